This design comes from an exercise in tuning for small area on the open sky130 flow, not from production work.
Function was checked by simulation only, so behaviour that the tests miss may differ from the original.
Runs are listed by start time; runs that overlapped did not see each other's results, and the first one shown may already differ from the original design.
Not every run is shown, and edits may drop behaviour that the tests do not exercise.
Power figures rest on the tool's default switching activity, not on a simulated workload. The flow treats the clock pin as an ideal source, which a real chip does not have.

File: flow/config.mk
export PLATFORM = sky130hd
export DESIGN_NAME = vacc
export DESIGN_NICKNAME = vacc
export VERILOG_FILES = /design/flow/design.v
export SDC_FILE = /design/flow/constraint.sdc
export NUM_CORES = 4
export LEC_CHECK = 0
export CAP_MARGIN = 20
export CORE_MARGIN = 2
export CORE_UTILIZATION = 40
export SLEW_MARGIN = 20
File: flow/constraint.sdc
create_clock -name core_clock -period 8.0 [get_ports {clk}]
set_input_delay 1.6000 -clock core_clock [delete_from_list [all_inputs] [get_ports {clk}]]
set_output_delay 1.6000 -clock core_clock [all_outputs]
set_load 0.01 [all_outputs]
File: flow/design.v
module dpram (
	clk,
	rst,
	in_a,
	addr_a,
	en_a,
	we_a,
	in_b,
	addr_b,
	en_b,
	we_b,
	out_a,
	out_b
);
	parameter integer ADDR_WIDTH = 11;
	parameter integer DATA_WIDTH = 16;
	input wire clk;
	input wire rst;
	input wire [DATA_WIDTH - 1:0] in_a;
	input wire [ADDR_WIDTH - 1:0] addr_a;
	input wire en_a;
	input wire we_a;
	input wire [DATA_WIDTH - 1:0] in_b;
	input wire [ADDR_WIDTH - 1:0] addr_b;
	input wire en_b;
	input wire we_b;
	output reg [DATA_WIDTH - 1:0] out_a;
	output reg [DATA_WIDTH - 1:0] out_b;
	reg [DATA_WIDTH - 1:0] RAM [0:(2 ** ADDR_WIDTH) - 1];
	integer i;
	always @(posedge clk)
		if (rst) begin
			for (i = 0; i < (2 ** ADDR_WIDTH); i = i + 1)
				RAM[i] <= 0;
		end
		else begin
			if (en_a && we_a)
				RAM[addr_a] <= in_a;
			if (en_b && we_b)
				RAM[addr_b] <= in_b;
		end
	always @(posedge clk) begin : portA
		if (en_a)
			out_a <= RAM[addr_a];
	end
	always @(posedge clk) begin : portB
		if (en_b)
			out_b <= RAM[addr_b];
	end
endmodule
module vacc (
	clk,
	ce,
	rst,
	acc_n,
	data_in,
	sync,
	trig,
	data_out,
	we,
	addr
);
	parameter integer VECTOR_WIDTH = 5;
	parameter integer INPUT_WIDTH = 36;
	parameter integer OUTPUT_WIDTH = 40;
	input wire clk;
	input wire ce;
	input wire rst;
	input wire [31:0] acc_n;
	input wire [INPUT_WIDTH - 1:0] data_in;
	input wire sync;
	input wire trig;
	output reg [OUTPUT_WIDTH - 1:0] data_out;
	output reg we;
	output reg [VECTOR_WIDTH - 1:0] addr;
	reg [2:0] state;
	reg [VECTOR_WIDTH - 1:0] data_addr;
	always @(posedge clk)
		if (rst)
			data_addr <= 0;
		else if (ce && (state != 3'd0))
			data_addr <= data_addr + 1;
		else
			data_addr <= data_addr;
	reg start;
	always @(*) start = data_addr == ((2 ** VECTOR_WIDTH) - 1);
	reg finish;
	always @(*) finish = addr == ((2 ** VECTOR_WIDTH) - 1);
	integer accumulations;
	always @(posedge clk)
		if (rst)
			state <= 3'd0;
		else if ((ce && (state == 3'd0)) && sync)
			state <= 3'd1;
		else if ((ce && (state == 3'd1)) && trig)
			state <= 3'd2;
		else if ((ce && (state == 3'd2)) && start)
			state <= 3'd3;
		else if ((ce && (state == 3'd3)) && (accumulations == acc_n))
			state <= 3'd4;
		else if ((ce && (state == 3'd4)) && finish)
			state <= 3'd1;
		else
			state <= state;
	reg [OUTPUT_WIDTH - 1:0] last_data_in;
	always @(posedge clk)
		if (rst)
			last_data_in <= 0;
		else if (ce && (state == 3'd3))
			last_data_in[INPUT_WIDTH - 1:0] <= data_in;
		else
			last_data_in <= 0;
	reg [VECTOR_WIDTH - 1:0] last_addr;
	always @(posedge clk)
		if (rst)
			last_addr <= 0;
		else if (ce && ((state == 3'd3) || (state == 3'd4)))
			last_addr <= data_addr;
		else
			last_addr <= last_addr;
	reg [OUTPUT_WIDTH - 1:0] in_a;
	reg [OUTPUT_WIDTH - 1:0] in_b;
	wire [OUTPUT_WIDTH - 1:0] out_a;
	wire [OUTPUT_WIDTH - 1:0] out_b;
	reg [VECTOR_WIDTH - 1:0] addr_a;
	reg [VECTOR_WIDTH - 1:0] addr_b;
	reg we_a;
	reg we_b;
	dpram #(
		.ADDR_WIDTH(VECTOR_WIDTH),
		.DATA_WIDTH(OUTPUT_WIDTH)
	) mem(
		.clk(clk),
		.rst(rst),
		.en_a(ce),
		.en_b(ce),
		.we_a(we_a),
		.we_b(we_b),
		.addr_a(addr_a),
		.addr_b(addr_b),
		.in_a(in_a),
		.in_b(in_b),
		.out_a(out_a),
		.out_b(out_b)
	);
	reg [OUTPUT_WIDTH - 1:0] acc;
	always @(posedge clk)
		if (rst)
			acc <= 0;
		else if (ce && (state == 3'd3))
			acc <= out_a + last_data_in;
		else
			acc <= 0;
	reg [VECTOR_WIDTH - 1:0] acc_addr;
	always @(posedge clk)
		if (rst)
			acc_addr <= 0;
		else if (ce && ((state == 3'd3) || (state == 3'd4)))
			acc_addr <= last_addr;
		else
			acc_addr <= acc_addr;
	reg [VECTOR_WIDTH - 1:0] out_addr;
	always @(posedge clk)
		if (rst)
			out_addr <= 0;
		else if (ce && ((state == 3'd3) || (state == 3'd4)))
			out_addr <= acc_addr;
		else
			out_addr <= out_addr;
	always @(posedge clk)
		if (rst)
			accumulations <= 0;
		else if ((ce && (state == 3'd3)) && (acc_addr == ((2 ** VECTOR_WIDTH) - 1)))
			accumulations <= accumulations + 1;
		else if (ce && (state == 3'd4))
			accumulations <= 0;
		else
			accumulations <= accumulations;
	always @(*)
		if (ce && (state == 3'd3)) begin
			in_a = 0;
			we_a = 0;
			addr_a = data_addr;
		end
		else if (ce && (state == 3'd4)) begin
			in_a = 0;
			we_a = 1;
			addr_a = out_addr;
		end
		else begin
			in_a = 0;
			we_a = 0;
			addr_a = 0;
		end
	always @(*)
		if (ce && (state == 3'd3)) begin
			in_b = acc;
			we_b = 1;
			addr_b = acc_addr;
		end
		else if (ce && (state == 3'd4)) begin
			in_b = 0;
			we_b = 0;
			addr_b = out_addr;
		end
		else begin
			in_b = 0;
			we_b = 0;
			addr_b = 0;
		end
	always @(*)
		if ((ce && (state == 3'd4)) && we)
			data_out = out_b;
		else
			data_out = 0;
	always @(posedge clk)
		if (rst)
			addr <= 0;
		else if (ce && (state == 3'd4))
			addr <= out_addr;
		else
			addr <= 0;
	always @(posedge clk)
		if (rst)
			we <= 0;
		else if ((ce && (state == 3'd4)) && !finish)
			we <= 1;
		else
			we <= 0;
endmodule
File: flow/run.sh
#!/bin/bash
# synth_recipe.tcl (not shown) runs the flow's synth.tcl, then flattens the netlist and writes it again
# the make line also repeats each setting of config.mk as NAME=value (left out here)
make -C /OpenROAD-flow-scripts/flow DESIGN_CONFIG=/design/flow/config.mk WORK_HOME=/design/flow/orfs CLKGATE_MAP_FILE= SYNTH_SCRIPT=/design/flow/synth_recipe.tcl finish
==> impl_metrics.csv, run 1 <==
group,metric,value,unit
detailed_routing,finalWirelength,330000,um
synth,synth_area_per_cell,9.03,sq um
sta,max_slew_margin,0.161,
global_routing,track_usage,0.325,
finish,drive_gt1_frac,0.0675,
floorplan,row_count,161,
synth,synthFlopType,"edfxtp_1",
setup_path,worstPathArrival,3.96,ns
synth,ys_warn_count,2,
synth,seq_area_frac_synth,0.565,
floorplan,die_h,443,um
global_routing,antenna_found_initial,18,
setup_path,worstPathCellList,"nor3b_2, and3_2, buf_4, and2_1, clkdlybuf4s50_1",
clocking,clk_pin_slew,0.06,ns
sta,worst-slew-pin-transition,1.26,ns
synth,synthesis.area,77100,sq um
synth,synth_cells,8538,
setup_path,critical-path-top-delay-family,"simple AND/OR/NAND/NOR gates",
finish,syn_to_final_growth,11.9,%
sta,min_period_over_period,0.695,
setup_path,crit_path_start_kind,"flip-flop",
detailed_routing,post_drt_wl_per_cell,30.3,um
finish,final_util,0.449,
sta,drv_slew,0,
setup_path,crit_slowest_cell,"nor3b_2",
floorplan,die_w,443,um
setup_path,crit_path_end_kind,"output pin",
clocking,clock_tree.root_cell,"clkbuf_16",
synth,async_reset_ff_frac,0,
synth,synth_edf_count,1360,
floorplan,die_area,196000,sq um
detailed_routing,via_per_inst,6.47,
clocking,post_cts_buffers,0,
detailed_routing,drcViolationCount,0,
global_routing,grt_pass1_wl,463000,um
floorplan,num_io_pins,119,
setup_path,path_depth,5,
clocking,cts_resized,0,
setup_path,critical_path_buf_inv_count,2,
finish,nets,8312,
synth,ys_types,62,
synth,synth_nets,8651,
clocking,htree_levels,4,
synth,synthTopCellsByCount,"nand2_1 (2393), nor2_1 (1382), edfxtp_1 (1360), a21oi_1 (697), clkbuf_1 (581)",
worst_hold_path,hold_path.class,"reg -> reg",
clocking,cts_sinks,1497,
clocking,holdBufCountCts,0,
floorplan,initial_utilization,0.402,
detailed_routing,ant_nets,0,
setup_path,slowest_delay,0.66,ns
run,drv_cap,0,
detailed_routing,vias,70500,
power_and_ir_drop,vdd_drop_max,0.000163,V
sta,rsz0062_at_grt,"no",
global_routing,grt_overflow,0,
sta,fmax,180,MHz
sta,hold_violations,0,
sta,period_needed,5.56,ns
power_and_ir_drop,power.leakage,29.1,nW
worst_hold_path,holdPathStages,2,
synth,yosysTopAreaCell,"edfxtp_1",
detailed_routing,drtIter0Drc,11900,
sta,setup_viol,0,
floorplan,core_area,192000,sq um
clocking,clkLatencyLatePin,0.84,ns
synth,ys_ff_latch,1497,
synth,synth_area_leaders,"edfxtp_1 (53%), nand2_1 (12%), nor2_1 (6.7%)",
setup_path,worst_ep_required_time,6.40,ns
run_status,status,"no timing/DRC/antenna violations",
placed_design,port_buffers,118,
synth,synth_top_area_frac,0.530,
placed_design,gp_congestion,0.922,
setup_path,worstSetupPathType,"reg -> out",
global_routing,grt_max_degree,164,
sta,tns,0,ns
clocking,cts_tree,"yes",
clocking,clockBufferDepth,3,
power_and_ir_drop,power_density,205,nW/um^2
setup_path,r2r_cells,10,
synth,synthMostInstantiatedCell,"nand2_1",
setup_path,crit_fanout,31,
detailed_routing,dr.pass1.iters,9,
global_routing,grt_pass1_vias,65500,
clocking,cts_buffers,164,
sta,worst_clock_skew,0.0379,ns
placed_design,hpwl,168000,um
[through the flow]
stage | cells | total power (W) | worst slack (ns) | hold WS (ns) | area (sq um)
2_1_floorplan | 8538 | 0.00947 | 3.55 | 0.443 | 77100
3_3_place_gp | 10600 | 0.00983 | 2.35 | 0.469 | 80500
3_5_place_dp | 10600 | 0.00986 | 2.29 | 0.483 | 80500
6_report | 10900 | 0.0177 | 2.44 | 0.494 | 86300
4_1_cts | 10900 | 0.0176 | 2.39 | 0.497 | 86000
5_1_grt | 10900 | 0.0180 | 2.32 | 0.521 | 86200
[registers in the layout, indices dropped and copies added, names as in the netlist]
| signal | cells |
|---|---|
| addr | 5 |
| state | 3 |
| mem.RAM | 1280 |
| out_addr | 5 |
| acc | 40 |
| last_addr | 5 |
| last_data_in | 36 |
| data_addr | 5 |
| acc_addr | 5 |
| mem.out_a | 40 |
| accumulations | 32 |
| mem.out_b | 40 |
| we | 1 |
[final cells by class]
cell class / instances / area (sq um)
Fill cell: 17900 / 106000
Clock buffer: 228 / 4590
Antenna cell: 24 / 60.1
Tap cell: 2526 / 3160
Inverter: 22 / 82.6
Timing Repair Buffer: 287 / 2900
Multi-Input combinational cell: 6227 / 31000
Sequential cell: 1497 / 43600
Clock inverter: 79 / 927
[worst paths after layout]
check	start	end	slack [ns]
max	state[2]	data_out[31]	2.44
min	last_addr[0]	acc_addr[0]	0.49
max reg2reg	state[2]	mem.out_b[20]	2.98
min reg2reg	last_addr[0]	acc_addr[0]	0.49
[kinds of logic after synthesis]
logic type | Yosys count | synth area share
simple gates | 4619 | 0.252
xor+xnor | 63 | 0.00716
fa+ha+maj | 40 | 0.00659
buf+inv | 814 | 0.0426
flops | 1497 | 0.565
compound gates | 1474 | 0.122
mux | 31 | 0.00419
[power by group]
| part | switching [W] | internal (W) |
|---|---|---|
| combinational | 0.000502 | 0.000206 |
| clock | 0.00341 | 0.00452 |
| sequential | 0.000182 | 0.00885 |
[layout by cell type, fill, tap and decap left out, drive strengths merged, types with 24 or more instances in the layout]
cell type      count
xor2              39
ha                39
nand2b            38
edfxtp          1360
o21ai             47
clkbuf           228
inv               27
a211oi           168
nand2           2394
nor3              29
nand3             35
dfxtp            137
nor4             247
clkinv            56
a311oi           161
diode             24
clkdlybuf4s50    116
a31oi            169
and2             261
nor2            1382
a21oi            697
a2111oi          162
and3             175
xnor2             24
buf              171
[worst register-to-register path, cell delays in order, from the launching register on]
cell      delay (ns)
dfxtp_1         0.43
and3b_1         0.35
and2_1          0.28
o21ai_4         0.75
buf_12          0.67
buf_4           0.93
nand2_1         0.16
and3_1          0.21
a311oi_1        0.35
nor4_1          0.11
nor4_1          0.49
[routing by layer]
layer	part of all wire	vias up	track usage	wire length, um
met5	0.00016	-	0	53
met4	0.066	8	0.197	21700
met3	0.15	1268	0.0893	49200
met2	0.42	6222	0.473	140000
met1	0.36	33800	0.430	119000
li1	-	29200	-	-
==> run 2: changes to the inputs <==
==> flow/design.v (replaced) <==
module vacc (
	clk,
	ce,
	rst,
	acc_n,
	data_in,
	sync,
	trig,
	data_out,
	we,
	addr
);
	parameter integer VECTOR_WIDTH = 5;
	parameter integer INPUT_WIDTH = 36;
	parameter integer OUTPUT_WIDTH = 40;
	localparam integer N = 2 ** VECTOR_WIDTH;
	localparam integer W = OUTPUT_WIDTH;
	input wire clk;
	input wire ce;
	input wire rst;
	input wire [31:0] acc_n;
	input wire [INPUT_WIDTH - 1:0] data_in;
	input wire sync;
	input wire trig;
	output reg [OUTPUT_WIDTH - 1:0] data_out;
	output reg we;
	output reg [VECTOR_WIDTH - 1:0] addr;
	localparam [2:0] S_WAIT_SYNC = 3'd0;
	localparam [2:0] S_WAIT_TRIG = 3'd1;
	localparam [2:0] S_WAIT_START = 3'd2;
	localparam [2:0] S_ACC = 3'd3;
	localparam [2:0] S_DRAIN = 3'd4;
	reg [2:0] state;
	reg [VECTOR_WIDTH - 1:0] data_addr;
	reg [VECTOR_WIDTH - 1:0] last_addr;
	reg [VECTOR_WIDTH - 1:0] acc_addr;
	reg [VECTOR_WIDTH - 1:0] out_addr;
	reg [31:0] accumulations;
	reg [INPUT_WIDTH - 1:0] last_data_in;
	wire in_acc = state == S_ACC;
	wire in_drain = state == S_DRAIN;
	wire start = data_addr == (N - 1);
	wire finish = addr == (N - 1);
	wire acc_done = accumulations == acc_n;
	always @(posedge clk)
		if (rst)
			data_addr <= 0;
		else if (ce && (state != S_WAIT_SYNC))
			data_addr <= data_addr + 1'b1;
	always @(posedge clk)
		if (rst)
			state <= S_WAIT_SYNC;
		else if (ce)
			case (state)
				S_WAIT_SYNC: if (sync) state <= S_WAIT_TRIG;
				S_WAIT_TRIG: if (trig) state <= S_WAIT_START;
				S_WAIT_START: if (start) state <= S_ACC;
				S_ACC: if (acc_done) state <= S_DRAIN;
				S_DRAIN: if (finish) state <= S_WAIT_TRIG;
				default: state <= state;
			endcase
	always @(posedge clk)
		if (rst) begin
			last_addr <= 0;
			acc_addr <= 0;
			out_addr <= 0;
		end
		else if (ce && (in_acc || in_drain)) begin
			last_addr <= data_addr;
			acc_addr <= last_addr;
			out_addr <= acc_addr;
		end
	always @(posedge clk)
		if (rst)
			accumulations <= 0;
		else if (ce && in_acc && (acc_addr == (N - 1)))
			accumulations <= accumulations + 1;
		else if (ce && in_drain)
			accumulations <= 0;
	always @(posedge clk)
		if (rst || !(ce && in_acc))
			last_data_in <= 0;
		else
			last_data_in <= data_in;
	always @(posedge clk)
		if (rst || !(ce && in_drain))
			addr <= 0;
		else
			addr <= out_addr;
	always @(posedge clk)
		if (rst)
			we <= 0;
		else
			we <= ce && in_drain && !finish;
	reg acc_zero;
	always @(posedge clk)
		acc_zero <= rst || !(ce && in_acc);
	reg [N * W - 1:0] ring;
	reg [N - 1:0] zero;
	wire add_now = in_acc && !acc_done;
	wire [W - 1:0] word31 = zero[N - 1] ? {W {1'b0}} : ring[(N - 1) * W +: W];
	wire [W - 1:0] sum = word31 + {{(W - INPUT_WIDTH) {1'b0}}, last_data_in};
	wire [VECTOR_WIDTH - 1:0] zaddr = in_acc ? acc_addr : out_addr;
	wire [VECTOR_WIDTH - 1:0] zpos = zaddr + ~data_addr;
	wire in_place = acc_addr == (data_addr - 2'd2);
	wire zwrite = in_drain || (in_acc && (acc_zero || !in_place));
	integer k;
	always @(posedge clk)
		if (ce) begin
			ring[(N - 2) * W - 1:0] <= ring[(N - 1) * W - 1:W];
			ring[(N - 2) * W +: W] <= add_now ? sum : ring[(N - 1) * W +: W];
			ring[(N - 1) * W +: W] <= ring[0 +: W];
		end
	always @(posedge clk)
		if (rst)
			zero <= {N {1'b1}};
		else if (ce) begin
			for (k = 0; k < N; k = k + 1)
				zero[k] <= zero[(k + 1) % N] || (zwrite && (zpos == k));
			if (add_now)
				zero[N - 2] <= 1'b0;
		end
	wire [VECTOR_WIDTH - 1:0] rpos = out_addr - data_addr;
	reg rd_sel;
	reg rd_zero;
	always @(posedge clk)
		if (ce) begin
			rd_sel <= rpos == 5'd1;
			rd_zero <= (rpos == 5'd1) ? zero[1] : ((rpos == 5'd29) ? zero[29] : 1'b1);
		end
	always @(*)
		if (ce && in_drain && we && !rd_zero)
			data_out = rd_sel ? ring[0 +: W] : ring[(N - 4) * W +: W];
		else
			data_out = 0;
endmodule
==> run 2 against run 1 <==
Sequential share of layout area is 24 points higher. Register-to-register slack better by 0.90 ns. Cell area is 36% lower. Global-route usage is 19 points lower.
==> impl_metrics.csv, run 2 <==
group,metric,value,unit
run_status,status,"no timing/DRC/antenna violations",
placed_design,port_buffers,118,
sta,setup_viol,0,
floorplan,die_w,349,um
finish,drive_gt1_frac,0.103,
synth,synth_nets,2551,
clocking,cts_sinks,1412,
setup_path,worstSetupPathType,"in -> out",
sta,min_period_over_period,0.694,
global_routing,grt_pass1_wl,123000,um
clocking,holdBufCountCts,0,
detailed_routing,dr.pass1.iters,6,
synth,synth_area_per_cell,19.7,sq um
clocking,cts_resized,0,
power_and_ir_drop,clkPwrFrac,0.411,
floorplan,core_area,118000,sq um
finish,design_area,55200,sq um
setup_path,worstPathArrival,3.95,ns
synth,synth_area_leaders,"edfxtp_1 (81%), dfxtp_1 (5.5%), ha_1 (1.3%)",
finish,largest_reg_flops,1280,
power_and_ir_drop,power.leakage,18.8,nW
finish,final_common_cell,"edfxtp_1",
clocking,cts_buffers,140,
setup_path,crit_path_start_kind,"input pin",
finish,fin_cells,4293,
detailed_routing,drcViolationCount,0,
detailed_routing,vias,21200,
detailed_routing,finalWirelength,79800,um
placed_design,dp.cells,4036,
finish,layout_common_cells,"edfxtp_1 (1282), clkbuf_16 (144), nor2_1 (130), dfxtp_1 (129), clkdlybuf4s50_1 (116)",
detailed_routing,post_drt_wl_per_cell,18.6,um
finish,largest_register,"ring",
synth,async_reset_ff_frac,0,
sta,max_slew_margin,0.270,
global_routing,grt_max_degree,203,
finish,reg_top3,"ring: 1280 flops, last_data_in: 36 flops",
floorplan,num_io_pins,119,
synth,synth_edf_count,1282,
synth,synthMostInstantiatedCell,"edfxtp_1",
floorplan,row_count,126,
finish,n_fill_cell,9655,
finish,regArea,41100,sq um
finish,multi_input_area,6250,sq um
power_and_ir_drop,power_frac_comb,0.029,
detailed_routing,drtIter0Drc,1980,
sta,hold_violations,0,
placed_design,hpwl,45100,um
clocking,clockBufferDepth,3,
clocking,clock_tree.root_cell,"clkbuf_16",
placed_design,gp_congestion,0.828,
global_routing,track_usage,0.130,
synth,synthTopCellsByCount,"edfxtp_1 (1282), nor2_1 (131), dfxtp_1 (130), nand2_1 (96), a21oi_1 (88)",
power_and_ir_drop,vdd_drop_max,0.000184,V
global_routing,antenna_found_initial,4,
synth,synth_top_area_frac,0.807,
setup_path,r2r-end,"ring[1224]",
sta,rsz0062_at_grt,"no",
floorplan,initial_utilization,0.404,
setup_path,crit_fanout,89,
setup_path,rrSetupSlack,3.88,ns
setup_path,r2r-start,"zero[31]",
synth,synthFlopType,"edfxtp_1",
clocking,post_cts_buffers,0,
run,drv_cap,0,
synth,ys_warn_count,1,
global_routing,grt_pass1_vias,21000,
floorplan,die_h,349,um
setup_path,r2r_cells,12,
finish,nets,2767,
synth,yosysTopAreaCell,"edfxtp_1",
power_and_ir_drop,p_int,0.0123,W
clocking,clk_pin_slew,0.06,ns
floorplan,die_area,122000,sq um
synth,ys_ff_latch,1412,
placed_design,dpl-instance-area,50700,sq um
synth,seq_area_frac_synth,0.862,
worst_hold_path,hold_path.class,"reg -> reg",
power_and_ir_drop,netSwitchingFraction,0.204,
setup_path,crit_start,"ce",
synth,synthesis.area,47700,sq um
detailed_routing,via_per_inst,4.95,
clocking,cts_tree,"yes",
synth,ys_types,65,
sta,worst-slew-pin-transition,1.10,ns
setup_path,worst_ep_required_time,6.40,ns
power_and_ir_drop,p_seq_frac,0.559,
detailed_routing,ant_nets,0,
clocking,htree_levels,4,
setup_path,crit_path_end_kind,"output pin",
power_and_ir_drop,p_sw,0.00314,W
sta,tns,0,ns
finish,syn_to_final_growth,15.9,%
setup_path,crit_path_end,"data_out[18]",
synth,synth_cells,2426,
clocking,clkLatencyLatePin,0.72,ns
power_and_ir_drop,power_density,279,nW/um^2
global_routing,grt_overflow,0,
sta,fmax,180,MHz
sta,drv_slew,0,
sta,worst_clock_skew,0.0276,ns
finish,antenna_cells,0,
sta,period_needed,5.55,ns
==> run 2: changes by cell type after synthesis, moves of 219 or more <==
cell	before	now
nor2_1	1382	131
clkbuf_1	581	57
a21oi_1	697	88
nor4_1	247	7
nand2_1	2393	96
and2_1	261	42
==> run 2: critical path, stage by stage <==
cell and delay [ns]:
buf_8 0.49, and3_1 0.51, nand3b_1 0.25, buf_4 0.32, nor2_1 0.17, clkdlybuf4s50_1 0.55
==> run 2: metrics by stage <==
stage	total power (W)	worst slack [ns]	hold slack, ns	utilization
final	0.0154	2.45	0.392	0.468
after global routing	0.0160	2.27	0.399	0.468
after CTS	0.0157	2.41	0.397	0.468
after detailed placement	0.00924	2.40	0.405	0.430
after floorplan	0.00892	3.74	0.400	-
after global placement	0.00922	2.48	0.400	0.430
==> run 2: logic make-up after synthesis <==
kind of cell | Yosys count | share of synthesized area
buffers and inverters | 88 | 0.00727
AOI/OAI and AO/OA | 254 | 0.0353
muxes | 80 | 0.0177
adders and majority gates | 52 | 0.0141
and+or+nand+nor | 456 | 0.0481
xor gates and xnor gates | 84 | 0.0154
DFF | 1412 | 0.862
==> run 2: layout make-up <==
type / count / share of cell area
Multi-Input combinational cell: 926 / 0.113
Clock buffer: 178 / 0.0681
Tap cell: 1536 / 0.0348
Clock inverter: 79 / 0.0136
Sequential cell: 1412 / 0.744
Timing Repair Buffer: 138 / 0.0248
Inverter: 24 / 0.00163
==> run 2: worst min-delay path by stage <==
stage               slack (ns)   endpoint  cells past startpoint  startpoint
detailed placement        0.40  ring[101]                      0   ring[141]
floorplan                 0.40    ring[0]                      0    ring[40]
finish                    0.39  ring[763]                      0   ring[803]
global route              0.40  ring[763]                      0   ring[803]
global placement          0.40  ring[933]                      0   ring[973]
CTS                       0.40  ring[763]                      0   ring[803]
==> run 2: metal layers <==
layer	GRT usage	vias up	wire length [um]
met4	0.0471	0	1960
met2	0.185	566	34500
met5	0	-	0
met1	0.198	10800	39600
li1	-	9722	-
met3	0.0257	143	3780
==> run 2: power by group through the flow <==
stage / Sequential, W / Clock, W / Combinational (W)
floorplan: 0.00871 / 0 / 0.000211
global placement: 0.00878 / 0 / 0.000445
detailed placement: 0.00878 / 0 / 0.000463
CTS: 0.00864 / 0.00655 / 0.000463
global route: 0.00867 / 0.00685 / 0.000499
finish: 0.00864 / 0.00635 / 0.000451
==> run 3: changes to the inputs <==
--- a/flow/config.mk
+++ b/flow/config.mk
@@ -10,2 +10,3 @@
 export CORE_UTILIZATION = 40
+export CTS_BUF_LIST = sky130_fd_sc_hd__clkbuf_4
 export SLEW_MARGIN = 20
==> run 3 against run 2 <==
Combinational power about the same. Highest routed layer unchanged. Non-clock buffer count unchanged. Largest cell class unchanged. Total power down 3.5%. Synthesized cell count is the same. Critical path type unchanged. Largest power group unchanged. Fmax down 0.40%. Still clean on timing, DRC and antenna.
==> impl_metrics.csv, run 3 <==
group,metric,value,unit
floorplan,die_h,349,um
detailed_routing,post_drt_wl_per_cell,17.8,um
sta,worst_clock_skew,0.121,ns
floorplan,core_area,118000,sq um
synth,yosysTopAreaCell,"edfxtp_1",
setup_path,rrSetupSlack,3.73,ns
detailed_routing,drtIter0Drc,2104,
finish,largest_register,"ring",
detailed_routing,finalWirelength,82800,um
finish,final_common_cell,"edfxtp_1",
floorplan,row_count,126,
placed_design,pre_cts_ws,2.40,ns
sta,setup_viol,0,
finish,drive_gt1_frac,0.201,
synth,ys_warn_count,1,
synth,seq_area_frac_synth,0.862,
synth,synthTopCellsByCount,"edfxtp_1 (1282), nor2_1 (131), dfxtp_1 (130), nand2_1 (96), a21oi_1 (88)",
detailed_routing,vias,22500,
synth,synthMostInstantiatedCell,"edfxtp_1",
finish,layout_common_cells,"edfxtp_1 (1282), clkbuf_4 (525), nor2_1 (130), dfxtp_1 (129), clkdlybuf4s50_1 (116)",
power_and_ir_drop,p_seq_frac,0.580,
global_routing,grt_pass1_vias,23100,
synth,synth_cells,2426,
detailed_routing,drcViolationCount,0,
sta,min_period_over_period,0.697,
sta,rsz0062_at_grt,"no",
synth,synth_xor_area_frac,0.0154,
power_and_ir_drop,vdd_drop_max,0.000108,V
power_and_ir_drop,p_int,0.0117,W
finish,syn_to_final_growth,15.6,%
sta,period_needed,5.57,ns
finish,n_fill_cell,9861,
synth,synth_top_family_by_area,"simple AND/OR/NAND/NOR gates",
clocking,clock_tree.root_cell,"clkbuf_4",
synth,synth_nets,2551,
floorplan,die_area,122000,sq um
setup_path,crit_path_start_kind,"input pin",
worst_hold_path,hp-start,"ring[128]",
floorplan,initial_utilization,0.404,
clocking,clkLatencyLatePin,1.16,ns
floorplan,die_w,349,um
detailed_routing,ant_nets,0,
placed_design,port_buffers,118,
global_routing,track_usage,0.135,
synth,synthAdderAreaFrac,0.0141,
clocking,clk_pin_slew,0.07,ns
placed_design,gp_congestion,0.828,
power_and_ir_drop,power.leakage,19.2,nW
setup_path,crit_path_end_kind,"output pin",
synth,synthFlopType,"edfxtp_1",
power_and_ir_drop,finalPower,0.0149,W
synth,synth_edf_count,1282,
floorplan,num_io_pins,119,
sta,fmax,179,MHz
sta,tns,0,ns
synth,synth_compound_area_frac,0.0353,
global_routing,grt_overflow,0,
detailed_routing,dr.pass1.iters,7,
setup_path,crit_fanout,89,
setup_path,worst_ep_required_time,6.40,ns
setup_path,r2r_cells,12,
worst_hold_path,holdPathStages,0,
synth,synth_top_area_frac,0.807,
finish,reg_top3,"ring: 1280 flops, last_data_in: 36 flops",
synth,async_reset_ff_frac,0,
placed_design,hpwl,45100,um
sta,drv_slew,0,
sta,hold_violations,0,
global_routing,grt_pass1_wl,128000,um
global_routing,antenna_found_initial,6,
synth,synthesis.area,47700,sq um
clocking,clockBufferDepth,4,
run_status,status,"no timing/DRC/antenna violations",
sta,setup_ws,2.43,ns
synth,yosys-mux-area-fraction,0.0177,
synth,synthSimpleGateAreaFrac,0.0481,
sta,max_slew_margin,0.272,
run,drv_cap,0,
synth,synth_area_per_cell,19.7,sq um
power_and_ir_drop,clkPwrFrac,0.390,
setup_path,worstPathArrival,3.97,ns
clocking,holdBufCountCts,0,
clocking,post_cts_buffers,0,
clocking,cts_sinks,1412,
clocking,htree_levels,5,
synth,synth_area_leaders,"edfxtp_1 (81%), dfxtp_1 (5.5%), ha_1 (1.3%)",
worst_hold_path,whs_endpoint,"ring[88]",
clocking,cts_resized,0,
setup_path,worstSetupPathType,"in -> out",
setup_path,r2r-start,"zero[31]",
finish,largest_reg_flops,1280,
power_and_ir_drop,power_frac_comb,0.030,
worst_hold_path,hold_path.class,"reg -> reg",
power_and_ir_drop,netSwitchingFraction,0.215,
power_and_ir_drop,power_density,270,nW/um^2
power_and_ir_drop,p_sw,0.00320,W
synth,ys_ff_latch,1412,
detailed_routing,via_per_inst,4.84,
synth,ys_types,65,
global_routing,grt_max_degree,203,
finish,nets,2987,
sta,worst-slew-pin-transition,1.09,ns
finish,final_util,0.467,
clocking,cts_tree,"yes",
setup_path,r2r-end,"ring[1220]",
clocking,cts_buffers,360,
## run 3: cell counts after synthesis
Identical to the previous run, type by type.
## run 3: routing by layer
layer	up-vias	wire length (um)	GRT usage
met5	-	0	0
met4	0	1570	0.0558
met3	133	4390	0.0377
met2	670	35800	0.189
met1	11400	41100	0.198
li1	10400	-	-
## run 3: worst max-delay path by stage
stage               cells after the start  slack [ns]           end  start
floorplan                               6        3.74   data_out[0]     ce
global placement                        6        2.48  data_out[35]     ce
detailed placement                      6        2.40  data_out[19]     ce
CTS                                     6        2.41  data_out[19]     ce
global route                            6        2.27  data_out[16]     ce
finish                                  6        2.43  data_out[29]     ce
## run 3: power groups by stage
| stage | clock (W) | combinational [W] | sequential, W |
|---|---|---|---|
| floorplan | 0 | 0.000211 | 0.00871 |
| global placement | 0 | 0.000445 | 0.00878 |
| detailed placement | 0 | 0.000463 | 0.00878 |
| CTS | 0.00608 | 0.000463 | 0.00864 |
| global route | 0.00646 | 0.000499 | 0.00867 |
| finish | 0.00581 | 0.000453 | 0.00864 |
## run 3: worst max-delay path, stage by stage
cell and delay (ns):
buf_8 0.49, and3_1 0.49, nand3b_1 0.27, buf_4 0.33, nor2_1 0.16, clkdlybuf4s50_1 0.56
## run 3: cell families (layout without fill, tap and decap cells)
kind of cell               count (synthesis)  count (layout)
DFF                                     1412            1412
and+or+nand+nor                          456             456
AOI/OAI and AO/OA                        254             254
buffers and inverters                     88             778
xor gates and xnor gates                  84              84
muxes                                     80              80
adders and majority gates                 52              52
other                                      0               1
## run 3: layout make-up
class / count / area, sq um / area share
antenna: 1 / 2.50 / 0.0000454
clock buffer: 525 / 3940 / 0.0715
clock inverter: 91 / 430 / 0.00781
inverter: 24 / 90.1 / 0.00163
multi-input combinational: 926 / 6250 / 0.113
sequential: 1412 / 41100 / 0.746
tap: 1536 / 1920 / 0.0349
timing repair buffer: 138 / 1370 / 0.0248
## run 3: per-stage QoR
stage / hold slack, ns / area [sq um] / std cells
floorplan: 0.400 / 47700 / 2426
global route: 0.322 / 55100 / 4653
detailed placement: 0.405 / 50700 / 4036
global placement: 0.400 / 50700 / 4036
finish: 0.343 / 55100 / 4653
CTS: 0.326 / 55100 / 4652
==> run 4: changes to the inputs <==
--- a/flow/config.mk
+++ b/flow/config.mk
@@ -10,3 +10,4 @@
 export CORE_UTILIZATION = 40
-export CTS_BUF_LIST = sky130_fd_sc_hd__clkbuf_4
+export CTS_BUF_LIST = sky130_fd_sc_hd__clkbuf_8
+export CTS_CLUSTER_SIZE = 30
 export SLEW_MARGIN = 20
==> run 4 against run 3 <==
Sequential power about the same. First-iteration DRC count fell by 7.9%. Combinational power about the same. Routed wire length down 2.0%. Critical path depth unchanged. Register-to-register slack improved by 0.11 ns. Setup slack worse by 0.0072 ns. Worst hold slack improved by 0.050 ns. Clock-buffer cell count down 304. Core utilization down 0.24 points.
==> impl_metrics.csv, run 4 <==
group,metric,value,unit
run_status,status,"no timing/DRC/antenna violations",
setup_path,slowest_delay,0.55,ns
setup_path,crit_fanout,89,
finish,syn_to_final_growth,15.0,%
sta,fmax,179,MHz
sta,worst_clock_skew,0.0383,ns
finish,layout_common_cells,"edfxtp_1 (1282), clkbuf_8 (221), nor2_1 (130), dfxtp_1 (129), clkdlybuf4s50_1 (116)",
finish,final_common_cell,"edfxtp_1",
detailed_routing,vias,21500,
sta,max_slew_margin,0.307,
synth,synthTopCellsByCount,"edfxtp_1 (1282), nor2_1 (131), dfxtp_1 (130), nand2_1 (96), a21oi_1 (88)",
clocking,cts_buffers,210,
power_and_ir_drop,power.leakage,19.0,nW
clocking,holdBufCountCts,0,
floorplan,num_io_pins,119,
floorplan,core_area,118000,sq um
synth,synth_area_leaders,"edfxtp_1 (81%), dfxtp_1 (5.5%), ha_1 (1.3%)",
synth,synth_nets,2551,
synth,async_reset_ff_frac,0,
setup_path,r2r-end,"ring[1224]",
clocking,cts_tree,"yes",
setup_path,worst_ep_required_time,6.40,ns
sta,min_period_over_period,0.698,
power_and_ir_drop,vdd_drop_max,0.000147,V
global_routing,grt_pass1_wl,125000,um
clocking,clock_tree.root_cell,"clkbuf_8",
floorplan,die_w,349,um
placed_design,gp_congestion,0.828,
synth,seq_area_frac_synth,0.862,
sta,rsz0062_at_grt,"no",
finish,largest_register,"ring",
setup_path,worstPathArrival,3.98,ns
finish,nets,2838,
power_and_ir_drop,power_density,267,nW/um^2
setup_path,critical-path-top-delay-family,"buffers and inverters",
global_routing,grt_overflow,0,
global_routing,track_usage,0.133,
placed_design,hpwl,45100,um
clocking,cts_sinks,1412,
worst_hold_path,hold_path.class,"reg -> reg",
detailed_routing,via_per_inst,4.86,
floorplan,die_h,349,um
setup_path,r2r_cells,12,
clocking,cts_resized,0,
detailed_routing,finalWirelength,81200,um
placed_design,port_buffers,118,
setup_path,worstPathCellList,"buf_8, and3_1, nand3b_1, buf_4, nor2_1, clkdlybuf4s50_1",
finish,final_util,0.464,
finish,fin_cells,4431,
setup_path,crit_slowest_cell,"clkdlybuf4s50_1",
global_routing,grt_pass1_vias,21700,
detailed_routing,dr.pass1.iters,5,
setup_path,rrSetupSlack,3.84,ns
synth,synth_edf_count,1282,
sta,drv_slew,0,
detailed_routing,post_drt_wl_per_cell,18.3,um
synth,synth_area_per_cell,19.7,sq um
synth,synthFlopType,"edfxtp_1",
placed_design,dp.cells,4036,
detailed_routing,drcViolationCount,0,
synth,synthMostInstantiatedCell,"edfxtp_1",
sta,period_needed,5.58,ns
sta,hold_ws,0.393,ns
floorplan,row_count,126,
synth,ys_types,65,
clocking,htree_levels,4,
synth,ys_warn_count,1,
synth,synth_top_area_frac,0.807,
setup_path,r2r-start,"zero[31]",
setup_path,worstSetupPathType,"in -> out",
floorplan,die_area,122000,sq um
clocking,clkLatencyLatePin,0.85,ns
synth,synth_cells,2426,
detailed_routing,drtIter0Drc,1938,
sta,hold_violations,0,
finish,reg_top3,"ring: 1280 flops, last_data_in: 36 flops",
global_routing,antenna_found_initial,6,
worst_hold_path,hp-start,"ring[756]",
setup_path,crit_path_start_kind,"input pin",
synth,synthesis.area,47700,sq um
setup_path,crit_path_end_kind,"output pin",
finish,drive_gt1_frac,0.119,
sta,setup_viol,0,
detailed_routing,ant_nets,0,
global_routing,grt_max_degree,203,
run,drv_cap,0,
finish,largest_reg_flops,1280,
worst_hold_path,whs_endpoint,"ring[716]",
sta,worst-slew-pin-transition,1.04,ns
sta,tns,0,ns
clocking,clk_pin_slew,0.06,ns
floorplan,initial_utilization,0.404,
clocking,clockBufferDepth,3,
synth,yosysTopAreaCell,"edfxtp_1",
setup_path,critical_path_buf_inv_count,3,
clocking,post_cts_buffers,0,
worst_hold_path,holdPathStages,0,
synth,ys_ff_latch,1412,
-- run 4: cell counts after synthesis --
Identical to the previous run, type by type.
-- run 4: cells by family (layout without fill, tap and decap cells) --
family / count (synthesis) / after routing / synth area share
buf+inv: 88 / 556 / 0.00727
fa+ha+maj: 52 / 52 / 0.0141
xor+xnor: 84 / 84 / 0.0154
other cells: 0 / 1 / 0
compound gates: 254 / 254 / 0.0353
simple gates: 456 / 456 / 0.0481
mux: 80 / 80 / 0.0177
flops: 1412 / 1412 / 0.862
-- run 4: cell type report --
type                    count  area [sq um]
fillers                  9767         63300
flip-flops and latches   1412         41100
multi-input cells         926          6250
clock buffers             221          3040
well taps                1536          1920
repair buffers            139          1400
clock inverters           172          1010
inverters                  24          90.1
diodes                      1          2.50
-- run 4: how the worst max path moves through the flow --
stage	startpoint	end	slack (ns)	depth (start not counted)
after floorplan	ce	data_out[0]	3.74	6
after global placement	ce	data_out[35]	2.48	6
after detailed placement	ce	data_out[19]	2.40	6
after CTS	ce	data_out[19]	2.39	6
after global routing	ce	data_out[16]	2.25	6
final	ce	data_out[18]	2.42	6
-- run 4: through the flow --
step | worst slack [ns] | power [W] | instance area (sq um)
final | 2.42 | 0.0146 | 54800
after global placement | 2.48 | 0.00922 | 50700
after global routing | 2.25 | 0.0153 | 54800
after detailed placement | 2.40 | 0.00924 | 50700
after floorplan | 3.74 | 0.00892 | 47700
after CTS | 2.39 | 0.0149 | 54800
-- run 4: metal layers --
| metal | vias to the layer above | GRT usage | part of all wire |
|---|---|---|---|
| met5 | - | 0 | 0 |
| met4 | 0 | 0.0507 | 0.022 |
| met3 | 132 | 0.0307 | 0.048 |
| met2 | 561 | 0.187 | 0.43 |
| met1 | 10900 | 0.199 | 0.50 |
| li1 | 9918 | - | - |
-- run 4: power breakdown --
| group | leakage, nW | switching, W | total, W | internal [W] |
|---|---|---|---|---|
| Sequential | 13.6 | 0.000144 | 0.00864 | 0.00850 |
| Combinational | 3.02 | 0.000309 | 0.000455 | 0.000146 |
| Clock | 2.36 | 0.00271 | 0.00555 | 0.00284 |
-- run 4: worst reg2reg max path, cell delays in order, from the launching register on --
cell	delay (ns)
dfxtp_2	0.48
buf_4	0.47
nor2b_1	0.11
ha_1	0.40
o211ai_1	0.13
nor2_1	0.06
o21ai_0	0.27
nand2_1	0.28
a2111oi_0	0.88
o211ai_1	0.27
a31oi_1	0.22
xnor2_1	0.10
mux2_2	0.27
==> run 5: changes to the inputs <==
--- a/flow/design.v
+++ b/flow/design.v
@@ -80,6 +80,3 @@
 	always @(posedge clk)
-		if (rst || !(ce && in_acc))
-			last_data_in <= 0;
-		else
-			last_data_in <= data_in;
+		last_data_in <= data_in;
 	always @(posedge clk)
@@ -94,8 +91,9 @@
 			we <= ce && in_drain && !finish;
-	reg acc_zero;
+	reg acc_valid;
 	always @(posedge clk)
-		acc_zero <= rst || !(ce && in_acc);
+		acc_valid <= !rst && ce && in_acc;
 	reg [N * W - 1:0] ring;
 	reg [N - 1:0] zero;
-	wire add_now = in_acc && !acc_done;
+	wire add_now = in_acc && !acc_done && acc_valid;
+	wire keep_now = in_acc && !acc_done && !acc_valid;
 	wire [W - 1:0] word31 = zero[N - 1] ? {W {1'b0}} : ring[(N - 1) * W +: W];
@@ -105,3 +103,3 @@
 	wire in_place = acc_addr == (data_addr - 2'd2);
-	wire zwrite = in_drain || (in_acc && (acc_zero || !in_place));
+	wire zwrite = in_drain || (in_acc && (!acc_valid || !in_place));
 	integer k;
@@ -118,5 +116,10 @@
 			for (k = 0; k < N; k = k + 1)
-				zero[k] <= zero[(k + 1) % N] || (zwrite && (zpos == k));
+				if ((k >= N - 4) || (k <= 1))
+					zero[k] <= zero[(k + 1) % N] || (zwrite && (zpos == k));
+				else
+					zero[k] <= zero[(k + 1) % N];
 			if (add_now)
 				zero[N - 2] <= 1'b0;
+			else if (keep_now)
+				zero[N - 2] <= zero[N - 1];
 		end
--- a/flow/config.mk
+++ b/flow/config.mk
@@ -10,3 +10,4 @@
 export CORE_UTILIZATION = 40
-export CTS_BUF_LIST = sky130_fd_sc_hd__clkbuf_8
+export CTS_BUF_LIST = sky130_fd_sc_hd__clkbuf_16
+export CTS_CLUSTER_DIAMETER = 100
 export CTS_CLUSTER_SIZE = 30
==> run 5 against run 4 <==
Combinational power fell by 28%. Highest routed layer is now met5. Non-clock buffer count fell by 3. Clock-buffer cell count fell by 163. Still clean. Area after synthesis fell by 0.47%. Critical endpoint is now data_out[13].
==> impl_metrics.csv, run 5 <==
group,metric,value,unit
detailed_routing,post_drt_wl_per_cell,18.4,um
sta,worst_clock_skew,0.0188,ns
synth,synth_top_area_frac,0.811,
power_and_ir_drop,vdd_drop_max,0.000163,V
synth,ys_types,69,
finish,largest_reg_flops,1280,
floorplan,initial_utilization,0.402,
finish,final_util,0.443,
floorplan,die_h,348,um
synth,synthSimpleGateAreaFrac,0.0452,
setup_path,crit_fanout,147,
setup_path,crit_path_end_kind,"output pin",
sta,hold_violations,0,
floorplan,num_io_pins,119,
clocking,clkLatencyLatePin,0.67,ns
clocking,clock_tree.root_cell,"clkbuf_16",
clocking,clockBufferDepth,3,
setup_path,crit_path_start_kind,"input pin",
sta,tns,0,ns
global_routing,top_usage_layer,"met1",
finish,design_area,52200,sq um
finish,syn_to_final_growth,10.0,%
detailed_routing,via_per_inst,4.94,
clocking,cts_resized,0,
synth,async_reset_ff_frac,0,
global_routing,grt_overflow,0,
detailed_routing,ant_nets,0,
floorplan,core_area,118000,sq um
placed_design,hpwl,43500,um
sta,setup_ws,2.48,ns
clocking,post_cts_buffers,0,
finish,final_common_cell,"edfxtp_1",
worst_hold_path,hold_path.class,"reg -> reg",
finish,n_fill_cell,9986,
sta,rsz0062_at_grt,"no",
power_and_ir_drop,power.leakage,17.7,nW
clocking,htree_levels,2,
clocking,cts_tree,"yes",
clocking,cts_sinks,1412,
placed_design,pre_cts_ws,2.46,ns
synth,synth_compound_area_frac,0.0380,
placed_design,dpl-instance-area,50500,sq um
synth,yosysTopAreaCell,"edfxtp_1",
finish,multi_input_area,6000,sq um
global_routing,grtUsageMet2,0.180,
floorplan,row_count,126,
detailed_routing,drcViolationCount,0,
clocking,clk_pin_slew,0.11,ns
global_routing,grt_use_met3,0.0195,
synth,synthTopCellsByCount,"edfxtp_1 (1282), dfxtp_1 (130), nor2_1 (120), nand2_1 (91), a21oi_1 (81)",
synth,synth_nets,2527,
clocking,holdBufCountCts,0,
setup_path,worstPathArrival,3.92,ns
finish,largest_register,"ring",
sta,setup_viol,0,
finish,regArea,41100,sq um
synth,synth_area_per_cell,19.8,sq um
synth,ys_warn_count,1,
finish,layout_common_cells,"edfxtp_1 (1282), dfxtp_1 (129), nor2_1 (120), clkdlybuf4s50_1 (116), nand2_1 (90)",
global_routing,grt_pass1_wl,117000,um
synth,ys_ff_latch,1412,
sta,hold_ws,0.413,ns
floorplan,die_w,348,um
detailed_routing,finalWirelength,75800,um
sta,worst-slew-pin-transition,1.07,ns
finish,nets,2658,
finish,antenna_cells,0,
placed_design,port_buffers,118,
detailed_routing,drtIter0Drc,2138,
synth,yosys-mux-area-fraction,0.0147,
global_routing,grt_pass1_vias,19500,
power_and_ir_drop,power_density,236,nW/um^2
finish,reg_top3,"ring: 1280 flops, last_data_in: 36 flops",
synth,synthMostInstantiatedCell,"edfxtp_1",
global_routing,track_usage,0.122,
synth,seq_area_frac_synth,0.866,
setup_path,worstSetupPathType,"in -> out",
synth,synth_top_family_by_area,"simple AND/OR/NAND/NOR gates",
run_status,status,"no timing/DRC/antenna violations",
synth,synthFlopType,"edfxtp_1",
global_routing,antenna_found_initial,3,
synth,synthAdderAreaFrac,0.0142,
sta,drv_slew,0,
finish,drive_gt1_frac,0.0450,
sta,min_period_over_period,0.690,
synth,synth_cells,2402,
sta,period_needed,5.52,ns
global_routing,grt_max_degree,211,
synth,synth_edf_count,1282,
synth,synth_area_leaders,"edfxtp_1 (81%), dfxtp_1 (5.5%), ha_1 (1.3%)",
synth,synthesis.area,47500,sq um
sta,fmax,181,MHz
sta,max_slew_margin,0.285,
setup_path,worst_ep_required_time,6.40,ns
synth,synth_xor_area_frac,0.0140,
placed_design,gp_congestion,0.890,
global_routing,grtUsageMet1,0.190,
run,drv_cap,0,
floorplan,die_area,121000,sq um
detailed_routing,vias,20300,
clocking,cts_buffers,54,
detailed_routing,dr.pass1.iters,5,
==> run 5: layer usage <==
metal / part of all wire / up-vias
met5: 0.00016 / -
met4: 0.017 / 2
met3: 0.042 / 86
met2: 0.43 / 387
met1: 0.51 / 10400
li1: - / 9428
==> run 5: final timing paths <==
path             endpoint  cells past startpoint       from  slack (ns)
max reg2reg    ring[1239]                     11   zero[31]        3.71
min reg2reg     ring[403]                      0  ring[443]        0.41
max          data_out[13]                      6         ce        2.48
min             ring[403]                      0  ring[443]        0.41
==> run 5: metrics by stage <==
step	cells	total power, W
after floorplan	2402	0.00883
after global placement	4012	0.00910
after detailed placement	4012	0.00911
after CTS	4114	0.0125
after global routing	4115	0.0128
final	4115	0.0123
==> run 5: cell families after synthesis <==
| logic type | Yosys count |
|---|---|
| flops | 1412 |
| simple gates | 423 |
| compound gates | 277 |
| buf+inv | 94 |
| xor+xnor | 76 |
| mux | 68 |
| fa+ha+maj | 52 |
==> run 5: worst max-delay path: stages <==
cell and delay (ns):
buf_12 0.48, and3_1 0.46, nand3b_1 0.22, buf_4 0.30
nor2_1 0.15, clkdlybuf4s50_1 0.55
==> run 5: report_power, final <==
part           switching, W  leakage, nW  internal, W
combinational      0.000226         3.09     0.000103
sequential         0.000141         13.6      0.00847
clock               0.00205        0.948      0.00134
total               0.00242         17.7      0.00992
==> run 5: area by class of cell <==
type                       instances  share of cell area
inverter                          33             0.00237
tap                             1536              0.0368
clock buffer                      58              0.0278
sequential                      1412               0.787
multi-input combinational        896               0.115
clock inverter                    44             0.00419
timing repair buffer             136              0.0266
==> run 6: changes to the inputs <==
--- a/flow/design.v
+++ b/flow/design.v
@@ -72,2 +72,10 @@
 		end
+	wire [32:0] acc_carry;
+	assign acc_carry[0] = 1'b1;
+	genvar gi;
+	generate
+		for (gi = 0; gi < 32; gi = gi + 1) begin : inc
+			assign acc_carry[gi + 1] = acc_carry[gi] & accumulations[gi];
+		end
+	endgenerate
 	always @(posedge clk)
@@ -76,3 +84,3 @@
 		else if (ce && in_acc && (acc_addr == (N - 1)))
-			accumulations <= accumulations + 1;
+			accumulations <= accumulations ^ acc_carry[31:0];
 		else if (ce && in_drain)
@@ -99,3 +107,5 @@
 	wire [W - 1:0] word31 = zero[N - 1] ? {W {1'b0}} : ring[(N - 1) * W +: W];
-	wire [W - 1:0] sum = word31 + {{(W - INPUT_WIDTH) {1'b0}}, last_data_in};
+	wire [W - 1:0] addend = {{(W - INPUT_WIDTH) {1'b0}}, last_data_in};
+	wire [W - 1:0] sum;
+	vacc_add #(.W(W), .K(5)) adder (.a(word31), .b(addend), .s(sum));
 	wire [VECTOR_WIDTH - 1:0] zaddr = in_acc ? acc_addr : out_addr;
@@ -139 +149,44 @@
 endmodule
+module vacc_add (
+	a,
+	b,
+	s
+);
+	parameter integer W = 40;
+	parameter integer K = 5;
+	localparam integer NG = (W + K - 1) / K;
+	input wire [W - 1:0] a;
+	input wire [W - 1:0] b;
+	output wire [W - 1:0] s;
+	wire [W - 1:0] g = a & b;
+	wire [W - 1:0] p = a ^ b;
+	wire [W:0] c;
+	wire [NG:0] gc;
+	wire [NG - 1:0] gg;
+	wire [NG - 1:0] gp;
+	assign gc[0] = 1'b0;
+	genvar j, i;
+	generate
+		for (j = 0; j < NG; j = j + 1) begin : grp
+			localparam integer LO = j * K;
+			localparam integer HI = ((LO + K) < W ? (LO + K) : W) - 1;
+			wire [HI - LO + 1:0] gs;
+			wire [HI - LO + 1:0] ps;
+			assign gs[0] = 1'b0;
+			assign ps[0] = 1'b1;
+			for (i = LO; i <= HI; i = i + 1) begin : bt
+				assign gs[i - LO + 1] = g[i] | (p[i] & gs[i - LO]);
+				assign ps[i - LO + 1] = p[i] & ps[i - LO];
+				if (i > LO) begin : rip
+					assign c[i] = g[i - 1] | (p[i - 1] & c[i - 1]);
+				end
+			end
+			assign gg[j] = gs[HI - LO + 1];
+			assign gp[j] = ps[HI - LO + 1];
+			assign c[LO] = gc[j];
+			assign gc[j + 1] = gg[j] | (gp[j] & gc[j]);
+		end
+	endgenerate
+	assign c[W] = gc[NG];
+	assign s = p ^ c[W - 1:0];
+endmodule
==> run 6 against run 5 <==
Still clean on timing, DRC and antenna. Global-route usage down 0.95 points. Core utilization up 0.15 points. Final cell count is 5.3% lower. Routed wire length fell by 9.0%. Cell area is 1.3% lower. Fmax fell by 15%. Highest routed layer is now met4.
==> impl_metrics.csv, run 6 <==
group,metric,value,unit
detailed_routing,drtIter0Drc,1801,
setup_path,worstSetupPathType,"reg -> reg",
run_status,status,"no timing/DRC/antenna violations",
synth,synth_cells,2177,
placed_design,gp_congestion,0.744,
synth,ys_warn_count,1,
floorplan,initial_utilization,0.403,
clocking,cts_resized,0,
clocking,cts_buffers,55,
synth,ys_types,50,
power_and_ir_drop,p_sw,0.00242,W
finish,layout_common_cells,"edfxtp_1 (1282), dfxtp_1 (129), clkdlybuf4s50_1 (116), nand2_1 (95), a21oi_1 (79)",
setup_path,critical_path_buf_inv_count,0,
clocking,cts_tree,"yes",
worst_hold_path,hold_path.class,"reg -> reg",
finish,syn_to_final_growth,10.2,%
finish,largest_register,"ring",
sta,min_period_over_period,0.812,
synth,synthTopCellsByCount,"edfxtp_1 (1282), dfxtp_1 (130), nand2_1 (95), a21oi_1 (79), ha_1 (76)",
synth,synth_nets,2357,
detailed_routing,finalWirelength,69000,um
floorplan,die_w,346,um
sta,hold_violations,0,
synth,synthFlopType,"edfxtp_1",
power_and_ir_drop,power_density,238,nW/um^2
detailed_routing,via_per_inst,4.78,
clocking,clockBufferDepth,3,
run,drv_cap,0,
synth,synth_area_leaders,"edfxtp_1 (82%), dfxtp_1 (5.6%), ha_1 (2.0%)",
placed_design,hpwl,38600,um
clocking,post_cts_buffers,0,
detailed_routing,post_drt_wl_per_cell,17.7,um
finish,final_common_cell,"edfxtp_1",
synth,synthMostInstantiatedCell,"edfxtp_1",
detailed_routing,vias,18600,
setup_path,worstPathArrival,6.92,ns
floorplan,num_io_pins,119,
sta,tns,0,ns
setup_path,slowest_delay,0.47,ns
global_routing,grt_max_degree,200,
setup_path,crit_top_cell,"fa_1",
synth,seq_area_frac_synth,0.879,
power_and_ir_drop,clkPwrFrac,0.276,
synth,synth_edf_count,1282,
detailed_routing,dr.pass1.iters,7,
placed_design,port_buffers,118,
synth,yosysTopAreaCell,"edfxtp_1",
finish,reg_top3,"ring: 1280 flops, last_data_in: 36 flops",
sta,setup_viol,0,
clocking,clock_tree.root_cell,"clkbuf_16",
power_and_ir_drop,p_seq_frac,0.701,
sta,drv_slew,0,
setup_path,worstPathCellList,"nor2b_1, ha_1, fa_1, fa_1, fa_1, fa_1, a21o_1, a21oi_1, o21ai_0, and3_1, or2_2, a211o_1, fa_1, fa_1, fa_1, fa_1, mux2_2",
clocking,clkLatencyLatePin,0.67,ns
sta,rsz0062_at_grt,"no",
setup_path,crit_path_end_kind,"flip-flop",
floorplan,row_count,125,
power_and_ir_drop,p_int,0.00985,W
synth,synthesis.area,46800,sq um
finish,multi_input_area,5410,sq um
detailed_routing,drcViolationCount,0,
detailed_routing,ant_nets,0,
synth,synth_area_per_cell,21.5,sq um
global_routing,grt_pass1_wl,107000,um
power_and_ir_drop,netSwitchingFraction,0.197,
synth,synth_top_area_frac,0.823,
clocking,holdBufCountCts,0,
global_routing,antenna_found_initial,2,
finish,nets,2503,
floorplan,die_area,120000,sq um
power_and_ir_drop,power_frac_comb,0.023,
global_routing,grt_overflow,0,
synth,async_reset_ff_frac,0,
setup_path,critical-path-top-delay-family,"adder cells",
sta,worst-slew-pin-transition,1.11,ns
finish,largest_reg_flops,1280,
sta,period_needed,6.50,ns
synth,ys_ff_latch,1412,
power_and_ir_drop,vdd_drop_max,0.000181,V
sta,max_slew_margin,0.250,
placed_design,dpl-instance-area,49900,sq um
finish,n_fill_cell,9755,
floorplan,die_h,346,um
global_routing,track_usage,0.113,
global_routing,grt_pass1_vias,18200,
sta,worst_clock_skew,0.0357,ns
setup_path,worst_ep_required_time,8.42,ns
finish,drive_gt1_frac,0.0595,
clocking,clk_pin_slew,0.11,ns
setup_path,crit_fanout,4,
setup_path,crit_path_start_kind,"flip-flop",
clocking,cts_sinks,1412,
power_and_ir_drop,power.leakage,17.5,nW
clocking,htree_levels,2,
finish,design_area,51500,sq um
finish,regArea,41100,sq um
setup_path,crit_slowest_cell,"fa_1",
sta,fmax,154,MHz
floorplan,core_area,116000,sq um
[run 6: final timing paths]
| kind | to | start | slack [ns] | cells past startpoint |
|---|---|---|---|---|
| worst max-delay path | ring[1233] | ring[1240] | 1.50 | 17 |
| worst min register to register | ring[629] | ring[669] | 0.41 | 0 |
| worst max register to register | ring[1233] | ring[1240] | 1.50 | 17 |
| worst min-delay path | ring[629] | ring[669] | 0.41 | 0 |
[run 6: final cells by class]
cell class,count,share of cell area
antenna,1,0.0000485
clock buffer,55,0.0267
clock inverter,49,0.00536
inverter,17,0.00124
multi-input combinational,698,0.105
sequential,1412,0.797
tap,1524,0.0370
timing repair buffer,139,0.0273
[run 6: kinds of logic after synthesis]
group,share of synthesized area
flip-flops,0.879
AND/OR/NAND/NOR,0.0329
AO/OA/AOI/OAI,0.0144
adder cells (fa/ha/maj),0.0336
multiplexers,0.0238
buffers and inverters,0.00605
XOR/XNOR,0.0107
[run 6: through the flow]
step / setup slack [ns] / util / std cells / power, W / hold WS [ns]
finish: 1.50 / 0.444 / 3895 / 0.0123 / 0.410
global route: 1.24 / 0.444 / 3894 / 0.0128 / 0.409
CTS: 1.41 / 0.444 / 3894 / 0.0125 / 0.410
detailed placement: 1.44 / 0.430 / 3790 / 0.00905 / 0.405
global placement: 1.51 / 0.430 / 3789 / 0.00904 / 0.402
floorplan: 1.98 / - / 2177 / 0.00878 / 0.400
[run 6: routing by layer]
layer / wire (um) / global-route usage / up-vias
li1: - / - / 8573
met1: 34800 / 0.175 / 9626
met2: 30000 / 0.162 / 326
met3: 2770 / 0.0203 / 86
met4: 1530 / 0.0320 / 0
met5: 0 / 0 / -
[run 6: power groups by stage]
stage               sequential (W)  clock [W]  combinational, W
floorplan                  0.00869          0         0.0000918
global placement           0.00876          0          0.000284
detailed placement         0.00876          0          0.000295
CTS                        0.00861    0.00357          0.000294
global route               0.00864    0.00381          0.000317
finish                     0.00860    0.00339          0.000285
[run 6: worst reg2reg max path: cells and delay by family, from the launching register on]
family / cells / cell delay (ns)
adders and majority gates: 9 / 3.66
muxes: 1 / 0.27
AOI/OAI and AO/OA: 4 / 1.01
and+or+nand+nor: 3 / 0.91
DFF: 1 / 0.40
==> run 7: changes to the inputs <==
--- a/flow/design.v
+++ b/flow/design.v
@@ -34,5 +34,4 @@
 	reg [VECTOR_WIDTH - 1:0] data_addr;
-	reg [VECTOR_WIDTH - 1:0] last_addr;
-	reg [VECTOR_WIDTH - 1:0] acc_addr;
-	reg [VECTOR_WIDTH - 1:0] out_addr;
+	reg stale_drain;
+	reg [1:0] shifts;
 	reg [31:0] accumulations;
@@ -63,11 +62,21 @@
 		if (rst) begin
-			last_addr <= 0;
-			acc_addr <= 0;
-			out_addr <= 0;
-		end
-		else if (ce && (in_acc || in_drain)) begin
-			last_addr <= data_addr;
-			acc_addr <= last_addr;
-			out_addr <= acc_addr;
-		end
+			stale_drain <= 1'b0;
+			shifts <= 2'd0;
+		end
+		else if (ce && in_drain && finish) begin
+			stale_drain <= 1'b1;
+			shifts <= 2'd0;
+		end
+		else if (ce && (in_acc || in_drain) && (shifts != 2'd3))
+			shifts <= shifts + 1'b1;
+	wire steady = shifts == 2'd3;
+	wire in_place = shifts[1];
+	reg [VECTOR_WIDTH - 1:0] out_addr;
+	always @(*)
+		if (steady)
+			out_addr = data_addr - 2'd3;
+		else if (stale_drain)
+			out_addr = {3'd0, shifts} + 1'b1;
+		else
+			out_addr = 0;
 	wire [32:0] acc_carry;
@@ -83,3 +92,3 @@
 			accumulations <= 0;
-		else if (ce && in_acc && (acc_addr == (N - 1)))
+		else if (ce && in_acc && in_place && (data_addr == 5'd1))
 			accumulations <= accumulations ^ acc_carry[31:0];
@@ -110,5 +119,8 @@
 	vacc_add #(.W(W), .K(5)) adder (.a(word31), .b(addend), .s(sum));
-	wire [VECTOR_WIDTH - 1:0] zaddr = in_acc ? acc_addr : out_addr;
-	wire [VECTOR_WIDTH - 1:0] zpos = zaddr + ~data_addr;
-	wire in_place = acc_addr == (data_addr - 2'd2);
+	reg [VECTOR_WIDTH - 1:0] zpos;
+	always @(*)
+		if (in_acc)
+			zpos = in_place ? 5'd29 : (stale_drain ? 5'd1 : ~{3'd0, shifts});
+		else
+			zpos = steady ? 5'd28 : (stale_drain ? 5'd0 : ~{3'd0, shifts});
 	wire zwrite = in_drain || (in_acc && (!acc_valid || !in_place));
@@ -135,3 +147,2 @@
 		end
-	wire [VECTOR_WIDTH - 1:0] rpos = out_addr - data_addr;
 	reg rd_sel;
@@ -140,4 +151,4 @@
 		if (ce) begin
-			rd_sel <= rpos == 5'd1;
-			rd_zero <= (rpos == 5'd1) ? zero[1] : ((rpos == 5'd29) ? zero[29] : 1'b1);
+			rd_sel <= !steady && stale_drain;
+			rd_zero <= steady ? zero[N - 3] : (stale_drain ? zero[1] : 1'b1);
 		end
==> run 7 against run 6 <==
Highest routed layer unchanged. Via count is 4.0% lower. Sequential power is 0.7% lower. Routed wire length is 2.2% lower. Synthesized cell count is 4.8% lower. Critical path type unchanged. Clock power is 2% lower. Worst hold slack better by 0.00053 ns. Sequential cell count is 12 lower. Sequential share of layout area is 1.1 points higher.
==> impl_metrics.csv, run 7 <==
group,metric,value,unit
synth,synth_area_leaders,"edfxtp_1 (84%), dfxtp_1 (5.2%), ha_1 (1.9%)",
global_routing,grt_max_degree,206,
setup_path,slowest_delay,0.48,ns
setup_path,r2r-start,"ring[1240]",
synth,seq_area_frac_synth,0.891,
global_routing,grt_pass1_vias,17500,
sta,drv_slew,0,
sta,worst-slew-pin-transition,1.10,ns
worst_hold_path,holdPathStages,0,
placed_design,dpl-instance-area,49000,sq um
sta,max_slew_margin,0.266,
setup_path,r2r_cells,17,
synth,synthMostInstantiatedCell,"edfxtp_1",
placed_design,port_buffers,118,
placed_design,hpwl,36400,um
clocking,cts_resized,0,
detailed_routing,ant_nets,0,
global_routing,track_usage,0.112,
synth,ys_types,49,
clocking,clk_pin_slew,0.11,ns
detailed_routing,vias,17900,
global_routing,antenna_found_initial,3,
clocking,cts_buffers,53,
synth,synth_area_per_cell,22.1,sq um
setup_path,r2r-end,"ring[1233]",
synth,synthTopCellsByCount,"edfxtp_1 (1282), dfxtp_1 (118), nand2_1 (76), nor2_1 (71), mux2i_1 (70)",
clocking,post_cts_buffers,0,
detailed_routing,finalWirelength,67500,um
global_routing,grt_overflow,0,
clocking,clkLatencyLatePin,0.67,ns
finish,syn_to_final_growth,10.3,%
setup_path,crit_top_cell,"fa_1",
power_and_ir_drop,power.leakage,17.2,nW
floorplan,initial_utilization,0.402,
clocking,holdBufCountCts,0,
synth,synthFlopType,"edfxtp_1",
setup_path,crit_path_end_kind,"flip-flop",
synth,synthesis.area,45900,sq um
power_and_ir_drop,vdd_drop_max,0.000149,V
finish,largest_reg_flops,1280,
floorplan,core_area,114000,sq um
sta,setup_viol,0,
setup_path,crit_path_start_kind,"flip-flop",
setup_path,critical_path_buf_inv_count,0,
finish,design_area,50600,sq um
setup_path,critical-path-top-delay-family,"adder cells",
detailed_routing,via_per_inst,4.73,
sta,period_needed,6.42,ns
placed_design,gp_congestion,0.814,
clocking,htree_levels,2,
synth,yosysTopAreaCell,"edfxtp_1",
synth,synth_cells,2072,
synth,synth_nets,2242,
detailed_routing,drcViolationCount,0,
setup_path,worstPathCellList,"nor2b_1, ha_1, fa_1, fa_1, fa_1, fa_1, a21oi_1, o21ai_0, a31oi_1, o21ai_0, a31oi_1, o21bai_1, fa_1, fa_1, fa_1, fa_1, mux2_2",
synth,synth_edf_count,1282,
sta,rsz0062_at_grt,"no",
setup_path,rrSetupSlack,1.58,ns
synth,ys_warn_count,1,
detailed_routing,post_drt_wl_per_cell,17.9,um
synth,ys_ff_latch,1400,
detailed_routing,drtIter0Drc,1718,
sta,hold_violations,0,
run,drv_cap,0,
finish,largest_register,"ring",
setup_path,crit_fanout,3,
worst_hold_path,hold_path.class,"reg -> reg",
finish,drive_gt1_frac,0.0504,
sta,hold_ws,0.411,ns
setup_path,worstPathArrival,6.85,ns
sta,worst_clock_skew,0.0274,ns
worst_hold_path,hp-start,"ring[519]",
floorplan,row_count,124,
setup_path,crit_slowest_cell,"a31oi_1",
clocking,clock_tree.root_cell,"clkbuf_16",
finish,final_common_cell,"edfxtp_1",
finish,nets,2389,
synth,async_reset_ff_frac,0,
setup_path,worstSetupPathType,"reg -> reg",
floorplan,die_h,343,um
global_routing,grt_pass1_wl,103000,um
finish,layout_common_cells,"edfxtp_1 (1282), dfxtp_1 (117), clkdlybuf4s50_1 (117), nand2_1 (76), nor2_1 (71)",
power_and_ir_drop,finalPower,0.0121,W
finish,reg_top3,"ring: 1280 flops, last_data_in: 36 flops",
floorplan,num_io_pins,119,
worst_hold_path,whs_endpoint,"ring[479]",
detailed_routing,dr.pass1.iters,5,
power_and_ir_drop,power_density,240,nW/um^2
clocking,cts_sinks,1400,
setup_path,worst_ep_required_time,8.43,ns
sta,fmax,156,MHz
sta,min_period_over_period,0.802,
clocking,cts_tree,"yes",
floorplan,die_w,343,um
sta,tns,0,ns
synth,synth_top_area_frac,0.839,
floorplan,die_area,117000,sq um
clocking,clockBufferDepth,3,
run_status,status,"no timing/DRC/antenna violations",
[run 7: logic make-up (layout without fill, tap and decap cells)]
| kind of cell | Yosys count | in the layout | share of synthesized area |
|---|---|---|---|
| and+or+nand+nor | 272 | 272 | 0.0283 |
| other | 0 | 1 | 0 |
| AOI/OAI and AO/OA | 92 | 92 | 0.0116 |
| DFF | 1400 | 1400 | 0.891 |
| buffers and inverters | 62 | 253 | 0.00551 |
| xor gates and xnor gates | 46 | 46 | 0.00878 |
| adders and majority gates | 97 | 97 | 0.0312 |
| muxes | 103 | 103 | 0.0237 |
[run 7: metrics by stage]
stage | setup WS [ns] | util | instances
3_3_place_gp | 1.47 | 0.429 | 3674
5_1_grt | 1.10 | 0.443 | 3775
6_report | 1.58 | 0.443 | 3776
2_1_floorplan | 2.16 | - | 2072
4_1_cts | 1.38 | 0.443 | 3774
3_5_place_dp | 1.42 | 0.429 | 3675
[run 7: layout make-up]
class                      instances  area [sq um]
antenna                            1          2.50
clock buffer                      55          1380
clock inverter                    44           200
fill                            9539         63500
inverter                          17          63.8
multi-input combinational        610          4770
sequential                      1400         40900
tap                             1512          1890
timing repair buffer             137          1410
[run 7: per-layer routing]
| layer | track usage | vias to the layer above | part of all wire |
|---|---|---|---|
| li1 | - | 8225 | - |
| met1 | 0.177 | 9302 | 0.51 |
| met2 | 0.161 | 255 | 0.43 |
| met3 | 0.0186 | 82 | 0.036 |
| met4 | 0.0300 | 0 | 0.019 |
| met5 | 0 | - | 0 |
[run 7: worst max-delay path by stage]
stage               depth (start not counted)             start                 to  slack [ns]
floorplan                                  33  accumulations[1]  accumulations[31]        2.16
detailed placement                         17        ring[1240]         ring[1233]        1.42
global route                               17        ring[1240]         ring[1233]        1.10
finish                                     17        ring[1240]         ring[1233]        1.58
global placement                           17        ring[1240]         ring[1233]        1.47
CTS                                        17        ring[1240]         ring[1233]        1.38
[run 7: power breakdown]
group / leakage (nW) / total [W] / internal (W) / switching, W
clock network: 0.913 / 0.00332 / 0.00128 / 0.00204
logic: 2.76 / 0.000254 / 0.0000761 / 0.000178
registers: 13.5 / 0.00854 / 0.00841 / 0.000133
total: 17.2 / 0.0121 / 0.00976 / 0.00235
==> run 8: changes to the inputs <==
--- a/flow/config.mk
+++ b/flow/config.mk
@@ -12,3 +12,3 @@
 export CTS_CLUSTER_DIAMETER = 100
-export CTS_CLUSTER_SIZE = 30
+export CTS_CLUSTER_SIZE = 24
 export SLEW_MARGIN = 20
==> run 8 against run 7 <==
Sequential power hardly changed. Critical path type unchanged. Clock-buffer cell count is 17 higher. Largest cell class unchanged. Final cell count grew 0.64%. Critical endpoint unchanged.
==> impl_metrics.csv, run 8 <==
group,metric,value,unit
setup_path,worst_ep_required_time,8.41,ns
sta,min_period_over_period,0.802,
detailed_routing,drtIter0Drc,1650,
finish,regArea,40900,sq um
clocking,clock_tree.root_cell,"clkbuf_16",
global_routing,grt_overflow,0,
synth,synth_edf_count,1282,
synth,synth_nets,2242,
finish,multi_input_area,4770,sq um
detailed_routing,dr.pass1.iters,5,
clocking,cts_buffers,69,
run_status,status,"no timing/DRC/antenna violations",
worst_hold_path,hold_path.class,"reg -> reg",
synth,ys_ff_latch,1400,
global_routing,grt_pass1_wl,104000,um
detailed_routing,ant_nets,0,
clocking,holdBufCountCts,0,
finish,drive_gt1_frac,0.0599,
sta,worst-slew-pin-transition,1.20,ns
synth,synthMostInstantiatedCell,"edfxtp_1",
clocking,cts_tree,"yes",
finish,final_common_cell,"edfxtp_1",
sta,hold_ws,0.406,ns
setup_path,crit_fanout,3,
synth,ys_types,49,
sta,tns,0,ns
synth,synth_area_per_cell,22.1,sq um
setup_path,crit_path_end_kind,"flip-flop",
finish,largest_reg_flops,1280,
global_routing,antenna_found_initial,2,
finish,syn_to_final_growth,11.3,%
floorplan,num_io_pins,119,
setup_path,worstSetupPathType,"reg -> reg",
synth,async_reset_ff_frac,0,
clocking,clk_pin_slew,0.10,ns
finish,layout_common_cells,"edfxtp_1 (1282), dfxtp_1 (117), clkdlybuf4s50_1 (117), nand2_1 (76), clkbuf_16 (72)",
placed_design,port_buffers,118,
power_and_ir_drop,vdd_drop_max,0.000151,V
sta,hold_violations,0,
sta,max_slew_margin,0.201,
synth,synthFlopType,"edfxtp_1",
detailed_routing,vias,18000,
setup_path,worstPathArrival,6.83,ns
global_routing,grt_max_degree,206,
detailed_routing,drcViolationCount,0,
global_routing,grt_pass1_vias,17600,
placed_design,gp_congestion,0.814,
placed_design,hpwl,36400,um
floorplan,die_area,117000,sq um
detailed_routing,via_per_inst,4.73,
finish,final_util,0.448,
floorplan,initial_utilization,0.402,
power_and_ir_drop,power.leakage,17.4,nW
global_routing,track_usage,0.113,
clocking,cts_resized,0,
power_and_ir_drop,power_density,247,nW/um^2
finish,reg_top3,"ring: 1280 flops, last_data_in: 36 flops",
clocking,post_cts_buffers,0,
clocking,htree_levels,3,
clocking,clockBufferDepth,3,
sta,rsz0062_at_grt,"no",
synth,synthesis.area,45900,sq um
synth,yosysTopAreaCell,"edfxtp_1",
clocking,cts_sinks,1400,
run,drv_cap,0,
sta,drv_slew,0,
synth,synth_cells,2072,
finish,n_fill_cell,9492,
synth,ys_warn_count,1,
clocking,clkLatencyLatePin,0.65,ns
synth,synth_area_leaders,"edfxtp_1 (84%), dfxtp_1 (5.2%), ha_1 (1.9%)",
sta,setup_viol,0,
floorplan,row_count,124,
floorplan,die_w,343,um
synth,seq_area_frac_synth,0.891,
sta,period_needed,6.42,ns
synth,synth_top_area_frac,0.839,
floorplan,core_area,114000,sq um
sta,worst_clock_skew,0.0256,ns
finish,nets,2406,
synth,synthTopCellsByCount,"edfxtp_1 (1282), dfxtp_1 (118), nand2_1 (76), nor2_1 (71), mux2i_1 (70)",
finish,largest_register,"ring",
detailed_routing,finalWirelength,67700,um
detailed_routing,post_drt_wl_per_cell,17.8,um
sta,fmax,156,MHz
floorplan,die_h,343,um
setup_path,crit_path_start_kind,"flip-flop",
## run 8: cell types whose count changed in the layout (fill, tap and decap cells not counted), sizes merged
cell / previous run / this run
inv: 58 / 63
clkbuf: 55 / 72
buf: 20 / 21
clkinv: 3 / 4
## run 8: worst max-delay path, stage by stage (launching register included)
cell and delay, ns:
edfxtp_1 0.39, nor2b_1 0.15, ha_1 0.19, fa_1 0.42, fa_1 0.43, fa_1 0.42
fa_1 0.44, a21oi_1 0.15, o21ai_0 0.16, a31oi_1 0.39, o21ai_0 0.31, a31oi_1 0.49
o21bai_1 0.18, fa_1 0.43, fa_1 0.45, fa_1 0.44, fa_1 0.46, mux2_2 0.28
## run 8: path summary, 6_finish.rpt
kind               from          to  slack (ns)  cells after the start
min reg2reg  ring[1112]  ring[1072]        0.41                      0
min          ring[1112]  ring[1072]        0.41                      0
max          ring[1240]  ring[1233]        1.58                     17
max reg2reg  ring[1240]  ring[1233]        1.58                     17
## run 8: area by class of cell
type                    instances  area share
clock buffers                  72      0.0353
clock inverters                50     0.00473
diodes                          1   0.0000490
flip-flops and latches       1400       0.800
repair buffers                138      0.0279
well taps                    1512      0.0371
multi-input cells             610      0.0934
inverters                      17     0.00125
## run 8: stage by stage
step | instance area [sq um] | setup WS (ns) | cells | power [W]
final | 51100 | 1.58 | 3800 | 0.0126
after global routing | 51000 | 1.11 | 3799 | 0.0131
after CTS | 51000 | 1.40 | 3797 | 0.0128
after detailed placement | 49000 | 1.42 | 3675 | 0.00896
after global placement | 48900 | 1.47 | 3674 | 0.00894
after floorplan | 45900 | 2.16 | 2072 | 0.00870
## run 8: cell families (layout without fill, tap and decap cells)
| group | after synthesis | in the layout | synth area share |
|---|---|---|---|
| buffers and inverters | 62 | 277 | 0.00551 |
| AO/OA/AOI/OAI | 92 | 92 | 0.0116 |
| AND/OR/NAND/NOR | 272 | 272 | 0.0283 |
| adder cells (fa/ha/maj) | 97 | 97 | 0.0312 |
| XOR/XNOR | 46 | 46 | 0.00878 |
| multiplexers | 103 | 103 | 0.0237 |
| other | 0 | 1 | 0 |
| flip-flops | 1400 | 1400 | 0.891 |
## run 8: metal layers
layer | wire, um | vias up | global-route usage
met5 | 0 | - | 0
met4 | 1330 | 0 | 0.0284
met3 | 2720 | 93 | 0.0227
met2 | 29200 | 279 | 0.162
met1 | 34400 | 9333 | 0.177
li1 | - | 8257 | -
## run 8: power breakdown
group / total, W / switching (W) / internal (W) / leakage, nW
Combinational: 0.000255 / 0.000178 / 0.0000769 / 2.77
Clock: 0.00380 / 0.00214 / 0.00166 / 1.15
Sequential: 0.00854 / 0.000133 / 0.00841 / 13.5
==> run 9: changes to the inputs <==
==> flow/flow/run.sh (new file) <==
#!/bin/bash
# Layout flow: the standard layout (standard.sh), with two changes made
# through the ORFS variables the standard scripts read:
#  - the input and output ports get a sky130_fd_sc_hd__buf_1 buffer each
#    (the standard flow picks a larger delay buffer);
#  - clock tree synthesis uses clkbuf_16 buffers on sink clusters of up to 30
#    flip-flops within 100 um, and inserts no dummy loads.
# The whole make output goes to flow_make.log in this folder; ORFS keeps each
# step's own log under orfs/logs/.
set -euo pipefail
export BUFFER_PORTS_ARGS="-buffer_cell sky130_fd_sc_hd__buf_1"
export CTS_ARGS="-sink_clustering_enable -repair_clock_nets -sink_clustering_size 30 -sink_clustering_max_diameter 100 -buf_list sky130_fd_sc_hd__clkbuf_16 -dont_use_dummy_load"
bash standard.sh > flow_make.log 2>&1
==> flow/standard.sh (new file) <==
#!/bin/bash
# synth_recipe.tcl (not shown) runs the flow's synth.tcl, then flattens the netlist and writes it again
# the make line also repeats each setting of config.mk as NAME=value (left out here)
make -C /OpenROAD-flow-scripts/flow DESIGN_CONFIG=/design/flow/config.mk WORK_HOME=/design/flow/orfs CLKGATE_MAP_FILE= SYNTH_SCRIPT=/design/flow/synth_recipe.tcl "${@:-finish}"
--- a/flow/config.mk
+++ b/flow/config.mk
@@ -12,3 +12,3 @@
 export CTS_CLUSTER_DIAMETER = 100
-export CTS_CLUSTER_SIZE = 24
+export CTS_CLUSTER_SIZE = 30
 export SLEW_MARGIN = 20
removed: flow/run.sh
==> run 9 against run 8 <==
Register-to-register slack worse by 0.09 ns. Area after synthesis stayed put. First-iteration DRC count up 7.6%. Largest power group unchanged. Combinational power shrank 12%. Total power fell by 5.2%. Critical path depth is the same. Clock power fell by 17%. Sequential cell count did not move. Setup slack worse by 0.090 ns. Critical path type unchanged. Via count down 0.76%. Highest routed layer is now met5.
==> impl_metrics.csv, run 9 <==
group,metric,value,unit
run_status,status,"no timing/DRC/antenna violations",
sta,max_slew_margin,0.203,
setup_path,worstSetupPathType,"reg -> reg",
finish,nets,2390,
finish,largest_reg_flops,1280,
worst_hold_path,whs_endpoint,"ring[247]",
worst_hold_path,holdPathStages,0,
synth,synth_area_per_cell,22.1,sq um
finish,n_fill_cell,9658,
global_routing,antenna_found_initial,5,
finish,largest_register,"ring",
synth,synth_compound_area_frac,0.0116,
clocking,cts_buffers,54,
detailed_routing,vias,17800,
detailed_routing,dr.pass1.iters,5,
power_and_ir_drop,p_seq_frac,0.715,
synth,synth_cells,2072,
floorplan,initial_utilization,0.402,
synth,ys_warn_count,1,
global_routing,grt_pass1_vias,17200,
power_and_ir_drop,power.leakage,16.6,nW
clocking,clk_pin_slew,0.11,ns
clocking,cts_resized,0,
synth,synthMostInstantiatedCell,"edfxtp_1",
power_and_ir_drop,p_sw,0.00226,W
power_and_ir_drop,power_density,241,nW/um^2
sta,rsz0062_at_grt,"no",
synth,ys_ff_latch,1400,
setup_path,rrSetupSlack,1.49,ns
detailed_routing,drtIter0Drc,1775,
setup_path,crit_path_start_kind,"flip-flop",
synth,synthTopCellsByCount,"edfxtp_1 (1282), dfxtp_1 (118), nand2_1 (76), nor2_1 (71), mux2i_1 (70)",
synth,synth_xor_area_frac,0.00878,
synth,synth_edf_count,1282,
detailed_routing,via_per_inst,4.78,
global_routing,grt_overflow,0,
clocking,cts_tree,"yes",
global_routing,grt_max_degree,214,
power_and_ir_drop,p_int,0.00967,W
power_and_ir_drop,power_frac_comb,0.019,
synth,seq_area_frac_synth,0.891,
placed_design,dp.cells,3676,
sta,drv_slew,0,
floorplan,die_w,343,um
clocking,htree_levels,2,
setup_path,worstPathCellList,"nor2b_1, ha_1, fa_1, fa_1, fa_1, fa_1, a21oi_1, o21ai_0, a31oi_1, o21ai_0, a31oi_1, o21bai_1, fa_1, fa_1, fa_1, fa_1, mux2_2",
clocking,post_cts_buffers,0,
setup_path,crit_slowest_cell,"a31oi_1",
synth,synth_top_family_by_area,"adder cells",
detailed_routing,finalWirelength,66600,um
setup_path,r2r-start,"ring[1240]",
synth,synthesis.area,45900,sq um
synth,synth_nets,2242,
finish,layout_common_cells,"edfxtp_1 (1282), dfxtp_1 (117), buf_1 (116), nand2_1 (76), nor2_1 (71)",
synth,yosysTopAreaCell,"edfxtp_1",
finish,regArea,40900,sq um
worst_hold_path,hold_path.class,"reg -> reg",
clocking,holdBufCountCts,0,
synth,synthSimpleGateAreaFrac,0.0283,
finish,syn_to_final_growth,8.09,%
clocking,clkLatencyLatePin,0.67,ns
floorplan,die_h,343,um
placed_design,pre_cts_ws,1.40,ns
finish,multi_input_area,4770,sq um
detailed_routing,drcViolationCount,0,
detailed_routing,post_drt_wl_per_cell,17.8,um
sta,period_needed,6.51,ns
synth,synth_top_area_frac,0.839,
sta,setup_ws,1.49,ns
power_and_ir_drop,clkPwrFrac,0.266,
run,drv_cap,0,
sta,worst-slew-pin-transition,1.20,ns
finish,drive_gt1_frac,0.0496,
global_routing,track_usage,0.110,
finish,reg_top3,"ring: 1280 flops, last_data_in: 36 flops",
setup_path,worst_ep_required_time,8.41,ns
setup_path,r2r_cells,17,
power_and_ir_drop,netSwitchingFraction,0.190,
clocking,cts_sinks,1400,
floorplan,row_count,124,
finish,fin_cells,3731,
setup_path,slowest_delay,0.50,ns
detailed_routing,ant_nets,0,
sta,hold_violations,0,
sta,worst_clock_skew,0.0768,ns
setup_path,crit_fanout,3,
clocking,clock_tree.root_cell,"clkbuf_16",
setup_path,crit_path_end_kind,"flip-flop",
floorplan,die_area,117000,sq um
sta,tns,0,ns
setup_path,r2r-end,"ring[1233]",
synth,yosys-mux-area-fraction,0.0237,
sta,min_period_over_period,0.814,
sta,hold_ws,0.389,ns
synth,synth_area_leaders,"edfxtp_1 (84%), dfxtp_1 (5.2%), ha_1 (1.9%)",
global_routing,grt_pass1_wl,102000,um
synth,async_reset_ff_frac,0,
sta,setup_viol,0,
placed_design,hpwl,36400,um
synth,synthAdderAreaFrac,0.0312,
floorplan,num_io_pins,119,
placed_design,dpl-instance-area,48200,sq um
floorplan,core_area,114000,sq um
worst_hold_path,hp-start,"ring[287]",
placed_design,port_buffers,118,
sta,fmax,154,MHz
finish,final_common_cell,"edfxtp_1",
setup_path,worstPathArrival,6.92,ns
setup_path,crit_top_cell,"fa_1",
placed_design,gp_congestion,0.824,
synth,synthFlopType,"edfxtp_1",
finish,design_area,49600,sq um
power_and_ir_drop,vdd_drop_max,0.000178,V
synth,ys_types,49,
clocking,clockBufferDepth,3,
==> run 9: cell counts after synthesis <==
No cell type changed its count.
==> run 9: per-stage QoR <==
stage,utilization,total power (W)
6_report,0.435,0.0119
5_1_grt,0.435,0.0124
3_3_place_gp,0.423,0.00892
4_1_cts,0.435,0.0121
3_5_place_dp,0.423,0.00893
2_1_floorplan,-,0.00870
==> run 9: cell families after synthesis <==
logic type	count (synthesis)
AND/OR/NAND/NOR	272
adder cells (fa/ha/maj)	97
AO/OA/AOI/OAI	92
buffers and inverters	62
XOR/XNOR	46
multiplexers	103
flip-flops	1400
==> run 9: power by group through the flow <==
stage	Clock, W	Combinational (W)	Sequential, W
4_1_cts	0.00334	0.000232	0.00855
2_1_floorplan	0	0.0000650	0.00863
3_3_place_gp	0	0.000221	0.00870
5_1_grt	0.00356	0.000253	0.00858
6_report	0.00317	0.000225	0.00854
3_5_place_dp	0	0.000234	0.00870
==> run 9: how the worst max path moves through the flow <==
stage | from | to | cells after the start
floorplan | accumulations[1] | accumulations[31] | 33
global placement | ring[1240] | ring[1233] | 17
detailed placement | ring[1240] | ring[1233] | 17
CTS | ring[1240] | ring[1233] | 17
global route | ring[1240] | ring[1233] | 17
finish | ring[1240] | ring[1233] | 17
==> run 9: layer usage <==
metal / part of all wire / wire length (um) / global-route usage
met1: 0.50 / 33600 / 0.175
met2: 0.43 / 28800 / 0.157
met3: 0.044 / 2930 / 0.0208
met4: 0.019 / 1260 / 0.0267
met5: 0.00041 / 27 / 0
==> run 9: final cells by class <==
class	count	area share
Antenna cell	1	0.0000505
Clock buffer	54	0.0273
Inverter	17	0.00129
Multi-Input combinational cell	610	0.0962
Sequential cell	1400	0.824
Tap cell	1512	0.0382
Timing Repair Buffer	137	0.0129
==> run 9: worst max-delay path, delay by kind of cell, from the launching register on <==
kind	cells	cell delay, ns
AND/OR/NAND/NOR	1	0.15
adder cells (fa/ha/maj)	9	3.67
AO/OA/AOI/OAI	6	1.73
flip-flops	1	0.41
multiplexers	1	0.28
==> run 10: changes to the inputs <==
--- a/flow/flow/run.sh
+++ b/flow/flow/run.sh
@@ -11,3 +11,3 @@
 export BUFFER_PORTS_ARGS="-buffer_cell sky130_fd_sc_hd__buf_1"
-export CTS_ARGS="-sink_clustering_enable -repair_clock_nets -sink_clustering_size 30 -sink_clustering_max_diameter 100 -buf_list sky130_fd_sc_hd__clkbuf_16 -dont_use_dummy_load"
+export CTS_ARGS="-sink_clustering_enable -repair_clock_nets -sink_clustering_size 40 -sink_clustering_max_diameter 60 -buf_list sky130_fd_sc_hd__clkbuf_16 -dont_use_dummy_load"
 bash standard.sh > flow_make.log 2>&1
==> run 10 against run 9 <==
Sequential share of layout area is 1.6 points lower. Via count is 1.4% higher. Critical endpoint unchanged. First-iteration DRC count increased by 2.1%. Combinational power about the same. Synthesized cell count stayed put. Largest power group unchanged. Worst hold slack worse by 0.022 ns. Sequential cell count did not move. Critical path depth unchanged. Setup slack improved by 0.050 ns. Die area stayed put.
==> impl_metrics.csv, run 10 <==
group,metric,value,unit
setup_path,crit_slowest_cell,"a31oi_1",
finish,design_area,50500,sq um
setup_path,crit_top_cell,"fa_1",
synth,synthFlopType,"edfxtp_1",
setup_path,crit_path_start_kind,"flip-flop",
worst_hold_path,hp-start,"ring[491]",
sta,hold_ws,0.366,ns
global_routing,grtUsageMet2,0.158,
clocking,htree_levels,3,
global_routing,antenna_found_initial,5,
clocking,clkLatencyLatePin,0.69,ns
power_and_ir_drop,power.leakage,17.1,nW
clocking,holdBufCountCts,0,
synth,synth_nets,2242,
setup_path,rrSetupSlack,1.54,ns
setup_path,crit_path_end_kind,"flip-flop",
global_routing,grt_max_degree,214,
setup_path,r2r-start,"ring[1240]",
global_routing,grt_pass1_vias,17500,
synth,synth_edf_count,1282,
synth,synthesis.area,45900,sq um
sta,min_period_over_period,0.807,
detailed_routing,post_drt_wl_per_cell,17.9,um
finish,drive_gt1_frac,0.0660,
sta,fmax,155,MHz
synth,synth_top_area_frac,0.839,
floorplan,core_area,114000,sq um
placed_design,port_buffers,118,
synth,seq_area_frac_synth,0.891,
clocking,cts_buffers,93,
finish,largest_register,"ring",
setup_path,r2r-end,"ring[1233]",
run,drv_cap,0,
global_routing,top_usage_layer,"met1",
global_routing,grt_use_met3,0.0230,
finish,regArea,40900,sq um
synth,synthMostInstantiatedCell,"edfxtp_1",
setup_path,r2r_cells,17,
finish,antenna_cells,0,
sta,tns,0,ns
run_status,status,"no timing/DRC/antenna violations",
placed_design,gp_congestion,0.824,
sta,hold_violations,0,
detailed_routing,finalWirelength,67400,um
worst_hold_path,hold_path.class,"reg -> reg",
global_routing,grtUsageMet1,0.177,
detailed_routing,dr.pass1.iters,5,
synth,synthTopCellsByCount,"edfxtp_1 (1282), dfxtp_1 (118), nand2_1 (76), nor2_1 (71), mux2i_1 (70)",
sta,worst-slew-pin-transition,1.34,ns
setup_path,slowest_delay,0.49,ns
synth,synth_area_leaders,"edfxtp_1 (84%), dfxtp_1 (5.2%), ha_1 (1.9%)",
power_and_ir_drop,power_density,256,nW/um^2
sta,rsz0062_at_grt,"no",
sta,worst_clock_skew,0.0766,ns
sta,max_slew_margin,0.106,
setup_path,worstPathCellList,"nor2b_1, ha_1, fa_1, fa_1, fa_1, fa_1, a21oi_1, o21ai_0, a31oi_1, o21ai_0, a31oi_1, o21bai_1, fa_1, fa_1, fa_1, fa_1, mux2_2",
detailed_routing,via_per_inst,4.80,
setup_path,worst_ep_required_time,8.40,ns
floorplan,initial_utilization,0.402,
clocking,cts_sinks,1400,
sta,setup_viol,0,
placed_design,hpwl,36400,um
clocking,clockBufferDepth,3,
finish,multi_input_area,4770,sq um
floorplan,die_h,343,um
clocking,clock_tree.root_cell,"clkbuf_16",
synth,async_reset_ff_frac,0,
clocking,cts_resized,0,
setup_path,crit_path_end,"ring[1233]",
power_and_ir_drop,p_seq_frac,0.660,
detailed_routing,drtIter0Drc,1813,
finish,largest_reg_flops,1280,
power_and_ir_drop,power_frac_comb,0.017,
finish,syn_to_final_growth,10.2,%
setup_path,worstPathArrival,6.86,ns
clocking,post_cts_buffers,0,
setup_path,worstSetupPathType,"reg -> reg",
floorplan,die_area,117000,sq um
detailed_routing,ant_nets,0,
finish,final_common_cell,"edfxtp_1",
finish,nets,2429,
detailed_routing,drcViolationCount,0,
floorplan,num_io_pins,119,
global_routing,track_usage,0.113,
finish,n_fill_cell,9576,
power_and_ir_drop,vdd_drop_max,0.000191,V
synth,synth_area_per_cell,22.1,sq um
floorplan,row_count,124,
global_routing,grt_pass1_wl,103000,um
floorplan,die_w,343,um
setup_path,crit_start,"ring[1240]",
sta,period_needed,6.46,ns
power_and_ir_drop,p_sw,0.00244,W
power_and_ir_drop,p_int,0.0105,W
synth,synth_cells,2072,
synth,ys_warn_count,1,
power_and_ir_drop,netSwitchingFraction,0.188,
power_and_ir_drop,clkPwrFrac,0.323,
setup_path,crit_fanout,3,
global_routing,grt_overflow,0,
finish,reg_top3,"ring: 1280 flops, last_data_in: 36 flops",
synth,ys_types,49,
sta,drv_slew,0,
finish,layout_common_cells,"edfxtp_1 (1282), dfxtp_1 (117), buf_1 (116), clkbuf_16 (93), nand2_1 (76)",
clocking,cts_tree,"yes",
synth,ys_ff_latch,1400,
clocking,clk_pin_slew,0.09,ns
placed_design,dpl-instance-area,48200,sq um
synth,yosysTopAreaCell,"edfxtp_1",
detailed_routing,vias,18100,
## run 10: cell counts after synthesis
No cell type changed its count.
## run 10: metrics by stage
step                      std cells  total power, W  worst slack, ns  utilization
after floorplan                2072         0.00870             2.16            -
after global placement         3674         0.00892             1.46        0.423
after detailed placement       3676         0.00893             1.40        0.423
after CTS                      3769          0.0132             1.31        0.443
after global routing           3769          0.0134             1.04        0.443
final                          3769          0.0130             1.54        0.443
## run 10: layer usage
layer / up-vias / part of all wire
met5: - / 0.00046
met4: 4 / 0.025
li1: 8263 / -
met1: 9352 / 0.50
met2: 337 / 0.43
met3: 125 / 0.044
## run 10: area by class of cell
type,count,area share
Sequential cell,1400,0.808
Multi-Input combinational cell,610,0.0943
Clock buffer,93,0.0460
Tap cell,1512,0.0374
Timing Repair Buffer,137,0.0126
Inverter,17,0.00126
## run 10: worst min path at each step
stage                            to  slack (ns)  depth (start not counted)
after floorplan             ring[0]        0.40                          0
after global placement     ring[93]        0.40                          0
after detailed placement  ring[100]        0.40                          0
after CTS                 ring[451]        0.37                          0
after global routing      ring[385]        0.36                          0
final                     ring[451]        0.37                          0
## run 10: critical path: cells and delay by family (launching register included)
kind                       cells  cell delay (ns)
AOI/OAI and AO/OA              6             1.70
muxes                          1             0.28
and+or+nand+nor                1             0.16
DFF                            1             0.40
adders and majority gates      9             3.68
## run 10: power groups by stage
stage / Combinational (W) / Sequential, W / Clock [W]
after floorplan: 0.0000650 / 0.00863 / 0
after global placement: 0.000221 / 0.00870 / 0
after detailed placement: 0.000234 / 0.00870 / 0
after CTS: 0.000232 / 0.00855 / 0.00436
after global routing: 0.000253 / 0.00858 / 0.00460
final: 0.000225 / 0.00855 / 0.00418
## run 10: cell families (layout without fill, tap and decap cells)
family | count (synthesis) | in the layout | synth area share
XOR/XNOR | 46 | 46 | 0.00878
adder cells (fa/ha/maj) | 97 | 97 | 0.0312
AND/OR/NAND/NOR | 272 | 272 | 0.0283
AO/OA/AOI/OAI | 92 | 92 | 0.0116
multiplexers | 103 | 103 | 0.0237
buffers and inverters | 62 | 247 | 0.00551
flip-flops | 1400 | 1400 | 0.891
==> run 11: changes to the inputs <==
--- a/flow/design.v
+++ b/flow/design.v
@@ -112,36 +112,31 @@
 	reg [N * W - 1:0] ring;
-	reg [N - 1:0] zero;
 	wire add_now = in_acc && !acc_done && acc_valid;
-	wire keep_now = in_acc && !acc_done && !acc_valid;
-	wire [W - 1:0] word31 = zero[N - 1] ? {W {1'b0}} : ring[(N - 1) * W +: W];
 	wire [W - 1:0] addend = {{(W - INPUT_WIDTH) {1'b0}}, last_data_in};
 	wire [W - 1:0] sum;
-	vacc_add #(.W(W), .K(5)) adder (.a(word31), .b(addend), .s(sum));
-	reg [VECTOR_WIDTH - 1:0] zpos;
-	always @(*)
-		if (in_acc)
-			zpos = in_place ? 5'd29 : (stale_drain ? 5'd1 : ~{3'd0, shifts});
-		else
-			zpos = steady ? 5'd28 : (stale_drain ? 5'd0 : ~{3'd0, shifts});
-	wire zwrite = in_drain || (in_acc && (!acc_valid || !in_place));
-	integer k;
+	vacc_add #(.W(W), .K(5)) adder (.a(ring[(N - 1) * W +: W]), .b(addend), .s(sum));
+	reg post_reset;
+	reg clr_28;
+	reg clr_0;
+	always @(posedge clk)
+		if (rst)
+			post_reset <= 1'b1;
+		else if (ce && in_acc)
+			post_reset <= 1'b0;
 	always @(posedge clk)
 		if (ce) begin
-			ring[(N - 2) * W - 1:0] <= ring[(N - 1) * W - 1:W];
+			clr_28 <= in_drain && steady;
+			clr_0 <= in_drain && !steady && stale_drain;
+		end
+	wire clr_30 = in_acc && in_place && !acc_valid;
+	wire clr_2 = in_acc && !in_place && stale_drain;
+	always @(posedge clk)
+		if (ce) begin
+			ring[W - 1:0] <= ring[2 * W - 1:W];
+			ring[W +: W] <= clr_2 ? {W {1'b0}} : ring[2 * W +: W];
+			ring[(N - 5) * W - 1:2 * W] <= ring[(N - 4) * W - 1:3 * W];
+			ring[(N - 5) * W +: W] <= (clr_28 || post_reset) ? {W {1'b0}} : ring[(N - 4) * W +: W];
+			ring[(N - 4) * W +: W] <= ring[(N - 3) * W +: W];
+			ring[(N - 3) * W +: W] <= clr_30 ? {W {1'b0}} : ring[(N - 2) * W +: W];
 			ring[(N - 2) * W +: W] <= add_now ? sum : ring[(N - 1) * W +: W];
-			ring[(N - 1) * W +: W] <= ring[0 +: W];
-		end
-	always @(posedge clk)
-		if (rst)
-			zero <= {N {1'b1}};
-		else if (ce) begin
-			for (k = 0; k < N; k = k + 1)
-				if ((k >= N - 4) || (k <= 1))
-					zero[k] <= zero[(k + 1) % N] || (zwrite && (zpos == k));
-				else
-					zero[k] <= zero[(k + 1) % N];
-			if (add_now)
-				zero[N - 2] <= 1'b0;
-			else if (keep_now)
-				zero[N - 2] <= zero[N - 1];
+			ring[(N - 1) * W +: W] <= clr_0 ? {W {1'b0}} : ring[0 +: W];
 		end
@@ -152,3 +147,3 @@
 			rd_sel <= !steady && stale_drain;
-			rd_zero <= steady ? zero[N - 3] : (stale_drain ? zero[1] : 1'b1);
+			rd_zero <= !steady && !stale_drain;
 		end
--- a/flow/flow/run.sh
+++ b/flow/flow/run.sh
@@ -11,3 +11,3 @@
 export BUFFER_PORTS_ARGS="-buffer_cell sky130_fd_sc_hd__buf_1"
-export CTS_ARGS="-sink_clustering_enable -repair_clock_nets -sink_clustering_size 40 -sink_clustering_max_diameter 60 -buf_list sky130_fd_sc_hd__clkbuf_16 -dont_use_dummy_load"
+export CTS_ARGS="-sink_clustering_enable -repair_clock_nets -sink_clustering_size 30 -sink_clustering_max_diameter 100 -buf_list sky130_fd_sc_hd__clkbuf_16 -dont_use_dummy_load"
 bash standard.sh > flow_make.log 2>&1
==> run 11 against run 10 <==
Sequential power is 2% lower. Cell area fell by 2.6%. Sequential share of layout area up 1.0 points. Non-clock buffer count is 2 lower. Clock power fell by 26%. Largest power group unchanged. Still clean. Global-route usage is 0.33 points higher. Core utilization down 0.70 points. Register-to-register slack worse by 0.12 ns. Critical path type unchanged. Sequential cell count shrank 29. Worst hold slack better by 0.022 ns. Total power decreased by 8.8%. Area after synthesis shrank 0.59%.
==> impl_metrics.csv, run 11 <==
group,metric,value,unit
finish,syn_to_final_growth,7.96,%
synth,ys_ff_latch,1371,
sta,tns,0,ns
synth,synth_xor_area_frac,0.00903,
clocking,post_cts_buffers,0,
sta,fmax,152,MHz
floorplan,die_w,342,um
sta,rsz0062_at_grt,"no",
worst_hold_path,hp-start,"ring[864]",
setup_path,r2r-start,"ring[1240]",
finish,largest_reg_flops,1280,
synth,synth_edf_count,1284,
synth,synth_area_leaders,"edfxtp_1 (85%), dfxtp_1 (3.8%), ha_1 (1.9%)",
synth,yosys-mux-area-fraction,0.0199,
setup_path,crit_fanout,3,
run,drv_cap,0,
synth,synth_top_family_by_area,"simple AND/OR/NAND/NOR gates",
placed_design,gp_congestion,0.808,
clocking,clkLatencyLatePin,0.65,ns
setup_path,worstPathArrival,7.00,ns
detailed_routing,ant_nets,0,
floorplan,row_count,123,
power_and_ir_drop,power.leakage,16.4,nW
finish,final_util,0.436,
synth,synthFlopType,"edfxtp_1",
clocking,cts_resized,0,
detailed_routing,via_per_inst,4.78,
floorplan,core_area,113000,sq um
synth,synthAdderAreaFrac,0.0314,
detailed_routing,finalWirelength,69100,um
synth,synthSimpleGateAreaFrac,0.0410,
sta,setup_viol,0,
sta,period_needed,6.58,ns
sta,worst_clock_skew,0.0373,ns
synth,ys_warn_count,1,
synth,synth_cells,2069,
synth,async_reset_ff_frac,0,
setup_path,crit_path_start_kind,"flip-flop",
sta,drv_slew,0,
sta,worst-slew-pin-transition,1.29,ns
worst_hold_path,holdPathStages,0,
clocking,htree_levels,2,
synth,synthTopCellsByCount,"edfxtp_1 (1284), nor2b_1 (122), dfxtp_1 (87), ha_1 (68), nor2_1 (57)",
global_routing,grt_max_degree,219,
setup_path,crit_start,"ring[1240]",
synth,synth_nets,2239,
synth,synthMostInstantiatedCell,"edfxtp_1",
clocking,clock_tree.root_cell,"clkbuf_16",
clocking,holdBufCountCts,0,
synth,synth_area_per_cell,22.0,sq um
global_routing,track_usage,0.116,
detailed_routing,dr.pass1.iters,4,
clocking,clockBufferDepth,3,
setup_path,worst_ep_required_time,8.41,ns
global_routing,grt_overflow,0,
global_routing,grt_pass1_vias,17500,
clocking,cts_buffers,52,
synth,ys_types,50,
clocking,cts_tree,"yes",
floorplan,num_io_pins,119,
clocking,cts_sinks,1371,
finish,largest_register,"ring",
synth,synth_top_area_frac,0.846,
floorplan,die_area,117000,sq um
detailed_routing,vias,17800,
detailed_routing,drcViolationCount,0,
detailed_routing,post_drt_wl_per_cell,18.6,um
setup_path,crit_slowest_cell,"a31oi_1",
finish,final_common_cell,"edfxtp_1",
floorplan,initial_utilization,0.404,
finish,drive_gt1_frac,0.0539,
setup_path,slowest_delay,0.62,ns
setup_path,crit_top_cell,"fa_1",
synth,synthesis.area,45600,sq um
detailed_routing,drtIter0Drc,1842,
setup_path,worstPathCellList,"ha_1, fa_1, fa_1, fa_1, fa_1, a21oi_1, o22ai_1, a311oi_1, o21ai_0, a31oi_1, o21bai_1, fa_1, fa_1, fa_1, fa_1, xor2_1, mux2_4",
global_routing,grt_pass1_wl,106000,um
sta,hold_violations,0,
setup_path,r2r_cells,17,
finish,nets,2380,
synth,synth_compound_area_frac,0.00906,
power_and_ir_drop,vdd_drop_max,0.000170,V
power_and_ir_drop,power_density,240,nW/um^2
setup_path,worstSetupPathType,"reg -> reg",
synth,yosysTopAreaCell,"edfxtp_1",
finish,reg_top3,"ring: 1280 flops, last_data_in: 36 flops, accumulations: 32 flops",
sta,min_period_over_period,0.823,
run_status,status,"no timing/DRC/antenna violations",
synth,seq_area_frac_synth,0.884,
placed_design,port_buffers,118,
worst_hold_path,hold_path.class,"reg -> reg",
finish,layout_common_cells,"edfxtp_1 (1284), nor2b_1 (122), buf_1 (117), dfxtp_1 (87), ha_1 (68)",
sta,max_slew_margin,0.143,
floorplan,die_h,342,um
placed_design,hpwl,37600,um
clocking,clk_pin_slew,0.11,ns
setup_path,crit_path_end_kind,"flip-flop",
global_routing,antenna_found_initial,7,
[run 11: cells by family after synthesis]
family,count (synthesis)
flip-flops,1371
AND/OR/NAND/NOR,344
adder cells (fa/ha/maj),97
multiplexers,82
AO/OA/AOI/OAI,70
buffers and inverters,58
XOR/XNOR,47
[run 11: final timing paths]
path,slack (ns),end
hold / removal,0.39,ring[824]
setup reg to reg,1.42,ring[1234]
hold reg to reg,0.39,ring[824]
setup / recovery,1.42,ring[1234]
[run 11: through the flow]
| stage | std cells | hold slack, ns | setup slack, ns | area [sq um] | total power (W) |
|---|---|---|---|---|---|
| final | 3712 | 0.389 | 1.42 | 49200 | 0.0118 |
| after global routing | 3708 | 0.382 | 1.07 | 49200 | 0.0123 |
| after CTS | 3708 | 0.380 | 1.19 | 49200 | 0.0120 |
| after detailed placement | 3656 | 0.405 | 1.23 | 47900 | 0.00887 |
| after global placement | 3656 | 0.401 | 1.19 | 47900 | 0.00885 |
| after floorplan | 2069 | 0.400 | 2.16 | 45600 | 0.00862 |
[run 11: critical path: cells and delay by family (launching register included)]
family | cells | cell delay [ns]
compound gates | 6 | 2.09
flops | 1 | 0.41
mux | 1 | 0.25
xor+xnor | 1 | 0.17
fa+ha+maj | 9 | 3.40
[run 11: cell type report]
class | count | area [sq um]
repair buffers | 135 | 641
diodes | 4 | 10.0
clock buffers | 52 | 1300
multi-input cells | 640 | 5060
well taps | 1500 | 1880
fillers | 9450 | 63600
inverters | 10 | 37.5
flip-flops and latches | 1371 | 40300
[run 11: report_power, final]
part / switching (W) / internal [W]
sequential: 0.000131 / 0.00826
clock: 0.00193 / 0.00117
combinational: 0.000220 / 0.0000977
total: 0.00228 / 0.00953
[run 11: layer usage]
metal | global-route usage | part of all wire | up-vias
met5 | 0 | 0.00090 | -
met3 | 0.0243 | 0.052 | 90
met1 | 0.181 | 0.50 | 9233
met2 | 0.165 | 0.43 | 319
li1 | - | - | 8105
met4 | 0.0289 | 0.021 | 10
==> run 12: changes to the inputs <==
--- a/flow/design.v
+++ b/flow/design.v
@@ -117,4 +117,7 @@
 	reg post_reset;
-	reg clr_28;
-	reg clr_0;
+	reg zero_29;
+	reg zero_28;
+	reg drained_28;
+	reg zero_1;
+	reg zero_0;
 	always @(posedge clk)
@@ -126,17 +129,16 @@
 		if (ce) begin
-			clr_28 <= in_drain && steady;
-			clr_0 <= in_drain && !steady && stale_drain;
-		end
-	wire clr_30 = in_acc && in_place && !acc_valid;
-	wire clr_2 = in_acc && !in_place && stale_drain;
+			zero_29 <= in_acc && in_place && !acc_valid;
+			zero_28 <= zero_29;
+			drained_28 <= in_drain && steady;
+			zero_1 <= in_acc && !in_place && stale_drain;
+			zero_0 <= zero_1 || (in_drain && !steady && stale_drain);
+		end
+	wire clear_28 = post_reset || drained_28 || zero_28;
 	always @(posedge clk)
 		if (ce) begin
-			ring[W - 1:0] <= ring[2 * W - 1:W];
-			ring[W +: W] <= clr_2 ? {W {1'b0}} : ring[2 * W +: W];
-			ring[(N - 5) * W - 1:2 * W] <= ring[(N - 4) * W - 1:3 * W];
-			ring[(N - 5) * W +: W] <= (clr_28 || post_reset) ? {W {1'b0}} : ring[(N - 4) * W +: W];
-			ring[(N - 4) * W +: W] <= ring[(N - 3) * W +: W];
-			ring[(N - 3) * W +: W] <= clr_30 ? {W {1'b0}} : ring[(N - 2) * W +: W];
+			ring[(N - 5) * W - 1:0] <= ring[(N - 4) * W - 1:W];
+			ring[(N - 5) * W +: W] <= clear_28 ? {W {1'b0}} : ring[(N - 4) * W +: W];
+			ring[(N - 2) * W - 1:(N - 4) * W] <= ring[(N - 1) * W - 1:(N - 3) * W];
 			ring[(N - 2) * W +: W] <= add_now ? sum : ring[(N - 1) * W +: W];
-			ring[(N - 1) * W +: W] <= clr_0 ? {W {1'b0}} : ring[0 +: W];
+			ring[(N - 1) * W +: W] <= zero_0 ? {W {1'b0}} : ring[0 +: W];
 		end
@@ -147,3 +149,3 @@
 			rd_sel <= !steady && stale_drain;
-			rd_zero <= !steady && !stale_drain;
+			rd_zero <= steady ? zero_29 : (!stale_drain || zero_1);
 		end
==> run 12 against run 11 <==
Die area down 0.96%. Non-clock buffer count is 1 higher. Clock skew rose by 0.0034 ns. Core utilization is 0.089 points lower. Sequential power barely moved. Worst hold slack better by 0.0050 ns. Critical path type unchanged. Largest power group unchanged. Highest routed layer is now met4.
==> impl_metrics.csv, run 12 <==
group,metric,value,unit
global_routing,antenna_found_initial,1,
finish,layout_common_cells,"edfxtp_1 (1287), buf_1 (116), dfxtp_1 (87), ha_1 (68), nor2_1 (60)",
synth,synthFlopType,"edfxtp_1",
global_routing,grt_pass1_wl,103000,um
floorplan,num_io_pins,119,
power_and_ir_drop,power_frac_comb,0.025,
clocking,clock_tree.root_cell,"clkbuf_16",
synth,yosys-mux-area-fraction,0.0201,
power_and_ir_drop,clkPwrFrac,0.263,
worst_hold_path,hp-start,"ring[923]",
synth,ys_types,44,
sta,period_needed,6.70,ns
sta,tns,0,ns
power_and_ir_drop,netSwitchingFraction,0.191,
clocking,holdBufCountCts,0,
power_and_ir_drop,power.leakage,16.2,nW
sta,fmax,149,MHz
clocking,post_cts_buffers,0,
placed_design,hpwl,35400,um
placed_design,port_buffers,118,
clocking,clk_pin_slew,0.11,ns
detailed_routing,via_per_inst,4.74,
floorplan,core_area,112000,sq um
global_routing,grt_pass1_vias,17100,
detailed_routing,finalWirelength,66500,um
detailed_routing,vias,17300,
synth,ys_ff_latch,1374,
finish,largest_register,"ring",
floorplan,die_w,340,um
global_routing,grt_overflow,0,
setup_path,crit_fanout,3,
synth,synth_top_family_by_area,"adder cells",
clocking,cts_resized,0,
detailed_routing,drtIter0Drc,1794,
run_status,status,"no timing/DRC/antenna violations",
power_and_ir_drop,p_sw,0.00226,W
synth,async_reset_ff_frac,0,
finish,final_util,0.435,
sta,max_slew_margin,0.271,
detailed_routing,dr.pass1.iters,6,
sta,rsz0062_at_grt,"no",
floorplan,die_h,340,um
clocking,clkLatencyLatePin,0.65,ns
synth,synthMostInstantiatedCell,"edfxtp_1",
floorplan,die_area,116000,sq um
detailed_routing,post_drt_wl_per_cell,18.3,um
placed_design,gp_congestion,0.829,
synth,synth_nets,2159,
synth,synthesis.area,45200,sq um
clocking,cts_buffers,53,
sta,worst-slew-pin-transition,1.09,ns
synth,synth_top_area_frac,0.856,
setup_path,worstPathArrival,7.11,ns
power_and_ir_drop,p_seq_frac,0.712,
finish,final_common_cell,"edfxtp_1",
power_and_ir_drop,power_density,242,nW/um^2
setup_path,rrSetupSlack,1.30,ns
finish,syn_to_final_growth,8.20,%
clocking,htree_levels,2,
setup_path,r2r-end,"ring[1229]",
worst_hold_path,whs_endpoint,"ring[883]",
synth,seq_area_frac_synth,0.895,
finish,drive_gt1_frac,0.0556,
clocking,cts_tree,"yes",
synth,synth_cells,1989,
synth,synth_compound_area_frac,0.00892,
finish,largest_reg_flops,1280,
floorplan,initial_utilization,0.402,
run,drv_cap,0,
setup_path,r2r-start,"ring[1240]",
sta,setup_viol,0,
sta,min_period_over_period,0.838,
sta,worst_clock_skew,0.0406,ns
setup_path,crit_path_start_kind,"flip-flop",
synth,synth_edf_count,1287,
finish,reg_top3,"ring: 1280 flops, last_data_in: 36 flops, accumulations: 32 flops",
finish,nets,2312,
synth,synthAdderAreaFrac,0.0317,
global_routing,track_usage,0.113,
sta,hold_violations,0,
setup_path,worstSetupPathType,"reg -> reg",
synth,synthTopCellsByCount,"edfxtp_1 (1287), dfxtp_1 (87), ha_1 (68), nor2_1 (60), a21oi_1 (48)",
power_and_ir_drop,vdd_drop_max,0.000160,V
setup_path,r2r_cells,17,
detailed_routing,drcViolationCount,0,
synth,synth_xor_area_frac,0.00912,
placed_design,pre_cts_ws,1.16,ns
synth,ys_warn_count,1,
worst_hold_path,hold_path.class,"reg -> reg",
finish,antenna_cells,0,
detailed_routing,ant_nets,0,
sta,drv_slew,0,
sta,setup_ws,1.30,ns
global_routing,grt_max_degree,214,
floorplan,row_count,123,
synth,synthSimpleGateAreaFrac,0.0311,
synth,yosysTopAreaCell,"edfxtp_1",
synth,synth_area_leaders,"edfxtp_1 (86%), dfxtp_1 (3.9%), ha_1 (1.9%)",
synth,synth_area_per_cell,22.7,sq um
clocking,cts_sinks,1374,
setup_path,worst_ep_required_time,8.41,ns
setup_path,crit_path_end_kind,"flip-flop",
clocking,clockBufferDepth,3,
power_and_ir_drop,p_int,0.00956,W
finish,n_fill_cell,9463,
worst_hold_path,holdPathStages,0,
run 12: changes by cell type after synthesis, sizes merged, moves of 2 or more:
| cell | previous run | this run |
|---|---|---|
| a21oi | 46 | 48 |
| buf | 13 | 11 |
| clkbuf | 35 | 27 |
| edfxtp | 1284 | 1287 |
| nor2 | 57 | 60 |
| nor2b | 122 | 44 |
| nor3b | 1 | 3 |
run 12: worst max-delay path: stages (launching register included):
cell and delay (ns):
edfxtp_1 0.42, ha_1 0.21, fa_1 0.39, fa_1 0.38
fa_1 0.39, fa_1 0.42, a21oi_1 0.17, o22ai_1 0.18
a311oi_1 0.72, o21ai_0 0.38, a31oi_1 0.55, inv_1 0.12
fa_1 0.41, fa_1 0.42, fa_1 0.43, fa_1 0.42
xor2_1 0.18, mux2_4 0.27
run 12: area by class of cell:
cell class              count  area, sq um  share of cell area
flip-flops and latches   1374        40400               0.827
multi-input cells         568         4570              0.0936
well taps                1500         1880              0.0384
clock buffers              53         1330              0.0271
repair buffers            136          653              0.0134
inverters                   9         33.8            0.000692
run 12: stage by stage:
step                hold WS (ns)  total power, W  cell area (sq um)  cells
floorplan                  0.400         0.00862              45200   1989
global placement           0.401         0.00886              47500   3586
detailed placement         0.405         0.00887              47500   3586
CTS                        0.395          0.0120              48800   3639
global route               0.398          0.0123              48900   3640
finish                     0.394          0.0118              48900   3640
run 12: power groups by stage:
| stage | registers, W | clock network, W | logic, W |
|---|---|---|---|
| after floorplan | 0.00851 | 0 | 0.000113 |
| after global placement | 0.00856 | 0 | 0.000292 |
| after detailed placement | 0.00856 | 0 | 0.000309 |
| after CTS | 0.00842 | 0.00328 | 0.000309 |
| after global routing | 0.00845 | 0.00350 | 0.000343 |
| final | 0.00841 | 0.00311 | 0.000300 |
run 12: worst max path at each step:
stage	startpoint	cells past startpoint	endpoint
global placement	ring[1240]	17	ring[1229]
global route	ring[1240]	17	ring[1229]
CTS	ring[1240]	17	ring[1229]
floorplan	accumulations[1]	33	accumulations[31]
detailed placement	ring[1240]	17	ring[1229]
finish	ring[1240]	17	ring[1229]
run 12: cell families after synthesis:
kind of cell             Yosys count
AO/OA/AOI/OAI                     71
XOR/XNOR                          47
adder cells (fa/ha/maj)           97
buffers and inverters             47
flip-flops                      1374
multiplexers                      82
AND/OR/NAND/NOR                  271
run 12: layer usage:
layer / track usage / routed length (um) / part of all wire
met5: 0 / 0 / 0
met4: 0.0265 / 1230 / 0.019
met3: 0.0166 / 2410 / 0.036
met2: 0.167 / 29400 / 0.44
met1: 0.177 / 33500 / 0.50
==> run 13: changes to the inputs <==
--- a/flow/config.mk
+++ b/flow/config.mk
@@ -9,6 +9,3 @@
 export CORE_MARGIN = 2
-export CORE_UTILIZATION = 40
-export CTS_BUF_LIST = sky130_fd_sc_hd__clkbuf_16
-export CTS_CLUSTER_DIAMETER = 100
-export CTS_CLUSTER_SIZE = 30
+export CORE_UTILIZATION = 60
 export SLEW_MARGIN = 20
==> run 13 against run 12 <==
Largest power group unchanged. Setup slack improved by 0.47 ns. Worst hold slack improved by 0.0077 ns. Synthesized cell count did not move. Sequential power barely moved. Fmax rose by 7.6%. Critical path type unchanged. Critical path depth rose by 16. Largest cell class unchanged. Via count fell by 1.2%. Die area fell by 33%. Clock-buffer cell count fell by 2. Sequential cell count did not move. Final cell count fell by 15%.
==> impl_metrics.csv, run 13 <==
group,metric,value,unit
placed_design,dpl-instance-area,46800,sq um
floorplan,initial_utilization,0.606,
synth,synthFlopType,"edfxtp_1",
clocking,clockBufferDepth,3,
placed_design,gp_congestion,0.872,
worst_hold_path,holdPathStages,0,
placed_design,dp.cells,3059,
sta,worst_clock_skew,0.0483,ns
placed_design,hpwl,32900,um
clocking,cts_buffers,51,
finish,nets,2315,
power_and_ir_drop,power_frac_comb,0.025,
detailed_routing,drtIter0Drc,1635,
floorplan,row_count,100,
setup_path,crit_top_cell,"ha_1",
floorplan,die_w,278,um
detailed_routing,vias,17100,
clocking,clkLatencyLatePin,0.64,ns
synth,synth_cells,1989,
run,drv_cap,0,
finish,largest_reg_flops,1280,
synth,ys_types,44,
sta,tns,0,ns
setup_path,r2r-end,"accumulations[31]",
finish,design_area,48200,sq um
detailed_routing,post_drt_wl_per_cell,19.9,um
synth,synth_top_area_frac,0.856,
power_and_ir_drop,power.leakage,16.2,nW
detailed_routing,drcViolationCount,0,
clocking,cts_resized,0,
setup_path,crit_path_end_kind,"flip-flop",
power_and_ir_drop,clkPwrFrac,0.258,
finish,antenna_cells,0,
sta,worst-slew-pin-transition,1.05,ns
clocking,clock_tree.root_cell,"clkbuf_16",
sta,min_period_over_period,0.779,
detailed_routing,via_per_inst,5.48,
clocking,clk_pin_slew,0.11,ns
clocking,cts_tree,"yes",
synth,synth_area_leaders,"edfxtp_1 (86%), dfxtp_1 (3.9%), ha_1 (1.9%)",
setup_path,worstPathArrival,6.70,ns
worst_hold_path,hold_path.class,"reg -> reg",
global_routing,grt_max_degree,226,
clocking,post_cts_buffers,0,
placed_design,port_buffers,118,
setup_path,crit_path_start_kind,"flip-flop",
finish,n_fill_cell,4899,
clocking,htree_levels,2,
setup_path,crit_fanout,3,
setup_path,r2r_cells,33,
power_and_ir_drop,p_sw,0.00221,W
power_and_ir_drop,p_seq_frac,0.717,
detailed_routing,dr.pass1.iters,5,
synth,synth_area_per_cell,22.7,sq um
synth,async_reset_ff_frac,0,
finish,syn_to_final_growth,6.66,%
setup_path,slowest_delay,0.35,ns
finish,largest_register,"ring",
worst_hold_path,hp-start,"ring[580]",
sta,hold_ws,0.401,ns
synth,ys_ff_latch,1374,
synth,synthMostInstantiatedCell,"edfxtp_1",
finish,layout_common_cells,"edfxtp_1 (1287), buf_1 (116), dfxtp_1 (87), ha_1 (68), nor2_1 (60)",
sta,period_needed,6.23,ns
finish,final_common_cell,"edfxtp_1",
sta,max_slew_margin,0.300,
setup_path,worstSetupPathType,"reg -> reg",
finish,reg_top3,"ring: 1280 flops, last_data_in: 36 flops, accumulations: 32 flops",
detailed_routing,finalWirelength,62000,um
synth,seq_area_frac_synth,0.895,
global_routing,grt_pass1_vias,16700,
detailed_routing,ant_nets,0,
power_and_ir_drop,netSwitchingFraction,0.189,
global_routing,antenna_found_initial,2,
sta,rsz0062_at_grt,"no",
synth,synthTopCellsByCount,"edfxtp_1 (1287), dfxtp_1 (87), ha_1 (68), nor2_1 (60), a21oi_1 (48)",
sta,setup_viol,0,
floorplan,die_area,77500,sq um
power_and_ir_drop,p_int,0.00952,W
synth,yosysTopAreaCell,"edfxtp_1",
finish,fin_cells,3112,
power_and_ir_drop,vdd_drop_max,0.000177,V
floorplan,die_h,278,um
sta,hold_violations,0,
power_and_ir_drop,finalPower,0.0117,W
clocking,holdBufCountCts,0,
global_routing,grt_overflow,0,
setup_path,rrSetupSlack,1.77,ns
finish,drive_gt1_frac,0.0565,
worst_hold_path,whs_endpoint,"ring[540]",
setup_path,r2r-start,"accumulations[1]",
synth,ys_warn_count,1,
floorplan,num_io_pins,119,
global_routing,grt_pass1_wl,95800,um
power_and_ir_drop,power_density,244,nW/um^2
synth,synth_edf_count,1287,
clocking,cts_sinks,1374,
synth,synthesis.area,45200,sq um
setup_path,crit_slowest_cell,"dfxtp_1",
global_routing,track_usage,0.160,
floorplan,core_area,74400,sq um
run_status,status,"no timing/DRC/antenna violations",
sta,drv_slew,0,
sta,fmax,161,MHz
setup_path,worst_ep_required_time,8.47,ns
synth,synth_nets,2159,
## run 13: cell count changes in the layout (fill, tap and decap cells not counted)
cell and change:
buf_4 +6, buf_12 -2, clkbuf_16 -2, buf_8 +1
or4_1 +1, or4_2 -1
## run 13: cells by family after synthesis
| group | count (synthesis) | share of synthesized area |
|---|---|---|
| buffers and inverters | 47 | 0.00449 |
| xor gates and xnor gates | 47 | 0.00912 |
| muxes | 82 | 0.0201 |
| AOI/OAI and AO/OA | 71 | 0.00892 |
| adders and majority gates | 97 | 0.0317 |
| and+or+nand+nor | 271 | 0.0311 |
| DFF | 1374 | 0.895 |
## run 13: layer usage
metal | routed length [um] | vias to the layer above | track usage
met2 | 26800 | 261 | 0.227
li1 | - | 7887 | -
met3 | 2210 | 79 | 0.0226
met1 | 31500 | 8842 | 0.262
met4 | 1460 | 0 | 0.0449
met5 | 0 | - | 0
## run 13: final cells by class
| class | count | area (sq um) | share of cell area |
|---|---|---|---|
| flip-flops and latches | 1374 | 40400 | 0.839 |
| multi-input cells | 568 | 4570 | 0.0950 |
| clock buffers | 51 | 1280 | 0.0265 |
| well taps | 969 | 1210 | 0.0252 |
| repair buffers | 141 | 673 | 0.0140 |
| inverters | 9 | 33.8 | 0.000701 |
## run 13: worst max-delay path, delay by kind of cell (launching register included)
kind                     cells  cell delay (ns)
adder cells (fa/ha/maj)     30             5.46
flip-flops                   1             0.35
XOR/XNOR                     1             0.15
AND/OR/NAND/NOR              2             0.13
## run 13: power by group through the flow
stage                     Sequential, W  Clock (W)  Combinational, W
final                           0.00841    0.00303          0.000290
after global routing            0.00845    0.00339          0.000333
after CTS                       0.00842    0.00317          0.000298
after detailed placement        0.00856          0          0.000300
after global placement          0.00857          0          0.000290
after floorplan                 0.00851          0          0.000113
## run 13: worst max-delay path by stage
stage,cells past startpoint,to,slack (ns),startpoint
2_1_floorplan,33,accumulations[31],2.16,accumulations[1]
3_3_place_gp,18,ring[1229],1.75,ring[1240]
3_5_place_dp,18,ring[1229],1.70,ring[1240]
4_1_cts,18,ring[1229],1.65,ring[1240]
5_1_grt,33,accumulations[31],1.43,accumulations[1]
6_report,33,accumulations[31],1.77,accumulations[1]
## run 13: through the flow
step / util / worst slack, ns
finish: 0.647 / 1.77
global route: 0.647 / 1.43
CTS: 0.646 / 1.65
detailed placement: 0.629 / 1.70
global placement: 0.629 / 1.75
floorplan: - / 2.16
==> run 14: changes to the inputs <==
--- a/flow/config.mk
+++ b/flow/config.mk
@@ -7,5 +7,5 @@
 export LEC_CHECK = 0
-export CAP_MARGIN = 20
+export CAP_MARGIN = 0
 export CORE_MARGIN = 2
-export CORE_UTILIZATION = 60
-export SLEW_MARGIN = 20
+export CORE_UTILIZATION = 40
+export SLEW_MARGIN = 0
==> run 14 against run 13 <==
Still clean on timing, DRC and antenna. Synthesized cell count is the same. Via count grew 1.0%. Register-to-register slack lost 0.49 ns. Highest routed layer unchanged.
==> impl_metrics.csv, run 14 <==
group,metric,value,unit
setup_path,crit_fanout,3,
sta,drv_slew,0,
finish,reg_top3,"ring: 1280 flops, last_data_in: 36 flops, accumulations: 32 flops",
floorplan,die_h,340,um
finish,n_fill_cell,9466,
sta,tns,0,ns
sta,setup_ws,1.28,ns
finish,largest_reg_flops,1280,
finish,largest_register,"ring",
power_and_ir_drop,p_sw,0.00226,W
global_routing,track_usage,0.113,
finish,antenna_cells,0,
finish,multi_input_area,4570,sq um
finish,final_util,0.435,
clocking,cts_tree,"yes",
clocking,cts_buffers,53,
setup_path,r2r_cells,17,
setup_path,worstSetupPathType,"reg -> reg",
power_and_ir_drop,p_int,0.00956,W
clocking,htree_levels,2,
placed_design,gp_congestion,0.829,
global_routing,antenna_found_initial,1,
setup_path,slowest_delay,0.73,ns
finish,layout_common_cells,"edfxtp_1 (1287), buf_1 (116), dfxtp_1 (87), ha_1 (68), nor2_1 (60)",
power_and_ir_drop,vdd_drop_max,0.000161,V
run,drv_cap,0,
floorplan,die_area,116000,sq um
synth,synthTopCellsByCount,"edfxtp_1 (1287), dfxtp_1 (87), ha_1 (68), nor2_1 (60), a21oi_1 (48)",
synth,synth_edf_count,1287,
setup_path,crit_path_end_kind,"flip-flop",
finish,regArea,40400,sq um
setup_path,crit_path_end,"ring[1229]",
synth,seq_area_frac_synth,0.895,
synth,synth_cells,1989,
run_status,status,"no timing/DRC/antenna violations",
synth,synthesis.area,45200,sq um
placed_design,dpl-instance-area,47500,sq um
worst_hold_path,hold_path.class,"reg -> reg",
detailed_routing,finalWirelength,66400,um
sta,setup_viol,0,
floorplan,core_area,112000,sq um
detailed_routing,ant_nets,0,
floorplan,initial_utilization,0.402,
synth,synth_area_leaders,"edfxtp_1 (86%), dfxtp_1 (3.9%), ha_1 (1.9%)",
detailed_routing,drcViolationCount,0,
setup_path,critical_path_buf_inv_count,1,
clocking,post_cts_buffers,0,
sta,rsz0062_at_grt,"no",
setup_path,crit_top_cell,"fa_1",
setup_path,r2r-end,"ring[1229]",
synth,synth_top_area_frac,0.856,
clocking,clkLatencyLatePin,0.65,ns
setup_path,path_depth,17,
clocking,holdBufCountCts,0,
synth,synthMostInstantiatedCell,"edfxtp_1",
synth,ys_warn_count,1,
sta,period_needed,6.72,ns
floorplan,num_io_pins,119,
clocking,cts_resized,0,
setup_path,critical-path-top-delay-family,"adder cells",
power_and_ir_drop,p_seq_frac,0.712,
sta,worst-slew-pin-transition,1.18,ns
synth,async_reset_ff_frac,0,
sta,max_slew_margin,0.215,
sta,min_period_over_period,0.840,
detailed_routing,dr.pass1.iters,5,
setup_path,worstPathCellList,"ha_1, fa_1, fa_1, fa_1, fa_1, a21oi_1, o22ai_1, a311oi_1, o21ai_0, a31oi_1, inv_1, fa_1, fa_1, fa_1, fa_1, xor2_1, mux2_4",
power_and_ir_drop,power_frac_comb,0.025,
global_routing,grt_max_degree,214,
power_and_ir_drop,clkPwrFrac,0.263,
placed_design,port_buffers,118,
finish,fin_cells,3639,
clocking,clk_pin_slew,0.11,ns
detailed_routing,post_drt_wl_per_cell,18.3,um
power_and_ir_drop,power_density,242,nW/um^2
setup_path,crit_path_start_kind,"flip-flop",
worst_hold_path,holdPathStages,0,
clocking,cts_sinks,1374,
power_and_ir_drop,netSwitchingFraction,0.191,
setup_path,crit_start,"ring[1240]",
synth,synthFlopType,"edfxtp_1",
power_and_ir_drop,power.leakage,16.2,nW
finish,drive_gt1_frac,0.0547,
sta,fmax,149,MHz
global_routing,grt_overflow,0,
floorplan,row_count,123,
setup_path,crit_slowest_cell,"a311oi_1",
placed_design,hpwl,35400,um
setup_path,rrSetupSlack,1.28,ns
placed_design,dp.cells,3586,
synth,synth_area_per_cell,22.7,sq um
placed_design,pre_cts_ws,1.16,ns
setup_path,worst_ep_required_time,8.41,ns
finish,design_area,48800,sq um
finish,final_common_cell,"edfxtp_1",
setup_path,worstPathArrival,7.13,ns
floorplan,die_w,340,um
setup_path,r2r-start,"ring[1240]",
synth,ys_types,44,
sta,hold_violations,0,
global_routing,grt_pass1_vias,17100,
clocking,clockBufferDepth,3,
synth,yosysTopAreaCell,"edfxtp_1",
synth,synth_nets,2159,
detailed_routing,vias,17200,
finish,nets,2311,
detailed_routing,drtIter0Drc,1852,
sta,worst_clock_skew,0.0400,ns
synth,ys_ff_latch,1374,
clocking,clock_tree.root_cell,"clkbuf_16",
detailed_routing,via_per_inst,4.74,
finish,syn_to_final_growth,8.14,%
global_routing,grt_pass1_wl,103000,um
[run 14: cell counts after synthesis]
No cell type changed its count.
[run 14: worst min path at each step]
stage                    start         end  slack, ns
finish               ring[923]   ring[883]       0.39
CTS                  ring[923]   ring[883]       0.39
floorplan             ring[40]     ring[0]       0.40
global placement    ring[1222]  ring[1182]       0.40
global route         ring[484]   ring[444]       0.40
detailed placement  ring[1196]  ring[1156]       0.40
[run 14: area by class of cell]
cell class / count / share of cell area
Clock buffer: 53 / 0.0272
Inverter: 9 / 0.000692
Multi-Input combinational cell: 568 / 0.0937
Sequential cell: 1374 / 0.827
Tap cell: 1500 / 0.0384
Timing Repair Buffer: 135 / 0.0128
[run 14: per-stage QoR]
stage	hold slack (ns)	total power, W
2_1_floorplan	0.400	0.00862
3_3_place_gp	0.401	0.00886
3_5_place_dp	0.405	0.00887
4_1_cts	0.395	0.0120
5_1_grt	0.398	0.0123
6_report	0.391	0.0118
[run 14: logic make-up after synthesis]
family | after synthesis | share of synthesized area
flip-flops | 1374 | 0.895
AND/OR/NAND/NOR | 271 | 0.0311
adder cells (fa/ha/maj) | 97 | 0.0317
multiplexers | 82 | 0.0201
AO/OA/AOI/OAI | 71 | 0.00892
XOR/XNOR | 47 | 0.00912
buffers and inverters | 47 | 0.00449
[run 14: worst register-to-register path, delay by kind of cell, from the launching register on]
kind / cells / cell delay [ns]
AO/OA/AOI/OAI: 5 / 2.01
XOR/XNOR: 1 / 0.18
adder cells (fa/ha/maj): 9 / 3.48
buffers and inverters: 1 / 0.12
flip-flops: 1 / 0.42
multiplexers: 1 / 0.27
[run 14: power by group through the flow]
stage / combinational (W) / clock [W] / sequential (W)
6_report: 0.000298 / 0.00311 / 0.00841
5_1_grt: 0.000341 / 0.00350 / 0.00845
4_1_cts: 0.000309 / 0.00328 / 0.00842
3_5_place_dp: 0.000309 / 0 / 0.00856
3_3_place_gp: 0.000292 / 0 / 0.00856
2_1_floorplan: 0.000113 / 0 / 0.00851
[run 14: routing by layer]
layer / share of wire / global-route usage
met1: 0.50 / 0.177
met2: 0.44 / 0.167
met3: 0.035 / 0.0166
met4: 0.019 / 0.0265
met5: 0 / 0
==> run 15: changes to the inputs <==
--- a/flow/design.v
+++ b/flow/design.v
@@ -144,14 +144,15 @@
 		end
-	reg rd_sel;
-	reg rd_zero;
-	always @(posedge clk)
-		if (ce) begin
-			rd_sel <= !steady && stale_drain;
-			rd_zero <= steady ? zero_29 : (!stale_drain || zero_1);
+	reg out_28;
+	reg out_0;
+	always @(posedge clk)
+		if (rst) begin
+			out_28 <= 1'b0;
+			out_0 <= 1'b0;
+		end
+		else begin
+			out_28 <= ce && in_drain && !finish && steady && !zero_29;
+			out_0 <= ce && in_drain && !finish && !steady && stale_drain && !zero_1;
 		end
 	always @(*)
-		if (ce && in_drain && we && !rd_zero)
-			data_out = rd_sel ? ring[0 +: W] : ring[(N - 4) * W +: W];
-		else
-			data_out = 0;
+		data_out = ({W {ce && out_28}} & ring[(N - 4) * W +: W]) | ({W {ce && out_0}} & ring[0 +: W]);
 endmodule
--- a/flow/config.mk
+++ b/flow/config.mk
@@ -7,5 +7,8 @@
 export LEC_CHECK = 0
-export CAP_MARGIN = 0
+export CAP_MARGIN = 20
 export CORE_MARGIN = 2
 export CORE_UTILIZATION = 40
-export SLEW_MARGIN = 0
+export CTS_BUF_LIST = sky130_fd_sc_hd__clkbuf_16
+export CTS_CLUSTER_DIAMETER = 100
+export CTS_CLUSTER_SIZE = 30
+export SLEW_MARGIN = 20
==> run 15 against run 14 <==
Clock power barely moved. Area after synthesis fell by 0.23%. First-iteration DRC count fell by 9.5%. Critical endpoint is now ring[1233]. Largest power group unchanged. Sequential cell count did not move. Die area fell by 0.23%. Critical path depth fell by 1. Final cell count fell by 0.74%.
==> impl_metrics.csv, run 15 <==
group,metric,value,unit
sta,fmax,158,MHz
floorplan,core_area,112000,sq um
power_and_ir_drop,power_density,243,nW/um^2
sta,hold_violations,0,
detailed_routing,drtIter0Drc,1676,
setup_path,crit_fanout,3,
power_and_ir_drop,power.leakage,16.2,nW
synth,synth_nets,2133,
synth,synthFlopType,"edfxtp_1",
sta,worst_clock_skew,0.118,ns
clocking,clkLatencyLatePin,0.68,ns
setup_path,r2r-end,"ring[1233]",
global_routing,track_usage,0.112,
detailed_routing,via_per_inst,4.77,
setup_path,worstPathArrival,6.74,ns
clocking,cts_buffers,54,
synth,ys_types,49,
setup_path,critical_path_buf_inv_count,0,
global_routing,antenna_found_initial,1,
sta,drv_slew,0,
worst_hold_path,whs_endpoint,"ring[1128]",
synth,synth_area_leaders,"edfxtp_1 (86%), dfxtp_1 (4.0%), ha_1 (1.9%)",
setup_path,crit_path_start_kind,"flip-flop",
run_status,status,"no timing/DRC/antenna violations",
setup_path,slowest_delay,0.53,ns
floorplan,die_area,115000,sq um
floorplan,initial_utilization,0.402,
floorplan,die_w,340,um
setup_path,rrSetupSlack,1.67,ns
sta,rsz0062_at_grt,"no",
clocking,clock_tree.root_cell,"clkbuf_16",
finish,multi_input_area,4480,sq um
global_routing,grt_pass1_wl,102000,um
finish,final_common_cell,"edfxtp_1",
synth,synthesis.area,45000,sq um
synth,synthMostInstantiatedCell,"edfxtp_1",
worst_hold_path,holdPathStages,0,
clocking,post_cts_buffers,0,
setup_path,crit_top_cell,"fa_1",
sta,setup_viol,0,
sta,worst-slew-pin-transition,1.15,ns
synth,async_reset_ff_frac,0,
synth,seq_area_frac_synth,0.896,
finish,layout_common_cells,"edfxtp_1 (1285), buf_1 (116), dfxtp_1 (89), ha_1 (68), a21oi_1 (55)",
synth,synthTopCellsByCount,"edfxtp_1 (1285), dfxtp_1 (89), ha_1 (68), a21oi_1 (55), nand2_1 (46)",
setup_path,worstSetupPathType,"reg -> reg",
clocking,htree_levels,2,
clocking,cts_tree,"yes",
synth,synth_top_area_frac,0.857,
finish,regArea,40400,sq um
sta,tns,0,ns
sta,period_needed,6.33,ns
placed_design,gp_congestion,0.756,
worst_hold_path,hold_path.class,"reg -> reg",
run,drv_cap,0,
sta,min_period_over_period,0.791,
finish,largest_register,"ring",
detailed_routing,finalWirelength,66500,um
floorplan,die_h,340,um
detailed_routing,post_drt_wl_per_cell,18.4,um
setup_path,critical-path-top-delay-family,"adder cells",
global_routing,grt_overflow,0,
synth,synth_area_per_cell,22.9,sq um
setup_path,r2r_cells,16,
finish,largest_reg_flops,1280,
detailed_routing,ant_nets,0,
finish,fin_cells,3612,
floorplan,row_count,123,
finish,drive_gt1_frac,0.0559,
worst_hold_path,hp-start,"ring[1168]",
detailed_routing,vias,17200,
global_routing,grt_max_degree,196,
placed_design,hpwl,36300,um
floorplan,num_io_pins,119,
finish,n_fill_cell,9610,
sta,max_slew_margin,0.231,
synth,synth_cells,1963,
setup_path,r2r-start,"ring[1240]",
clocking,cts_sinks,1374,
finish,reg_top3,"ring: 1280 flops, last_data_in: 36 flops, accumulations: 32 flops",
clocking,clockBufferDepth,3,
setup_path,crit_path_end_kind,"flip-flop",
synth,synth_edf_count,1285,
clocking,clk_pin_slew,0.11,ns
clocking,holdBufCountCts,0,
setup_path,worst_ep_required_time,8.42,ns
placed_design,dp.cells,3558,
power_and_ir_drop,vdd_drop_max,0.000124,V
finish,nets,2284,
synth,ys_ff_latch,1374,
finish,syn_to_final_growth,8.19,%
synth,ys_warn_count,1,
detailed_routing,dr.pass1.iters,5,
global_routing,grt_pass1_vias,16900,
finish,antenna_cells,0,
detailed_routing,drcViolationCount,0,
setup_path,worstPathCellList,"ha_1, fa_1, fa_1, fa_1, fa_1, a21oi_1, o22ai_1, a311oi_1, o21ai_0, a31oi_1, o21bai_1, fa_1, fa_1, fa_1, fa_1, mux2_4",
synth,yosysTopAreaCell,"edfxtp_1",
setup_path,crit_slowest_cell,"a31oi_1",
clocking,cts_resized,0,
placed_design,port_buffers,118,
## run 15: cell count changes in the layout (fill, tap and decap cells not counted), moves of 3 or more
cell     delta
nor2_1     -28
xnor2_1     +5
mux2_4     +17
a21oi_1     +7
xor2_1      -5
nor2b_1     -3
mux2i_1    -40
mux2_2     -24
a22o_1     +40
## run 15: logic make-up after synthesis
group | synth area share
xor gates and xnor gates | 0.00914
muxes | 0.0109
adders and majority gates | 0.0318
AOI/OAI and AO/OA | 0.0182
DFF | 0.896
and+or+nand+nor | 0.0289
buffers and inverters | 0.00480
## run 15: per-layer routing
layer / wire length, um / track usage / up-vias
li1: - / - / 7836
met1: 33400 / 0.175 / 9065
met2: 29500 / 0.165 / 245
met3: 2380 / 0.0199 / 83
met4: 1220 / 0.0256 / 0
met5: 0 / 0 / -
## run 15: worst max path at each step
stage / startpoint / cells past startpoint / slack (ns) / to
floorplan: accumulations[1] / 33 / 2.16 / accumulations[31]
global placement: ring[1240] / 16 / 1.52 / ring[1233]
detailed placement: ring[1240] / 16 / 1.48 / ring[1233]
CTS: ring[1240] / 16 / 1.47 / ring[1233]
global route: ring[1240] / 16 / 1.23 / ring[1233]
finish: ring[1240] / 16 / 1.67 / ring[1233]
## run 15: worst reg2reg max path: stages, from the launching register on
cell and delay [ns]:
edfxtp_1 0.41, ha_1 0.21, fa_1 0.37, fa_1 0.40, fa_1 0.39, fa_1 0.42
a21oi_1 0.23, o22ai_1 0.22, a311oi_1 0.48, o21ai_0 0.41, a31oi_1 0.53, o21bai_1 0.16
fa_1 0.40, fa_1 0.39, fa_1 0.39, fa_1 0.43, mux2_4 0.26
## run 15: layout make-up
class | count | area share
sequential | 1374 | 0.828
multi-input combinational | 540 | 0.0919
clock buffer | 54 | 0.0277
inverter | 8 | 0.000616
timing repair buffer | 136 | 0.0129
tap | 1500 | 0.0385
## run 15: report_power, final
group / internal [W] / switching, W
registers: 0.00828 / 0.000136
logic: 0.0000839 / 0.000199
clock network: 0.00121 / 0.00193
total: 0.00958 / 0.00226
## run 15: stage by stage
stage	hold WS (ns)	utilization	instance area, sq um	worst slack [ns]	total power, W
final	0.390	0.435	48700	1.67	0.0118
after global routing	0.399	0.435	48700	1.23	0.0123
after CTS	0.389	0.435	48700	1.47	0.0120
after detailed placement	0.405	0.423	47400	1.48	0.00886
after global placement	0.400	0.423	47400	1.52	0.00884
after floorplan	0.400	-	45000	2.16	0.00861
==> run 16: changes to the inputs <==
--- a/flow/flow/run.sh
+++ b/flow/flow/run.sh
@@ -11,3 +11,3 @@
 export BUFFER_PORTS_ARGS="-buffer_cell sky130_fd_sc_hd__buf_1"
-export CTS_ARGS="-sink_clustering_enable -repair_clock_nets -sink_clustering_size 30 -sink_clustering_max_diameter 100 -buf_list sky130_fd_sc_hd__clkbuf_16 -dont_use_dummy_load"
+export CTS_ARGS="-sink_clustering_enable -repair_clock_nets -sink_clustering_size 36 -sink_clustering_max_diameter 100 -buf_list sky130_fd_sc_hd__clkbuf_16 -dont_use_dummy_load"
 bash standard.sh > flow_make.log 2>&1
--- a/flow/config.mk
+++ b/flow/config.mk
@@ -10,5 +10,3 @@
 export CORE_UTILIZATION = 40
-export CTS_BUF_LIST = sky130_fd_sc_hd__clkbuf_16
-export CTS_CLUSTER_DIAMETER = 100
-export CTS_CLUSTER_SIZE = 30
+export PLACE_DENSITY = 0.85
 export SLEW_MARGIN = 20
==> run 16 against run 15 <==
Clock power down 7.6%. Worst hold slack got worse by 0.028 ns. Area after synthesis unchanged. Final cell count down 0.19%. Non-clock buffer count unchanged. Cell area is 0.35% lower. Still clean on timing, DRC and antenna. Sequential power hardly changed. Sequential share of layout area up 0.29 points. Critical path depth rose by 17. First-iteration DRC count grew 21%. Via count rose by 0.56%.
==> impl_metrics.csv, run 16 <==
group,metric,value,unit
run_status,status,"no timing/DRC/antenna violations",
setup_path,slowest_delay,0.35,ns
synth,synthTopCellsByCount,"edfxtp_1 (1285), dfxtp_1 (89), ha_1 (68), a21oi_1 (55), nand2_1 (46)",
clocking,clk_pin_slew,0.12,ns
synth,ys_ff_latch,1374,
setup_path,worstSetupPathType,"reg -> reg",
clocking,clockBufferDepth,3,
floorplan,core_area,112000,sq um
detailed_routing,dr.pass1.iters,5,
finish,drive_gt1_frac,0.0513,
detailed_routing,ant_nets,0,
clocking,clock_tree.root_cell,"clkbuf_16",
finish,syn_to_final_growth,7.81,%
global_routing,grt_overflow,0,
setup_path,crit_slowest_cell,"dfxtp_1",
synth,synth_edf_count,1285,
clocking,cts_sinks,1374,
sta,worst-slew-pin-transition,1.13,ns
global_routing,grt_pass1_vias,16400,
synth,synth_cells,1963,
finish,final_util,0.433,
detailed_routing,wl_met1,34200,um
power_and_ir_drop,power_density,239,nW/um^2
sta,min_period_over_period,0.790,
sta,max_slew_margin,0.247,
synth,synth_nets,2133,
setup_path,crit_path_start_kind,"flip-flop",
detailed_routing,wl_met2,29900,um
synth,yosysTopAreaCell,"edfxtp_1",
sta,period_needed,6.32,ns
synth,synthMostInstantiatedCell,"edfxtp_1",
sta,drv_slew,0,
clocking,post_cts_buffers,0,
placed_design,hpwl,40800,um
detailed_routing,vias,17300,
setup_path,worst_ep_required_time,8.48,ns
setup_path,worstPathArrival,6.79,ns
detailed_routing,highest_layer,"met5",
clocking,holdBufCountCts,0,
power_and_ir_drop,vdd_drop_max,0.000155,V
clocking,htree_levels,2,
floorplan,initial_utilization,0.402,
clocking,cts_tree,"yes",
synth,synth_area_per_cell,22.9,sq um
placed_design,gp_congestion,0.768,
finish,reg_top3,"ring: 1280 flops, last_data_in: 36 flops, accumulations: 32 flops",
floorplan,num_io_pins,119,
synth,seq_area_frac_synth,0.896,
detailed_routing,post_drt_wl_per_cell,19.1,um
finish,largest_reg_flops,1280,
finish,final_common_cell,"edfxtp_1",
detailed_routing,via_per_inst,4.81,
sta,rsz0062_at_grt,"no",
detailed_routing,finalWirelength,68900,um
floorplan,die_area,115000,sq um
sta,hold_violations,0,
synth,synth_top_area_frac,0.857,
sta,setup_viol,0,
clocking,clkLatencyLatePin,0.66,ns
clocking,cts_resized,0,
power_and_ir_drop,power.leakage,16.1,nW
setup_path,crit_path_end_kind,"flip-flop",
synth,ys_types,49,
floorplan,die_w,340,um
synth,synthesis.area,45000,sq um
sta,worst_clock_skew,0.0676,ns
sta,fmax,158,MHz
floorplan,row_count,123,
worst_hold_path,hold_path.class,"reg -> reg",
finish,layout_common_cells,"edfxtp_1 (1285), buf_1 (116), dfxtp_1 (89), ha_1 (68), a21oi_1 (55)",
global_routing,grt_pass1_wl,102000,um
run,drv_cap,0,
placed_design,port_buffers,118,
detailed_routing,drcViolationCount,0,
global_routing,grt_max_degree,211,
sta,tns,0,ns
setup_path,crit_fanout,3,
synth,synthFlopType,"edfxtp_1",
synth,synth_area_leaders,"edfxtp_1 (86%), dfxtp_1 (4.0%), ha_1 (1.9%)",
synth,ys_warn_count,1,
finish,nets,2276,
clocking,cts_buffers,46,
synth,async_reset_ff_frac,0,
finish,largest_register,"ring",
setup_path,crit_top_cell,"ha_1",
global_routing,track_usage,0.115,
detailed_routing,drtIter0Drc,2028,
floorplan,die_h,340,um
detailed_routing,met3_length,3410,um
global_routing,antenna_found_initial,6,
run 16: cell counts after synthesis:
No cell type changed its count.
run 16: kinds of logic after synthesis:
| kind of cell | count (synthesis) | share of synthesized area |
|---|---|---|
| simple gates | 240 | 0.0289 |
| compound gates | 121 | 0.0182 |
| xor+xnor | 47 | 0.00914 |
| buf+inv | 49 | 0.00480 |
| fa+ha+maj | 97 | 0.0318 |
| mux | 35 | 0.0109 |
| flops | 1374 | 0.896 |
run 16: worst max-delay path, delay by kind of cell (launching register included):
family | cells | cell delay [ns]
xor+xnor | 1 | 0.15
fa+ha+maj | 30 | 5.53
flops | 1 | 0.35
simple gates | 2 | 0.13
run 16: power by group:
part | switching, W | internal (W)
clock network | 0.00186 | 0.00105
registers | 0.000145 | 0.00828
logic | 0.000212 | 0.0000879
run 16: cell type report:
| cell class | count | area [sq um] |
|---|---|---|
| clock buffer | 46 | 1150 |
| timing repair buffer | 136 | 661 |
| inverter | 8 | 30.0 |
| multi-input combinational | 540 | 4480 |
| antenna | 1 | 2.50 |
| tap | 1500 | 1880 |
| sequential | 1374 | 40400 |
| fill | 9385 | 63500 |
run 16: routing by layer:
layer | vias to the layer above | global-route usage
li1 | 7814 | -
met1 | 9075 | 0.181
met2 | 360 | 0.166
met3 | 75 | 0.0214
met4 | 2 | 0.0270
met5 | - | 0
run 16: path summary, 6_finish.rpt:
path                    startpoint                end  slack, ns  depth (start not counted)
setup reg to reg  accumulations[1]  accumulations[31]       1.68                         33
setup / recovery  accumulations[1]  accumulations[31]       1.68                         33
hold reg to reg          ring[146]          ring[106]       0.36                          0
hold / removal           ring[146]          ring[106]       0.36                          0
run 16: metrics by stage:
stage               hold WS (ns)  cells  worst slack [ns]  cell area [sq um]  total power (W)
detailed placement         0.405   3556              1.70              47400          0.00888
global placement           0.401   3556              1.81              47400          0.00885
floorplan                  0.400   1963              2.16              45000          0.00861
finish                     0.362   3605              1.68              48600           0.0116
global route               0.362   3604              1.29              48600           0.0120
CTS                        0.363   3602              1.66              48500           0.0118
==> run 17: changes to the inputs <==
--- a/flow/design.v
+++ b/flow/design.v
@@ -115,3 +115,3 @@
 	wire [W - 1:0] sum;
-	vacc_add #(.W(W), .K(5)) adder (.a(ring[(N - 1) * W +: W]), .b(addend), .s(sum));
+	vacc_add #(.W(W), .K(4)) adder (.a(ring[(N - 1) * W +: W]), .b(addend), .s(sum));
 	reg post_reset;
--- a/flow/flow/run.sh
+++ b/flow/flow/run.sh
@@ -11,3 +11,3 @@
 export BUFFER_PORTS_ARGS="-buffer_cell sky130_fd_sc_hd__buf_1"
-export CTS_ARGS="-sink_clustering_enable -repair_clock_nets -sink_clustering_size 36 -sink_clustering_max_diameter 100 -buf_list sky130_fd_sc_hd__clkbuf_16 -dont_use_dummy_load"
+export CTS_ARGS="-sink_clustering_enable -repair_clock_nets -sink_clustering_size 30 -sink_clustering_max_diameter 100 -buf_list sky130_fd_sc_hd__clkbuf_16 -dont_use_dummy_load"
 bash standard.sh > flow_make.log 2>&1
--- a/flow/config.mk
+++ b/flow/config.mk
@@ -10,3 +10,5 @@
 export CORE_UTILIZATION = 40
-export PLACE_DENSITY = 0.85
+export CTS_BUF_LIST = sky130_fd_sc_hd__clkbuf_16
+export CTS_CLUSTER_DIAMETER = 100
+export CTS_CLUSTER_SIZE = 30
 export SLEW_MARGIN = 20
==> run 17 against run 16 <==
Setup slack better by 0.069 ns. Largest cell class unchanged. Register-to-register slack better by 0.07 ns. Sequential power hardly changed. Via count is 0.84% lower. Largest power group unchanged. Sequential share of layout area shrank 0.20 points.
==> impl_metrics.csv, run 17 <==
group,metric,value,unit
floorplan,core_area,111000,sq um
setup_path,crit_path_end_kind,"flip-flop",
sta,worst-slew-pin-transition,1.06,ns
sta,period_needed,6.25,ns
synth,synth_nets,2147,
clocking,clockBufferDepth,3,
worst_hold_path,hold_path.class,"reg -> reg",
synth,synthesis.area,44900,sq um
detailed_routing,dr.pass1.iters,5,
detailed_routing,via_per_inst,4.75,
synth,synthMostInstantiatedCell,"edfxtp_1",
worst_hold_path,whs_endpoint,"ring[671]",
floorplan,die_w,339,um
setup_path,r2r_cells,33,
synth,ys_types,47,
clocking,cts_resized,0,
setup_path,slowest_delay,0.36,ns
finish,syn_to_final_growth,8.33,%
sta,fmax,160,MHz
floorplan,initial_utilization,0.404,
detailed_routing,drtIter0Drc,1648,
clocking,cts_sinks,1374,
setup_path,crit_top_cell,"ha_1",
detailed_routing,post_drt_wl_per_cell,18.2,um
setup_path,rrSetupSlack,1.75,ns
finish,largest_reg_flops,1280,
setup_path,crit_fanout,3,
setup_path,crit_slowest_cell,"dfxtp_1",
power_and_ir_drop,power.leakage,16.2,nW
clocking,clk_pin_slew,0.11,ns
floorplan,die_h,339,um
clocking,post_cts_buffers,0,
sta,worst_clock_skew,0.0856,ns
clocking,cts_buffers,56,
finish,drive_gt1_frac,0.0555,
setup_path,r2r-start,"accumulations[1]",
finish,layout_common_cells,"edfxtp_1 (1285), buf_1 (116), dfxtp_1 (89), ha_1 (70), a21oi_1 (59)",
worst_hold_path,hp-start,"ring[711]",
setup_path,crit_path_start_kind,"flip-flop",
global_routing,grt_pass1_wl,101000,um
run_status,status,"no timing/DRC/antenna violations",
setup_path,worstSetupPathType,"reg -> reg",
finish,final_common_cell,"edfxtp_1",
global_routing,grt_pass1_vias,16900,
clocking,clock_tree.root_cell,"clkbuf_16",
synth,async_reset_ff_frac,0,
floorplan,die_area,115000,sq um
synth,ys_warn_count,1,
sta,tns,0,ns
finish,nets,2299,
placed_design,gp_congestion,0.768,
clocking,htree_levels,2,
synth,yosysTopAreaCell,"edfxtp_1",
setup_path,r2r-end,"accumulations[31]",
sta,min_period_over_period,0.781,
floorplan,num_io_pins,119,
synth,ys_ff_latch,1374,
synth,synth_area_per_cell,22.7,sq um
detailed_routing,ant_nets,0,
sta,max_slew_margin,0.293,
placed_design,hpwl,35700,um
synth,seq_area_frac_synth,0.898,
clocking,clkLatencyLatePin,0.68,ns
sta,drv_slew,0,
sta,setup_viol,0,
synth,synth_top_area_frac,0.859,
finish,largest_register,"ring",
detailed_routing,finalWirelength,65900,um
finish,reg_top3,"ring: 1280 flops, last_data_in: 36 flops, accumulations: 32 flops",
run,drv_cap,0,
global_routing,antenna_found_initial,2,
synth,synth_edf_count,1285,
floorplan,row_count,122,
detailed_routing,drcViolationCount,0,
global_routing,track_usage,0.111,
sta,rsz0062_at_grt,"no",
synth,synth_area_leaders,"edfxtp_1 (86%), dfxtp_1 (4.0%), ha_1 (1.9%)",
sta,setup_ws,1.75,ns
placed_design,pre_cts_ws,1.75,ns
setup_path,worst_ep_required_time,8.50,ns
synth,synthFlopType,"edfxtp_1",
sta,hold_violations,0,
setup_path,worstPathArrival,6.75,ns
clocking,cts_tree,"yes",
worst_hold_path,holdPathStages,0,
power_and_ir_drop,vdd_drop_max,0.000169,V
global_routing,grt_max_degree,195,
global_routing,grt_overflow,0,
power_and_ir_drop,finalPower,0.0119,W
detailed_routing,vias,17200,
clocking,holdBufCountCts,0,
power_and_ir_drop,power_density,244,nW/um^2
finish,n_fill_cell,9408,
placed_design,port_buffers,118,
synth,synth_cells,1977,
synth,synthTopCellsByCount,"edfxtp_1 (1285), dfxtp_1 (89), ha_1 (70), a21oi_1 (60), nand2_1 (54)",
[run 17: changes by cell type in the layout (fill, tap and decap cells not counted), sizes merged, moves of 3 or more]
cell	delta
clkbuf	+10
nand2	+8
a21oi	+4
nor2	+4
and2	-3
nand4	+3
[run 17: kinds of logic after synthesis]
logic type,after synthesis,synth area share
AOI/OAI and AO/OA,125,0.0183
buffers and inverters,51,0.00476
DFF,1374,0.898
xor gates and xnor gates,49,0.00955
and+or+nand+nor,247,0.0288
muxes,34,0.00871
adders and majority gates,97,0.0315
[run 17: how the worst max path moves through the flow]
| stage | startpoint | endpoint |
|---|---|---|
| 4_1_cts | accumulations[1] | accumulations[31] |
| 3_5_place_dp | accumulations[1] | accumulations[31] |
| 6_report | accumulations[1] | accumulations[31] |
| 5_1_grt | accumulations[1] | accumulations[31] |
| 2_1_floorplan | accumulations[1] | accumulations[31] |
| 3_3_place_gp | accumulations[1] | accumulations[31] |
[run 17: final cells by class]
cell class	instances	area, sq um	area share
Clock buffer	56	1400	0.0288
Timing Repair Buffer	136	628	0.0129
Antenna cell	1	2.50	0.0000514
Sequential cell	1374	40400	0.829
Multi-Input combinational cell	552	4390	0.0901
Tap cell	1488	1860	0.0382
Inverter	9	33.8	0.000694
[run 17: per-layer routing]
| layer | global-route usage | routed length (um) | part of all wire |
|---|---|---|---|
| met1 | 0.174 | 33300 | 0.51 |
| met2 | 0.161 | 28600 | 0.43 |
| met3 | 0.0167 | 2410 | 0.037 |
| met4 | 0.0355 | 1590 | 0.024 |
| met5 | 0 | 0 | 0 |
[run 17: power breakdown]
part | internal, W | leakage (nW) | switching (W)
clock | 0.00125 | 0.690 | 0.00195
combinational | 0.0000798 | 2.09 | 0.000201
sequential | 0.00828 | 13.4 | 0.000137
total | 0.00961 | 16.2 | 0.00229
[run 17: critical path, delay by kind of cell (launching register included)]
kind / cells / cell delay (ns)
XOR/XNOR: 1 / 0.15
adder cells (fa/ha/maj): 30 / 5.47
flip-flops: 1 / 0.36
AND/OR/NAND/NOR: 2 / 0.13
[run 17: per-stage QoR]
stage	utilization	hold WS (ns)	instance area [sq um]	instances
6_report	0.438	0.331	48700	3616
3_5_place_dp	0.425	0.405	47300	3559
3_3_place_gp	0.425	0.401	47300	3559
4_1_cts	0.438	0.340	48700	3615
2_1_floorplan	-	0.400	44900	1977
5_1_grt	0.438	0.331	48700	3615
==> run 18: changes to the inputs <==
--- a/flow/flow/run.sh
+++ b/flow/flow/run.sh
@@ -11,3 +11,3 @@
 export BUFFER_PORTS_ARGS="-buffer_cell sky130_fd_sc_hd__buf_1"
-export CTS_ARGS="-sink_clustering_enable -repair_clock_nets -sink_clustering_size 30 -sink_clustering_max_diameter 100 -buf_list sky130_fd_sc_hd__clkbuf_16 -dont_use_dummy_load"
+export CTS_ARGS="-sink_clustering_enable -repair_clock_nets -sink_clustering_size 33 -sink_clustering_max_diameter 100 -buf_list sky130_fd_sc_hd__clkbuf_16 -dont_use_dummy_load"
 bash standard.sh > flow_make.log 2>&1
==> run 18 against run 17 <==
Critical path depth unchanged. Sequential cell count unchanged. First-iteration DRC count up 0.73%. Sequential power about the same. Still clean. Setup slack worse by 0.0024 ns. Die area unchanged. Total power down 0.87%. Synthesized cell count unchanged. Routed wire length down 0.35%. Worst hold slack worse by 0.0080 ns. Fmax about the same. Core utilization down 0.090 points.
==> impl_metrics.csv, run 18 <==
group,metric,value,unit
synth,seq_area_frac_synth,0.898,
floorplan,initial_utilization,0.404,
run_status,status,"no timing/DRC/antenna violations",
sta,fmax,160,MHz
finish,largest_reg_flops,1280,
synth,yosys-mux-area-fraction,0.00871,
floorplan,die_w,339,um
sta,hold_violations,0,
detailed_routing,highest_layer,"met4",
power_and_ir_drop,power_density,243,nW/um^2
synth,ys_types,47,
worst_hold_path,holdPathStages,0,
setup_path,worstSetupPathType,"reg -> reg",
floorplan,num_io_pins,119,
power_and_ir_drop,finalPower,0.0118,W
clocking,clock_tree.root_cell,"clkbuf_16",
finish,largest_register,"ring",
detailed_routing,wl_met1,33200,um
clocking,cts_resized,0,
floorplan,die_h,339,um
synth,synthFlopType,"edfxtp_1",
detailed_routing,post_drt_wl_per_cell,18.2,um
synth,yosysTopAreaCell,"edfxtp_1",
placed_design,hpwl,35700,um
setup_path,crit_path_start_kind,"flip-flop",
floorplan,die_area,115000,sq um
setup_path,path_depth,33,
synth,synth_compound_area_frac,0.0183,
finish,nets,2295,
clocking,clockBufferDepth,3,
detailed_routing,wl_met2,28600,um
sta,max_slew_margin,0.237,
synth,synth_top_family_by_area,"adder cells",
clocking,cts_tree,"yes",
clocking,clk_pin_slew,0.11,ns
synth,synth_xor_area_frac,0.00955,
setup_path,crit_path_end_kind,"flip-flop",
clocking,holdBufCountCts,0,
detailed_routing,drtIter0Drc,1660,
detailed_routing,finalWirelength,65600,um
clocking,cts_buffers,52,
detailed_routing,drcViolationCount,0,
synth,synth_area_per_cell,22.7,sq um
detailed_routing,met3_length,2380,um
sta,worst-slew-pin-transition,1.14,ns
detailed_routing,via_per_inst,4.75,
synth,synth_top_area_frac,0.859,
global_routing,antenna_found_initial,2,
sta,rsz0062_at_grt,"no",
setup_path,worstPathArrival,6.74,ns
synth,synthAdderAreaFrac,0.0315,
setup_path,crit_slowest_cell,"dfxtp_1",
detailed_routing,ant_nets,0,
setup_path,crit_fanout,3,
synth,synthesis.area,44900,sq um
worst_hold_path,hold_path.class,"reg -> reg",
global_routing,grt_pass1_vias,16900,
clocking,post_cts_buffers,0,
global_routing,track_usage,0.111,
sta,period_needed,6.25,ns
clocking,htree_levels,2,
power_and_ir_drop,power.leakage,16.1,nW
placed_design,port_buffers,118,
sta,setup_viol,0,
finish,reg_top3,"ring: 1280 flops, last_data_in: 36 flops, accumulations: 32 flops",
finish,drive_gt1_frac,0.0537,
global_routing,grt_max_degree,195,
finish,layout_common_cells,"edfxtp_1 (1285), buf_1 (116), dfxtp_1 (89), ha_1 (70), a21oi_1 (59)",
clocking,cts_sinks,1374,
power_and_ir_drop,vdd_drop_max,0.000129,V
synth,synth_nets,2147,
setup_path,r2r_cells,33,
clocking,clkLatencyLatePin,0.68,ns
finish,syn_to_final_growth,8.11,%
synth,async_reset_ff_frac,0,
sta,worst_clock_skew,0.0932,ns
run,drv_cap,0,
synth,synth_area_leaders,"edfxtp_1 (86%), dfxtp_1 (4.0%), ha_1 (1.9%)",
setup_path,worst_ep_required_time,8.49,ns
synth,ys_ff_latch,1374,
sta,min_period_over_period,0.782,
finish,final_common_cell,"edfxtp_1",
synth,synth_edf_count,1285,
setup_path,slowest_delay,0.36,ns
synth,synthMostInstantiatedCell,"edfxtp_1",
setup_path,critical_path_buf_inv_count,0,
synth,ys_warn_count,1,
global_routing,grt_overflow,0,
finish,n_fill_cell,9417,
synth,synthSimpleGateAreaFrac,0.0288,
synth,synthTopCellsByCount,"edfxtp_1 (1285), dfxtp_1 (89), ha_1 (70), a21oi_1 (60), nand2_1 (54)",
sta,tns,0,ns
synth,synth_cells,1977,
placed_design,gp_congestion,0.768,
detailed_routing,vias,17200,
global_routing,grt_pass1_wl,101000,um
sta,drv_slew,0,
detailed_routing,dr.pass1.iters,5,
floorplan,core_area,111000,sq um
setup_path,critical-path-top-delay-family,"adder cells",
floorplan,row_count,122,
setup_path,crit_top_cell,"ha_1",
==> run 18: through the flow <==
step / cell area, sq um / std cells / hold slack (ns) / util / worst slack (ns)
floorplan: 44900 / 1977 / 0.400 / - / 2.17
global placement: 47300 / 3559 / 0.401 / 0.425 / 1.71
detailed placement: 47300 / 3559 / 0.405 / 0.425 / 1.75
CTS: 48600 / 3611 / 0.321 / 0.437 / 1.70
global route: 48600 / 3611 / 0.328 / 0.437 / 1.38
finish: 48600 / 3612 / 0.323 / 0.437 / 1.75
==> run 18: logic make-up after synthesis <==
| group | count (synthesis) |
|---|---|
| and+or+nand+nor | 247 |
| buffers and inverters | 51 |
| muxes | 34 |
| xor gates and xnor gates | 49 |
| DFF | 1374 |
| adders and majority gates | 97 |
| AOI/OAI and AO/OA | 125 |
==> run 18: per-layer routing <==
layer | global-route usage | vias up
met5 | 0 | -
met4 | 0.0335 | 0
met3 | 0.0168 | 77
met2 | 0.161 | 278
met1 | 0.174 | 8936
li1 | - | 7877
==> run 18: path summary, 6_finish.rpt <==
kind / slack, ns / end / start
min reg2reg: 0.32 / ring[395] / ring[435]
max reg2reg: 1.75 / accumulations[31] / accumulations[1]
min: 0.32 / ring[395] / ring[435]
max: 1.75 / accumulations[31] / accumulations[1]
==> run 18: worst register-to-register path, delay by kind of cell (launching register included) <==
family | cells | cell delay, ns
fa+ha+maj | 30 | 5.48
simple gates | 2 | 0.13
flops | 1 | 0.36
xor+xnor | 1 | 0.15
==> run 18: power by group <==
group,switching (W),internal (W)
clock,0.00193,0.00117
sequential,0.000137,0.00828
combinational,0.000201,0.0000799
total,0.00227,0.00953
==> run 18: final cells by class <==
cell class,instances,area (sq um),share of cell area
repair buffers,136,628,0.0129
clock buffers,52,1300,0.0268
flip-flops and latches,1374,40400,0.831
well taps,1488,1860,0.0383
inverters,9,33.8,0.000695
diodes,1,2.50,0.0000515
multi-input cells,552,4390,0.0903
==> run 19: changes to the inputs <==
--- a/flow/flow/run.sh
+++ b/flow/flow/run.sh
@@ -11,3 +11,3 @@
 export BUFFER_PORTS_ARGS="-buffer_cell sky130_fd_sc_hd__buf_1"
-export CTS_ARGS="-sink_clustering_enable -repair_clock_nets -sink_clustering_size 33 -sink_clustering_max_diameter 100 -buf_list sky130_fd_sc_hd__clkbuf_16 -dont_use_dummy_load"
+export CTS_ARGS="-sink_clustering_enable -repair_clock_nets -sink_clustering_size 30 -sink_clustering_max_diameter 130 -buf_list sky130_fd_sc_hd__clkbuf_16 -dont_use_dummy_load"
 bash standard.sh > flow_make.log 2>&1
==> run 19 against run 18 <==
Worst hold slack better by 0.0028 ns. Fmax is 0.20% lower. Sequential share of layout area is essentially flat. Via count grew 0.15%. Highest routed layer unchanged. Setup slack got worse by 0.013 ns. Clock-buffer cell count unchanged. Critical path depth unchanged. Clock power is essentially flat. First-iteration DRC count rose by 5.1%. Non-clock buffer count unchanged. Cell area is essentially flat. Register-to-register slack about the same.
==> impl_metrics.csv, run 19 <==
group,metric,value,unit
run_status,status,"no timing/DRC/antenna violations",
finish,largest_reg_flops,1280,
synth,async_reset_ff_frac,0,
detailed_routing,ant_nets,0,
synth,synthMostInstantiatedCell,"edfxtp_1",
setup_path,crit_path_end_kind,"flip-flop",
finish,syn_to_final_growth,8.12,%
clocking,cts_buffers,52,
floorplan,num_io_pins,119,
sta,worst-slew-pin-transition,1.02,ns
setup_path,crit_top_cell,"ha_1",
placed_design,dp.cells,3559,
global_routing,grt_overflow,0,
detailed_routing,drtIter0Drc,1744,
sta,drv_slew,0,
placed_design,gp_congestion,0.768,
sta,hold_violations,0,
finish,reg_top3,"ring: 1280 flops, last_data_in: 36 flops, accumulations: 32 flops",
floorplan,row_count,122,
power_and_ir_drop,vdd_drop_max,0.000175,V
worst_hold_path,hold_path.class,"reg -> reg",
synth,synth_top_area_frac,0.859,
clocking,cts_sinks,1374,
sta,period_needed,6.26,ns
finish,nets,2295,
clocking,holdBufCountCts,0,
clocking,clk_pin_slew,0.12,ns
sta,setup_viol,0,
clocking,clock_tree.root_cell,"clkbuf_16",
synth,synthFlopType,"edfxtp_1",
sta,tns,0,ns
clocking,clockBufferDepth,3,
global_routing,grt_pass1_wl,101000,um
floorplan,die_h,339,um
global_routing,antenna_found_initial,2,
finish,largest_register,"ring",
setup_path,worst_ep_required_time,8.49,ns
synth,ys_warn_count,1,
finish,fin_cells,3613,
setup_path,crit_path_start_kind,"flip-flop",
setup_path,critical_path_buf_inv_count,0,
clocking,cts_tree,"yes",
synth,synth_nets,2147,
power_and_ir_drop,power.leakage,16.1,nW
clocking,post_cts_buffers,0,
sta,max_slew_margin,0.321,
detailed_routing,finalWirelength,65700,um
setup_path,crit_fanout,3,
placed_design,dpl-instance-area,47300,sq um
synth,synth_cells,1977,
setup_path,critical-path-top-delay-family,"adder cells",
synth,yosysTopAreaCell,"edfxtp_1",
setup_path,worstPathArrival,6.76,ns
detailed_routing,dr.pass1.iters,5,
floorplan,die_w,339,um
finish,design_area,48600,sq um
setup_path,crit_slowest_cell,"dfxtp_1",
clocking,htree_levels,2,
floorplan,die_area,115000,sq um
sta,worst_clock_skew,0.0968,ns
synth,synth_edf_count,1285,
synth,synth_area_leaders,"edfxtp_1 (86%), dfxtp_1 (4.0%), ha_1 (1.9%)",
global_routing,grt_max_degree,195,
global_routing,track_usage,0.111,
finish,final_common_cell,"edfxtp_1",
floorplan,initial_utilization,0.404,
finish,drive_gt1_frac,0.0537,
detailed_routing,drcViolationCount,0,
run,drv_cap,0,
synth,synthTopCellsByCount,"edfxtp_1 (1285), dfxtp_1 (89), ha_1 (70), a21oi_1 (60), nand2_1 (54)",
synth,ys_ff_latch,1374,
floorplan,core_area,111000,sq um
placed_design,port_buffers,118,
synth,seq_area_frac_synth,0.898,
detailed_routing,vias,17200,
global_routing,grt_pass1_vias,16900,
sta,rsz0062_at_grt,"no",
setup_path,slowest_delay,0.36,ns
finish,n_fill_cell,9416,
clocking,cts_resized,0,
finish,layout_common_cells,"edfxtp_1 (1285), buf_1 (116), dfxtp_1 (89), ha_1 (70), a21oi_1 (59)",
setup_path,worstSetupPathType,"reg -> reg",
synth,synth_area_per_cell,22.7,sq um
synth,synthesis.area,44900,sq um
placed_design,hpwl,35700,um
sta,min_period_over_period,0.783,
power_and_ir_drop,power_density,243,nW/um^2
synth,ys_types,47,
clocking,clkLatencyLatePin,0.68,ns
sta,fmax,160,MHz
detailed_routing,post_drt_wl_per_cell,18.2,um
detailed_routing,via_per_inst,4.76,
[run 19: changes by cell type in the layout (fill, tap and decap cells not counted)]
| cell | previous run | this run |
|---|---|---|
| diode_2 | 1 | 2 |
[run 19: per-stage QoR]
step | util | setup slack [ns] | power [W] | hold slack [ns]
2_1_floorplan | - | 2.17 | 0.00861 | 0.400
3_3_place_gp | 0.425 | 1.71 | 0.00885 | 0.401
3_5_place_dp | 0.425 | 1.75 | 0.00886 | 0.405
4_1_cts | 0.437 | 1.70 | 0.0120 | 0.330
5_1_grt | 0.437 | 1.38 | 0.0123 | 0.328
6_report | 0.437 | 1.74 | 0.0118 | 0.326
[run 19: final timing paths]
path | depth (start not counted) | startpoint | slack, ns | to
worst min-delay path | 0 | ring[871] | 0.33 | ring[831]
worst max-delay path | 33 | accumulations[1] | 1.74 | accumulations[31]
worst min register to register | 0 | ring[871] | 0.33 | ring[831]
worst max register to register | 33 | accumulations[1] | 1.74 | accumulations[31]
[run 19: final cells by class]
type                            count  area [sq um]  share of cell area
Clock buffer                       52          1300              0.0268
Tap cell                         1488          1860              0.0383
Sequential cell                  1374         40400               0.831
Timing Repair Buffer              136           628              0.0129
Inverter                            9          33.8            0.000695
Antenna cell                        2          5.00            0.000103
Multi-Input combinational cell    552          4390              0.0903
[run 19: logic make-up (layout without fill, tap and decap cells)]
logic type / Yosys count / count (layout) / synth area share
fa+ha+maj: 97 / 97 / 0.0315
buf+inv: 51 / 197 / 0.00476
simple gates: 247 / 247 / 0.0288
mux: 34 / 34 / 0.00871
compound gates: 125 / 125 / 0.0183
xor+xnor: 49 / 49 / 0.00955
flops: 1374 / 1374 / 0.898
other cells: 0 / 2 / 0
[run 19: metal layers]
layer,part of all wire,vias up,global-route usage
met5,0,-,0
met4,0.020,0,0.0287
met3,0.038,73,0.0198
met2,0.44,277,0.161
met1,0.51,8960,0.174
li1,-,7884,-
[run 19: report_power, final]
group	switching (W)	total [W]	leakage, nW	internal (W)
sequential	0.000136	0.00841	13.4	0.00828
combinational	0.000201	0.000281	2.09	0.0000800
clock	0.00194	0.00311	0.641	0.00117
==> run 20: changes to the inputs <==
--- a/flow/design.v
+++ b/flow/design.v
@@ -81,4 +81,5 @@
 			out_addr = 0;
-	wire [32:0] acc_carry;
-	assign acc_carry[0] = 1'b1;
+	wire acc_count = ce && in_acc && in_place && (data_addr == 5'd1);
+	wire [32:0] acc_ones;
+	assign acc_ones[0] = 1'b1;
 	genvar gi;
@@ -86,12 +87,11 @@
 		for (gi = 0; gi < 32; gi = gi + 1) begin : inc
-			assign acc_carry[gi + 1] = acc_carry[gi] & accumulations[gi];
+			assign acc_ones[gi + 1] = acc_ones[gi] & accumulations[gi];
 		end
 	endgenerate
-	always @(posedge clk)
-		if (rst)
+	wire [31:0] acc_carry = {32 {acc_count}} & acc_ones[31:0];
+	always @(posedge clk)
+		if (rst || (ce && in_drain))
 			accumulations <= 0;
-		else if (ce && in_acc && in_place && (data_addr == 5'd1))
-			accumulations <= accumulations ^ acc_carry[31:0];
-		else if (ce && in_drain)
-			accumulations <= 0;
+		else
+			accumulations <= accumulations ^ acc_carry;
 	always @(posedge clk)
--- a/flow/flow/run.sh
+++ b/flow/flow/run.sh
@@ -11,3 +11,3 @@
 export BUFFER_PORTS_ARGS="-buffer_cell sky130_fd_sc_hd__buf_1"
-export CTS_ARGS="-sink_clustering_enable -repair_clock_nets -sink_clustering_size 30 -sink_clustering_max_diameter 130 -buf_list sky130_fd_sc_hd__clkbuf_16 -dont_use_dummy_load"
+export CTS_ARGS="-sink_clustering_enable -repair_clock_nets -sink_clustering_size 30 -sink_clustering_max_diameter 100 -buf_list sky130_fd_sc_hd__clkbuf_16 -dont_use_dummy_load"
 bash standard.sh > flow_make.log 2>&1
==> run 20 against run 19 <==
Global-route usage rose by 0.33 points. Register-to-register slack gained 1.1 ns. Fmax rose by 20%. Sequential cell count unchanged. Die area down 0.31%. Largest cell class unchanged. Sequential power hardly changed. First-iteration DRC count is 9.4% higher.
==> impl_metrics.csv, run 20 <==
group,metric,value,unit
clocking,cts_resized,0,
synth,synthMostInstantiatedCell,"edfxtp_1",
detailed_routing,ant_nets,0,
clocking,clock_tree.root_cell,"clkbuf_16",
sta,setup_viol,0,
floorplan,die_w,339,um
global_routing,top_usage_layer,"met1",
clocking,cts_tree,"yes",
global_routing,grtUsageMet2,0.164,
power_and_ir_drop,p_sw,0.00228,W
synth,async_reset_ff_frac,0,
sta,tns,0,ns
worst_hold_path,hold_path.class,"reg -> reg",
placed_design,dp.cells,3541,
setup_path,crit_path_end_kind,"output pin",
sta,min_period_over_period,0.653,
setup_path,crit_fanout,27,
placed_design,hpwl,38100,um
clocking,clkLatencyLatePin,0.66,ns
global_routing,grtUsageMet1,0.180,
global_routing,grt_pass1_wl,103000,um
run_status,status,"no timing/DRC/antenna violations",
sta,worst_clock_skew,0.0412,ns
clocking,clockBufferDepth,3,
synth,synth_area_per_cell,23.0,sq um
clocking,post_cts_buffers,0,
placed_design,port_buffers,118,
global_routing,track_usage,0.115,
clocking,cts_sinks,1374,
sta,rsz0062_at_grt,"no",
synth,ys_warn_count,1,
finish,drive_gt1_frac,0.0561,
floorplan,initial_utilization,0.404,
finish,layout_common_cells,"edfxtp_1 (1285), buf_1 (117), dfxtp_1 (89), nor2_1 (63), xnor2_1 (59)",
detailed_routing,post_drt_wl_per_cell,18.8,um
power_and_ir_drop,clkPwrFrac,0.261,
detailed_routing,via_per_inst,4.78,
synth,synthFlopType,"edfxtp_1",
power_and_ir_drop,power.leakage,15.9,nW
finish,antenna_cells,0,
global_routing,antenna_found_initial,5,
sta,hold_violations,0,
sta,worst-slew-pin-transition,1.21,ns
sta,max_slew_margin,0.192,
synth,seq_area_frac_synth,0.901,
synth,synth_cells,1952,
finish,largest_register,"ring",
floorplan,die_h,339,um
power_and_ir_drop,power_frac_comb,0.026,
finish,reg_top3,"ring: 1280 flops, last_data_in: 36 flops, accumulations: 32 flops",
floorplan,row_count,122,
setup_path,worstSetupPathType,"in -> out",
synth,synth_top_area_frac,0.861,
clocking,cts_buffers,52,
detailed_routing,vias,17200,
finish,nets,2248,
synth,synth_edf_count,1285,
floorplan,core_area,111000,sq um
synth,synth_area_leaders,"edfxtp_1 (86%), dfxtp_1 (4.0%), fa_1 (1.2%)",
finish,syn_to_final_growth,8.19,%
finish,final_common_cell,"edfxtp_1",
run,drv_cap,0,
synth,synthesis.area,44800,sq um
finish,largest_reg_flops,1280,
detailed_routing,drtIter0Drc,1908,
global_routing,grt_use_met3,0.0188,
global_routing,grt_overflow,0,
power_and_ir_drop,netSwitchingFraction,0.193,
clocking,htree_levels,2,
placed_design,gp_congestion,0.807,
setup_path,crit_path_start_kind,"input pin",
detailed_routing,drcViolationCount,0,
floorplan,num_io_pins,119,
synth,synth_nets,2093,
power_and_ir_drop,power_density,244,nW/um^2
detailed_routing,dr.pass1.iters,5,
power_and_ir_drop,p_int,0.00954,W
power_and_ir_drop,vdd_drop_max,0.000157,V
synth,ys_ff_latch,1374,
clocking,holdBufCountCts,0,
sta,period_needed,5.23,ns
detailed_routing,finalWirelength,67500,um
sta,fmax,191,MHz
global_routing,grt_max_degree,192,
synth,yosysTopAreaCell,"edfxtp_1",
power_and_ir_drop,p_seq_frac,0.713,
setup_path,worst_ep_required_time,6.40,ns
clocking,clk_pin_slew,0.10,ns
synth,ys_types,53,
synth,synthTopCellsByCount,"edfxtp_1 (1285), dfxtp_1 (89), nor2_1 (63), xnor2_1 (59), and2_1 (46)",
sta,drv_slew,0,
floorplan,die_area,115000,sq um
global_routing,grt_pass1_vias,17100,
setup_path,worstPathArrival,3.63,ns
finish,fin_cells,3593,
==> run 20: cell count changes after synthesis, sizes merged, moves of 15 or more <==
cell   change
a21oi     -33
nand3     -18
nor2      +35
ha        -29
xnor2     +15
nand2     -32
==> run 20: kinds of logic after synthesis <==
kind of cell | after synthesis | synth area share
compound gates | 104 | 0.0166
mux | 33 | 0.00824
flops | 1374 | 0.901
simple gates | 254 | 0.0316
fa+ha+maj | 68 | 0.0235
xor+xnor | 77 | 0.0151
buf+inv | 42 | 0.00383
==> run 20: critical path, cell delays in order <==
cell and delay, ns:
clkbuf_4 0.40, and2_2 0.59, buf_4 0.47, a22o_1 0.21, buf_1 0.32
==> run 20: area by class of cell <==
cell class,count,area [sq um]
fillers,9406,62400
flip-flops and latches,1374,40400
multi-input cells,536,4270
well taps,1488,1860
clock buffers,52,1300
repair buffers,133,629
inverters,10,37.5
==> run 20: final timing paths <==
path	to	slack (ns)	depth (start not counted)	start
min	ring[636]	0.40	0	ring[676]
min reg2reg	ring[636]	0.40	0	ring[676]
max reg2reg	ring[1230]	2.88	15	ring[1240]
max	data_out[36]	2.77	5	ce
==> run 20: metal layers <==
layer,share of wire,vias up
met5,0,-
met1,0.51,8991
li1,-,7783
met3,0.041,85
met2,0.43,305
met4,0.024,0
==> run 20: through the flow <==
step / cell area (sq um) / utilization / hold slack (ns) / total power [W] / setup slack [ns]
after global placement: 47200 / 0.426 / 0.401 / 0.00888 / 2.73
after global routing: 48500 / 0.437 / 0.408 / 0.0123 / 2.56
final: 48500 / 0.437 / 0.401 / 0.0118 / 2.77
after floorplan: 44800 / - / 0.400 / 0.00863 / 3.63
after detailed placement: 47200 / 0.426 / 0.405 / 0.00890 / 2.68
after CTS: 48500 / 0.437 / 0.403 / 0.0120 / 2.69
==> run 20: power by group through the flow <==
stage	Sequential (W)	Combinational [W]	Clock, W
CTS	0.00844	0.000312	0.00327
global route	0.00847	0.000346	0.00347
detailed placement	0.00859	0.000313	0
global placement	0.00858	0.000292	0
floorplan	0.00851	0.000123	0
finish	0.00843	0.000306	0.00308
==> run 21: changes to the inputs <==
--- a/flow/design.v
+++ b/flow/design.v
@@ -139,6 +139,6 @@
 			ring[(N - 5) * W - 1:0] <= ring[(N - 4) * W - 1:W];
-			ring[(N - 5) * W +: W] <= clear_28 ? {W {1'b0}} : ring[(N - 4) * W +: W];
+			ring[(N - 5) * W +: W] <= ~(ring[(N - 4) * W +: W] & {W {!clear_28}});
 			ring[(N - 2) * W - 1:(N - 4) * W] <= ring[(N - 1) * W - 1:(N - 3) * W];
 			ring[(N - 2) * W +: W] <= add_now ? sum : ring[(N - 1) * W +: W];
-			ring[(N - 1) * W +: W] <= zero_0 ? {W {1'b0}} : ring[0 +: W];
+			ring[(N - 1) * W +: W] <= ~(ring[0 +: W] | {W {zero_0}});
 		end
@@ -156,3 +156,3 @@
 	always @(*)
-		data_out = ({W {ce && out_28}} & ring[(N - 4) * W +: W]) | ({W {ce && out_0}} & ring[0 +: W]);
+		data_out = ({W {ce && out_28}} & ring[(N - 4) * W +: W]) | ({W {ce && out_0}} & ~ring[0 +: W]);
 endmodule
==> run 21 against run 20 <==
First-iteration DRC count fell by 2.9%. Critical path depth rose by 9. Sequential power fell by 1%. Core utilization fell by 0.065 points. Sequential cell count did not move. Die area fell by 0.40%. Area after synthesis fell by 0.40%. Synthesized cell count rose by 1.7%. Non-clock buffer count rose by 3. Final cell count rose by 1.0%. Critical path type is now reg -> reg. Largest cell class unchanged. Largest power group unchanged.
==> impl_metrics.csv, run 21 <==
group,metric,value,unit
detailed_routing,post_drt_wl_per_cell,18.5,um
clocking,clockBufferDepth,3,
synth,synth_edf_count,1285,
global_routing,grt_pass1_wl,101000,um
global_routing,grt_use_met3,0.0202,
sta,hold_violations,0,
global_routing,grt_pass1_vias,16900,
setup_path,crit_path_end_kind,"flip-flop",
clocking,holdBufCountCts,0,
clocking,clock_tree.root_cell,"clkbuf_16",
clocking,clk_pin_slew,0.11,ns
synth,async_reset_ff_frac,0,
floorplan,die_w,338,um
synth,synth_area_per_cell,22.5,sq um
finish,final_common_cell,"edfxtp_1",
finish,antenna_cells,0,
finish,largest_register,"ring",
clocking,cts_resized,0,
synth,synthesis.area,44600,sq um
placed_design,gp_congestion,0.794,
run,drv_cap,0,
setup_path,crit_fanout,2,
setup_path,worst_ep_required_time,8.42,ns
placed_design,port_buffers,118,
synth,ys_warn_count,1,
sta,setup_viol,0,
synth,seq_area_frac_synth,0.905,
detailed_routing,finalWirelength,67100,um
clocking,htree_levels,2,
synth,synth_top_area_frac,0.865,
finish,drive_gt1_frac,0.0565,
sta,rsz0062_at_grt,"no",
synth,synth_nets,2127,
floorplan,die_area,114000,sq um
sta,hold_ws,0.381,ns
clocking,post_cts_buffers,0,
sta,max_slew_margin,0.305,
sta,min_period_over_period,0.648,
clocking,cts_buffers,53,
sta,worst_clock_skew,0.0424,ns
synth,synth_area_leaders,"edfxtp_1 (86%), dfxtp_1 (4.0%), fa_1 (1.2%)",
detailed_routing,vias,17200,
synth,ys_ff_latch,1374,
clocking,cts_tree,"yes",
global_routing,grt_max_degree,216,
detailed_routing,drtIter0Drc,1853,
sta,period_needed,5.18,ns
power_and_ir_drop,power.leakage,15.1,nW
floorplan,row_count,122,
floorplan,core_area,111000,sq um
setup_path,worstPathArrival,5.60,ns
floorplan,die_h,338,um
synth,synthFlopType,"edfxtp_1",
sta,fmax,193,MHz
detailed_routing,dr.pass1.iters,5,
synth,synthMostInstantiatedCell,"edfxtp_1",
setup_path,crit_path_start_kind,"flip-flop",
detailed_routing,via_per_inst,4.75,
synth,synthTopCellsByCount,"edfxtp_1 (1285), nand2_1 (112), nor2_1 (93), dfxtp_1 (89), xnor2_1 (54)",
placed_design,hpwl,37600,um
sta,worst-slew-pin-transition,1.04,ns
floorplan,initial_utilization,0.403,
clocking,clkLatencyLatePin,0.66,ns
global_routing,track_usage,0.116,
worst_hold_path,hold_path.class,"reg -> reg",
global_routing,grtUsageMet1,0.178,
detailed_routing,drcViolationCount,0,
run_status,status,"no timing/DRC/antenna violations",
finish,final_util,0.437,
power_and_ir_drop,vdd_drop_max,0.000213,V
floorplan,num_io_pins,119,
global_routing,top_usage_layer,"met1",
global_routing,grtUsageMet2,0.170,
finish,syn_to_final_growth,8.31,%
finish,reg_top3,"ring: 1280 flops, last_data_in: 36 flops, accumulations: 32 flops",
setup_path,worstSetupPathType,"reg -> reg",
synth,synth_cells,1986,
detailed_routing,ant_nets,0,
sta,drv_slew,0,
synth,yosysTopAreaCell,"edfxtp_1",
finish,layout_common_cells,"edfxtp_1 (1285), buf_1 (117), nand2_1 (110), nor2_1 (93), dfxtp_1 (89)",
power_and_ir_drop,power_density,243,nW/um^2
clocking,cts_sinks,1374,
finish,largest_reg_flops,1280,
finish,nets,2285,
global_routing,antenna_found_initial,4,
finish,n_fill_cell,9346,
synth,ys_types,57,
global_routing,grt_overflow,0,
sta,tns,0,ns
-- run 21: cell count changes after synthesis, sizes merged, moves of 5 or more --
cell,previous run,this run
nand4,15,21
xnor2,59,54
a21o,8,13
a22o,40,1
and2,46,9
nor2b,42,0
o21ai,10,54
nand2,22,112
nand3,18,12
nor2,71,95
a21oi,27,17
clkbuf,24,29
-- run 21: path summary, 6_finish.rpt --
check | start | end | slack, ns | depth (start not counted)
setup / recovery | ring[1240] | ring[1234] | 2.82 | 14
hold / removal | ring[800] | ring[760] | 0.38 | 0
setup reg to reg | ring[1240] | ring[1234] | 2.82 | 14
hold reg to reg | ring[800] | ring[760] | 0.38 | 0
-- run 21: logic make-up after synthesis --
family	synth area share
xor+xnor	0.0149
mux	0.00850
flops	0.905
buf+inv	0.00440
fa+ha+maj	0.0236
simple gates	0.0304
compound gates	0.0134
-- run 21: where the power goes --
group          switching, W  internal, W  leakage [nW]  total (W)
clock network       0.00193      0.00119         0.653    0.00312
logic              0.000213    0.0000888          1.84   0.000302
registers          0.000128      0.00819          12.6    0.00832
total               0.00227      0.00948          15.1     0.0117
-- run 21: layout make-up --
cell class | instances | area [sq um] | share of cell area
multi-input cells | 570 | 4070 | 0.0841
clock buffers | 53 | 1330 | 0.0274
repair buffers | 136 | 672 | 0.0139
flip-flops and latches | 1374 | 40400 | 0.835
well taps | 1488 | 1860 | 0.0385
inverters | 9 | 33.8 | 0.000699
-- run 21: critical path, cell delays in order (launching register included) --
cell and delay, ns:
edfxtp_1 0.42, ha_1 0.22, fa_1 0.38, fa_1 0.38, fa_1 0.42, a21oi_1 0.17, nand4b_1 0.15, a31oi_1 0.20
a31oi_1 0.47, a21oi_1 0.22, a41o_1 0.38, fa_1 0.41, fa_1 0.40, fa_1 0.44, mux2_2 0.27
-- run 21: per-layer routing --
layer / wire (um) / share of wire
met1: 32600 / 0.49
met2: 29900 / 0.45
met3: 3090 / 0.046
met4: 1480 / 0.022
met5: 0 / 0
-- run 21: per-stage QoR --
step,setup WS (ns),cell area (sq um),power (W),std cells
finish,2.82,48300,0.0117,3630
global route,2.52,48300,0.0122,3630
CTS,2.67,48300,0.0119,3628
detailed placement,2.45,46900,0.00879,3575
global placement,2.66,46900,0.00877,3575
floorplan,3.68,44600,0.00853,1986
==> run 22: changes to the inputs <==
--- a/flow/design.v
+++ b/flow/design.v
@@ -113,3 +113,3 @@
 	wire add_now = in_acc && !acc_done && acc_valid;
-	wire [W - 1:0] addend = {{(W - INPUT_WIDTH) {1'b0}}, last_data_in};
+	wire [W - 1:0] addend = {{(W - INPUT_WIDTH) {1'b0}}, last_data_in & {INPUT_WIDTH {add_now}}};
 	wire [W - 1:0] sum;
@@ -141,3 +141,3 @@
 			ring[(N - 2) * W - 1:(N - 4) * W] <= ring[(N - 1) * W - 1:(N - 3) * W];
-			ring[(N - 2) * W +: W] <= add_now ? sum : ring[(N - 1) * W +: W];
+			ring[(N - 2) * W +: W] <= sum;
 			ring[(N - 1) * W +: W] <= ~(ring[0 +: W] | {W {zero_0}});
==> run 22 against run 21 <==
Non-clock buffer count rose by 1. Critical path depth grew 8. Routed wire length shrank 1.1%. Largest power group unchanged.
==> impl_metrics.csv, run 22 <==
group,metric,value,unit
finish,n_fill_cell,9282,
sta,rsz0062_at_grt,"no",
clocking,clock_tree.root_cell,"clkbuf_16",
detailed_routing,vias,17300,
finish,syn_to_final_growth,8.47,%
synth,ys_types,53,
floorplan,row_count,122,
global_routing,track_usage,0.115,
sta,period_needed,7.08,ns
setup_path,crit_fanout,22,
synth,synth_edf_count,1285,
finish,largest_register,"ring",
finish,drive_gt1_frac,0.0408,
finish,antenna_cells,0,
clocking,clkLatencyLatePin,0.69,ns
floorplan,die_w,337,um
clocking,cts_tree,"yes",
synth,async_reset_ff_frac,0,
synth,synth_area_per_cell,22.5,sq um
detailed_routing,dr.pass1.iters,5,
clocking,cts_resized,0,
synth,synthFlopType,"edfxtp_1",
clocking,cts_sinks,1374,
synth,yosysTopAreaCell,"edfxtp_1",
setup_path,r2r-start,"accumulations[4]",
floorplan,initial_utilization,0.402,
clocking,holdBufCountCts,0,
clocking,clk_pin_slew,0.11,ns
power_and_ir_drop,power.leakage,15.4,nW
finish,fin_cells,3619,
setup_path,crit_start,"acc_n[9]",
synth,ys_ff_latch,1374,
placed_design,gp_congestion,0.839,
synth,synthMostInstantiatedCell,"edfxtp_1",
clocking,cts_buffers,53,
setup_path,r2r-end,"ring[1231]",
sta,drv_slew,0,
floorplan,num_io_pins,119,
finish,reg_top3,"ring: 1280 flops, last_data_in: 36 flops, accumulations: 32 flops",
detailed_routing,post_drt_wl_per_cell,18.3,um
sta,setup_viol,0,
clocking,htree_levels,2,
run_status,status,"no timing/DRC/antenna violations",
floorplan,die_h,337,um
placed_design,port_buffers,118,
setup_path,crit_path_end,"ring[1231]",
setup_path,r2r_cells,21,
synth,seq_area_frac_synth,0.909,
worst_hold_path,hold_path.class,"reg -> reg",
setup_path,worst_ep_required_time,8.44,ns
placed_design,dp.cells,3564,
synth,synthesis.area,44400,sq um
finish,final_common_cell,"edfxtp_1",
detailed_routing,drcViolationCount,0,
setup_path,worstSetupPathType,"in -> reg",
clocking,post_cts_buffers,0,
synth,synth_cells,1974,
sta,min_period_over_period,0.885,
floorplan,core_area,110000,sq um
global_routing,grt_pass1_vias,16800,
sta,hold_violations,0,
synth,ys_warn_count,1,
synth,synth_nets,2115,
sta,worst_clock_skew,0.0919,ns
detailed_routing,ant_nets,0,
global_routing,grt_max_degree,225,
finish,nets,2274,
placed_design,hpwl,36600,um
power_and_ir_drop,power_density,242,nW/um^2
run,drv_cap,0,
detailed_routing,drtIter0Drc,1972,
finish,largest_reg_flops,1280,
finish,layout_common_cells,"edfxtp_1 (1285), buf_1 (117), nand2_1 (103), nor2_1 (94), dfxtp_1 (89)",
sta,fmax,141,MHz
synth,synth_area_leaders,"edfxtp_1 (87%), dfxtp_1 (4.0%), fa_1 (1.2%)",
floorplan,die_area,114000,sq um
sta,max_slew_margin,0.272,
global_routing,antenna_found_initial,8,
global_routing,grt_overflow,0,
detailed_routing,finalWirelength,66300,um
setup_path,crit_path_end_kind,"flip-flop",
setup_path,crit_path_start_kind,"input pin",
power_and_ir_drop,vdd_drop_max,0.000168,V
setup_path,rrSetupSlack,1.47,ns
clocking,clockBufferDepth,3,
sta,tns,0,ns
synth,synth_top_area_frac,0.869,
setup_path,worstPathArrival,7.52,ns
sta,worst-slew-pin-transition,1.09,ns
global_routing,grt_pass1_wl,101000,um
detailed_routing,via_per_inst,4.78,
synth,synthTopCellsByCount,"edfxtp_1 (1285), nand2_1 (104), nor2_1 (94), dfxtp_1 (89), xnor2_1 (47)",
==> run 22: cell types whose count changed after synthesis, moves of 7 or more <==
cell / change
and3_1: +38
nand2_1: -8
mux2_2: -31
xnor2_1: -7
o21ai_0: -7
==> run 22: area by class of cell <==
cell class	instances	area [sq um]	share of cell area
clock buffer	53	1330	0.0275
inverter	7	26.3	0.000545
multi-input combinational	560	3910	0.0811
sequential	1374	40400	0.838
tap	1488	1860	0.0387
timing repair buffer	137	679	0.0141
==> run 22: metrics by stage <==
step | instance area (sq um) | setup WS, ns | hold slack, ns | power (W) | utilization
detailed placement | 46800 | 0.173 | 0.405 | 0.00869 | 0.424
global placement | 46800 | 0.205 | 0.400 | 0.00867 | 0.424
CTS | 48100 | 0.892 | 0.357 | 0.0118 | 0.436
floorplan | 44400 | 1.26 | 0.400 | 0.00847 | -
global route | 48200 | 0.621 | 0.368 | 0.0121 | 0.436
finish | 48200 | 0.919 | 0.356 | 0.0117 | 0.436
==> run 22: critical path, cell delays in order <==
cell and delay, ns:
buf_1 0.08, xnor2_1 0.15, nand4_1 0.11, nor4_1 0.53, a21oi_4 0.30, and3_1 0.28
ha_1 0.19, fa_1 0.45, fa_1 0.43, fa_1 0.44, a21oi_1 0.17, or2_2 0.13
a31oi_1 0.20, a211oi_1 0.36, buf_4 0.20, a21oi_1 0.11, a41oi_1 0.25, nor2_1 0.08
fa_1 0.43, fa_1 0.44, fa_1 0.41, xor2_1 0.15
==> run 22: how the worst min path moves through the flow <==
stage / depth (start not counted) / end / slack, ns / from
finish: 0 / ring[269] / 0.36 / ring[309]
global placement: 0 / ring[1135] / 0.40 / ring[1175]
detailed placement: 0 / ring[1043] / 0.40 / ring[1083]
floorplan: 0 / ring[0] / 0.40 / ring[40]
CTS: 0 / ring[269] / 0.36 / ring[309]
global route: 0 / ring[269] / 0.37 / ring[309]
==> run 22: cell families (layout without fill, tap and decap cells) <==
kind of cell               count (synthesis)  after routing  synth area share
AOI/OAI and AO/OA                         97             97            0.0133
and+or+nand+nor                          320            320            0.0356
muxes                                      3              3          0.000676
xor gates and xnor gates                  72             72            0.0142
buffers and inverters                     40            197           0.00344
adders and majority gates                 68             68            0.0237
DFF                                     1374           1374             0.909
==> run 22: metal layers <==
metal / track usage / part of all wire / wire length (um) / up-vias
li1: - / - / - / 7843
met1: 0.184 / 0.51 / 33500 / 8994
met2: 0.157 / 0.41 / 27300 / 363
met3: 0.0295 / 0.064 / 4260 / 81
met4: 0.0259 / 0.018 / 1200 / 8
met5: 0 / 0.00065 / 43 / -
==> run 22: power breakdown <==
group / total [W] / switching (W) / internal [W]
sequential: 0.00831 / 0.000115 / 0.00820
combinational: 0.000217 / 0.000171 / 0.0000462
clock: 0.00312 / 0.00193 / 0.00119
total: 0.0117 / 0.00222 / 0.00944
==> run 23: changes to the inputs <==
--- a/flow/flow/run.sh
+++ b/flow/flow/run.sh
@@ -11,3 +11,3 @@
 export BUFFER_PORTS_ARGS="-buffer_cell sky130_fd_sc_hd__buf_1"
-export CTS_ARGS="-sink_clustering_enable -repair_clock_nets -sink_clustering_size 30 -sink_clustering_max_diameter 100 -buf_list sky130_fd_sc_hd__clkbuf_16 -dont_use_dummy_load"
+export CTS_ARGS="-sink_clustering_enable -repair_clock_nets -sink_clustering_size 30 -sink_clustering_max_diameter 100 -buf_list {sky130_fd_sc_hd__clkbuf_8 sky130_fd_sc_hd__clkbuf_16} -dont_use_dummy_load"
 bash standard.sh > flow_make.log 2>&1
==> run 23 against run 22 <==
Sequential cell count stayed put. Routed wire length stayed put. Sequential power barely moved. Fmax did not move. Worst hold slack unchanged. First-iteration DRC count stayed put. Final cell count stayed put. Setup slack unchanged. Critical endpoint unchanged. Highest routed layer unchanged.
==> impl_metrics.csv, run 23 <==
group,metric,value,unit
synth,async_reset_ff_frac,0,
run_status,status,"no timing/DRC/antenna violations",
sta,period_needed,7.08,ns
placed_design,port_buffers,118,
sta,drv_slew,0,
setup_path,worstPathArrival,7.52,ns
synth,synth_edf_count,1285,
finish,largest_register,"ring",
global_routing,track_usage,0.115,
floorplan,die_h,337,um
placed_design,hpwl,36600,um
run,drv_cap,0,
setup_path,worstPathCellList,"buf_1, xnor2_1, nand4_1, nor4_1, a21oi_4, and3_1, ha_1, fa_1, fa_1, fa_1, a21oi_1, or2_2, a31oi_1, a211oi_1, buf_4, a21oi_1, a41oi_1, nor2_1, fa_1, fa_1, fa_1, xor2_1",
power_and_ir_drop,p_seq_frac,0.713,
clocking,clkLatencyLatePin,0.69,ns
finish,largest_reg_flops,1280,
finish,final_common_cell,"edfxtp_1",
global_routing,grt_pass1_wl,101000,um
setup_path,r2r-start,"accumulations[4]",
clocking,holdBufCountCts,0,
detailed_routing,vias,17300,
synth,synthFlopType,"edfxtp_1",
setup_path,crit_path_end_kind,"flip-flop",
clocking,post_cts_buffers,0,
power_and_ir_drop,vdd_drop_max,0.000168,V
finish,layout_common_cells,"edfxtp_1 (1285), buf_1 (117), nand2_1 (103), nor2_1 (94), dfxtp_1 (89)",
setup_path,r2r_cells,21,
synth,synth_cells,1974,
detailed_routing,finalWirelength,66300,um
synth,yosysTopAreaCell,"edfxtp_1",
global_routing,antenna_found_initial,8,
power_and_ir_drop,p_sw,0.00222,W
finish,antenna_cells,0,
sta,worst_clock_skew,0.0919,ns
floorplan,initial_utilization,0.402,
global_routing,grtUsageMet2,0.157,
setup_path,crit_fanout,22,
worst_hold_path,hold_path.class,"reg -> reg",
clocking,htree_levels,2,
finish,nets,2274,
detailed_routing,drcViolationCount,0,
finish,drive_gt1_frac,0.0408,
detailed_routing,post_drt_wl_per_cell,18.3,um
setup_path,rrSetupSlack,1.47,ns
setup_path,crit_path_end,"ring[1231]",
power_and_ir_drop,power_frac_comb,0.019,
floorplan,die_w,337,um
sta,rsz0062_at_grt,"no",
sta,hold_violations,0,
power_and_ir_drop,power.leakage,15.4,nW
synth,ys_ff_latch,1374,
synth,synthMostInstantiatedCell,"edfxtp_1",
finish,syn_to_final_growth,8.47,%
setup_path,path_depth,22,
synth,synth_area_per_cell,22.5,sq um
synth,synthTopCellsByCount,"edfxtp_1 (1285), nand2_1 (104), nor2_1 (94), dfxtp_1 (89), xnor2_1 (47)",
setup_path,worstSetupPathType,"in -> reg",
global_routing,grt_max_degree,225,
power_and_ir_drop,clkPwrFrac,0.268,
setup_path,critical_path_buf_inv_count,2,
floorplan,row_count,122,
finish,n_fill_cell,9282,
finish,final_util,0.436,
floorplan,die_area,114000,sq um
sta,max_slew_margin,0.272,
detailed_routing,drtIter0Drc,1972,
global_routing,top_usage_layer,"met1",
synth,synthesis.area,44400,sq um
sta,tns,0,ns
global_routing,grt_pass1_vias,16800,
clocking,cts_tree,"yes",
power_and_ir_drop,netSwitchingFraction,0.190,
detailed_routing,dr.pass1.iters,5,
synth,ys_warn_count,1,
clocking,clk_pin_slew,0.11,ns
finish,reg_top3,"ring: 1280 flops, last_data_in: 36 flops, accumulations: 32 flops",
global_routing,grt_use_met3,0.0295,
clocking,cts_resized,0,
clocking,cts_buffers,53,
power_and_ir_drop,power_density,242,nW/um^2
clocking,cts_sinks,1374,
clocking,clockBufferDepth,3,
clocking,clock_tree.root_cell,"clkbuf_16",
setup_path,crit_path_start_kind,"input pin",
power_and_ir_drop,p_int,0.00944,W
sta,fmax,141,MHz
sta,setup_viol,0,
setup_path,critical-path-top-delay-family,"adder cells",
setup_path,slowest_delay,0.53,ns
synth,ys_types,53,
sta,worst-slew-pin-transition,1.09,ns
setup_path,crit_start,"acc_n[9]",
synth,synth_nets,2115,
setup_path,crit_slowest_cell,"nor4_1",
floorplan,core_area,110000,sq um
detailed_routing,ant_nets,0,
synth,synth_top_area_frac,0.869,
setup_path,crit_top_cell,"fa_1",
detailed_routing,via_per_inst,4.78,
placed_design,gp_congestion,0.839,
global_routing,grtUsageMet1,0.184,
sta,min_period_over_period,0.885,
setup_path,worst_ep_required_time,8.44,ns
synth,seq_area_frac_synth,0.909,
synth,synth_area_leaders,"edfxtp_1 (87%), dfxtp_1 (4.0%), fa_1 (1.2%)",
floorplan,num_io_pins,119,
global_routing,grt_overflow,0,
setup_path,r2r-end,"ring[1231]",
[run 23: routing by layer]
metal  part of all wire  vias to the layer above
li1                   -                     7843
met1               0.51                     8994
met2               0.41                      363
met3              0.064                       81
met4              0.018                        8
met5            0.00065                        -
[run 23: cells by family after synthesis]
family                   after synthesis  share of synthesized area
adder cells (fa/ha/maj)               68                     0.0237
buffers and inverters                 40                    0.00344
AND/OR/NAND/NOR                      320                     0.0356
multiplexers                           3                   0.000676
flip-flops                          1374                      0.909
XOR/XNOR                              72                     0.0142
AO/OA/AOI/OAI                         97                     0.0133
[run 23: power by group through the flow]
stage | Sequential [W] | Combinational [W] | Clock [W]
final | 0.00831 | 0.000217 | 0.00312
after global routing | 0.00835 | 0.000244 | 0.00350
after floorplan | 0.00841 | 0.0000566 | 0
after global placement | 0.00847 | 0.000208 | 0
after detailed placement | 0.00847 | 0.000221 | 0
after CTS | 0.00832 | 0.000219 | 0.00328
[run 23: worst min path at each step]
stage                           from         end  slack [ns]  depth (start not counted)
after global placement    ring[1175]  ring[1135]        0.40                          0
after detailed placement  ring[1083]  ring[1043]        0.40                          0
after global routing       ring[309]   ring[269]        0.37                          0
after CTS                  ring[309]   ring[269]        0.36                          0
final                      ring[309]   ring[269]        0.36                          0
after floorplan             ring[40]     ring[0]        0.40                          0
[run 23: per-stage QoR]
step / area (sq um) / setup WS, ns / std cells / hold WS [ns] / power, W
finish: 48200 / 0.919 / 3619 / 0.356 / 0.0117
global route: 48200 / 0.621 / 3619 / 0.368 / 0.0121
CTS: 48100 / 0.892 / 3617 / 0.357 / 0.0118
detailed placement: 46800 / 0.173 / 3564 / 0.405 / 0.00869
global placement: 46800 / 0.205 / 3564 / 0.400 / 0.00867
floorplan: 44400 / 1.26 / 1974 / 0.400 / 0.00847
[run 23: area by class of cell]
type | count | area (sq um) | share of cell area
flip-flops and latches | 1374 | 40400 | 0.838
multi-input cells | 560 | 3910 | 0.0811
well taps | 1488 | 1860 | 0.0387
clock buffers | 53 | 1330 | 0.0275
repair buffers | 137 | 679 | 0.0141
inverters | 7 | 26.3 | 0.000545
[run 23: worst register-to-register path, cell delays in order (launching register included)]
cell	delay, ns
dfxtp_1	0.49
xnor2_1	0.17
nand4_1	0.10
nor4_1	0.49
a21oi_4	0.30
and3_1	0.29
ha_1	0.19
fa_1	0.45
fa_1	0.43
fa_1	0.44
a21oi_1	0.17
or2_2	0.13
a31oi_1	0.20
a211oi_1	0.36
buf_4	0.20
a21oi_1	0.11
a41oi_1	0.25
nor2_1	0.08
fa_1	0.43
fa_1	0.44
fa_1	0.41
xor2_1	0.15
==> run 24: changes to the inputs <==
--- a/flow/flow/run.sh
+++ b/flow/flow/run.sh
@@ -11,3 +11,3 @@
 export BUFFER_PORTS_ARGS="-buffer_cell sky130_fd_sc_hd__buf_1"
-export CTS_ARGS="-sink_clustering_enable -repair_clock_nets -sink_clustering_size 30 -sink_clustering_max_diameter 100 -buf_list {sky130_fd_sc_hd__clkbuf_8 sky130_fd_sc_hd__clkbuf_16} -dont_use_dummy_load"
+export CTS_ARGS="-sink_clustering_enable -repair_clock_nets -sink_clustering_size 30 -sink_clustering_max_diameter 100 -buf_list sky130_fd_sc_hd__clkbuf_16 -dont_use_dummy_load"
 bash standard.sh > flow_make.log 2>&1
--- a/flow/config.mk
+++ b/flow/config.mk
@@ -10,5 +10,3 @@
 export CORE_UTILIZATION = 40
-export CTS_BUF_LIST = sky130_fd_sc_hd__clkbuf_16
-export CTS_CLUSTER_DIAMETER = 100
-export CTS_CLUSTER_SIZE = 30
+export PLACE_DENSITY = 0.9
 export SLEW_MARGIN = 20
==> run 24 against run 23 <==
Setup slack worse by 0.13 ns. Highest routed layer unchanged. Combinational power is essentially flat. Worst hold slack improved by 0.014 ns. Final cell count is 0.11% higher. Global-route usage up 0.54 points. Still clean. Cell area is essentially flat. Clock-buffer cell count down 1. Area after synthesis unchanged. Critical endpoint is now ring[1235]. Sequential power barely moved. Non-clock buffer count grew 2. Largest cell class unchanged. Register-to-register slack worse by 0.07 ns. Largest power group unchanged. Synthesized cell count unchanged.
==> impl_metrics.csv, run 24 <==
group,metric,value,unit
run_status,status,"no timing/DRC/antenna violations",
worst_hold_path,hp-start,"ring[654]",
power_and_ir_drop,vdd_drop_max,0.000139,V
power_and_ir_drop,p_int,0.00942,W
power_and_ir_drop,power_frac_comb,0.019,
worst_hold_path,whs_endpoint,"ring[614]",
global_routing,grt_pass1_wl,104000,um
detailed_routing,vias,17600,
placed_design,port_buffers,118,
synth,synth_area_leaders,"edfxtp_1 (87%), dfxtp_1 (4.0%), fa_1 (1.2%)",
worst_hold_path,hold_path.class,"reg -> reg",
synth,synthesis.area,44400,sq um
global_routing,grt_pass1_vias,16800,
power_and_ir_drop,p_seq_frac,0.717,
sta,worst_clock_skew,0.103,ns
clocking,cts_resized,0,
placed_design,hpwl,41500,um
synth,synth_cells,1974,
sta,setup_viol,0,
finish,final_common_cell,"edfxtp_1",
worst_hold_path,holdPathStages,0,
detailed_routing,via_per_inst,4.85,
synth,synth_top_area_frac,0.869,
finish,reg_top3,"ring: 1280 flops, last_data_in: 36 flops, accumulations: 32 flops",
finish,layout_common_cells,"edfxtp_1 (1285), buf_1 (117), nand2_1 (103), nor2_1 (94), dfxtp_1 (88)",
setup_path,r2r-start,"accumulations[3]",
synth,async_reset_ff_frac,0,
floorplan,initial_utilization,0.402,
setup_path,crit_path_end_kind,"flip-flop",
synth,ys_warn_count,1,
sta,period_needed,7.21,ns
global_routing,antenna_found_initial,14,
detailed_routing,drtIter0Drc,1955,
floorplan,die_area,114000,sq um
sta,max_slew_margin,0.295,
power_and_ir_drop,power.leakage,15.4,nW
finish,largest_register,"ring",
detailed_routing,ant_nets,0,
run,drv_cap,0,
clocking,clockBufferDepth,3,
setup_path,worst_ep_required_time,8.38,ns
global_routing,grt_overflow,0,
synth,synth_nets,2115,
synth,yosysTopAreaCell,"edfxtp_1",
sta,drv_slew,0,
clocking,holdBufCountCts,0,
detailed_routing,drcViolationCount,0,
setup_path,crit_fanout,36,
setup_path,r2r_cells,21,
sta,hold_ws,0.369,ns
detailed_routing,dr.pass1.iters,7,
sta,worst-slew-pin-transition,1.06,ns
synth,synthFlopType,"edfxtp_1",
global_routing,track_usage,0.121,
floorplan,die_w,337,um
floorplan,core_area,110000,sq um
floorplan,num_io_pins,119,
synth,seq_area_frac_synth,0.909,
finish,drive_gt1_frac,0.0417,
sta,tns,0,ns
sta,rsz0062_at_grt,"no",
clocking,clkLatencyLatePin,0.67,ns
placed_design,gp_congestion,0.837,
setup_path,rrSetupSlack,1.40,ns
finish,nets,2275,
clocking,clk_pin_slew,0.10,ns
setup_path,r2r-end,"ring[1235]",
synth,synth_area_per_cell,22.5,sq um
clocking,cts_buffers,52,
synth,ys_ff_latch,1374,
setup_path,crit_path_start_kind,"input pin",
clocking,post_cts_buffers,0,
synth,synth_edf_count,1285,
power_and_ir_drop,p_sw,0.00220,W
synth,ys_types,53,
clocking,clock_tree.root_cell,"clkbuf_16",
finish,syn_to_final_growth,8.43,%
sta,min_period_over_period,0.901,
global_routing,grt_max_degree,209,
setup_path,worstPathArrival,7.59,ns
floorplan,die_h,337,um
clocking,cts_sinks,1374,
detailed_routing,post_drt_wl_per_cell,19.6,um
clocking,cts_tree,"yes",
floorplan,row_count,122,
finish,largest_reg_flops,1280,
detailed_routing,finalWirelength,71000,um
power_and_ir_drop,power_density,241,nW/um^2
clocking,htree_levels,2,
power_and_ir_drop,netSwitchingFraction,0.189,
power_and_ir_drop,clkPwrFrac,0.264,
setup_path,worstSetupPathType,"in -> reg",
sta,fmax,139,MHz
synth,synthMostInstantiatedCell,"edfxtp_1",
synth,synthTopCellsByCount,"edfxtp_1 (1285), nand2_1 (104), nor2_1 (94), dfxtp_1 (89), xnor2_1 (47)",
sta,hold_violations,0,
[run 24: cell counts after synthesis]
No cell type changed its count.
[run 24: kinds of logic after synthesis]
family                   after synthesis  synth area share
AO/OA/AOI/OAI                         97            0.0133
XOR/XNOR                              72            0.0142
adder cells (fa/ha/maj)               68            0.0237
buffers and inverters                 40           0.00344
flip-flops                          1374             0.909
multiplexers                           3          0.000676
AND/OR/NAND/NOR                      320            0.0356
[run 24: layer usage]
layer / track usage / part of all wire / vias to the layer above
met2: 0.178 / 0.43 / 598
li1: - / - / 7839
met5: 0 / 0.0014 / -
met1: 0.174 / 0.45 / 9015
met3: 0.0385 / 0.091 / 98
met4: 0.0308 / 0.023 / 16
[run 24: worst max path at each step]
stage	from	to	slack, ns	depth (start not counted)
after floorplan	acc_n[9]	ring[1231]	1.26	20
after global placement	acc_n[11]	ring[1231]	0.44	22
after detailed placement	acc_n[16]	ring[1235]	0.25	22
after CTS	acc_n[16]	ring[1235]	0.83	22
after global routing	acc_n[10]	ring[1235]	0.60	22
final	acc_n[18]	ring[1235]	0.79	22
[run 24: worst max-delay path, cell delays in order]
cell	delay [ns]
buf_1	0.08
xnor2_1	0.19
nand4_1	0.12
nor4_1	0.56
a21oi_4	0.19
buf_4	0.30
and3_1	0.24
fa_1	0.40
fa_1	0.45
fa_1	0.46
a21oi_1	0.21
or2_2	0.15
a31oi_1	0.19
a211oi_1	0.31
buf_4	0.18
a211oi_1	0.08
o21ai_0	0.19
nand2b_1	0.13
fa_1	0.45
fa_1	0.45
fa_1	0.46
xor2_1	0.16
[run 24: stage by stage]
step / setup slack [ns] / utilization / cell area, sq um / power, W / cells
after floorplan: 1.26 / - / 44400 / 0.00847 / 1974
after global placement: 0.442 / 0.424 / 46800 / 0.00867 / 3566
after detailed placement: 0.250 / 0.424 / 46800 / 0.00870 / 3566
after CTS: 0.828 / 0.436 / 48100 / 0.0117 / 3618
after global routing: 0.598 / 0.436 / 48100 / 0.0120 / 3620
final: 0.789 / 0.436 / 48200 / 0.0116 / 3623
[run 24: power groups by stage]
stage	clock network, W	registers (W)	logic [W]
after floorplan	0	0.00841	0.0000566
after global placement	0	0.00847	0.000203
after detailed placement	0	0.00848	0.000216
after CTS	0.00317	0.00833	0.000215
after global routing	0.00335	0.00835	0.000243
final	0.00307	0.00833	0.000216
[run 24: cell type report]
type                       count  area (sq um)
fill                        8981         62200
sequential                  1374         40400
multi-input combinational    560          3910
tap                         1488          1860
clock buffer                  52          1300
timing repair buffer         139           677
inverter                       7          26.3
antenna                        3          7.51
==> run 25: changes to the inputs <==
--- a/flow/flow/run.sh
+++ b/flow/flow/run.sh
@@ -11,3 +11,3 @@
 export BUFFER_PORTS_ARGS="-buffer_cell sky130_fd_sc_hd__buf_1"
-export CTS_ARGS="-sink_clustering_enable -repair_clock_nets -sink_clustering_size 30 -sink_clustering_max_diameter 100 -buf_list sky130_fd_sc_hd__clkbuf_16 -dont_use_dummy_load"
+export CTS_ARGS="-sink_clustering_enable -repair_clock_nets -sink_clustering_size 33 -sink_clustering_max_diameter 100 -buf_list sky130_fd_sc_hd__clkbuf_16 -dont_use_dummy_load"
 bash standard.sh > flow_make.log 2>&1
==> run 25 against run 24 <==
Fmax up 0.19%. Sequential cell count unchanged. Global-route usage down 0.13 points. Sequential share of layout area up 0.27 points. Clock skew down 0.045 ns. Worst hold slack better by 0.033 ns. Still clean.
==> impl_metrics.csv, run 25 <==
group,metric,value,unit
sta,hold_violations,0,
clocking,clk_pin_slew,0.12,ns
setup_path,worst_ep_required_time,8.38,ns
synth,synthMostInstantiatedCell,"edfxtp_1",
finish,reg_top3,"ring: 1280 flops, last_data_in: 36 flops, accumulations: 32 flops",
sta,fmax,139,MHz
sta,max_slew_margin,0.285,
power_and_ir_drop,p_sw,0.00216,W
power_and_ir_drop,power.leakage,15.3,nW
synth,ys_ff_latch,1374,
floorplan,num_io_pins,119,
global_routing,grt_pass1_vias,16700,
clocking,clkLatencyLatePin,0.65,ns
floorplan,initial_utilization,0.402,
finish,drive_gt1_frac,0.0390,
run,drv_cap,0,
setup_path,crit_path_end_kind,"flip-flop",
detailed_routing,finalWirelength,70600,um
detailed_routing,ant_nets,0,
synth,synthesis.area,44400,sq um
floorplan,die_h,337,um
finish,largest_reg_flops,1280,
synth,seq_area_frac_synth,0.909,
power_and_ir_drop,power_frac_comb,0.019,
power_and_ir_drop,p_int,0.00931,W
placed_design,hpwl,41500,um
floorplan,die_w,337,um
synth,synth_compound_area_frac,0.0133,
global_routing,grt_overflow,0,
global_routing,track_usage,0.119,
floorplan,row_count,122,
synth,synth_cells,1974,
placed_design,dp.cells,3566,
synth,synth_top_family_by_area,"simple AND/OR/NAND/NOR gates",
placed_design,port_buffers,118,
synth,synth_xor_area_frac,0.0142,
detailed_routing,via_per_inst,4.86,
synth,synth_top_area_frac,0.869,
clocking,cts_sinks,1374,
sta,period_needed,7.20,ns
power_and_ir_drop,netSwitchingFraction,0.188,
synth,synth_area_leaders,"edfxtp_1 (87%), dfxtp_1 (4.0%), fa_1 (1.2%)",
synth,synthAdderAreaFrac,0.0237,
synth,async_reset_ff_frac,0,
clocking,cts_buffers,47,
synth,synthFlopType,"edfxtp_1",
synth,ys_warn_count,1,
finish,nets,2269,
sta,tns,0,ns
power_and_ir_drop,power_density,239,nW/um^2
sta,min_period_over_period,0.900,
global_routing,grt_max_degree,209,
power_and_ir_drop,p_seq_frac,0.726,
clocking,htree_levels,2,
global_routing,antenna_found_initial,14,
worst_hold_path,hold_path.class,"reg -> reg",
setup_path,crit_fanout,36,
synth,synthTopCellsByCount,"edfxtp_1 (1285), nand2_1 (104), nor2_1 (94), dfxtp_1 (89), xnor2_1 (47)",
global_routing,grt_pass1_wl,103000,um
power_and_ir_drop,vdd_drop_max,0.000162,V
finish,final_common_cell,"edfxtp_1",
synth,synth_nets,2115,
detailed_routing,drcViolationCount,0,
finish,largest_register,"ring",
synth,yosysTopAreaCell,"edfxtp_1",
synth,synthSimpleGateAreaFrac,0.0356,
finish,layout_common_cells,"edfxtp_1 (1285), buf_1 (117), nand2_1 (103), nor2_1 (94), dfxtp_1 (88)",
clocking,clockBufferDepth,3,
floorplan,die_area,114000,sq um
detailed_routing,post_drt_wl_per_cell,19.5,um
floorplan,core_area,110000,sq um
sta,worst_clock_skew,0.0578,ns
setup_path,worstPathArrival,7.58,ns
setup_path,worstSetupPathType,"in -> reg",
clocking,holdBufCountCts,0,
finish,syn_to_final_growth,8.08,%
synth,synth_edf_count,1285,
finish,fin_cells,3616,
synth,yosys-mux-area-fraction,0.000676,
clocking,cts_tree,"yes",
sta,rsz0062_at_grt,"no",
synth,synth_area_per_cell,22.5,sq um
synth,ys_types,53,
clocking,clock_tree.root_cell,"clkbuf_16",
power_and_ir_drop,clkPwrFrac,0.255,
detailed_routing,dr.pass1.iters,5,
clocking,post_cts_buffers,0,
run_status,status,"no timing/DRC/antenna violations",
sta,worst-slew-pin-transition,1.07,ns
setup_path,crit_path_start_kind,"input pin",
detailed_routing,drtIter0Drc,2003,
sta,setup_viol,0,
placed_design,gp_congestion,0.837,
power_and_ir_drop,finalPower,0.0115,W
detailed_routing,vias,17600,
sta,drv_slew,0,
clocking,cts_resized,0,
-- run 25: final cells by class --
class / instances / area (sq um)
Tap cell: 1488 / 1860
Timing Repair Buffer: 138 / 649
Multi-Input combinational cell: 560 / 3910
Fill cell: 9015 / 62400
Sequential cell: 1374 / 40400
Antenna cell: 2 / 5.00
Inverter: 7 / 26.3
Clock buffer: 47 / 1180
-- run 25: worst paths after layout --
check | start | end | slack (ns) | depth (start not counted)
hold / removal | ring[302] | ring[262] | 0.40 | 0
hold reg to reg | ring[302] | ring[262] | 0.40 | 0
setup / recovery | acc_n[18] | ring[1235] | 0.80 | 22
setup reg to reg | accumulations[18] | ring[1235] | 1.40 | 21
-- run 25: power by group through the flow --
stage	clock network [W]	registers, W	logic, W
2_1_floorplan	0	0.00841	0.0000566
3_3_place_gp	0	0.00847	0.000203
3_5_place_dp	0	0.00848	0.000216
4_1_cts	0.00303	0.00833	0.000215
5_1_grt	0.00321	0.00835	0.000241
6_report	0.00293	0.00833	0.000215
-- run 25: logic make-up after synthesis --
group | after synthesis
XOR/XNOR | 72
adder cells (fa/ha/maj) | 68
buffers and inverters | 40
flip-flops | 1374
AO/OA/AOI/OAI | 97
AND/OR/NAND/NOR | 320
multiplexers | 3
-- run 25: per-layer routing --
layer	GRT usage	part of all wire	vias up	wire length, um
met5	0	0.0010	-	74
met4	0.0267	0.020	14	1380
met3	0.0338	0.090	97	6350
met2	0.176	0.44	629	30900
met1	0.177	0.45	9015	31800
li1	-	-	7832	-
-- run 25: worst max-delay path: stages --
cell	delay (ns)
buf_1	0.08
xnor2_1	0.19
nand4_1	0.12
nor4_1	0.56
a21oi_4	0.20
buf_4	0.31
and3_1	0.25
fa_1	0.39
fa_1	0.44
fa_1	0.46
a21oi_1	0.23
or2_2	0.16
a31oi_1	0.20
a211oi_1	0.29
buf_4	0.17
a211oi_1	0.08
o21ai_0	0.20
nand2b_1	0.13
fa_1	0.45
fa_1	0.45
fa_1	0.45
xor2_1	0.16
-- run 25: stage by stage --
step	hold slack (ns)	setup WS [ns]	utilization	cell area [sq um]
after global routing	0.410	0.613	0.435	48000
after global placement	0.400	0.442	0.424	46800
final	0.402	0.803	0.435	48000
after CTS	0.402	0.869	0.435	48000
after floorplan	0.400	1.26	-	44400
after detailed placement	0.405	0.250	0.424	46800
==> run 26: changes to the inputs <==
--- a/flow/flow/run.sh
+++ b/flow/flow/run.sh
@@ -5,3 +5,3 @@
 #    (the standard flow picks a larger delay buffer);
-#  - clock tree synthesis uses clkbuf_16 buffers on sink clusters of up to 30
+#  - clock tree synthesis uses clkbuf_16 buffers on sink clusters of up to 33
 #    flip-flops within 100 um, and inserts no dummy loads.
==> run 26 against run 25 <==
Still clean. Sequential share of layout area unchanged. Clock skew did not move. Total power did not move. Synthesized cell count stayed put. Fmax did not move. Largest cell class unchanged.
==> impl_metrics.csv, run 26 <==
group,metric,value,unit
synth,seq_area_frac_synth,0.909,
power_and_ir_drop,finalPower,0.0115,W
power_and_ir_drop,p_sw,0.00216,W
run,drv_cap,0,
floorplan,num_io_pins,119,
finish,reg_top3,"ring: 1280 flops, last_data_in: 36 flops, accumulations: 32 flops",
clocking,clkLatencyLatePin,0.65,ns
sta,drv_slew,0,
synth,ys_ff_latch,1374,
synth,synthFlopType,"edfxtp_1",
detailed_routing,via_per_inst,4.86,
clocking,cts_tree,"yes",
clocking,holdBufCountCts,0,
detailed_routing,drtIter0Drc,2003,
clocking,clk_pin_slew,0.12,ns
setup_path,crit_fanout,36,
finish,syn_to_final_growth,8.08,%
setup_path,worstSetupPathType,"in -> reg",
finish,largest_register,"ring",
clocking,cts_buffers,47,
power_and_ir_drop,power_density,239,nW/um^2
sta,fmax,139,MHz
finish,final_common_cell,"edfxtp_1",
synth,ys_types,53,
synth,synth_area_leaders,"edfxtp_1 (87%), dfxtp_1 (4.0%), fa_1 (1.2%)",
clocking,post_cts_buffers,0,
global_routing,grt_overflow,0,
sta,max_slew_margin,0.285,
detailed_routing,drcViolationCount,0,
power_and_ir_drop,netSwitchingFraction,0.188,
sta,hold_violations,0,
detailed_routing,vias,17600,
synth,synth_area_per_cell,22.5,sq um
setup_path,r2r_cells,21,
global_routing,track_usage,0.119,
setup_path,r2r-start,"accumulations[18]",
global_routing,grt_max_degree,209,
setup_path,r2r-end,"ring[1235]",
clocking,clock_tree.root_cell,"clkbuf_16",
power_and_ir_drop,p_int,0.00931,W
sta,min_period_over_period,0.900,
finish,nets,2269,
synth,synth_cells,1974,
floorplan,die_w,337,um
sta,worst-slew-pin-transition,1.07,ns
clocking,cts_sinks,1374,
global_routing,antenna_found_initial,14,
synth,synth_edf_count,1285,
clocking,clockBufferDepth,3,
setup_path,crit_start,"acc_n[18]",
sta,tns,0,ns
power_and_ir_drop,power.leakage,15.3,nW
synth,synthMostInstantiatedCell,"edfxtp_1",
detailed_routing,post_drt_wl_per_cell,19.5,um
setup_path,rrSetupSlack,1.40,ns
detailed_routing,ant_nets,0,
placed_design,hpwl,41500,um
global_routing,grt_pass1_wl,103000,um
synth,async_reset_ff_frac,0,
power_and_ir_drop,power_frac_comb,0.019,
power_and_ir_drop,vdd_drop_max,0.000162,V
clocking,htree_levels,2,
sta,rsz0062_at_grt,"no",
sta,setup_viol,0,
setup_path,worstPathArrival,7.58,ns
worst_hold_path,hold_path.class,"reg -> reg",
synth,ys_warn_count,1,
synth,synth_top_area_frac,0.869,
power_and_ir_drop,p_seq_frac,0.726,
setup_path,crit_path_end_kind,"flip-flop",
placed_design,port_buffers,118,
power_and_ir_drop,clkPwrFrac,0.255,
finish,drive_gt1_frac,0.0390,
synth,synthTopCellsByCount,"edfxtp_1 (1285), nand2_1 (104), nor2_1 (94), dfxtp_1 (89), xnor2_1 (47)",
synth,yosysTopAreaCell,"edfxtp_1",
finish,n_fill_cell,9015,
synth,synthesis.area,44400,sq um
sta,period_needed,7.20,ns
setup_path,crit_path_start_kind,"input pin",
floorplan,row_count,122,
floorplan,initial_utilization,0.402,
global_routing,grt_pass1_vias,16700,
setup_path,worst_ep_required_time,8.38,ns
detailed_routing,dr.pass1.iters,5,
detailed_routing,finalWirelength,70600,um
floorplan,die_area,114000,sq um
finish,largest_reg_flops,1280,
floorplan,die_h,337,um
run_status,status,"no timing/DRC/antenna violations",
placed_design,gp_congestion,0.837,
synth,synth_nets,2115,
clocking,cts_resized,0,
finish,layout_common_cells,"edfxtp_1 (1285), buf_1 (117), nand2_1 (103), nor2_1 (94), dfxtp_1 (88)",
floorplan,core_area,110000,sq um
sta,worst_clock_skew,0.0578,ns
setup_path,crit_path_end,"ring[1235]",
[run 26: cell families (layout without fill, tap and decap cells)]
family          Yosys count  after routing  synth area share
other cells               0              2                 0
simple gates            320            320            0.0356
compound gates           97             97            0.0133
fa+ha+maj                68             68            0.0237
mux                       3              3          0.000676
xor+xnor                 72             72            0.0142
buf+inv                  40            192           0.00344
flops                  1374           1374             0.909
[run 26: worst min-delay path by stage]
| stage | cells after the start | to | slack, ns | start |
|---|---|---|---|---|
| 6_report | 0 | ring[262] | 0.40 | ring[302] |
| 5_1_grt | 0 | ring[262] | 0.41 | ring[302] |
| 4_1_cts | 0 | ring[1143] | 0.40 | ring[1183] |
| 3_5_place_dp | 0 | ring[1026] | 0.40 | ring[1066] |
| 3_3_place_gp | 0 | ring[1136] | 0.40 | ring[1176] |
| 2_1_floorplan | 0 | ring[0] | 0.40 | ring[40] |
[run 26: layout make-up]
class	count	area (sq um)	share of cell area
inverters	7	26.3	0.000547
multi-input cells	560	3910	0.0814
repair buffers	138	649	0.0135
diodes	2	5.00	0.000104
clock buffers	47	1180	0.0245
flip-flops and latches	1374	40400	0.841
well taps	1488	1860	0.0388
[run 26: worst max-delay path, cell delays in order]
cell and delay, ns:
buf_1 0.08, xnor2_1 0.19, nand4_1 0.12, nor4_1 0.56, a21oi_4 0.20, buf_4 0.31, and3_1 0.25, fa_1 0.39
fa_1 0.44, fa_1 0.46, a21oi_1 0.23, or2_2 0.16, a31oi_1 0.20, a211oi_1 0.29, buf_4 0.17, a211oi_1 0.08
o21ai_0 0.20, nand2b_1 0.13, fa_1 0.45, fa_1 0.45, fa_1 0.45, xor2_1 0.16
[run 26: power groups by stage]
stage | combinational (W) | clock (W) | sequential (W)
after CTS | 0.000215 | 0.00303 | 0.00833
after global routing | 0.000241 | 0.00321 | 0.00835
after floorplan | 0.0000566 | 0 | 0.00841
after global placement | 0.000203 | 0 | 0.00847
final | 0.000215 | 0.00293 | 0.00833
after detailed placement | 0.000216 | 0 | 0.00848
[run 26: per-stage QoR]
| stage | worst slack (ns) | hold WS [ns] | std cells | area [sq um] | utilization |
|---|---|---|---|---|---|
| after floorplan | 1.26 | 0.400 | 1974 | 44400 | - |
| after CTS | 0.869 | 0.402 | 3613 | 48000 | 0.435 |
| after global placement | 0.442 | 0.400 | 3566 | 46800 | 0.424 |
| after detailed placement | 0.250 | 0.405 | 3566 | 46800 | 0.424 |
| after global routing | 0.613 | 0.410 | 3614 | 48000 | 0.435 |
| final | 0.803 | 0.402 | 3616 | 48000 | 0.435 |
[run 26: routing by layer]
| metal | vias up | track usage | share of wire |
|---|---|---|---|
| met5 | - | 0 | 0.0010 |
| met4 | 14 | 0.0267 | 0.020 |
| met3 | 97 | 0.0338 | 0.090 |
| met2 | 629 | 0.176 | 0.44 |
| met1 | 9015 | 0.177 | 0.45 |
| li1 | 7832 | - | - |

[static timing again, ports no longer ideal]
Ports are ideal in the flow. The routed layouts listed here were re-timed in OpenROAD. Step 1: set_driving_cell puts a clkbuf_16 on clk and a buf_2 on each other input, an assumption about the parent block. Step 2 also shifts input and output timing later by t, the mid clock arrival at the registers, as if the neighbouring blocks saw the same clock. Three values: ideal, step 1, step 2; two values: the first two.
run	shift t [ns]	slack for setup (ns)	hold WS [ns]	worst slew at a driven data input, ns
run 1	0.915	2.439 / 2.350 / 2.123	0.494 / 0.494 / 0.494	0.07
run 2	0.784	2.448 / 2.387 / 2.387	0.392 / 0.392 / 0.392	0.07
run 3	1.155	2.426 / 2.367 / 2.367	0.343 / 0.343 / 0.343	0.07
run 4	0.893	2.419 / 2.360 / 2.360	0.393 / 0.393 / 0.393	0.08
run 5	0.729	2.482 / 2.419 / 2.419	0.413 / 0.413 / 0.413	0.16
run 6	0.722	1.501 / 1.501 / 1.501	0.410 / 0.410 / 0.410	0.07
run 7	0.721	1.585 / 1.585 / 1.585	0.411 / 0.411 / 0.411	0.06
run 8	0.699	1.581 / 1.581 / 1.581	0.406 / 0.406 / 0.406	0.06
run 9	0.694	1.491 / 1.491 / 1.491	0.389 / 0.389 / 0.389	0.11
run 10	0.709	1.540 / 1.540 / 1.540	0.366 / 0.366 / 0.366	0.11
run 11	0.702	1.417 / 1.417 / 1.417	0.389 / 0.389 / 0.389	0.09
run 12	0.689	1.298 / 1.298 / 1.298	0.394 / 0.394 / 0.394	0.05
run 13	0.679	1.769 / 1.770 / 1.770	0.401 / 0.401 / 0.401	0.07
run 14	0.688	1.283 / 1.283 / 1.283	0.391 / 0.391 / 0.391	0.05
run 15	0.693	1.673 / 1.673 / 1.673	0.390 / 0.390 / 0.390	0.08
run 16	0.683	1.682 / 1.682 / 1.682	0.362 / 0.362 / 0.362	0.06
run 17	0.712	1.750 / 1.750 / 1.750	0.331 / 0.331 / 0.331	0.06
run 18	0.704	1.748 / 1.748 / 1.748	0.323 / 0.323 / 0.323	0.06
run 19	0.705	1.735 / 1.735 / 1.735	0.326 / 0.326 / 0.326	0.06
run 20	0.708	2.773 / 2.727 / 2.727	0.401 / 0.401 / 0.401	0.07
run 21	0.696	2.818 / 2.818 / 2.535	0.381 / 0.381 / 0.381	0.07
run 22	0.712	0.919 / 0.967 / 0.255	0.356 / 0.356 / 0.356	0.14
run 23	0.712	0.919 / 0.967 / 0.255	0.356 / 0.356 / 0.356	0.14
run 24	0.682	0.789 / 0.833 / 0.150	0.369 / 0.369 / 0.369	0.19
run 25	0.687	0.803 / 0.848 / 0.161	0.402 / 0.402 / 0.402	0.18
run 26	0.687	0.803 / 0.848 / 0.161	0.402 / 0.402 / 0.402	0.18
After both steps setup and hold are still met in every run listed.
